From an optimization exercise on the open Yosys and OpenROAD flow, aimed at small area; shortcuts taken in it are not production practice. At most, simulation tests tie the RTL to the original design; equivalence was not proved. Order is by start time. A run may have started before the one above it ended, and the first run may already hold edits. Not every run is shown, and edits may drop behaviour that the tests do not exercise. For runs 5 and 6, only the layout was checked, not whether the RTL still works. The clock cells of runs 4 to 18 come from the design's own scripts or RTL, not from TritonCTS. The flow treats the clock pin as an ideal source. Dropping or thinning the clock tree relies on that and would not hold on a real chip. Power and IR drop assume default switching activity.

===== design.v =====
module random_byte(
	input  logic       clk,
	input  logic       rst,
	input  logic       fwd,
	input  logic       bwd,
	output logic [4:0] row,
	output logic [1:0] spr
);
	logic [27:0] w;
	wire fb_f = ^(w & 28'h6339973);
	wire fb_b = ^(w & 28'hb19ccb9);
	always_ff @(posedge clk, posedge rst)
		if (rst)	w <= 28'hb6cc389;
		else if (fwd)	w <= {fb_f, w[27:1]};
		else if (bwd)	w <= {w[26:0], fb_b};
	assign row[0] = ^(w & 28'h98c62b4);
	assign row[1] = ^(w & 28'h1);
	assign row[2] = ^(w & 28'h220ce32);
	assign row[3] = ^(w & 28'h7ea580);
	assign row[4] = ^(w & 28'h2f51055);
	assign spr[0] = ^(w & 28'hb4c4c56);
	assign spr[1] = ^(w & 28'h5d08b47);
endmodule
module digits(
	input [3:0]		  digit,
	input [3:0]		  line,
	output logic [15:0]		data_line
);	
	wire [7:0] address = {digit, line};
	always_comb 
		case (address)
			8'b0000_0010: data_line = 16'b00111111_11111100;
			8'b0000_0011: data_line = 16'b00111111_11111100;
			8'b0000_0100: data_line = 16'b00110000_00001100;
			8'b0000_0101: data_line = 16'b00110000_00001100;
			8'b0000_0110: data_line = 16'b00110000_00001100;
			8'b0000_0111: data_line = 16'b00110000_00001100;
			8'b0000_1000: data_line = 16'b00110000_00001100;
			8'b0000_1001: data_line = 16'b00110000_00001100;
			8'b0000_1010: data_line = 16'b00110000_00001100;
			8'b0000_1011: data_line = 16'b00110000_00001100;
			8'b0000_1100: data_line = 16'b00111111_11111100;
			8'b0000_1101: data_line = 16'b00111111_11111100;
			8'b0001_0010: data_line = 16'b00111111_11000000;
			8'b0001_0011: data_line = 16'b00111111_11000000;
			8'b0001_0100: data_line = 16'b00000000_11000000;
			8'b0001_0101: data_line = 16'b00000000_11000000;
			8'b0001_0110: data_line = 16'b00000000_11000000;
			8'b0001_0111: data_line = 16'b00000000_11000000;
			8'b0001_1000: data_line = 16'b00000000_11000000;
			8'b0001_1001: data_line = 16'b00000000_11000000;
			8'b0001_1010: data_line = 16'b00000000_11000000;
			8'b0001_1011: data_line = 16'b00000000_11000000;
			8'b0001_1100: data_line = 16'b00111111_11111100;
			8'b0001_1101: data_line = 16'b00111111_11111100;
			8'b0010_0010: data_line = 16'b00111111_11111100;
			8'b0010_0011: data_line = 16'b00111111_11111100;
			8'b0010_0100: data_line = 16'b00000000_00001100;
			8'b0010_0101: data_line = 16'b00000000_00001100;
			8'b0010_0110: data_line = 16'b00111111_11111100;
			8'b0010_0111: data_line = 16'b00111111_11111100;
			8'b0010_1000: data_line = 16'b00110000_00000000;
			8'b0010_1001: data_line = 16'b00110000_00000000;
			8'b0010_1010: data_line = 16'b00110000_00000000;
			8'b0010_1011: data_line = 16'b00110000_00000000;
			8'b0010_1100: data_line = 16'b00111111_11111100;
			8'b0010_1101: data_line = 16'b00111111_11111100;
			8'b0011_0010: data_line = 16'b00111111_11111100;
			8'b0011_0011: data_line = 16'b00111111_11111100;
			8'b0011_0100: data_line = 16'b00000000_00001100;
			8'b0011_0101: data_line = 16'b00000000_00001100;
			8'b0011_0110: data_line = 16'b00111111_11111100;
			8'b0011_0111: data_line = 16'b00111111_11111100;
			8'b0011_1000: data_line = 16'b00000000_00001100;
			8'b0011_1001: data_line = 16'b00000000_00001100;
			8'b0011_1010: data_line = 16'b00000000_00001100;
			8'b0011_1011: data_line = 16'b00000000_00001100;
			8'b0011_1100: data_line = 16'b00111111_11111100;
			8'b0011_1101: data_line = 16'b00111111_11111100;
			8'b0100_0010: data_line = 16'b00110000_00001100;
			8'b0100_0011: data_line = 16'b00110000_00001100;
			8'b0100_0100: data_line = 16'b00110000_00001100;
			8'b0100_0101: data_line = 16'b00110000_00001100;
			8'b0100_0110: data_line = 16'b00111111_11111100;
			8'b0100_0111: data_line = 16'b00111111_11111100;
			8'b0100_1000: data_line = 16'b00000000_00001100;
			8'b0100_1001: data_line = 16'b00000000_00001100;
			8'b0100_1010: data_line = 16'b00000000_00001100;
			8'b0100_1011: data_line = 16'b00000000_00001100;
			8'b0100_1100: data_line = 16'b00000000_00001100;
			8'b0100_1101: data_line = 16'b00000000_00001100;
			8'b0101_0010: data_line = 16'b00111111_11111100;
			8'b0101_0011: data_line = 16'b00111111_11111100;
			8'b0101_0100: data_line = 16'b00110000_00000000;
			8'b0101_0101: data_line = 16'b00110000_00000000;
			8'b0101_0110: data_line = 16'b00111111_11111100;
			8'b0101_0111: data_line = 16'b00111111_11111100;
			8'b0101_1000: data_line = 16'b00000000_00001100;
			8'b0101_1001: data_line = 16'b00000000_00001100;
			8'b0101_1010: data_line = 16'b00000000_00001100;
			8'b0101_1011: data_line = 16'b00000000_00001100;
			8'b0101_1100: data_line = 16'b00111111_11111100;
			8'b0101_1101: data_line = 16'b00111111_11111100;
			8'b0110_0010: data_line = 16'b00111111_11111100;
			8'b0110_0011: data_line = 16'b00111111_11111100;
			8'b0110_0100: data_line = 16'b00110000_00000000;
			8'b0110_0101: data_line = 16'b00110000_00000000;
			8'b0110_0110: data_line = 16'b00111111_11111100;
			8'b0110_0111: data_line = 16'b00111111_11111100;
			8'b0110_1000: data_line = 16'b00110000_00001100;
			8'b0110_1001: data_line = 16'b00110000_00001100;
			8'b0110_1010: data_line = 16'b00110000_00001100;
			8'b0110_1011: data_line = 16'b00110000_00001100;
			8'b0110_1100: data_line = 16'b00111111_11111100;
			8'b0110_1101: data_line = 16'b00111111_11111100;
			8'b0111_0010: data_line = 16'b00111111_11111100;
			8'b0111_0011: data_line = 16'b00111111_11111100;
			8'b0111_0100: data_line = 16'b00000000_00001100;
			8'b0111_0101: data_line = 16'b00000000_00001100;
			8'b0111_0110: data_line = 16'b00000000_00001100;
			8'b0111_0111: data_line = 16'b00000000_00001100;
			8'b0111_1000: data_line = 16'b00000000_00110000;
			8'b0111_1001: data_line = 16'b00000000_00110000;
			8'b0111_1010: data_line = 16'b00000000_11000000;
			8'b0111_1011: data_line = 16'b00000000_11000000;
			8'b0111_1100: data_line = 16'b00000000_11000000;
			8'b0111_1101: data_line = 16'b00000000_11000000;
			8'b1000_0010: data_line = 16'b00111111_11111100;
			8'b1000_0011: data_line = 16'b00111111_11111100;
			8'b1000_0100: data_line = 16'b00110000_00001100;
			8'b1000_0101: data_line = 16'b00110000_00001100;
			8'b1000_0110: data_line = 16'b00111111_11111100;
			8'b1000_0111: data_line = 16'b00111111_11111100;
			8'b1000_1000: data_line = 16'b00110000_00001100;
			8'b1000_1001: data_line = 16'b00110000_00001100;
			8'b1000_1010: data_line = 16'b00110000_00001100;
			8'b1000_1011: data_line = 16'b00110000_00001100;
			8'b1000_1100: data_line = 16'b00111111_11111100;
			8'b1000_1101: data_line = 16'b00111111_11111100;
			8'b1001_0010: data_line = 16'b00111111_11111100;
			8'b1001_0011: data_line = 16'b00111111_11111100;
			8'b1001_0100: data_line = 16'b00110000_00001100;
			8'b1001_0101: data_line = 16'b00110000_00001100;
			8'b1001_0110: data_line = 16'b00111111_11111100;
			8'b1001_0111: data_line = 16'b00111111_11111100;
			8'b1001_1000: data_line = 16'b00000000_00001100;
			8'b1001_1001: data_line = 16'b00000000_00001100;
			8'b1001_1010: data_line = 16'b00000000_00001100;
			8'b1001_1011: data_line = 16'b00000000_00001100;
			8'b1001_1100: data_line = 16'b00111111_11111100;
			8'b1001_1101: data_line = 16'b00111111_11111100;
			default: 	 data_line = 8'b00000000_00000000;
		endcase
endmodule
module rom_ship(
	input	[3:0]     y,
	output logic [15:0] 	bits
);
always_comb case(y)
	4'b0000: bits = 16'b0000_0000_0000_0000;
	4'b0001: bits = 16'b0000_0000_0000_0000;
	4'b0010: bits = 16'b0011_1111_1111_1100;
	4'b0011: bits = 16'b0011_1111_0000_0000;
	4'b0100: bits = 16'b0011_1000_0000_0000;
	4'b0101: bits = 16'b0111_0000_0000_0000;
	4'b0110: bits = 16'b0111_1111_0000_0000;
	4'b0111: bits = 16'b0111_1111_1111_0000;
	4'b1000: bits = 16'b0111_1111_1111_0000;
	4'b1001: bits = 16'b0111_1111_0000_0000;
	4'b1010: bits = 16'b0111_0000_0000_0000;
	4'b1011: bits = 16'b0011_1000_0000_0000;
	4'b1100: bits = 16'b0011_1111_0000_0000;
	4'b1101: bits = 16'b0011_1111_1111_1100;
	4'b1110: bits = 16'b0000_0000_0000_0000;
	4'b1111: bits = 16'b0000_0000_0000_0000;
endcase
endmodule
module rom_tail(
	input	[3:0]     y,
	input [1:0]		  frame,
	output logic [15:0] 	bits
);
always_comb case({frame, y})
	6'b00_0000: bits = 16'b0000_0000_0000_0000;
	6'b00_0001: bits = 16'b0000_0000_0000_0000;
	6'b00_0010: bits = 16'b0000_0000_0000_0000;
	6'b00_0011: bits = 16'b0000_0000_0000_0000;
	6'b00_0100: bits = 16'b0000_0000_0000_0000;
	6'b00_0101: bits = 16'b0000_0000_0000_0111;
	6'b00_0110: bits = 16'b0000_0000_0001_1111;
	6'b00_0111: bits = 16'b0000_0000_1111_1111;
	6'b00_1000: bits = 16'b0000_0000_1111_1111;
	6'b00_1001: bits = 16'b0000_0000_0001_1111;
	6'b00_1010: bits = 16'b0000_0000_0000_0111;
	6'b00_1011: bits = 16'b0000_0000_0000_0000;
	6'b00_1100: bits = 16'b0000_0000_0000_0000;
	6'b00_1101: bits = 16'b0000_0000_0000_0000;
	6'b00_1110: bits = 16'b0000_0000_0000_0000;
	6'b00_1111: bits = 16'b0000_0000_0000_0000;
	6'b01_0000: bits = 16'b0000_0000_0000_0000;
	6'b01_0001: bits = 16'b0000_0000_0000_0000;
	6'b01_0010: bits = 16'b0000_0000_0000_0000;
	6'b01_0011: bits = 16'b0000_0000_0000_0000;
	6'b01_0100: bits = 16'b0000_0000_0000_0000;
	6'b01_0101: bits = 16'b0000_0000_0000_1110;
	6'b01_0110: bits = 16'b0000_0000_0011_0000;
	6'b01_0111: bits = 16'b0000_0001_1111_1100;
	6'b01_1000: bits = 16'b0000_0001_1111_1100;
	6'b01_1001: bits = 16'b0000_0000_0011_0000;
	6'b01_1010: bits = 16'b0000_0000_0000_1110;
	6'b01_1011: bits = 16'b0000_0000_0000_0000;
	6'b01_1100: bits = 16'b0000_0000_0000_0000;
	6'b01_1101: bits = 16'b0000_0000_0000_0000;
	6'b01_1110: bits = 16'b0000_0000_0000_0000;
	6'b01_1111: bits = 16'b0000_0000_0000_0000;
	6'b10_0000: bits = 16'b0000_0000_0000_0000;
	6'b10_0001: bits = 16'b0000_0000_0000_0000;
	6'b10_0010: bits = 16'b0000_0000_0000_0000;
	6'b10_0011: bits = 16'b0000_0000_0000_0000;
	6'b10_0100: bits = 16'b0000_0000_0000_0000;
	6'b10_0101: bits = 16'b0000_0000_0001_1000;
	6'b10_0110: bits = 16'b0000_0000_1111_0000;
	6'b10_0111: bits = 16'b0000_0111_1100_0001;
	6'b10_1000: bits = 16'b0000_0111_1100_0001;
	6'b10_1001: bits = 16'b0000_0000_1111_0000;
	6'b10_1010: bits = 16'b0000_0000_0001_1000;
	6'b10_1011: bits = 16'b0000_0000_0000_0000;
	6'b10_1100: bits = 16'b0000_0000_0000_0000;
	6'b10_1101: bits = 16'b0000_0000_0000_0000;
	6'b10_1110: bits = 16'b0000_0000_0000_0000;
	6'b10_1111: bits = 16'b0000_0000_0000_0000;
	6'b11_0000: bits = 16'b0000_0000_0000_0000;
	6'b11_0001: bits = 16'b0000_0000_0000_0000;
	6'b11_0010: bits = 16'b0000_0000_0000_0000;
	6'b11_0011: bits = 16'b0000_0000_0000_0000;
	6'b11_0100: bits = 16'b0000_0000_0000_0000;
	6'b11_0101: bits = 16'b0000_0000_0011_0001;
	6'b11_0110: bits = 16'b0000_0001_1000_0011;
	6'b11_0111: bits = 16'b0000_0111_0001_1111;
	6'b11_1000: bits = 16'b0000_0111_0001_1111;
	6'b11_1001: bits = 16'b0000_0001_1000_0011;
	6'b11_1010: bits = 16'b0000_0000_0011_0001;
	6'b11_1011: bits = 16'b0000_0000_0000_0000;
	6'b11_1100: bits = 16'b0000_0000_0000_0000;
	6'b11_1101: bits = 16'b0000_0000_0000_0000;
	6'b11_1110: bits = 16'b0000_0000_0000_0000;
	6'b11_1111: bits = 16'b0000_0000_0000_0000;
endcase
endmodule
module rom_meteor(
	input	[3:0]     y,
	input	[1:0]	    sprite,
	output logic [15:0] 	bits
);
always_comb case({y, sprite})
	6'b0000_00: bits = 16'b0000_0000_0000_0000;
	6'b0001_00: bits = 16'b0000_1111_1000_0000;
	6'b0010_00: bits = 16'b0001_1111_1110_0000;
	6'b0011_00: bits = 16'b0000_0000_1111_0000;
	6'b0100_00: bits = 16'b0010_1111_0111_1000;
	6'b0101_00: bits = 16'b0111_0111_0111_1000;
	6'b0110_00: bits = 16'b0111_1111_1001_1100;
	6'b0111_00: bits = 16'b0111_1111_1001_1100;
	6'b1000_00: bits = 16'b0111_0011_1111_1110;
	6'b1001_00: bits = 16'b0111_0111_1111_1110;
	6'b1010_00: bits = 16'b0111_1101_1111_1110;
	6'b1011_00: bits = 16'b0111_1111_1001_1100;
	6'b1100_00: bits = 16'b0011_1111_0001_1100;
	6'b1101_00: bits = 16'b0000_1111_1111_1000;
	6'b1110_00: bits = 16'b0000_0011_1111_0000;
	6'b1111_00: bits = 16'b0000_0000_0000_0000;
	6'b0000_01: bits = 16'b0000_0000_0000_0000;
	6'b0001_01: bits = 16'b0000_0111_1100_0000;
	6'b0010_01: bits = 16'b0000_1111_1110_0000;
	6'b0011_01: bits = 16'b0001_1110_1111_0000;
	6'b0100_01: bits = 16'b0011_1000_1111_1000;
	6'b0101_01: bits = 16'b0011_1001_1111_1100;
	6'b0110_01: bits = 16'b0101_1111_1110_0110;
	6'b0111_01: bits = 16'b0100_1110_1111_0110;
	6'b1000_01: bits = 16'b0111_1100_1101_1110;
	6'b1001_01: bits = 16'b0111_1111_1111_1110;
	6'b1010_01: bits = 16'b0011_1111_1111_1100;
	6'b1011_01: bits = 16'b0011_1001_1100_1000;
	6'b1100_01: bits = 16'b0000_1111_1011_0000;
	6'b1101_01: bits = 16'b0000_0111_1110_0000;
	6'b1110_01: bits = 16'b0000_0000_0000_0000;
	6'b1111_01: bits = 16'b0000_0000_0000_0000;
	6'b0000_10: bits = 16'b0000_0000_0000_0000;
	6'b0001_10: bits = 16'b0000_1111_1000_0000;
	6'b0010_10: bits = 16'b0001_1111_1110_0000;
	6'b0011_10: bits = 16'b0000_0000_1111_0000;
	6'b0100_10: bits = 16'b0010_1111_0111_1000;
	6'b0101_10: bits = 16'b0111_0111_0111_1000;
	6'b0110_10: bits = 16'b0111_1111_1001_1100;
	6'b0111_10: bits = 16'b0111_1111_1001_1100;
	6'b1000_10: bits = 16'b0011_0011_1111_1110;
	6'b1001_10: bits = 16'b0011_0111_1111_1110;
	6'b1010_10: bits = 16'b0001_1101_1111_1110;
	6'b1011_10: bits = 16'b0001_1111_1001_1100;
	6'b1100_10: bits = 16'b0000_0111_0001_1100;
	6'b1101_10: bits = 16'b0000_0011_1111_1000;
	6'b1110_10: bits = 16'b0000_0000_0111_0000;
	6'b1111_10: bits = 16'b0000_0000_0000_0000;
	6'b0000_11: bits = 16'b0000_0000_0000_0000;
	6'b0001_11: bits = 16'b0000_0000_0000_0000;
	6'b0010_11: bits = 16'b0000_0011_1000_0000;
	6'b0011_11: bits = 16'b0000_0110_1100_0000;
	6'b0100_11: bits = 16'b0000_0110_1100_0000;
	6'b0101_11: bits = 16'b0000_1100_1110_0000;
	6'b0110_11: bits = 16'b0000_1100_0110_0000;
	6'b0111_11: bits = 16'b0000_1100_0110_0000;
	6'b1000_11: bits = 16'b0000_1100_0110_0000;
	6'b1001_11: bits = 16'b0000_1100_0110_0000;
	6'b1010_11: bits = 16'b0000_1100_1110_0000;
	6'b1011_11: bits = 16'b0000_0110_1100_0000;
	6'b1100_11: bits = 16'b0000_0110_1100_0000;
	6'b1101_11: bits = 16'b0000_0011_1000_0000;
	6'b1110_11: bits = 16'b0000_0000_0000_0000;
	6'b1111_11: bits = 16'b0000_0000_0000_0000;
endcase
endmodule
module main(
	input logic		_clk, _rst,
	input logic		up, down,
	output logic		hsync, vsync,
	output logic		active,
	output logic		r, g, b
);
	logic clk;
	logic rst;
	assign clk = _clk;
	assign rst = ~_rst;
	localparam MAX_H = 799;
	localparam MAX_V = 524;
	logic [9:0] hp, vp;
	always_ff @(posedge clk, posedge rst)
		if (rst)		hp <= '0;
		else if (hp == MAX_H)	hp <= '0;
		else			hp <= hp + 1'b1;
	always_ff @(posedge clk, posedge rst)
		if (rst)		vp <= '0;
		else if (hp == MAX_H) begin
			if (vp == MAX_V)	vp <= '0;
			else 			vp <= vp + 1'b1;
		end
	wire tick = (hp == MAX_H) && (vp == 10'd489);
	assign hsync = (10'd656 <= hp && hp <= 10'd751);
	assign vsync = (10'd490 <= vp && vp <= 10'd491);
	assign active = (hp < 10'd640) && (vp < 10'd480);
	wire [5:0] col = hp[9:4];
	wire [4:0] trow = vp[8:4];
	wire [3:0] py = vp[3:0];
	wire [3:0] px = hp[3:0];
	logic [4:0] ship_y;
	always_ff @(posedge clk, posedge rst)
		if (rst) 				ship_y <= '0;
		else if (!tick)				ship_y <= ship_y;
		else if (~up && (ship_y != '0))		ship_y <= ship_y - 5'd1;
		else if (~down && (ship_y != 5'd29))	ship_y <= ship_y + 5'd1;
	logic [5:0] d;
	always_ff @(posedge clk, posedge rst)
		if (rst)		d <= 6'd43;
		else if (tick)		d <= (d == 6'd0) ? 6'd3 : d - 6'd1;
	wire [1:0] tail_frame = ~d[1:0];
	wire fwd = (px == 4'd15 && col < 6'd39) || tick;
	wire bwd = (hp >= 10'd640) && (hp < 10'd679);
	logic [4:0] obj_row;
	logic [1:0] obj_spr;
	random_byte random_byte(.clk(clk), .rst(rst), .fwd(fwd), .bwd(bwd), .row(obj_row), .spr(obj_spr));
	logic ship_in_coin;
	logic [2:0] taken;
	always_ff @(posedge clk, posedge rst)
		if (rst)		taken <= '0;
		else if (tick)		taken <= {ship_in_coin, taken[2:1]};
	wire filled = ({1'b0, col} + 7'd3 >= {1'b0, d}) && !(col < 6'd3 && taken[col[1:0]]);
	wire coin_now = filled && (obj_row == ship_y) && (obj_spr == 2'b11);
	wire at_ship = (col == 6'd3);
	always_ff @(posedge clk, posedge rst)
		if (rst)		ship_in_coin <= 1'b0;
		else if (at_ship)	ship_in_coin <= coin_now;
	logic [3:0] score_0, score_1, score_2, score_3;
	always_ff @(posedge clk, posedge rst)
		if (rst)	begin
			score_0 <= '0;
			score_1 <= '0;
			score_2 <= '0;
			score_3 <= '0;
		end else if (at_ship && coin_now && !ship_in_coin) begin
			if (score_0 == 4'd9) begin
				score_0 <= '0;
				if (score_1 == 4'd9) begin
					score_1 <= '0;
					if (score_2 == 4'd9) begin
						score_2 <= '0;
						if (score_3 == 4'd9) begin
							score_3 <= '0;
						end else begin
							score_3 <= score_3 + 4'd1;
						end
					end else begin
						score_2 <= score_2 + 4'd1;
					end
				end else begin
					score_1 <= score_1 + 4'd1;
				end
			end else begin
				score_0 <= score_0 + 4'd1;
			end
		end
	logic [15:0] ship_line, tail_line, meteor_line, digit_line;
	logic [3:0] digit_to_show;
	always_comb
		case (hp[5:4])
			2'b00: digit_to_show = score_3;
			2'b01: digit_to_show = score_2;
			2'b10: digit_to_show = score_1;
			2'b11: digit_to_show = score_0;
		endcase
	rom_ship rom_ship(.y(py), .bits(ship_line));
	rom_tail rom_tail(.y(py), .frame(tail_frame), .bits(tail_line));
	rom_meteor rom_meteor(.y(py), .sprite(obj_spr), .bits(meteor_line));
	digits digits(.digit(digit_to_show), .line(py), .data_line(digit_line));
	wire ship_row = (trow == ship_y);
	wire ship_px = ship_row && (col == 6'd3) && ship_line[~px];
	wire tail_px = ship_row && (col == 6'd2) && tail_line[~px];
	wire score_px = (trow == 5'd1) && (col[5:2] == 4'd8) && digit_line[~px];
	wire enemy_px = filled && (obj_row == trow) && meteor_line[~px];
	wire coin_px = enemy_px && (obj_spr == 2'b11);
	wire blank = !enemy_px && !ship_px && !score_px && !tail_px;
	assign r = active && (blank || ship_px || score_px);
	assign g = active && (blank || coin_px);
	assign b = active && (blank || coin_px);
endmodule

===== config.mk =====
export PLATFORM = sky130hd
export DESIGN_NAME = main
export DESIGN_NICKNAME = main
export VERILOG_FILES = /design/flow/design.v
export SDC_FILE = /design/flow/constraint.sdc
export NUM_CORES = 8
export LEC_CHECK = 0
export CAP_MARGIN = 20
export CORE_MARGIN = 2
export CORE_UTILIZATION = 30
export PLACE_DENSITY = 0.45
export SLEW_MARGIN = 20

===== constraint.sdc =====
create_clock -name core_clock -period 40.0 [get_ports {_clk}]
set_input_delay 8.0000 -clock core_clock [delete_from_list [all_inputs] [get_ports {_clk}]]
set_output_delay 8.0000 -clock core_clock [all_outputs]
set_load 0.01 [all_outputs]

===== run.sh =====
#!/bin/bash
# synth_recipe.tcl (not shown) runs the flow's synth.tcl, then flattens the netlist and writes it again
# the make line also repeats each setting of config.mk as NAME=value (left out here)
make -C /OpenROAD-flow-scripts/flow DESIGN_CONFIG=/design/flow/config.mk WORK_HOME=/design/flow/orfs CLKGATE_MAP_FILE= SYNTH_SCRIPT=/design/flow/synth_recipe.tcl finish

==> results.yml, run 1 <==
run_status:
  outcome: "timing/DRC/antenna clean"
timing:
  rsz0062_at_grt: "no"
  period_share_pct: 31.6
  setup_viol: 0
  slew_violations: 0
  hold_violations: 0
  slew_headroom_pct: 38.0
  tns_ps: 0
  tightest_slew_ps: 925
  fmax_mhz: 79.1
  finalCriticalPeriod_ps: 12650
  skew_ps: 10.5
die:
  io_pins: 10
  core_area_um2: 22800
  row_count: 55
  dieWidth_um: 157
  die-area_um2: 24600
  die_y_um: 157
  initial_core_util_pct: 30.8
logic_synthesis:
  synth_area_leaders: "dfrtp_1 22%, xnor2_1 8.7%, dfstp_2 6.7%"
  synth_most_common_cell: "nand2_1"
  synth_cells: 846
  synth_fp_nets: 881
  syn_avg_cell_area_um2: 8.29
  ys.flop_type: "dfrtp_1"
  synth_warnings: 6
  synth-edff-count: 0
  syn_area_um2: 7010
  postSynth.asyncResetShare_pct: 100
  netlist.area_leader.share_pct: 21.8
  synth.top_cells.by_count: "125 x nand2_1, 70 x xnor2_1, 61 x dfrtp_1"
  ys_seq_area_share_pct: 28.5
  yosysTopAreaCell: "dfrtp_1"
  ys_ff_latch: 79
  synth.distinct_cells: 77
setup_path:
  setup.worst_path.start: "random_byte.w[25]$_DFFE_PN1P_"
  reg2reg_depth: 10
  path_class: "reg -> out"
  start_kind: "register"
  cp.arrival_ps: 4650
  required_ps: 32000
  r2r-start: "vp[2]$_DFFE_PN0N_"
  cp-end-kind: "primary output"
  cp_max_fo: 19
worst_hold_path:
  hp-class: "reg -> reg"
  min_from: "random_byte.w[3]$_DFFE_PN1P_"
  holdPathStages: 2
detailed_routing:
  drtIter0Drc: 490
  wl_per_cell_um: 18.4
  drt_wl_total_um: 21000
  drt_drc_violations_left: 0
  vias: 6227
  drt-pass1-iter-count: 7
  routed_via_density: 5.47
  ant_nets: 0
cells_and_area:
  area_delta_synth_final_pct: 9.93
  nFillCells: 2400
  drive_gt1_share_pct: 9.08
  num_antenna_cells: 0
  fin_area_um2: 7700
  fin_nets: 856
placement:
  dp_hpwl_um: 14900
  placed_cell_area_um2: 7350
  port_buffers: 9
  gp_congestion: 0.878
global_route:
  gr-usage-met2_pct: 27.7
  grt_pass1_wl_um: 33800
  top_usage_layer: "met2"
  grt_max_degree: 57
  grt_util_all_layers_pct: 17.5
  grt_overflow: 0
  antenna_found_initial: 0
  grt_pass1_vias: 5939
  use_met3_pct: 3.07
  met1_usage_pct: 24.1
clocking:
  cts_hold_buf: 0
  cts_setup_buffers: 0
  clkTransAtPathRegs_ps: 60
  clock_latency_ps: 360
  postCtsResizedCells: 0
  cts_buffers: 9
  root_buffer: "clkbuf_16"
  clock-sinks: 79
  tritoncts: "built"
  clockBufferDepth: 2
  htreeDepth: 3
run:
  cap_violations: 0
[worst paths after layout]
kind	end	slack, ps
min reg2reg	random_byte.w[3]$_DFFE_PN1P_	490
max in group asynchronous	ship_y[0]$_DFFE_PN0P_	31390
min in group asynchronous	score_2[2]$_DFFE_PN0P_	7520
min	random_byte.w[3]$_DFFE_PN1P_	490
max	b	27350
max reg2reg	random_byte.w[17]$_DFFE_PN0P_	36060
[routing by layer]
metal / vias up / wire [µm]
met5: - / 0
met1: 3014 / 9880
met2: 179 / 9510
met4: 0 / 514
li1: 2999 / -
met3: 35 / 1050
[cell families (layout without fill, tap and decap cells)]
logic type	Yosys count	in the layout	synth area share, %
xor+xnor	105	105	15.2
simple gates	286	286	19.3
fa+ha+maj	32	32	5.78
mux	24	24	3.66
buf+inv	89	69	4.94
flops	79	79	28.5
compound gates	231	231	22.6
[worst max-delay path, stage by stage, from the launching register on]
cell             delay (ps)
dfstp_2                 580
xor2_1                  370
xor3_1                  560
xnor2_2                 740
nor3_1                   80
a2111oi_0               440
o41ai_1                 150
o211ai_1                130
nand4_1                 150
a21oi_2                 200
mux2i_1                 310
clkdlybuf4s50_1         590
[sequential cells by signal, indices dropped and copies added (netlist names)]
signal and cells:
ship_in_coin 1, ship_y 5, taken 3, hp 10, d 6, score_3 4, random_byte.w 28, vp 10
score_2 4, score_0 4, score_1 4
[metrics by stage]
step / setup WS (ps) / cells / hold slack, ps / util, %
2_1_floorplan: 28550 / 846 / 449 / -
3_3_place_gp: 27820 / 1123 / 473 / 32.3
3_5_place_dp: 27800 / 1123 / 481 / 32.3
4_1_cts: 27370 / 1139 / 491 / 33.8
5_1_grt: 27030 / 1139 / 499 / 33.8
6_report: 27350 / 1139 / 489 / 33.8
[cell type report]
type                    instances  area (µm²)  area share [%]
multi-input cells             678        4670            60.6
flip-flops and latches         79        2000            26.0
well taps                     313         392            5.08
clock buffers                  10         239            3.10
repair buffers                 19         163            2.11
inverters                      34         128            1.66
clock inverters                 6         115            1.49
[placed cells by master (no fill, tap or decap), drive strengths merged, types with 10 or more instances in the layout]
cell	instances
nand2	125
xnor2	74
dfrtp	61
nor2	59
a21oi	47
o21ai	46
inv	36
a22oi	32
ha	30
xor2	24
nand3	21
dfstp	18
nor3	17
mux2	13
nor2b	12
nand4	12
a211oi	12
o211ai	11
mux2i	11
buf	11
clkbuf	10
Power of run 1 is not shown: the default activity estimate is doubtful for this run.
==> inputs of run 2 (changes only) <==
--- a/config.mk
+++ b/config.mk
@@ -8,5 +8,8 @@
 export CAP_MARGIN = 20
 export CORE_MARGIN = 2
 export CORE_UTILIZATION = 30
+export CTS_BUF_LIST = sky130_fd_sc_hd__clkbuf_16
+export CTS_CLUSTER_DIAMETER = 500
+export CTS_CLUSTER_SIZE = 80
 export PLACE_DENSITY = 0.45
 export SLEW_MARGIN = 20
==> run 2 against run 1 <==
Net effect:
- non-clock buffer count unchanged
- worst hold slack unchanged
- critical path depth unchanged
- register-to-register slack about the same
- clock skew unchanged
- wire length unchanged
- flip-flop and latch count unchanged
- clock-buffer cell count decreased by 1
- global-route usage unchanged
- final area decreased by 0.13%
- sequential share of layout area about the same
- maximum frequency about the same
==> results.yml, run 2 <==
run_status:
  outcome: "timing/DRC/antenna clean"
timing:
  slew_headroom_pct: 38.0
  tightest_slew_ps: 925
  rsz0062_at_grt: "no"
  finalCriticalPeriod_ps: 12650
  tns_ps: 0
  period_share_pct: 31.6
  fmax_mhz: 79.1
  slew_violations: 0
  hold_violations: 0
  hold_ws_ps: 489
  setup_viol: 0
  skew_ps: 10.5
setup_path:
  reg2reg_depth: 10
  cp-end-kind: "primary output"
  r2r-start: "vp[2]$_DFFE_PN0N_"
  path_class: "reg -> out"
  cp-endpoint: "b"
  setup.worst_path.start: "random_byte.w[18]$_DFFE_PN1P_"
  required_ps: 32000
  start_kind: "register"
  r2r_setup_slack_ps: 36060
  cp_max_fo: 19
  cp.arrival_ps: 4650
  r2r_end: "random_byte.w[17]$_DFFE_PN0P_"
detailed_routing:
  drtIter0Drc: 490
  ant_nets: 0
  drt_drc_violations_left: 0
  wl_per_cell_um: 18.4
  routed_via_density: 5.47
  vias: 6227
  drt-pass1-iter-count: 7
  drt_wl_total_um: 21000
global_route:
  grt_util_all_layers_pct: 17.5
  grt_overflow: 0
  grt_pass1_vias: 5939
  grt_max_degree: 57
  antenna_found_initial: 0
  grt_pass1_wl_um: 33800
cells_and_area:
  num_antenna_cells: 0
  drive_gt1_share_pct: 8.96
  largestRegisters: "random_byte.w: 28 flops, hp: 10 flops, vp: 10 flops"
  nFillCells: 2401
  fin_nets: 856
  area_delta_synth_final_pct: 9.78
  largest_reg_flops: 28
  final_cell_mix: "125 x nand2_1, 70 x xnor2_1, 61 x dfrtp_1"
  final_common_cell: "nand2_1"
  max_flop_register: "random_byte.w"
die:
  initial_core_util_pct: 30.8
  row_count: 55
  die-area_um2: 24600
  die_y_um: 157
  core_area_um2: 22800
  dieWidth_um: 157
  io_pins: 10
logic_synthesis:
  synth_warnings: 6
  synth_area_leaders: "dfrtp_1 22%, xnor2_1 8.7%, dfstp_2 6.7%"
  netlist.area_leader.share_pct: 21.8
  syn_avg_cell_area_um2: 8.29
  ys_seq_area_share_pct: 28.5
  synth-edff-count: 0
  ys.flop_type: "dfrtp_1"
  synth_most_common_cell: "nand2_1"
  synth_fp_nets: 881
  synth.distinct_cells: 77
  synth.top_cells.by_count: "125 x nand2_1, 70 x xnor2_1, 61 x dfrtp_1"
  postSynth.asyncResetShare_pct: 100
  ys_ff_latch: 79
  syn_area_um2: 7010
  synth_cells: 846
  yosysTopAreaCell: "dfrtp_1"
run:
  cap_violations: 0
clocking:
  root_buffer: "clkbuf_16"
  cts_hold_buf: 0
  htreeDepth: 3
  clkTransAtPathRegs_ps: 60
  clock_latency_ps: 360
  tritoncts: "built"
  cts_buffers: 9
  postCtsResizedCells: 0
  cts_setup_buffers: 0
  clockBufferDepth: 2
  clock-sinks: 79
placement:
  gp_congestion: 0.878
  dp_hpwl_um: 14900
  port_buffers: 9
worst_hold_path:
  holdPathStages: 2
  hp-class: "reg -> reg"
==> run 2: cell counts after synthesis <==
No cell type changed its count.
==> run 2: cell families (layout without fill, tap and decap cells) <==
kind of cell               after synthesis  after routing  share of synthesized area (%)
AOI/OAI and AO/OA                      231            231                           22.6
muxes                                   24             24                           3.66
buffers and inverters                   89             69                           4.94
xor gates and xnor gates               105            105                           15.2
DFF                                     79             79                           28.5
adders and majority gates               32             32                           5.78
and+or+nand+nor                        286            286                           19.3
==> run 2: stage by stage <==
step                      instances  util (%)  area [µm²]  worst slack [ps]
after floorplan                 846         -        7010             28550
after global placement         1123      32.3        7350             27820
after detailed placement       1123      32.3        7350             27800
after CTS                      1139      33.8        7690             27370
after global routing           1139      33.8        7690             27030
final                          1139      33.8        7690             27350
==> run 2: layout make-up <==
| type | instances | area, µm² | area share, % |
|---|---|---|---|
| sequential | 79 | 2000 | 26.0 |
| clock inverter | 7 | 119 | 1.54 |
| inverter | 34 | 128 | 1.66 |
| tap | 313 | 392 | 5.09 |
| timing repair buffer | 19 | 163 | 2.11 |
| clock buffer | 9 | 225 | 2.93 |
| multi-input combinational | 678 | 4670 | 60.7 |
==> run 2: worst min-delay path by stage <==
| stage | from | slack [ps] | end |
|---|---|---|---|
| 2_1_floorplan | random_byte.w[27]$_DFFE_PN1P_ | 450 | random_byte.w[27]$_DFFE_PN1P_ |
| 3_3_place_gp | random_byte.w[27]$_DFFE_PN1P_ | 470 | random_byte.w[27]$_DFFE_PN1P_ |
| 3_5_place_dp | random_byte.w[3]$_DFFE_PN1P_ | 480 | random_byte.w[3]$_DFFE_PN1P_ |
| 4_1_cts | random_byte.w[3]$_DFFE_PN1P_ | 490 | random_byte.w[3]$_DFFE_PN1P_ |
| 5_1_grt | random_byte.w[27]$_DFFE_PN1P_ | 500 | random_byte.w[27]$_DFFE_PN1P_ |
| 6_report | random_byte.w[3]$_DFFE_PN1P_ | 490 | random_byte.w[3]$_DFFE_PN1P_ |
==> run 2: worst max-delay path: stages (launching register included) <==
cell	delay, ps
dfstp_2	580
xor2_1	310
xnor3_1	570
xnor2_2	780
nor3_1	80
a2111oi_0	440
o41ai_1	150
o211ai_1	130
nand4_1	150
a21oi_2	200
mux2i_1	310
clkdlybuf4s50_1	590
==> run 2: metal layers <==
layer	wire, µm	up-vias	global-route usage, %	part of all wire (%)
met2	9510	179	27.7	45
li1	-	2999	-	-
met3	1050	35	3.07	5.0
met1	9880	3014	24.1	47
met4	514	0	5.77	2.5
met5	0	-	0	0
Power of run 2 is not shown: the default activity estimate is doubtful for this run.
==> inputs of run 3 (changes only) <==
--- a/config.mk
+++ b/config.mk
@@ -8,8 +8,8 @@
 export CAP_MARGIN = 20
 export CORE_MARGIN = 2
 export CORE_UTILIZATION = 30
-export CTS_BUF_LIST = sky130_fd_sc_hd__clkbuf_16
-export CTS_CLUSTER_DIAMETER = 500
-export CTS_CLUSTER_SIZE = 80
+export CTS_BUF_LIST = sky130_fd_sc_hd__clkbuf_8
+export CTS_CLUSTER_DIAMETER = 200
+export CTS_CLUSTER_SIZE = 40
 export PLACE_DENSITY = 0.45
 export SLEW_MARGIN = 20
==> run 3 against run 2 <==
Net effect:
- global-route usage down 0.10 points
- still clean
- highest routed layer unchanged
- utilization down 0.40 points
- clock skew up 5.6 ps
- largest cell class unchanged
- critical path type unchanged
==> results.yml, run 3 <==
run_status:
  outcome: "timing/DRC/antenna clean"
detailed_routing:
  ant_nets: 0
  drt_wl_total_um: 20900
  drt-pass1-iter-count: 8
  routed_via_density: 5.45
  wl_per_cell_um: 18.3
  drt_drc_violations_left: 0
  drtIter0Drc: 558
  vias: 6203
clocking:
  cts_buffers: 9
  clockBufferDepth: 2
  postCtsResizedCells: 0
  root_buffer: "clkbuf_8"
  cts_setup_buffers: 0
  htreeDepth: 3
  clock-sinks: 79
  cts_hold_buf: 0
  clock_latency_ps: 380
  tritoncts: "built"
  clkTransAtPathRegs_ps: 90
logic_synthesis:
  postSynth.asyncResetShare_pct: 100
  ys_seq_area_share_pct: 28.5
  synth_fp_nets: 881
  syn_area_um2: 7010
  synth_warnings: 6
  syn_avg_cell_area_um2: 8.29
  ys.flop_type: "dfrtp_1"
  synth-compound-area-share_pct: 22.6
  synth.distinct_cells: 77
  synthSimpleGateAreaFrac_pct: 19.3
  synth.top_cells.by_count: "125 x nand2_1, 70 x xnor2_1, 61 x dfrtp_1"
  synth_top_family_by_area: "compound AO/OA/AOI/OAI gates"
  ys_ff_latch: 79
  synth.area.mux_share_pct: 3.66
  netlist.area_leader.share_pct: 21.8
  synth_area_leaders: "dfrtp_1 22%, xnor2_1 8.7%, dfstp_2 6.7%"
  synth-edff-count: 0
  synth-adder-area-share_pct: 5.78
  synth_cells: 846
  synth-xor-area-share_pct: 15.2
  yosysTopAreaCell: "dfrtp_1"
  synth_most_common_cell: "nand2_1"
die:
  row_count: 55
  dieWidth_um: 157
  core_area_um2: 22800
  io_pins: 10
  die-area_um2: 24600
  die_y_um: 157
  initial_core_util_pct: 30.8
setup_path:
  reg2reg_depth: 10
  path_class: "reg -> out"
  cp-end-kind: "primary output"
  crit_cells: 11
  required_ps: 32000
  cp-endpoint: "b"
  setup.worst_path.start: "random_byte.w[18]$_DFFE_PN1P_"
  cp_max_fo: 7
  r2r-start: "vp[2]$_DFFE_PN0N_"
  cp_cell_sequence: "xor2_1 > xnor3_1 > xnor2_1 > and3_1 > or2_1 > or3_1 > a221oi_1 > o32ai_1 > a21oi_2 > mux2i_1 > clkdlybuf4s50_1"
  cp.arrival_ps: 4670
  start_kind: "register"
  slowest_delay_ps: 590
  crit_buf_inv: 1
  path_delay_family: "XOR/XNOR gates"
  r2r_setup_slack_ps: 36000
  r2r_end: "random_byte.w[17]$_DFFE_PN0P_"
  timing.critical_path.slowest_stage_cell: "dfstp_2"
placement:
  dp_hpwl_um: 14900
  port_buffers: 9
  gp_congestion: 0.878
cells_and_area:
  area_delta_synth_final_pct: 8.48
  ff_latch_area_um2: 2000
  largest_reg_flops: 28
  largestRegisters: "random_byte.w: 28 flops, hp: 10 flops, vp: 10 flops"
  final_cell_mix: "125 x nand2_1, 70 x xnor2_1, 61 x dfrtp_1"
  max_flop_register: "random_byte.w"
  final_common_cell: "nand2_1"
  num_antenna_cells: 0
  drive_gt1_share_pct: 9.08
  nFillCells: 2417
  multi_input_area_um2: 4670
  fin_nets: 856
global_route:
  grt_pass1_vias: 5944
  grt_pass1_wl_um: 33800
  grt_overflow: 0
  grt_max_degree: 57
  antenna_found_initial: 0
  grt_util_all_layers_pct: 17.4
worst_hold_path:
  hp-class: "reg -> reg"
timing:
  slew_violations: 0
  tns_ps: 0
  fmax_mhz: 78.9
  skew_ps: 16.1
  period_share_pct: 31.7
  setup_viol: 0
  hold_ws_ps: 491
  rsz0062_at_grt: "no"
  hold_violations: 0
  tightest_slew_ps: 913
  finalCriticalPeriod_ps: 12670
  slew_headroom_pct: 39.0
run:
  cap_violations: 0
run 3: cells by family (layout without fill, tap and decap cells):
group / Yosys count / after routing
XOR/XNOR: 105 / 105
AND/OR/NAND/NOR: 286 / 286
adder cells (fa/ha/maj): 32 / 32
multiplexers: 24 / 24
buffers and inverters: 89 / 69
flip-flops: 79 / 79
AO/OA/AOI/OAI: 231 / 231
run 3: how the worst min path moves through the flow:
| stage | from | to | slack [ps] | cells past startpoint |
|---|---|---|---|---|
| floorplan | random_byte.w[27]$_DFFE_PN1P_ | random_byte.w[27]$_DFFE_PN1P_ | 450 | 2 |
| global placement | random_byte.w[27]$_DFFE_PN1P_ | random_byte.w[27]$_DFFE_PN1P_ | 470 | 2 |
| detailed placement | random_byte.w[3]$_DFFE_PN1P_ | random_byte.w[3]$_DFFE_PN1P_ | 480 | 2 |
| global route | random_byte.w[27]$_DFFE_PN1P_ | random_byte.w[27]$_DFFE_PN1P_ | 500 | 2 |
| finish | random_byte.w[27]$_DFFE_PN1P_ | random_byte.w[27]$_DFFE_PN1P_ | 490 | 2 |
| CTS | random_byte.w[3]$_DFFE_PN1P_ | random_byte.w[3]$_DFFE_PN1P_ | 490 | 2 |
run 3: through the flow:
| step | instance area [µm²] | util [%] | cells | worst slack, ps |
|---|---|---|---|---|
| after detailed placement | 7350 | 32.3 | 1123 | 27800 |
| after CTS | 7600 | 33.4 | 1139 | 27330 |
| after global routing | 7600 | 33.4 | 1139 | 26990 |
| after floorplan | 7010 | - | 846 | 28550 |
| after global placement | 7350 | 32.3 | 1123 | 27820 |
| final | 7600 | 33.4 | 1139 | 27330 |
run 3: tightest hold or removal path, cell delays in order (launching register included):
cell	delay, ps
dfstp_2	390
nand2_1	50
nand2_1	50
run 3: area by class of cell:
| cell class | count | share of cell area [%] |
|---|---|---|
| well taps | 313 | 5.15 |
| repair buffers | 19 | 2.14 |
| flip-flops and latches | 79 | 26.3 |
| inverters | 34 | 1.68 |
| clock inverters | 6 | 1.51 |
| clock buffers | 10 | 1.81 |
| multi-input cells | 678 | 61.4 |
run 3: metal layers:
metal / track usage (%) / share of wire [%]
met2: 27.7 / 46
met1: 24.1 / 47
met5: 0 / 0
met3: 2.99 / 5.0
met4: 5.11 / 2.2
Power of run 3 is not shown: the default activity estimate is doubtful for this run.
==> inputs of run 4 (changes only) <==
==> flow/run.sh (new file) <==
#!/bin/bash
# Own layout flow: the standard flow (standard.sh) with two changes:
#  - synthesis maps the combinational logic with a stronger ABC script
#    (area.abc); registers are mapped before ABC, as in the standard synthesis;
#  - the clock is distributed by cts_own.tcl (a few clock buffers driven by
#    the clock port) instead of ORFS's CTS.
# Each step's output goes to a log file of its own in the work folder.
set -euo pipefail
W=$(pwd)
export OWN_ABC_SCRIPT=$W/flow/area.abc
export OWN_CLOCK_PORT=_clk
export OWN_CLOCK_BUF=${OWN_CLOCK_BUF:-sky130_fd_sc_hd__clkbuf_16}
export OWN_CLOCK_GROUPS=${OWN_CLOCK_GROUPS:-4}
S=(SYNTH_SCRIPT=$W/flow/own_synth.tcl ADDER_MAP_FILE= "BUFFER_PORTS_ARGS=-buffer_cell sky130_fd_sc_hd__buf_1")
bash standard.sh "${S[@]}" place > $W/flow_place.log 2>&1
bash standard.sh "${S[@]}" RUN_SCRIPT=$W/flow/cts_own.tcl RUN_LOG_NAME_STEM=4_1_cts run > $W/flow_cts.log 2>&1
bash standard.sh "${S[@]}" finish > $W/flow_finish.log 2>&1
==> flow/area.abc (new file) <==
strash
&get -n
&deepsyn -T 30
&put
dch -f
amap
topo
==> flow/cts_own.tcl (new file) <==
# Clock distribution for a small design: the registers are split into
# OWN_CLOCK_GROUPS groups by place (k-means), and one clock buffer per group,
# driven by the clock port, drives the group's clock pins (ORFS's CTS builds a
# nine-buffer tree plus dummy loads for 79 registers). Writes the same
# results as ORFS's cts step.
source $::env(SCRIPTS_DIR)/load.tcl
erase_non_stage_variables cts
load_design 3_place.odb 3_place.sdc
set_dont_use $::env(DONT_USE_CELLS)

set block [ord::get_db_block]
set db [ord::get_db]
set port_net [[$block findBTerm $::env(OWN_CLOCK_PORT)] getNet]
set master [$db findMaster $::env(OWN_CLOCK_BUF)]
set k $::env(OWN_CLOCK_GROUPS)
$port_net setSigType CLOCK

# the clock pins and their locations
set pins {}
foreach it [$port_net getITerms] {
  set bb [[$it getInst] getBBox]
  lappend pins [list $it [expr { ([$bb xMin] + [$bb xMax]) / 2.0 }] \
    [expr { ([$bb yMin] + [$bb yMax]) / 2.0 }]]
}
set n [llength $pins]
# k-means on the pin locations, seeded along the sorted x order
set sorted [lsort -real -index 1 $pins]
set cx {}
set cy {}
for { set g 0 } { $g < $k } { incr g } {
  set p [lindex $sorted [expr { int(($g + 0.5) * $n / $k) }]]
  lappend cx [lindex $p 1]
  lappend cy [lindex $p 2]
}
for { set iter 0 } { $iter < 50 } { incr iter } {
  set assign {}
  foreach p $pins {
    set best 0
    set bd 1e30
    for { set g 0 } { $g < $k } { incr g } {
      set dx [expr { [lindex $p 1] - [lindex $cx $g] }]
      set dy [expr { [lindex $p 2] - [lindex $cy $g] }]
      set d [expr { abs($dx) + abs($dy) }]
      if { $d < $bd } { set bd $d; set best $g }
    }
    lappend assign $best
  }
  for { set g 0 } { $g < $k } { incr g } {
    set sx 0.0; set sy 0.0; set m 0
    foreach p $pins a $assign {
      if { $a == $g } {
        set sx [expr { $sx + [lindex $p 1] }]
        set sy [expr { $sy + [lindex $p 2] }]
        incr m
      }
    }
    if { $m > 0 } {
      lset cx $g [expr { $sx / $m }]
      lset cy $g [expr { $sy / $m }]
    }
  }
}
for { set g 0 } { $g < $k } { incr g } {
  set buf [odb::dbInst_create $block $master clkbuf_own_$g]
  set net [odb::dbNet_create $block clknet_own_$g]
  $net setSigType CLOCK
  set m 0
  foreach p $pins a $assign {
    if { $a == $g } {
      set it [lindex $p 0]
      $it disconnect
      $it connect $net
      incr m
    }
  }
  puts "clock buffer $g drives $m clock pins"
  [$buf findITerm A] connect $port_net
  [$buf findITerm X] connect $net
  $buf setLocation [expr { int([lindex $cx $g]) }] [expr { int([lindex $cy $g]) }]
  $buf setPlacementStatus PLACED
}

set_placement_padding -global \
  -left $::env(CELL_PAD_IN_SITES_DETAIL_PLACEMENT) \
  -right $::env(CELL_PAD_IN_SITES_DETAIL_PLACEMENT)
detailed_placement
check_placement -verbose

set_propagated_clock [all_clocks]
estimate_parasitics -placement
report_clock_skew
report_check_types -max_slew -max_capacitance -violators
repair_timing_helper
detailed_placement
check_placement -verbose
report_metrics 4 "cts final"
orfs_write_db $::env(RESULTS_DIR)/4_1_cts.odb
orfs_write_sdc $::env(RESULTS_DIR)/4_cts.sdc
==> flow/own_synth.tcl (new file) <==
# The standard synthesis (synth_recipe.tcl), with one change: ABC maps the
# combinational logic with the script named by OWN_ABC_SCRIPT instead of
# ORFS's speed script. Registers are mapped before ABC runs, so they come out
# as in the standard synthesis.
proc synth {args} { yosys synth -nofsm -noshare {*}$args }
proc abc {args} {
  set i [lsearch -exact $args -script]
  if { $i >= 0 } { lset args [expr { $i + 1 }] $::env(OWN_ABC_SCRIPT) }
  yosys abc {*}$args
}
source $::env(SCRIPTS_DIR)/synth.tcl
# left out here: clear keep_hierarchy, flatten, clean up, hide names made inside functions, write 1_2_yosys.v
==> standard.sh (new file) <==
#!/bin/bash
# synth_recipe.tcl (not shown) runs the flow's synth.tcl, then flattens the netlist and writes it again
# the make line also repeats each setting of config.mk as NAME=value (left out here)
make -C /OpenROAD-flow-scripts/flow DESIGN_CONFIG=/design/flow/config.mk WORK_HOME=/design/flow/orfs CLKGATE_MAP_FILE= SYNTH_SCRIPT=/design/flow/synth_recipe.tcl "${@:-finish}"
==> config.mk (replaced) <==
export PLATFORM = sky130hd
export DESIGN_NAME = main
export DESIGN_NICKNAME = main
export VERILOG_FILES = /design/flow/design.v
export SDC_FILE = /design/flow/constraint.sdc
export NUM_CORES = 8
export LEC_CHECK = 0
export CAP_MARGIN = 20
export CORE_MARGIN = 2
export CORE_UTILIZATION = 70
export GPL_TIMING_DRIVEN = 0
export PLACE_DENSITY = 0.8
export SLEW_MARGIN = 20
removed: run.sh
==> run 4 against run 3 <==
Net effect:
- die area fell by 66%
- synthesized area fell by 23%
- largest cell class unchanged
- critical path type unchanged
- cell count fell by 24%
- still clean
- critical path depth rose by 13
- first-iteration DRC count rose by 46%
- flip-flop and latch count did not move
- wire length fell by 24%
- worst setup slack got worse by 1400 ps
- via count fell by 2.0%
==> results.yml, run 4 <==
logic_synthesis:
  postSynth.asyncResetShare_pct: 100
  ys_seq_area_share_pct: 37.2
  ys.flop_type: "dfrtp_1"
  netlist.area_leader.share_pct: 28.4
  synth.top_cells.by_count: "169 x nor2_1, 121 x clkinv_1, 75 x nand2_1"
  syn_area_um2: 5370
  synth.distinct_cells: 40
  syn_avg_cell_area_um2: 7.16
  synth_fp_nets: 754
  synth_most_common_cell: "nor2_1"
  yosysTopAreaCell: "dfrtp_1"
  synth_cells: 750
  synth-edff-count: 0
  ys_ff_latch: 79
  synth_warnings: 6
  synth_area_leaders: "dfrtp_1 28%, nor2_1 12%, dfstp_2 8.8%"
setup_path:
  start_kind: "register"
  r2r_setup_slack_ps: 33380
  path_class: "reg -> out"
  r2r-start: "random_byte.w[0]$_DFFE_PN1P_"
  cp_cell_sequence: "clkinv_1 > o22ai_1 > nor2_1 > a21oi_1 > nor2_1 > a21oi_1 > clkinv_1 > o22ai_1 > nor2_1 > a21oi_1 > nor2_1 > a21oi_1 > clkinv_1 > nor2_1 > clkinv_1 > o31ai_1 > a31oi_1 > a211oi_1 > nor4_1 > nor3_1 > o21ai_0 > o31ai_1 > buf_4 > buf_1"
  path_delay_family: "compound AO/OA/AOI/OAI gates"
  cp-end-kind: "primary output"
  setup.worst_path.start: "random_byte.w[0]$_DFFE_PN1P_"
  cp.arrival_ps: 6090
  required_ps: 32000
  crit_top_cell: "nor2_1"
  crit_buf_inv: 6
  cp_max_fo: 9
  slowest_delay_ps: 630
  timing.critical_path.slowest_stage_cell: "dfstp_2"
timing:
  period_share_pct: 35.2
  setup_slack_ps: 25910
  slew_violations: 0
  tightest_slew_ps: 1110
  slew_headroom_pct: 26.3
  setup_viol: 0
  skew_ps: 18.9
  tns_ps: 0
  fmax_mhz: 71.0
  rsz0062_at_grt: "no"
  finalCriticalPeriod_ps: 14090
  hold_violations: 0
die:
  die-area_um2: 8390
  initial_core_util_pct: 73.3
  dieWidth_um: 91.6
  die_y_um: 91.6
  row_count: 31
  core_area_um2: 7330
  io_pins: 10
cells_and_area:
  area_delta_synth_final_pct: 5.73
  final_common_cell: "nor2_1"
  final_cells: 864
  final_cell_mix: "168 x nor2_1, 121 x clkinv_1, 75 x nand2_1"
  num_antenna_cells: 0
  drive_gt1_share_pct: 3.66
  largest_reg_flops: 28
  largestRegisters: "random_byte.w: 28 flops, hp: 10 flops, vp: 10 flops"
  nFillCells: 525
  fin_util_pct: 77.5
  fin_nets: 771
  max_flop_register: "random_byte.w"
detailed_routing:
  drt_drc_violations_left: 0
  drt-pass1-iter-count: 9
  drt_wl_total_um: 15900
  vias: 6077
  drtIter0Drc: 814
  ant_nets: 0
  routed_via_density: 7.03
  wl_per_cell_um: 18.4
run_status:
  outcome: "timing/DRC/antenna clean"
global_route:
  antenna_found_initial: 0
  grt_max_degree: 36
  grt_pass1_wl_um: 26200
  grt_util_all_layers_pct: 37.6
  grt_overflow: 0
  grt_pass1_vias: 5416
placement:
  place_inst: 860
  port_buffers: 9
  place_ws_ps: 26530
  gp_congestion: 1.07
  dp_hpwl_um: 11800
clocking:
  cts_hold_buf: 0
  clkTransAtPathRegs_ps: 90
  cts_setup_buffers: 0
  postCtsResizedCells: 0
  clock_latency_ps: 160
worst_hold_path:
  min_from: "d[5]$_DFFE_PN1P_"
  hp-class: "reg -> reg"
run:
  cap_violations: 0
## run 4: changes by cell type after synthesis, sizes merged, moves of 23 or more
cell and change:
a22oi -27, clkbuf -46, clkinv +121, ha -30, inv -34, nand2 -50
nor2 +110, o22ai +49, xnor2 -74, xor2 -23
## run 4: final timing paths
path / endpoint / depth (start not counted)
setup / recovery: g / 24
hold / removal: d[5]$_DFFE_PN1P_ / 2
setup reg to reg: score_3[1]$_DFFE_PN0P_ / 29
hold reg to reg: d[5]$_DFFE_PN1P_ / 2
max in group asynchronous: d[5]$_DFFE_PN1P_ / 2
min in group asynchronous: ship_y[1]$_DFFE_PN0P_ / 1
## run 4: kinds of logic (layout without fill, tap and decap cells)
family	Yosys count	after routing	synth area share, %
simple gates	303	303	23.2
compound gates	245	245	30.8
buf+inv	122	137	8.60
flops	79	79	37.2
xor+xnor	1	1	0.163
## run 4: worst reg2reg max path: cells and delay by family (launching register included)
family,cells,cell delay [ps]
buffers and inverters,4,1100
AO/OA/AOI/OAI,7,1620
flip-flops,1,630
AND/OR/NAND/NOR,18,3190
## run 4: area by class of cell
| class | count | area [µm²] | share of cell area, % |
|---|---|---|---|
| Buffer | 5 | 108 | 1.89 |
| Sequential cell | 79 | 2000 | 35.2 |
| Multi-Input combinational cell | 549 | 2920 | 51.4 |
| Tap cell | 99 | 124 | 2.18 |
| Timing Repair Buffer | 11 | 75.1 | 1.32 |
| Inverter | 121 | 454 | 8.00 |
## run 4: per-layer routing
metal | GRT usage (%) | share of wire, % | vias to the layer above
met3 | 6.14 | 12 | 81
met5 | 0 | 0 | -
met4 | 10.1 | 3.9 | 0
met1 | 54.4 | 40 | 2768
met2 | 58.9 | 44 | 465
li1 | - | - | 2763
## run 4: metrics by stage
stage                     area [µm²]  hold slack, ps
after floorplan                 5370             457
after global placement          5530             476
after detailed placement        5570             489
after global routing            5680             523
final                           5680             503
Power of run 4 is not shown: the default activity estimate is doubtful for this run.
==> inputs of run 5 (changes only) <==
==> design.v (replaced) <==
module random_byte(
	input  logic       clk,
	input  logic       rst,
	input  logic       fwd,
	input  logic       bwd,
	output logic [4:0] row,
	output logic [1:0] spr
);
	logic [27:0] w;
	wire x0 = w[4] ^ w[25];
	wire x1 = w[0] ^ w[20];
	wire x2 = w[1] ^ w[11];
	wire x3 = w[16] ^ x1;
	wire x4 = w[5] ^ w[15];
	wire x5 = w[10] ^ x0;
	wire x6 = w[14] ^ x5;
	wire x7 = w[18] ^ w[22];
	wire x8 = w[19] ^ w[27];
	wire x9 = w[6] ^ x2;
	wire x10 = w[2] ^ w[23];
	wire x11 = w[24] ^ x8;
	wire x12 = w[21] ^ x4;
	wire x13 = w[8] ^ w[17];
	wire x14 = x0 ^ x3;
	wire x15 = w[9] ^ x10;
	wire x16 = w[21] ^ x7;
	wire x17 = w[7] ^ w[13];
	wire x18 = x6 ^ x11;
	wire x19 = w[26] ^ x9;
	wire x20 = w[12] ^ x14;
	assign row[0] = w[4] ^ w[5] ^ w[14] ^ w[18] ^ x11 ^ x15 ^ x17;
	assign row[1] = w[0];
	assign row[2] = w[9] ^ x2 ^ x6 ^ x12;
	assign row[3] = w[10] ^ w[15] ^ w[19] ^ w[20] ^ x13 ^ x16 ^ x17;
	assign row[4] = w[6] ^ x10 ^ x16 ^ x20;
	assign spr[0] = w[2] ^ x7 ^ x9 ^ x18;
	assign spr[1] = w[8] ^ w[15] ^ w[22] ^ w[24] ^ x1 ^ x15 ^ x19;
	wire fb_f = x12 ^ x13 ^ x19 ^ x20;
	wire fb_b = w[3] ^ w[7] ^ w[11] ^ x3 ^ x4 ^ x18;
	always_ff @(posedge clk, posedge rst)
		if (rst)	w <= 28'hb6cc389;
		else if (fwd)	w <= {fb_f, w[27:1]};
		else if (bwd)	w <= {w[26:0], fb_b};
endmodule
module digits(input [3:0] digit, input [3:0] line, input [3:0] x, output logic pixel);
	wire d3 = digit[3];
	wire d2 = digit[2];
	wire d1 = digit[1];
	wire d0 = digit[0];
	wire y3 = line[3];
	wire y2 = line[2];
	wire y1 = line[1];
	wire y0 = line[0];
	wire x3 = x[3];
	wire x2 = x[2];
	wire x1 = x[1];
	wire x0 = x[0];
  wire new_n14, new_n15, new_n16, new_n17, new_n18, new_n19, new_n20,
    new_n21, new_n22, new_n23, new_n24, new_n25, new_n26, new_n27, new_n28,
    new_n29, new_n30, new_n31, new_n32, new_n33, new_n34, new_n35, new_n36,
    new_n37, new_n38, new_n39, new_n40, new_n41, new_n42, new_n43, new_n44,
    new_n45, new_n46, new_n47, new_n48, new_n49, new_n50, new_n51, new_n52,
    new_n53, new_n54, new_n55, new_n56, new_n57, new_n58, new_n59, new_n60,
    new_n61, new_n62, new_n63, new_n64, new_n65, new_n66, new_n67, new_n68,
    new_n69, new_n70, new_n71;
  assign new_n14 = y3 & d2;
  assign new_n15 = d1 & ~new_n14;
  assign new_n16 = y1 & ~y3;
  assign new_n17 = ~y3 & ~d1;
  assign new_n18 = ~y3 & ~d2;
  assign new_n19 = ~d0 & ~new_n18;
  assign new_n20 = y2 & y3;
  assign new_n21 = ~y1 & ~y3;
  assign new_n22 = ~y2 & new_n21;
  assign new_n23 = ~new_n20 & ~new_n22;
  assign new_n24 = ~new_n17 & ~new_n19;
  assign new_n25 = new_n23 & ~new_n24;
  assign new_n26 = new_n15 & ~new_n16;
  assign new_n27 = new_n25 & new_n26;
  assign new_n28 = ~x1 & ~new_n27;
  assign new_n29 = x2 & ~new_n28;
  assign new_n30 = ~y2 & ~y1;
  assign new_n31 = d1 & new_n30;
  assign new_n32 = ~x1 & ~x2;
  assign new_n33 = new_n31 & new_n32;
  assign new_n34 = d2 & ~d1;
  assign new_n35 = ~d0 & new_n34;
  assign new_n36 = d0 & d2;
  assign new_n37 = ~y1 & new_n20;
  assign new_n38 = d1 & new_n36;
  assign new_n39 = new_n37 & ~new_n38;
  assign new_n40 = ~d2 & ~d1;
  assign new_n41 = ~d3 & new_n40;
  assign new_n42 = ~new_n38 & ~new_n41;
  assign new_n43 = d0 & ~new_n15;
  assign new_n44 = ~new_n42 & new_n43;
  assign new_n45 = x1 & ~new_n31;
  assign new_n46 = ~x2 & ~new_n45;
  assign new_n47 = y2 & ~new_n42;
  assign new_n48 = ~y2 & new_n35;
  assign new_n49 = ~new_n47 & ~new_n48;
  assign new_n50 = new_n16 & new_n49;
  assign new_n51 = ~new_n23 & ~new_n37;
  assign new_n52 = ~d1 & new_n36;
  assign new_n53 = ~y3 & new_n52;
  assign new_n54 = ~new_n51 & ~new_n53;
  assign new_n55 = ~x2 & ~new_n44;
  assign new_n56 = new_n54 & ~new_n55;
  assign new_n57 = new_n44 & ~new_n46;
  assign new_n58 = ~new_n50 & ~new_n56;
  assign new_n59 = ~new_n57 & ~new_n58;
  assign new_n60 = ~new_n35 & new_n39;
  assign new_n61 = ~new_n59 & ~new_n60;
  assign new_n62 = new_n25 & new_n55;
  assign new_n63 = y3 & new_n35;
  assign new_n64 = ~new_n32 & ~new_n63;
  assign new_n65 = ~x3 & new_n64;
  assign new_n66 = ~new_n39 & ~new_n62;
  assign new_n67 = ~new_n50 & new_n66;
  assign new_n68 = new_n65 & ~new_n67;
  assign new_n69 = ~new_n29 & ~new_n33;
  assign new_n70 = x3 & ~new_n61;
  assign new_n71 = new_n69 & new_n70;
  assign pixel = new_n68 | new_n71;
endmodule
module rom_ship(input [3:0] y, input [3:0] x, output logic pixel);
	wire y3 = y[3];
	wire y2 = y[2];
	wire y1 = y[1];
	wire y0 = y[0];
	wire x3 = x[3];
	wire x2 = x[2];
	wire x1 = x[1];
	wire x0 = x[0];
  wire new_n10, new_n11, new_n12, new_n13, new_n14, new_n15, new_n16,
    new_n17, new_n18, new_n19, new_n20, new_n21, new_n22, new_n23, new_n24,
    new_n25, new_n26, new_n27, new_n28, new_n29, new_n30, new_n31, new_n32,
    new_n33, new_n34, new_n35, new_n36;
  assign new_n10 = ~x3 & ~x2;
  assign new_n11 = y3 & ~y2;
  assign new_n12 = ~y3 & y2;
  assign new_n13 = ~new_n11 & ~new_n12;
  assign new_n14 = ~x3 & ~x0;
  assign new_n15 = ~new_n13 & ~new_n14;
  assign new_n16 = ~y1 & ~y3;
  assign new_n17 = y1 & y3;
  assign new_n18 = ~new_n16 & ~new_n17;
  assign new_n19 = new_n13 & ~new_n18;
  assign new_n20 = ~y3 & y0;
  assign new_n21 = y3 & ~y0;
  assign new_n22 = ~new_n20 & ~new_n21;
  assign new_n23 = ~x1 & new_n22;
  assign new_n24 = ~y2 & ~y0;
  assign new_n25 = y2 & y0;
  assign new_n26 = ~new_n24 & ~new_n25;
  assign new_n27 = ~x2 & ~new_n26;
  assign new_n28 = x3 & ~new_n27;
  assign new_n29 = new_n10 & ~new_n23;
  assign new_n30 = ~new_n15 & new_n23;
  assign new_n31 = ~new_n29 & ~new_n30;
  assign new_n32 = new_n18 & ~new_n28;
  assign new_n33 = new_n31 & ~new_n32;
  assign new_n34 = new_n10 & ~new_n15;
  assign new_n35 = ~x1 & new_n34;
  assign new_n36 = ~new_n33 & ~new_n35;
  assign pixel = ~new_n19 & new_n36;
endmodule
module rom_tail(input [3:0] y, input [1:0] frame, input [3:0] x, output logic pixel);
	wire f1 = frame[1];
	wire f0 = frame[0];
	wire y3 = y[3];
	wire y2 = y[2];
	wire y1 = y[1];
	wire y0 = y[0];
	wire x3 = x[3];
	wire x2 = x[2];
	wire x1 = x[1];
	wire x0 = x[0];
  wire new_n12, new_n13, new_n14, new_n15, new_n16, new_n17, new_n18,
    new_n19, new_n20, new_n21, new_n22, new_n23, new_n24, new_n25, new_n26,
    new_n27, new_n28, new_n29, new_n30, new_n31, new_n32, new_n33, new_n34,
    new_n35, new_n36, new_n37, new_n38, new_n39, new_n40, new_n41, new_n42,
    new_n43, new_n44, new_n45, new_n46, new_n47, new_n48, new_n49, new_n50,
    new_n51, new_n52, new_n53, new_n54, new_n55, new_n56, new_n57, new_n58,
    new_n59, new_n60, new_n61, new_n62, new_n63, new_n64, new_n65;
  assign new_n12 = f0 & x1;
  assign new_n13 = ~f1 & ~f0;
  assign new_n14 = x3 & ~new_n13;
  assign new_n15 = y2 & ~y1;
  assign new_n16 = ~y2 & y1;
  assign new_n17 = ~new_n15 & ~new_n16;
  assign new_n18 = x2 & new_n17;
  assign new_n19 = x1 & x0;
  assign new_n20 = ~f0 & ~new_n19;
  assign new_n21 = ~new_n12 & ~new_n20;
  assign new_n22 = y2 & ~y0;
  assign new_n23 = ~y2 & y0;
  assign new_n24 = ~new_n22 & ~new_n23;
  assign new_n25 = new_n21 & new_n24;
  assign new_n26 = f1 & new_n12;
  assign new_n27 = ~new_n25 & ~new_n26;
  assign new_n28 = new_n18 & new_n27;
  assign new_n29 = new_n14 & new_n28;
  assign new_n30 = ~y3 & y2;
  assign new_n31 = y3 & ~y2;
  assign new_n32 = ~new_n30 & ~new_n31;
  assign new_n33 = ~x1 & ~x0;
  assign new_n34 = ~new_n19 & ~new_n33;
  assign new_n35 = ~new_n21 & ~new_n34;
  assign new_n36 = f1 & new_n24;
  assign new_n37 = ~new_n35 & ~new_n36;
  assign new_n38 = ~f1 & ~new_n24;
  assign new_n39 = ~new_n37 & ~new_n38;
  assign new_n40 = new_n18 & new_n39;
  assign new_n41 = ~new_n33 & new_n40;
  assign new_n42 = ~x3 & ~new_n41;
  assign new_n43 = ~x2 & ~new_n19;
  assign new_n44 = ~new_n12 & new_n43;
  assign new_n45 = x1 & new_n24;
  assign new_n46 = ~f0 & ~new_n45;
  assign new_n47 = ~f1 & new_n12;
  assign new_n48 = ~new_n24 & new_n33;
  assign new_n49 = ~new_n47 & ~new_n48;
  assign new_n50 = ~x2 & new_n49;
  assign new_n51 = ~new_n46 & new_n50;
  assign new_n52 = ~new_n24 & new_n44;
  assign new_n53 = ~f1 & new_n52;
  assign new_n54 = ~new_n51 & ~new_n53;
  assign new_n55 = ~x2 & ~new_n17;
  assign new_n56 = ~new_n35 & ~new_n55;
  assign new_n57 = ~new_n44 & ~new_n56;
  assign new_n58 = ~f1 & ~new_n56;
  assign new_n59 = f1 & ~new_n57;
  assign new_n60 = ~new_n58 & ~new_n59;
  assign new_n61 = new_n24 & new_n60;
  assign new_n62 = new_n17 & new_n54;
  assign new_n63 = ~new_n61 & ~new_n62;
  assign new_n64 = ~new_n29 & ~new_n32;
  assign new_n65 = ~new_n42 & new_n64;
  assign pixel = ~new_n63 & new_n65;
endmodule
module rom_meteor(input [3:0] y, input [1:0] sprite, input [3:0] x, output logic pixel);
	wire s1 = sprite[1];
	wire s0 = sprite[0];
	wire y3 = y[3];
	wire y2 = y[2];
	wire y1 = y[1];
	wire y0 = y[0];
	wire x3 = x[3];
	wire x2 = x[2];
	wire x1 = x[1];
	wire x0 = x[0];
  wire new_n12, new_n13, new_n14, new_n15, new_n16, new_n17, new_n18,
    new_n19, new_n20, new_n21, new_n22, new_n23, new_n24, new_n25, new_n26,
    new_n27, new_n28, new_n29, new_n30, new_n31, new_n32, new_n33, new_n34,
    new_n35, new_n36, new_n37, new_n38, new_n39, new_n40, new_n41, new_n42,
    new_n43, new_n44, new_n45, new_n46, new_n47, new_n48, new_n49, new_n50,
    new_n51, new_n52, new_n53, new_n54, new_n55, new_n56, new_n57, new_n58,
    new_n59, new_n60, new_n61, new_n62, new_n63, new_n64, new_n65, new_n66,
    new_n67, new_n68, new_n69, new_n70, new_n71, new_n72, new_n73, new_n74,
    new_n75, new_n76, new_n77, new_n78, new_n79, new_n80, new_n81, new_n82,
    new_n83, new_n84, new_n85, new_n86, new_n87, new_n88, new_n89, new_n90,
    new_n91, new_n92, new_n93, new_n94, new_n95, new_n96, new_n97, new_n98,
    new_n99, new_n100, new_n101, new_n102, new_n103, new_n104, new_n105,
    new_n106, new_n107, new_n108, new_n109, new_n110, new_n111, new_n112,
    new_n113, new_n114, new_n115, new_n116, new_n117, new_n118, new_n119,
    new_n120, new_n121, new_n122, new_n123, new_n124, new_n125, new_n126,
    new_n127, new_n128, new_n129, new_n130, new_n131, new_n132, new_n133,
    new_n134, new_n135, new_n136, new_n137, new_n138, new_n139, new_n140,
    new_n141, new_n142, new_n143, new_n144, new_n145, new_n146, new_n147,
    new_n148, new_n149, new_n150, new_n151, new_n152, new_n153, new_n154,
    new_n155, new_n156, new_n157, new_n158, new_n159, new_n160, new_n161,
    new_n162, new_n163, new_n164, new_n165, new_n166, new_n167, new_n168,
    new_n169, new_n170, new_n171, new_n172, new_n173, new_n174, new_n175,
    new_n176, new_n177, new_n178, new_n179, new_n180, new_n181;
  assign new_n12 = ~x1 & ~x0;
  assign new_n13 = ~x2 & ~new_n12;
  assign new_n14 = ~s1 & y3;
  assign new_n15 = new_n13 & new_n14;
  assign new_n16 = y1 & y0;
  assign new_n17 = ~y0 & x0;
  assign new_n18 = ~y1 & new_n17;
  assign new_n19 = x1 & new_n16;
  assign new_n20 = ~new_n18 & ~new_n19;
  assign new_n21 = x1 & x0;
  assign new_n22 = y2 & ~new_n12;
  assign new_n23 = ~new_n21 & ~new_n22;
  assign new_n24 = ~y3 & ~new_n20;
  assign new_n25 = ~s0 & new_n24;
  assign new_n26 = ~new_n23 & ~new_n25;
  assign new_n27 = y2 & y1;
  assign new_n28 = ~y2 & ~y1;
  assign new_n29 = ~new_n27 & ~new_n28;
  assign new_n30 = x1 & ~new_n29;
  assign new_n31 = ~x3 & ~new_n30;
  assign new_n32 = y1 & ~x1;
  assign new_n33 = s1 & y1;
  assign new_n34 = s0 & ~new_n33;
  assign new_n35 = y3 & ~y2;
  assign new_n36 = y0 & ~new_n12;
  assign new_n37 = ~new_n34 & new_n35;
  assign new_n38 = ~new_n36 & new_n37;
  assign new_n39 = ~new_n32 & new_n38;
  assign new_n40 = x2 & ~new_n39;
  assign new_n41 = ~x1 & ~new_n13;
  assign new_n42 = ~s0 & ~new_n41;
  assign new_n43 = ~x1 & ~new_n42;
  assign new_n44 = ~x2 & ~new_n43;
  assign new_n45 = y0 & ~new_n44;
  assign new_n46 = s0 & ~new_n21;
  assign new_n47 = new_n16 & ~new_n46;
  assign new_n48 = x2 & new_n47;
  assign new_n49 = ~y1 & ~new_n45;
  assign new_n50 = ~new_n48 & ~new_n49;
  assign new_n51 = y0 & ~x3;
  assign new_n52 = x2 & ~new_n51;
  assign new_n53 = y2 & ~y1;
  assign new_n54 = ~s0 & new_n53;
  assign new_n55 = y3 & new_n50;
  assign new_n56 = new_n54 & ~new_n55;
  assign new_n57 = ~new_n52 & new_n56;
  assign new_n58 = ~new_n17 & new_n57;
  assign new_n59 = new_n31 & ~new_n40;
  assign new_n60 = ~new_n58 & ~new_n59;
  assign new_n61 = new_n36 & new_n54;
  assign new_n62 = ~y3 & ~y2;
  assign new_n63 = ~new_n21 & ~new_n61;
  assign new_n64 = ~new_n62 & new_n63;
  assign new_n65 = ~y0 & new_n53;
  assign new_n66 = y3 & ~y0;
  assign new_n67 = y1 & ~new_n66;
  assign new_n68 = y3 & new_n65;
  assign new_n69 = ~new_n67 & ~new_n68;
  assign new_n70 = new_n22 & new_n69;
  assign new_n71 = ~y0 & new_n70;
  assign new_n72 = new_n64 & ~new_n71;
  assign new_n73 = x2 & ~new_n72;
  assign new_n74 = new_n64 & ~new_n69;
  assign new_n75 = new_n42 & new_n74;
  assign new_n76 = ~new_n73 & ~new_n75;
  assign new_n77 = ~x2 & ~x0;
  assign new_n78 = ~new_n21 & ~new_n77;
  assign new_n79 = ~new_n17 & ~new_n78;
  assign new_n80 = ~x3 & new_n79;
  assign new_n81 = x3 & x1;
  assign new_n82 = new_n17 & new_n81;
  assign new_n83 = ~y3 & ~new_n82;
  assign new_n84 = ~x3 & ~x2;
  assign new_n85 = new_n32 & new_n84;
  assign new_n86 = new_n16 & new_n81;
  assign new_n87 = ~new_n85 & ~new_n86;
  assign new_n88 = ~new_n27 & new_n87;
  assign new_n89 = ~new_n80 & new_n83;
  assign new_n90 = ~new_n88 & ~new_n89;
  assign new_n91 = ~s1 & ~y1;
  assign new_n92 = ~y3 & ~x3;
  assign new_n93 = x0 & new_n92;
  assign new_n94 = y3 & y2;
  assign new_n95 = y0 & new_n94;
  assign new_n96 = ~y0 & new_n62;
  assign new_n97 = ~new_n95 & ~new_n96;
  assign new_n98 = ~y1 & new_n62;
  assign new_n99 = ~new_n21 & ~new_n98;
  assign new_n100 = new_n97 & ~new_n99;
  assign new_n101 = ~y0 & x1;
  assign new_n102 = new_n91 & new_n101;
  assign new_n103 = ~y2 & new_n77;
  assign new_n104 = new_n102 & new_n103;
  assign new_n105 = x3 & new_n104;
  assign new_n106 = new_n93 & ~new_n100;
  assign new_n107 = new_n91 & new_n106;
  assign new_n108 = ~new_n105 & ~new_n107;
  assign new_n109 = ~new_n84 & ~new_n100;
  assign new_n110 = s1 & ~new_n109;
  assign new_n111 = new_n21 & ~new_n97;
  assign new_n112 = s1 & new_n12;
  assign new_n113 = ~new_n29 & new_n112;
  assign new_n114 = y2 & ~new_n65;
  assign new_n115 = x1 & ~new_n114;
  assign new_n116 = y3 & ~x3;
  assign new_n117 = ~s1 & ~new_n116;
  assign new_n118 = ~new_n12 & ~new_n35;
  assign new_n119 = ~new_n117 & new_n118;
  assign new_n120 = new_n97 & ~new_n115;
  assign new_n121 = new_n119 & ~new_n120;
  assign new_n122 = y2 & ~x1;
  assign new_n123 = ~s1 & y1;
  assign new_n124 = ~y3 & ~new_n123;
  assign new_n125 = x1 & ~new_n14;
  assign new_n126 = ~x1 & new_n14;
  assign new_n127 = ~new_n125 & ~new_n126;
  assign new_n128 = ~y0 & ~x3;
  assign new_n129 = new_n127 & ~new_n128;
  assign new_n130 = ~new_n92 & new_n129;
  assign new_n131 = y1 & new_n130;
  assign new_n132 = ~new_n115 & new_n124;
  assign new_n133 = ~new_n122 & new_n132;
  assign new_n134 = ~new_n131 & ~new_n133;
  assign new_n135 = new_n94 & ~new_n121;
  assign new_n136 = ~s1 & ~new_n135;
  assign new_n137 = ~x1 & ~new_n97;
  assign new_n138 = new_n31 & ~new_n137;
  assign new_n139 = ~x3 & ~new_n94;
  assign new_n140 = s1 & new_n65;
  assign new_n141 = new_n12 & new_n140;
  assign new_n142 = new_n32 & new_n36;
  assign new_n143 = new_n14 & new_n142;
  assign new_n144 = new_n102 & new_n139;
  assign new_n145 = ~new_n143 & ~new_n144;
  assign new_n146 = x2 & new_n145;
  assign new_n147 = ~new_n141 & new_n146;
  assign new_n148 = ~x0 & ~new_n134;
  assign new_n149 = ~new_n136 & ~new_n138;
  assign new_n150 = ~new_n148 & ~new_n149;
  assign new_n151 = new_n147 & new_n150;
  assign new_n152 = ~new_n111 & ~new_n113;
  assign new_n153 = ~x2 & ~new_n121;
  assign new_n154 = new_n152 & new_n153;
  assign new_n155 = ~new_n151 & ~new_n154;
  assign new_n156 = ~new_n90 & new_n108;
  assign new_n157 = ~new_n110 & new_n156;
  assign new_n158 = ~new_n155 & new_n157;
  assign new_n159 = ~y1 & x1;
  assign new_n160 = ~new_n18 & ~new_n159;
  assign new_n161 = ~x3 & new_n160;
  assign new_n162 = s1 & new_n161;
  assign new_n163 = ~s1 & ~x2;
  assign new_n164 = new_n18 & new_n163;
  assign new_n165 = ~new_n16 & ~new_n164;
  assign new_n166 = ~new_n13 & ~new_n163;
  assign new_n167 = new_n32 & new_n166;
  assign new_n168 = new_n165 & ~new_n167;
  assign new_n169 = ~new_n84 & ~new_n162;
  assign new_n170 = new_n168 & new_n169;
  assign new_n171 = new_n50 & ~new_n82;
  assign new_n172 = new_n62 & ~new_n171;
  assign new_n173 = ~new_n102 & ~new_n170;
  assign new_n174 = new_n94 & new_n173;
  assign new_n175 = ~new_n172 & ~new_n174;
  assign new_n176 = x3 & ~new_n76;
  assign new_n177 = s0 & ~new_n158;
  assign new_n178 = ~new_n176 & ~new_n177;
  assign new_n179 = new_n175 & new_n178;
  assign new_n180 = ~new_n26 & ~new_n60;
  assign new_n181 = ~new_n15 & new_n180;
  assign pixel = new_n179 & ~new_n181;
endmodule
module main(
	input logic		_clk, _rst,
	input logic		up, down,
	output logic		hsync, vsync,
	output logic		active,
	output logic		r, g, b
);
	logic clk;
	logic rst;
	assign clk = _clk;
	assign rst = ~_rst;
	localparam MAX_H = 799;
	localparam MAX_V = 524;
	logic [9:0] hp, vp;
	always_ff @(posedge clk, posedge rst)
		if (rst)		hp <= '0;
		else if (hp == MAX_H)	hp <= '0;
		else			hp <= hp + 1'b1;
	always_ff @(posedge clk, posedge rst)
		if (rst)		vp <= '0;
		else if (hp == MAX_H) begin
			if (vp == MAX_V)	vp <= '0;
			else 			vp <= vp + 1'b1;
		end
	wire hblank = hp[9] && (hp[8] || hp[7]);	 
	wire tick = (hp == MAX_H) && (vp == 10'd489);
	assign hsync = (10'd656 <= hp && hp <= 10'd751);
	assign vsync = (10'd490 <= vp && vp <= 10'd491);
	assign active = !hblank && (vp < 10'd480);
	wire [5:0] col = hp[9:4];
	wire [4:0] trow = vp[8:4];
	wire [3:0] py = vp[3:0];
	wire [3:0] px = hp[3:0];
	logic [4:0] ship_y;
	always_ff @(posedge clk, posedge rst)
		if (rst) 				ship_y <= '0;
		else if (!tick)				ship_y <= ship_y;
		else if (~up && (ship_y != '0))		ship_y <= ship_y - 5'd1;
		else if (~down && (ship_y != 5'd29))	ship_y <= ship_y + 5'd1;
	logic [5:0] d;
	always_ff @(posedge clk, posedge rst)
		if (rst)		d <= 6'd43;
		else if (tick)		d <= (d == 6'd0) ? 6'd3 : d - 6'd1;
	wire [1:0] tail_frame = ~d[1:0];
	wire fwd = (px == 4'd15 && !hblank) || tick;
	wire bwd = hblank && (hp[1:0] == 2'b00);
	logic [4:0] obj_row;
	logic [1:0] obj_spr;
	random_byte random_byte(.clk(clk), .rst(rst), .fwd(fwd), .bwd(bwd), .row(obj_row), .spr(obj_spr));
	logic ship_in_coin;
	logic [2:0] taken;
	always_ff @(posedge clk, posedge rst)
		if (rst)		taken <= '0;
		else if (tick)		taken <= {ship_in_coin, taken[2:1]};
	wire filled = ({1'b0, col} + 7'd3 >= {1'b0, d}) && !(col < 6'd3 && taken[col[1:0]]);
	wire coin_now = filled && (obj_row == ship_y) && (obj_spr == 2'b11);
	wire at_ship = (col == 6'd3);
	always_ff @(posedge clk, posedge rst)
		if (rst)		ship_in_coin <= 1'b0;
		else if (at_ship)	ship_in_coin <= coin_now;
	logic [3:0] score_0, score_1, score_2, score_3;
	always_ff @(posedge clk, posedge rst)
		if (rst)	begin
			score_0 <= '0;
			score_1 <= '0;
			score_2 <= '0;
			score_3 <= '0;
		end else if (at_ship && coin_now && !ship_in_coin) begin
			if (score_0 == 4'd9) begin
				score_0 <= '0;
				if (score_1 == 4'd9) begin
					score_1 <= '0;
					if (score_2 == 4'd9) begin
						score_2 <= '0;
						if (score_3 == 4'd9) begin
							score_3 <= '0;
						end else begin
							score_3 <= score_3 + 4'd1;
						end
					end else begin
						score_2 <= score_2 + 4'd1;
					end
				end else begin
					score_1 <= score_1 + 4'd1;
				end
			end else begin
				score_0 <= score_0 + 4'd1;
			end
		end
	logic ship_bit, tail_bit, meteor_bit, digit_bit;
	logic [3:0] digit_to_show;
	always_comb
		case (hp[5:4])
			2'b00: digit_to_show = score_3;
			2'b01: digit_to_show = score_2;
			2'b10: digit_to_show = score_1;
			2'b11: digit_to_show = score_0;
		endcase
	rom_ship rom_ship(.y(py), .x(px), .pixel(ship_bit));
	rom_tail rom_tail(.y(py), .frame(tail_frame), .x(px), .pixel(tail_bit));
	rom_meteor rom_meteor(.y(py), .sprite(obj_spr), .x(px), .pixel(meteor_bit));
	digits digits(.digit(digit_to_show), .line(py), .x(px), .pixel(digit_bit));
	wire ship_row = (trow == ship_y);
	wire ship_px = ship_row && (col == 6'd3) && ship_bit;
	wire tail_px = ship_row && (col == 6'd2) && tail_bit;
	wire score_px = (trow == 5'd1) && (col[5:2] == 4'd8) && digit_bit;
	wire enemy_px = filled && (obj_row == trow) && meteor_bit;
	wire coin_px = enemy_px && (obj_spr == 2'b11);
	wire blank = !enemy_px && !ship_px && !score_px && !tail_px;
	assign r = active && (blank || ship_px || score_px);
	assign g = active && (blank || coin_px);
	assign b = active && (blank || coin_px);
endmodule
==> run 5 against run 4 <==
Net effect:
- still clean
- synthesized cell count shrank 8.5%
- first-iteration DRC count fell by 18%
- final area fell by 3.5%
- cell count fell by 6.9%
- utilization down 1.1 points
- maximum frequency is 7.3% higher
- critical path type unchanged
- worst setup slack improved by 960 ps
- global-route usage decreased by 0.35 points
- worst hold slack better by 2.5 ps
==> results.yml, run 5 <==
setup_path:
  cp-end-kind: "primary output"
  crit_top_cell: "nor2_1"
  path_class: "reg -> out"
  slowest_delay_ps: 390
  r2r_setup_slack_ps: 33280
  crit_buf_inv: 6
  setup.worst_path.start: "random_byte.w[11]$_DFFE_PN0P_"
  path_delay_family: "compound AO/OA/AOI/OAI gates"
  cp.arrival_ps: 5130
  cp_max_fo: 7
  start_kind: "register"
  r2r-start: "hp[1]$_DFF_PN0_"
  required_ps: 32000
  timing.critical_path.slowest_stage_cell: "nor4_1"
timing:
  tns_ps: 0
  slew_violations: 0
  tightest_slew_ps: 905
  hold_violations: 0
  period_share_pct: 32.8
  skew_ps: 26.9
  finalCriticalPeriod_ps: 13130
  rsz0062_at_grt: "no"
  fmax_mhz: 76.2
  setup_viol: 0
  slew_headroom_pct: 39.1
cells_and_area:
  nFillCells: 514
  area_delta_synth_final_pct: 6.98
  largest_reg_flops: 28
  final_cell_mix: "124 x nor2_1, 122 x clkinv_1, 61 x dfrtp_1"
  final_common_cell: "nor2_1"
  fin_nets: 711
  num_antenna_cells: 0
  drive_gt1_share_pct: 4.68
  largestRegisters: "random_byte.w: 28 flops, hp: 10 flops, vp: 10 flops"
  max_flop_register: "random_byte.w"
die:
  die_y_um: 89.6
  core_area_um2: 7180
  io_pins: 10
  die-area_um2: 8020
  initial_core_util_pct: 71.4
  dieWidth_um: 89.6
  row_count: 31
global_route:
  grt_overflow: 0
  antenna_found_initial: 0
  grt_pass1_vias: 4947
  grt_util_all_layers_pct: 37.3
  grt_pass1_wl_um: 23800
  grt_max_degree: 36
detailed_routing:
  wl_per_cell_um: 18.4
  ant_nets: 0
  drt_drc_violations_left: 0
  drtIter0Drc: 667
  drt-pass1-iter-count: 9
  drt_wl_total_um: 14800
  vias: 5596
  routed_via_density: 6.96
logic_synthesis:
  ys_seq_area_share_pct: 39.0
  synth_most_common_cell: "nor2_1"
  ys_ff_latch: 79
  netlist.area_leader.share_pct: 29.8
  yosysTopAreaCell: "dfrtp_1"
  synth_cells: 686
  synth_warnings: 2
  synth_fp_nets: 690
  syn_avg_cell_area_um2: 7.47
  synth-edff-count: 0
  synth_area_leaders: "dfrtp_1 30%, dfstp_2 9.2%, nor2_1 9.2%"
  synth.top_cells.by_count: "126 x nor2_1, 122 x clkinv_1, 61 x dfrtp_1"
  synth.distinct_cells: 44
  syn_area_um2: 5120
  ys.flop_type: "dfrtp_1"
  postSynth.asyncResetShare_pct: 100
worst_hold_path:
  min_from: "d[3]$_DFFE_PN1P_"
  hp-class: "reg -> reg"
placement:
  dp_hpwl_um: 11000
  gp_congestion: 1.01
  port_buffers: 9
clocking:
  cts_setup_buffers: 0
  postCtsResizedCells: 0
  clock_latency_ps: 160
  cts_hold_buf: 0
  clkTransAtPathRegs_ps: 80
run:
  cap_violations: 0
run_status:
  outcome: "timing/DRC/antenna clean"
==> run 5: cell count changes after synthesis, sizes merged, moves of 8 or more <==
cell    before  now
a21oi       57   49
a222oi      21   29
nand2       75   49
nor2       169  126
o21ai       34   45
o221ai      15    4
==> run 5: tightest hold or removal path, delay by kind of cell, from the launching register on <==
family / cells / cell delay (ps)
flip-flops: 1 / 390
AO/OA/AOI/OAI: 1 / 60
AND/OR/NAND/NOR: 1 / 60
==> run 5: cell families (layout without fill, tap and decap cells) <==
logic type / Yosys count / count (layout) / share of synthesized area (%)
simple gates: 238 / 238 / 19.7
flops: 79 / 79 / 39.0
xor+xnor: 5 / 5 / 0.855
compound gates: 241 / 241 / 31.3
buf+inv: 123 / 142 / 9.08
==> run 5: final timing paths <==
kind / end / depth (start not counted)
worst max-delay path: g / 27
worst min-delay path: d[3]$_DFFE_PN1P_ / 2
worst max register to register: random_byte.w[4]$_DFFE_PN0P_ / 18
worst min register to register: d[3]$_DFFE_PN1P_ / 2
max in group asynchronous: d[1]$_DFFE_PN1P_ / 3
min in group asynchronous: score_1[2]$_DFFE_PN0P_ / 1
==> run 5: area by class of cell <==
type                    instances  area [µm²]  share of cell area (%)
multi-input cells             484        2670                    48.7
flip-flops and latches         79        2000                    36.5
inverters                     122         458                    8.35
repair buffers                 15         125                    2.28
well taps                      99         124                    2.26
plain buffers                   5         108                    1.96
==> run 5: metrics by stage <==
step                      cell area (µm²)  cells  util, %  worst slack, ps  hold slack [ps]
final                                5480    804     76.4            26870              505
after global routing                 5480    804     76.4            26530              518
after detailed placement             5380    799     74.9            26610              492
after global placement               5280    794     73.6            26690              466
after floorplan                      5120    686        -            28040              450
==> run 5: routing by layer <==
| layer | GRT usage, % | wire [µm] | share of wire, % | up-vias |
|---|---|---|---|---|
| li1 | - | - | - | 2578 |
| met2 | 63.6 | 7010 | 47 | 402 |
| met4 | 11.4 | 600 | 4.1 | 0 |
| met5 | 0 | 0 | 0 | - |
| met1 | 50.4 | 5640 | 38 | 2547 |
| met3 | 3.51 | 1560 | 11 | 69 |
Power of run 5 is not shown: the default activity estimate is doubtful for this run.
==> inputs of run 6 (changes only) <==
--- a/flow/run.sh
+++ b/flow/run.sh
@@ -10,7 +10,7 @@
 export OWN_ABC_SCRIPT=$W/flow/area.abc
 export OWN_CLOCK_PORT=_clk
 export OWN_CLOCK_BUF=${OWN_CLOCK_BUF:-sky130_fd_sc_hd__clkbuf_16}
-export OWN_CLOCK_GROUPS=${OWN_CLOCK_GROUPS:-4}
+export OWN_CLOCK_GROUPS=${OWN_CLOCK_GROUPS:-3}
 S=(SYNTH_SCRIPT=$W/flow/own_synth.tcl ADDER_MAP_FILE= "BUFFER_PORTS_ARGS=-buffer_cell sky130_fd_sc_hd__buf_1")
 bash standard.sh "${S[@]}" place > $W/flow_place.log 2>&1
 bash standard.sh "${S[@]}" RUN_SCRIPT=$W/flow/cts_own.tcl RUN_LOG_NAME_STEM=4_1_cts run > $W/flow_cts.log 2>&1
--- a/config.mk
+++ b/config.mk
@@ -5,9 +5,9 @@
 export SDC_FILE = /design/flow/constraint.sdc
 export NUM_CORES = 8
 export LEC_CHECK = 0
-export CAP_MARGIN = 20
+export CAP_MARGIN = 5
 export CORE_MARGIN = 2
 export CORE_UTILIZATION = 70
 export GPL_TIMING_DRIVEN = 0
 export PLACE_DENSITY = 0.8
-export SLEW_MARGIN = 20
+export SLEW_MARGIN = 5
==> run 6 against run 5 <==
Net effect:
- final area down 0.55%
- flip-flop and latch count unchanged
- wire length fell by 0.90%
- utilization decreased by 0.42 points
- sequential share of layout area increased by 0.20 points
- critical path depth shrank 3
- cell count fell by 0.25%
- die area unchanged
- worst setup slack got worse by 600 ps
- maximum frequency shrank 4.4%
- largest cell class unchanged
- highest routed layer unchanged
==> results.yml, run 6 <==
timing:
  skew_ps: 20.3
  finalCriticalPeriod_ps: 13730
  period_share_pct: 34.3
  rsz0062_at_grt: "no"
  tightest_slew_ps: 1100
  setup_viol: 0
  slew_violations: 0
  fmax_mhz: 72.9
  tns_ps: 0
  hold_violations: 0
  slew_headroom_pct: 25.9
die:
  row_count: 31
  io_pins: 10
  die-area_um2: 8020
  initial_core_util_pct: 71.4
  dieWidth_um: 89.6
  core_area_um2: 7180
  die_y_um: 89.6
run_status:
  outcome: "timing/DRC/antenna clean"
cells_and_area:
  num_antenna_cells: 0
  fin_util_pct: 76.0
  area_delta_synth_final_pct: 6.40
  final_common_cell: "nor2_1"
  final_cell_mix: "124 x nor2_1, 122 x clkinv_1, 61 x dfrtp_1"
  drive_gt1_share_pct: 4.41
  fin_area_um2: 5450
  fin_nets: 709
  largestRegisters: "random_byte.w: 28 flops, hp: 10 flops, vp: 10 flops"
  nFillCells: 515
  max_flop_register: "random_byte.w"
  largest_reg_flops: 28
setup_path:
  start_kind: "register"
  required_ps: 32000
  slowest_delay_ps: 870
  reg2reg_depth: 18
  timing.critical_path.slowest_stage_cell: "o21ai_0"
  path_class: "reg -> out"
  cp_max_fo: 8
  r2r_setup_slack_ps: 33220
  cp-end-kind: "primary output"
  r2r_end: "random_byte.w[18]$_DFFE_PN1P_"
  r2r-start: "hp[1]$_DFF_PN0_"
  cp_cell_sequence: "clkinv_1 > o22ai_1 > nand2_1 > o21ai_0 > clkinv_1 > o22ai_1 > a21oi_1 > o21ai_0 > clkinv_1 > nor2_1 > o21ai_0 > nand3_1 > o21ai_0 > a21oi_1 > nor2_1 > o32a_1 > nor4_1 > nor2_1 > nor4_1 > a31oi_1 > a22oi_1 > nor2_1 > buf_4 > buf_1"
  cp.arrival_ps: 5730
run:
  cap_violations: 0
detailed_routing:
  drt-pass1-iter-count: 6
  wl_per_cell_um: 18.3
  drt_drc_violations_left: 0
  vias: 5462
  drtIter0Drc: 704
  drt_wl_total_um: 14700
  ant_nets: 0
  routed_via_density: 6.81
worst_hold_path:
  holdPathStages: 2
  hp-class: "reg -> reg"
  min_from: "d[3]$_DFFE_PN1P_"
  min_to: "d[3]$_DFFE_PN1P_"
logic_synthesis:
  synth-xor-area-share_pct: 0.855
  ys.flop_type: "dfrtp_1"
  syn_avg_cell_area_um2: 7.47
  synth_fp_nets: 690
  synth-compound-area-share_pct: 31.3
  yosysTopAreaCell: "dfrtp_1"
  synth.area.mux_share_pct: 0
  synth.distinct_cells: 44
  synth-edff-count: 0
  synth_area_leaders: "dfrtp_1 30%, dfstp_2 9.2%, nor2_1 9.2%"
  synth_top_family_by_area: "compound AO/OA/AOI/OAI gates"
  synth.top_cells.by_count: "126 x nor2_1, 122 x clkinv_1, 61 x dfrtp_1"
  synthSimpleGateAreaFrac_pct: 19.7
  ys_seq_area_share_pct: 39.0
  synth_warnings: 2
  synth-adder-area-share_pct: 0
  ys_ff_latch: 79
  synth_most_common_cell: "nor2_1"
  netlist.area_leader.share_pct: 29.8
  synth_cells: 686
  postSynth.asyncResetShare_pct: 100
  syn_area_um2: 5120
global_route:
  grt_max_degree: 38
  grt_pass1_vias: 5039
  grt_pass1_wl_um: 24100
  grt_overflow: 0
  grt_util_all_layers_pct: 37.8
  antenna_found_initial: 0
clocking:
  clock_latency_ps: 170
  cts_hold_buf: 0
  cts_setup_buffers: 0
  postCtsResizedCells: 0
  clkTransAtPathRegs_ps: 100
placement:
  placed_cell_area_um2: 5380
  port_buffers: 9
  dp_hpwl_um: 11000
  gp_congestion: 1.01
run 6: worst max-delay path by stage:
stage	startpoint	to	slack (ps)
floorplan	random_byte.w[11]$_DFFE_PN0P_	g	28040
global placement	random_byte.w[11]$_DFFE_PN0P_	g	26690
detailed placement	random_byte.w[11]$_DFFE_PN0P_	g	26770
CTS	random_byte.w[24]$_DFFE_PN1P_	g	26480
global route	random_byte.w[11]$_DFFE_PN0P_	g	25880
finish	random_byte.w[24]$_DFFE_PN1P_	g	26270
run 6: area by class of cell:
| cell class | count | area [µm²] | area share [%] |
|---|---|---|---|
| multi-input cells | 484 | 2670 | 48.9 |
| well taps | 99 | 124 | 2.27 |
| flip-flops and latches | 79 | 2000 | 36.7 |
| repair buffers | 14 | 120 | 2.20 |
| plain buffers | 4 | 82.6 | 1.51 |
| inverters | 122 | 458 | 8.40 |
run 6: metal layers:
layer  up-vias  part of all wire (%)  track usage, %
met5         -                     0               0
met1      2494                    39            50.0
met3        70                   9.0            4.06
met2       347                    48            64.6
met4         0                   4.2            13.0
li1       2551                     -               -
run 6: logic make-up (layout without fill, tap and decap cells):
group | Yosys count | count (layout)
DFF | 79 | 79
AOI/OAI and AO/OA | 241 | 241
xor gates and xnor gates | 5 | 5
buffers and inverters | 123 | 140
and+or+nand+nor | 238 | 238
run 6: critical path, delay by kind of cell, from the launching register on:
family | cells | cell delay [ps]
buf+inv | 5 | 1050
compound gates | 11 | 2620
simple gates | 8 | 1310
flops | 1 | 560
run 6: through the flow:
| stage | std cells | setup WS (ps) | hold slack [ps] |
|---|---|---|---|
| final | 802 | 26270 | 507 |
| after global routing | 802 | 25880 | 521 |
| after detailed placement | 799 | 26770 | 492 |
| after global placement | 794 | 26690 | 466 |
| after floorplan | 686 | 28040 | 450 |
Power of run 6 is not shown: the default activity estimate is doubtful for this run.
==> inputs of run 7 (changes only) <==
--- a/design.v
+++ b/design.v
@@ -240,16 +240,16 @@
   assign pixel = ~new_n63 & new_n65;
 endmodule
 module rom_meteor(input [3:0] y, input [1:0] sprite, input [3:0] x, output logic pixel);
-	wire s1 = sprite[1];
-	wire s0 = sprite[0];
 	wire y3 = y[3];
-	wire y2 = y[2];
-	wire y1 = y[1];
-	wire y0 = y[0];
-	wire x3 = x[3];
+	wire s0 = sprite[0];
 	wire x2 = x[2];
-	wire x1 = x[1];
+	wire x3 = x[3];
+	wire y1 = y[1];
+	wire y2 = y[2];
+	wire s1 = sprite[1];
 	wire x0 = x[0];
+	wire x1 = x[1];
+	wire y0 = y[0];
   wire new_n12, new_n13, new_n14, new_n15, new_n16, new_n17, new_n18,
     new_n19, new_n20, new_n21, new_n22, new_n23, new_n24, new_n25, new_n26,
     new_n27, new_n28, new_n29, new_n30, new_n31, new_n32, new_n33, new_n34,
@@ -270,180 +270,165 @@
     new_n141, new_n142, new_n143, new_n144, new_n145, new_n146, new_n147,
     new_n148, new_n149, new_n150, new_n151, new_n152, new_n153, new_n154,
     new_n155, new_n156, new_n157, new_n158, new_n159, new_n160, new_n161,
-    new_n162, new_n163, new_n164, new_n165, new_n166, new_n167, new_n168,
-    new_n169, new_n170, new_n171, new_n172, new_n173, new_n174, new_n175,
-    new_n176, new_n177, new_n178, new_n179, new_n180, new_n181;
-  assign new_n12 = ~x1 & ~x0;
-  assign new_n13 = ~x2 & ~new_n12;
-  assign new_n14 = ~s1 & y3;
-  assign new_n15 = new_n13 & new_n14;
-  assign new_n16 = y1 & y0;
-  assign new_n17 = ~y0 & x0;
-  assign new_n18 = ~y1 & new_n17;
-  assign new_n19 = x1 & new_n16;
-  assign new_n20 = ~new_n18 & ~new_n19;
-  assign new_n21 = x1 & x0;
-  assign new_n22 = y2 & ~new_n12;
-  assign new_n23 = ~new_n21 & ~new_n22;
-  assign new_n24 = ~y3 & ~new_n20;
-  assign new_n25 = ~s0 & new_n24;
-  assign new_n26 = ~new_n23 & ~new_n25;
-  assign new_n27 = y2 & y1;
-  assign new_n28 = ~y2 & ~y1;
-  assign new_n29 = ~new_n27 & ~new_n28;
-  assign new_n30 = x1 & ~new_n29;
-  assign new_n31 = ~x3 & ~new_n30;
-  assign new_n32 = y1 & ~x1;
-  assign new_n33 = s1 & y1;
-  assign new_n34 = s0 & ~new_n33;
-  assign new_n35 = y3 & ~y2;
-  assign new_n36 = y0 & ~new_n12;
-  assign new_n37 = ~new_n34 & new_n35;
-  assign new_n38 = ~new_n36 & new_n37;
-  assign new_n39 = ~new_n32 & new_n38;
-  assign new_n40 = x2 & ~new_n39;
-  assign new_n41 = ~x1 & ~new_n13;
-  assign new_n42 = ~s0 & ~new_n41;
-  assign new_n43 = ~x1 & ~new_n42;
-  assign new_n44 = ~x2 & ~new_n43;
-  assign new_n45 = y0 & ~new_n44;
-  assign new_n46 = s0 & ~new_n21;
-  assign new_n47 = new_n16 & ~new_n46;
-  assign new_n48 = x2 & new_n47;
-  assign new_n49 = ~y1 & ~new_n45;
-  assign new_n50 = ~new_n48 & ~new_n49;
-  assign new_n51 = y0 & ~x3;
-  assign new_n52 = x2 & ~new_n51;
-  assign new_n53 = y2 & ~y1;
-  assign new_n54 = ~s0 & new_n53;
-  assign new_n55 = y3 & new_n50;
-  assign new_n56 = new_n54 & ~new_n55;
-  assign new_n57 = ~new_n52 & new_n56;
-  assign new_n58 = ~new_n17 & new_n57;
-  assign new_n59 = new_n31 & ~new_n40;
-  assign new_n60 = ~new_n58 & ~new_n59;
-  assign new_n61 = new_n36 & new_n54;
-  assign new_n62 = ~y3 & ~y2;
-  assign new_n63 = ~new_n21 & ~new_n61;
-  assign new_n64 = ~new_n62 & new_n63;
-  assign new_n65 = ~y0 & new_n53;
-  assign new_n66 = y3 & ~y0;
-  assign new_n67 = y1 & ~new_n66;
-  assign new_n68 = y3 & new_n65;
-  assign new_n69 = ~new_n67 & ~new_n68;
-  assign new_n70 = new_n22 & new_n69;
-  assign new_n71 = ~y0 & new_n70;
-  assign new_n72 = new_n64 & ~new_n71;
-  assign new_n73 = x2 & ~new_n72;
-  assign new_n74 = new_n64 & ~new_n69;
-  assign new_n75 = new_n42 & new_n74;
-  assign new_n76 = ~new_n73 & ~new_n75;
-  assign new_n77 = ~x2 & ~x0;
-  assign new_n78 = ~new_n21 & ~new_n77;
-  assign new_n79 = ~new_n17 & ~new_n78;
-  assign new_n80 = ~x3 & new_n79;
-  assign new_n81 = x3 & x1;
-  assign new_n82 = new_n17 & new_n81;
-  assign new_n83 = ~y3 & ~new_n82;
-  assign new_n84 = ~x3 & ~x2;
-  assign new_n85 = new_n32 & new_n84;
-  assign new_n86 = new_n16 & new_n81;
-  assign new_n87 = ~new_n85 & ~new_n86;
-  assign new_n88 = ~new_n27 & new_n87;
-  assign new_n89 = ~new_n80 & new_n83;
+    new_n162, new_n163, new_n164, new_n165, new_n166, new_n167, new_n168;
+  assign new_n12 = ~x2 & x3;
+  assign new_n13 = y3 & x0;
+  assign new_n14 = y1 & ~x0;
+  assign new_n15 = ~y3 & new_n14;
+  assign new_n16 = y2 & ~new_n13;
+  assign new_n17 = ~y1 & new_n16;
+  assign new_n18 = ~new_n15 & ~new_n17;
+  assign new_n19 = ~y1 & x0;
+  assign new_n20 = ~x2 & ~x3;
+  assign new_n21 = ~new_n19 & new_n20;
+  assign new_n22 = y1 & y0;
+  assign new_n23 = x0 & new_n22;
+  assign new_n24 = ~y2 & ~new_n23;
+  assign new_n25 = y3 & new_n24;
+  assign new_n26 = ~y1 & ~y0;
+  assign new_n27 = y1 & y2;
+  assign new_n28 = ~new_n26 & ~new_n27;
+  assign new_n29 = x2 & ~y1;
+  assign new_n30 = ~x0 & ~new_n29;
+  assign new_n31 = ~y3 & ~new_n30;
+  assign new_n32 = x0 & new_n26;
+  assign new_n33 = y2 & ~new_n32;
+  assign new_n34 = ~x3 & new_n19;
+  assign new_n35 = new_n33 & ~new_n34;
+  assign new_n36 = new_n31 & new_n35;
+  assign new_n37 = ~new_n21 & new_n25;
+  assign new_n38 = new_n12 & new_n28;
+  assign new_n39 = ~new_n37 & ~new_n38;
+  assign new_n40 = ~new_n36 & new_n39;
+  assign new_n41 = ~x1 & ~new_n40;
+  assign new_n42 = ~y3 & ~new_n22;
+  assign new_n43 = y3 & ~y2;
+  assign new_n44 = ~new_n42 & ~new_n43;
+  assign new_n45 = ~y1 & y0;
+  assign new_n46 = ~x3 & ~new_n45;
+  assign new_n47 = ~x0 & ~x1;
+  assign new_n48 = ~x3 & ~new_n47;
+  assign new_n49 = ~y1 & ~y2;
+  assign new_n50 = x0 & x1;
+  assign new_n51 = ~y3 & ~y1;
+  assign new_n52 = ~new_n50 & ~new_n51;
+  assign new_n53 = ~new_n27 & ~new_n49;
+  assign new_n54 = x1 & ~new_n53;
+  assign new_n55 = new_n52 & new_n54;
+  assign new_n56 = y0 & new_n50;
+  assign new_n57 = y3 & new_n22;
+  assign new_n58 = ~new_n49 & ~new_n57;
+  assign new_n59 = new_n46 & ~new_n58;
+  assign new_n60 = ~y1 & y2;
+  assign new_n61 = ~y3 & new_n60;
+  assign new_n62 = ~new_n59 & ~new_n61;
+  assign new_n63 = ~new_n48 & ~new_n55;
+  assign new_n64 = ~new_n46 & new_n63;
+  assign new_n65 = ~new_n56 & ~new_n62;
+  assign new_n66 = ~new_n64 & ~new_n65;
+  assign new_n67 = ~new_n15 & new_n44;
+  assign new_n68 = y1 & new_n67;
+  assign new_n69 = x2 & ~new_n68;
+  assign new_n70 = new_n66 & new_n69;
+  assign new_n71 = new_n12 & ~new_n18;
+  assign new_n72 = ~new_n70 & ~new_n71;
+  assign new_n73 = ~new_n41 & new_n72;
+  assign new_n74 = ~x3 & y2;
+  assign new_n75 = ~y3 & ~new_n26;
+  assign new_n76 = ~y2 & y0;
+  assign new_n77 = new_n14 & new_n76;
+  assign new_n78 = ~y2 & new_n42;
+  assign new_n79 = new_n33 & ~new_n75;
+  assign new_n80 = ~new_n78 & ~new_n79;
+  assign new_n81 = ~new_n77 & new_n80;
+  assign new_n82 = ~new_n74 & new_n81;
+  assign new_n83 = ~x2 & ~s1;
+  assign new_n84 = x1 & new_n83;
+  assign new_n85 = x3 & new_n22;
+  assign new_n86 = y3 & new_n85;
+  assign new_n87 = new_n84 & ~new_n86;
+  assign new_n88 = new_n42 & ~new_n74;
+  assign new_n89 = new_n44 & ~new_n82;
   assign new_n90 = ~new_n88 & ~new_n89;
-  assign new_n91 = ~s1 & ~y1;
-  assign new_n92 = ~y3 & ~x3;
-  assign new_n93 = x0 & new_n92;
-  assign new_n94 = y3 & y2;
-  assign new_n95 = y0 & new_n94;
-  assign new_n96 = ~y0 & new_n62;
-  assign new_n97 = ~new_n95 & ~new_n96;
-  assign new_n98 = ~y1 & new_n62;
-  assign new_n99 = ~new_n21 & ~new_n98;
-  assign new_n100 = new_n97 & ~new_n99;
-  assign new_n101 = ~y0 & x1;
-  assign new_n102 = new_n91 & new_n101;
-  assign new_n103 = ~y2 & new_n77;
-  assign new_n104 = new_n102 & new_n103;
-  assign new_n105 = x3 & new_n104;
-  assign new_n106 = new_n93 & ~new_n100;
-  assign new_n107 = new_n91 & new_n106;
-  assign new_n108 = ~new_n105 & ~new_n107;
-  assign new_n109 = ~new_n84 & ~new_n100;
-  assign new_n110 = s1 & ~new_n109;
-  assign new_n111 = new_n21 & ~new_n97;
-  assign new_n112 = s1 & new_n12;
-  assign new_n113 = ~new_n29 & new_n112;
-  assign new_n114 = y2 & ~new_n65;
-  assign new_n115 = x1 & ~new_n114;
-  assign new_n116 = y3 & ~x3;
-  assign new_n117 = ~s1 & ~new_n116;
-  assign new_n118 = ~new_n12 & ~new_n35;
-  assign new_n119 = ~new_n117 & new_n118;
-  assign new_n120 = new_n97 & ~new_n115;
-  assign new_n121 = new_n119 & ~new_n120;
-  assign new_n122 = y2 & ~x1;
-  assign new_n123 = ~s1 & y1;
-  assign new_n124 = ~y3 & ~new_n123;
-  assign new_n125 = x1 & ~new_n14;
-  assign new_n126 = ~x1 & new_n14;
+  assign new_n91 = new_n87 & new_n90;
+  assign new_n92 = ~new_n28 & new_n66;
+  assign new_n93 = ~x0 & new_n92;
+  assign new_n94 = new_n91 & ~new_n93;
+  assign new_n95 = y1 & new_n50;
+  assign new_n96 = ~x2 & ~new_n95;
+  assign new_n97 = new_n33 & ~new_n47;
+  assign new_n98 = ~new_n49 & ~new_n96;
+  assign new_n99 = ~y0 & new_n98;
+  assign new_n100 = ~new_n97 & ~new_n99;
+  assign new_n101 = new_n12 & new_n47;
+  assign new_n102 = ~x3 & new_n29;
+  assign new_n103 = ~new_n101 & ~new_n102;
+  assign new_n104 = new_n76 & ~new_n103;
+  assign new_n105 = y1 & new_n12;
+  assign new_n106 = new_n100 & new_n105;
+  assign new_n107 = ~x3 & ~new_n100;
+  assign new_n108 = ~new_n106 & ~new_n107;
+  assign new_n109 = ~new_n104 & new_n108;
+  assign new_n110 = ~y3 & new_n109;
+  assign new_n111 = ~x3 & x1;
+  assign new_n112 = x2 & ~new_n81;
+  assign new_n113 = new_n111 & new_n112;
+  assign new_n114 = ~new_n101 & ~new_n113;
+  assign new_n115 = new_n12 & ~new_n47;
+  assign new_n116 = x2 & ~x1;
+  assign new_n117 = ~new_n50 & new_n115;
+  assign new_n118 = ~x3 & new_n116;
+  assign new_n119 = ~new_n117 & ~new_n118;
+  assign new_n120 = new_n81 & ~new_n119;
+  assign new_n121 = ~new_n27 & ~new_n114;
+  assign new_n122 = ~new_n49 & new_n121;
+  assign new_n123 = ~new_n120 & ~new_n122;
+  assign new_n124 = ~s1 & ~new_n110;
+  assign new_n125 = ~new_n123 & ~new_n124;
+  assign new_n126 = ~s1 & ~new_n73;
   assign new_n127 = ~new_n125 & ~new_n126;
-  assign new_n128 = ~y0 & ~x3;
-  assign new_n129 = new_n127 & ~new_n128;
-  assign new_n130 = ~new_n92 & new_n129;
-  assign new_n131 = y1 & new_n130;
-  assign new_n132 = ~new_n115 & new_n124;
-  assign new_n133 = ~new_n122 & new_n132;
-  assign new_n134 = ~new_n131 & ~new_n133;
-  assign new_n135 = new_n94 & ~new_n121;
-  assign new_n136 = ~s1 & ~new_n135;
-  assign new_n137 = ~x1 & ~new_n97;
-  assign new_n138 = new_n31 & ~new_n137;
-  assign new_n139 = ~x3 & ~new_n94;
-  assign new_n140 = s1 & new_n65;
-  assign new_n141 = new_n12 & new_n140;
-  assign new_n142 = new_n32 & new_n36;
-  assign new_n143 = new_n14 & new_n142;
-  assign new_n144 = new_n102 & new_n139;
-  assign new_n145 = ~new_n143 & ~new_n144;
-  assign new_n146 = x2 & new_n145;
-  assign new_n147 = ~new_n141 & new_n146;
-  assign new_n148 = ~x0 & ~new_n134;
-  assign new_n149 = ~new_n136 & ~new_n138;
-  assign new_n150 = ~new_n148 & ~new_n149;
-  assign new_n151 = new_n147 & new_n150;
-  assign new_n152 = ~new_n111 & ~new_n113;
-  assign new_n153 = ~x2 & ~new_n121;
-  assign new_n154 = new_n152 & new_n153;
-  assign new_n155 = ~new_n151 & ~new_n154;
-  assign new_n156 = ~new_n90 & new_n108;
-  assign new_n157 = ~new_n110 & new_n156;
-  assign new_n158 = ~new_n155 & new_n157;
-  assign new_n159 = ~y1 & x1;
-  assign new_n160 = ~new_n18 & ~new_n159;
-  assign new_n161 = ~x3 & new_n160;
-  assign new_n162 = s1 & new_n161;
-  assign new_n163 = ~s1 & ~x2;
-  assign new_n164 = new_n18 & new_n163;
-  assign new_n165 = ~new_n16 & ~new_n164;
-  assign new_n166 = ~new_n13 & ~new_n163;
-  assign new_n167 = new_n32 & new_n166;
-  assign new_n168 = new_n165 & ~new_n167;
-  assign new_n169 = ~new_n84 & ~new_n162;
-  assign new_n170 = new_n168 & new_n169;
-  assign new_n171 = new_n50 & ~new_n82;
-  assign new_n172 = new_n62 & ~new_n171;
-  assign new_n173 = ~new_n102 & ~new_n170;
-  assign new_n174 = new_n94 & new_n173;
-  assign new_n175 = ~new_n172 & ~new_n174;
-  assign new_n176 = x3 & ~new_n76;
-  assign new_n177 = s0 & ~new_n158;
-  assign new_n178 = ~new_n176 & ~new_n177;
-  assign new_n179 = new_n175 & new_n178;
-  assign new_n180 = ~new_n26 & ~new_n60;
-  assign new_n181 = ~new_n15 & new_n180;
-  assign pixel = new_n179 & ~new_n181;
+  assign new_n128 = ~new_n94 & new_n127;
+  assign new_n129 = ~new_n52 & new_n115;
+  assign new_n130 = ~new_n102 & new_n116;
+  assign new_n131 = ~new_n19 & new_n130;
+  assign new_n132 = ~new_n129 & ~new_n131;
+  assign new_n133 = y2 & ~new_n132;
+  assign new_n134 = new_n110 & ~new_n133;
+  assign new_n135 = ~new_n27 & ~new_n132;
+  assign new_n136 = new_n12 & ~new_n26;
+  assign new_n137 = x2 & ~s1;
+  assign new_n138 = new_n74 & new_n137;
+  assign new_n139 = x1 & new_n138;
+  assign new_n140 = ~new_n111 & ~new_n138;
+  assign new_n141 = ~s1 & new_n26;
+  assign new_n142 = ~new_n29 & ~new_n141;
+  assign new_n143 = ~new_n140 & ~new_n142;
+  assign new_n144 = ~new_n136 & ~new_n139;
+  assign new_n145 = ~new_n143 & new_n144;
+  assign new_n146 = s1 & new_n47;
+  assign new_n147 = y1 & new_n146;
+  assign new_n148 = ~new_n145 & ~new_n147;
+  assign new_n149 = ~new_n22 & new_n148;
+  assign new_n150 = new_n22 & ~new_n47;
+  assign new_n151 = ~new_n50 & ~new_n150;
+  assign new_n152 = x3 & new_n151;
+  assign new_n153 = ~y2 & ~x1;
+  assign new_n154 = ~new_n14 & ~new_n153;
+  assign new_n155 = x2 & y0;
+  assign new_n156 = ~new_n83 & ~new_n155;
+  assign new_n157 = ~new_n154 & new_n156;
+  assign new_n158 = new_n48 & ~new_n157;
+  assign new_n159 = x2 & new_n32;
+  assign new_n160 = ~new_n152 & ~new_n158;
+  assign new_n161 = y2 & ~new_n159;
+  assign new_n162 = ~new_n160 & ~new_n161;
+  assign new_n163 = y3 & ~new_n135;
+  assign new_n164 = ~new_n149 & new_n163;
+  assign new_n165 = ~new_n162 & new_n164;
+  assign new_n166 = ~new_n134 & ~new_n165;
+  assign new_n167 = ~s0 & new_n166;
+  assign new_n168 = s0 & ~new_n128;
+  assign pixel = new_n167 | new_n168;
 endmodule
 module main(
 	input logic		_clk, _rst,
--- a/flow/run.sh
+++ b/flow/run.sh
@@ -11,7 +11,11 @@
 export OWN_CLOCK_PORT=_clk
 export OWN_CLOCK_BUF=${OWN_CLOCK_BUF:-sky130_fd_sc_hd__clkbuf_16}
 export OWN_CLOCK_GROUPS=${OWN_CLOCK_GROUPS:-3}
-S=(SYNTH_SCRIPT=$W/flow/own_synth.tcl ADDER_MAP_FILE= "BUFFER_PORTS_ARGS=-buffer_cell sky130_fd_sc_hd__buf_1")
+# the platform's don't-use cells, plus the largest buffers, which repair_design
+# otherwise picks for the high-fanout reset and select nets
+DU=$(bash standard.sh print-DONT_USE_CELLS 2>/dev/null | sed -n 's/^DONT_USE_CELLS: //p')
+DU="$DU ${OWN_EXTRA_DONT_USE-sky130_fd_sc_hd__buf_4 sky130_fd_sc_hd__buf_6 sky130_fd_sc_hd__buf_8 sky130_fd_sc_hd__buf_12 sky130_fd_sc_hd__buf_16 sky130_fd_sc_hd__bufbuf_8 sky130_fd_sc_hd__bufbuf_16}"
+S=(SYNTH_SCRIPT=$W/flow/own_synth.tcl ADDER_MAP_FILE= "BUFFER_PORTS_ARGS=-buffer_cell sky130_fd_sc_hd__buf_1" "DONT_USE_CELLS=$DU" "MIN_BUF_CELL_AND_PORTS=sky130_fd_sc_hd__buf_1 A X")
 bash standard.sh "${S[@]}" place > $W/flow_place.log 2>&1
 bash standard.sh "${S[@]}" RUN_SCRIPT=$W/flow/cts_own.tcl RUN_LOG_NAME_STEM=4_1_cts run > $W/flow_cts.log 2>&1
 bash standard.sh "${S[@]}" finish > $W/flow_finish.log 2>&1
==> run 7 against run 6 <==
Net effect:
- still clean
- utilization fell by 0.44 points
- critical path depth down 4
- via count is 0.62% lower
- sequential share of layout area is 0.21 points higher
- clock skew is 2.1 ps lower
- register-to-register slack improved by 190 ps
- synthesized cell count up 1.3%
- first-iteration DRC count shrank 11%
- final area is 0.57% lower
- maximum frequency up 8.5%
- global-route usage is 5.0 points lower
- critical path type unchanged
- critical endpoint unchanged
- largest cell class unchanged
- highest routed layer unchanged
==> results.yml, run 7 <==
detailed_routing:
  drt_wl_total_um: 13900
  drt-pass1-iter-count: 7
  drt_drc_violations_left: 0
  ant_nets: 0
  vias: 5428
  wl_per_cell_um: 17.1
  drtIter0Drc: 630
  routed_via_density: 6.69
timing:
  skew_ps: 18.2
  hold_violations: 0
  finalCriticalPeriod_ps: 12650
  slew_violations: 0
  rsz0062_at_grt: "no"
  setup_viol: 0
  tightest_slew_ps: 904
  tns_ps: 0
  setup_slack_ps: 27350
  period_share_pct: 31.6
  slew_headroom_pct: 39.3
  hold_ws_ps: 521
  fmax_mhz: 79.0
logic_synthesis:
  netlist.area_leader.share_pct: 29.6
  synth-edff-count: 0
  ys_ff_latch: 79
  postSynth.asyncResetShare_pct: 100
  ys.flop_type: "dfrtp_1"
  synth_warnings: 2
  synth.top_cells.by_count: "123 x nor2_1, 120 x clkinv_1, 67 x nand2_1"
  synth.distinct_cells: 48
  ys_seq_area_share_pct: 38.8
  synth_most_common_cell: "nor2_1"
  yosysTopAreaCell: "dfrtp_1"
  synth_area_leaders: "dfrtp_1 30%, dfstp_2 9.2%, nor2_1 9.0%"
  syn_area_um2: 5150
  synth_cells: 695
  syn_avg_cell_area_um2: 7.41
  synth_fp_nets: 699
global_route:
  grt_overflow: 0
  grt_max_degree: 37
  top_usage_layer: "met2"
  grt_pass1_wl_um: 22500
  gr-usage-met2_pct: 54.6
  use_met3_pct: 3.35
  grt_pass1_vias: 4786
  met1_usage_pct: 45.7
  grt_util_all_layers_pct: 32.8
  antenna_found_initial: 0
placement:
  dp_hpwl_um: 10300
  placed_cell_area_um2: 5350
  gp_congestion: 1.00
  port_buffers: 9
  place_ws_ps: 27840
setup_path:
  timing.critical_path.slowest_stage_cell: "dfrtp_1"
  r2r_setup_slack_ps: 33410
  r2r_end: "random_byte.w[1]$_DFFE_PN0P_"
  slowest_delay_ps: 630
  path_class: "reg -> out"
  required_ps: 32000
  cp_cell_sequence: "clkinv_1 > o22ai_1 > clkinv_1 > nor2_1 > nand2_1 > clkinv_1 > nor2_1 > or4_1 > a31oi_1 > nor3_1 > o211ai_1 > a21oi_1 > a2111oi_0 > o21ai_0 > o41ai_1 > nor2_1 > a31oi_1 > nor2_1 > buf_1 > buf_1"
  cp-end-kind: "primary output"
  crit_top_cell: "nor2_1"
  cp.arrival_ps: 4650
  r2r-start: "hp[1]$_DFF_PN0_"
  cp_max_fo: 12
  reg2reg_depth: 21
  start_kind: "register"
cells_and_area:
  largestRegisters: "random_byte.w: 28 flops, hp: 10 flops, vp: 10 flops"
  drive_gt1_share_pct: 4.21
  final_common_cell: "nor2_1"
  fin_area_um2: 5420
  fin_nets: 718
  area_delta_synth_final_pct: 5.20
  final_cell_mix: "121 x nor2_1, 120 x clkinv_1, 67 x nand2_1"
  max_flop_register: "random_byte.w"
  num_antenna_cells: 0
  largest_reg_flops: 28
worst_hold_path:
  holdPathStages: 2
  min_from: "d[3]$_DFFE_PN1P_"
  hp-class: "reg -> reg"
  min_to: "d[3]$_DFFE_PN1P_"
run_status:
  outcome: "timing/DRC/antenna clean"
die:
  die_y_um: 89.8
  dieWidth_um: 89.8
  die-area_um2: 8060
  io_pins: 10
  initial_core_util_pct: 71.8
  core_area_um2: 7180
  row_count: 31
clocking:
  clock_latency_ps: 170
  clkTransAtPathRegs_ps: 110
  postCtsResizedCells: 0
  cts_setup_buffers: 0
  cts_hold_buf: 0
run:
  cap_violations: 0
pwr:
  totalPowerFinal_uw: 118
  power_density_nw_per_um2: 21.8
  p_leak_nw: 2.01
  ir_worst_vdd_uv: 40.2
run 7: changes by cell type in the layout (fill, tap and decap cells not counted), sizes merged, moves of 3 or more:
cell / change
a211oi: +4
a21oi: +5
a222oi: -5
a22oi: +4
nand2: +18
nor2: -3
nor3: -3
nor4: -3
o21ai: +7
o22ai: -16
o31ai: -3
run 7: area by class of cell:
class | instances | area, µm²
repair buffers | 14 | 60.1
inverters | 120 | 450
well taps | 99 | 124
fillers | 552 | 1760
flip-flops and latches | 79 | 2000
plain buffers | 4 | 78.8
multi-input cells | 495 | 2710
run 7: worst max-delay path by stage:
| stage | from | cells past startpoint | end | slack, ps |
|---|---|---|---|---|
| 6_report | vp[2]$_DFFE_PN0N_ | 20 | g | 27350 |
| 5_1_grt | vp[2]$_DFFE_PN0N_ | 20 | g | 27060 |
| 3_5_place_dp | vp[2]$_DFFE_PN0N_ | 20 | g | 27840 |
| 3_3_place_gp | vp[2]$_DFFE_PN0N_ | 20 | g | 27790 |
| 4_1_cts | vp[2]$_DFFE_PN0N_ | 20 | g | 27580 |
| 2_1_floorplan | random_byte.w[22]$_DFFE_PN1P_ | 18 | g | 28760 |
run 7: critical path, delay by kind of cell, from the launching register on:
| kind | cells | cell delay (ps) |
|---|---|---|
| AO/OA/AOI/OAI | 8 | 1840 |
| AND/OR/NAND/NOR | 7 | 1070 |
| buffers and inverters | 5 | 940 |
| flip-flops | 1 | 630 |
run 7: layer usage:
layer	vias up	share of wire (%)
li1	2571	-
met4	0	3.6
met1	2476	41
met3	63	8.9
met2	318	46
met5	-	0
run 7: cell families after synthesis:
kind of cell    after synthesis  synth area share [%]
compound gates              246                  31.9
flops                        79                  38.8
simple gates                246                  19.9
buf+inv                     121                  8.81
xor+xnor                      3                 0.510
run 7: where the power goes:
group	internal, mW	total, mW	switching (mW)
Sequential	0.0802	0.0806	0.000453
Combinational	0.000612	0.00297	0.00236
Clock	0.0139	0.0343	0.0204
run 7: metrics by stage:
step	cells	util, %
after floorplan	695	-
after global routing	811	75.5
after detailed placement	808	74.5
final	811	75.5
after global placement	803	74.0
==> inputs of run 8 (changes only) <==
--- a/design.v
+++ b/design.v
@@ -43,85 +43,80 @@
 		else if (bwd)	w <= {w[26:0], fb_b};
 endmodule
 module digits(input [3:0] digit, input [3:0] line, input [3:0] x, output logic pixel);
-	wire d3 = digit[3];
+	wire x3 = x[3];
+	wire x0 = x[0];
+	wire y3 = line[3];
 	wire d2 = digit[2];
 	wire d1 = digit[1];
 	wire d0 = digit[0];
-	wire y3 = line[3];
 	wire y2 = line[2];
+	wire x1 = x[1];
+	wire x2 = x[2];
 	wire y1 = line[1];
+	wire d3 = digit[3];
 	wire y0 = line[0];
-	wire x3 = x[3];
-	wire x2 = x[2];
-	wire x1 = x[1];
-	wire x0 = x[0];
   wire new_n14, new_n15, new_n16, new_n17, new_n18, new_n19, new_n20,
     new_n21, new_n22, new_n23, new_n24, new_n25, new_n26, new_n27, new_n28,
     new_n29, new_n30, new_n31, new_n32, new_n33, new_n34, new_n35, new_n36,
     new_n37, new_n38, new_n39, new_n40, new_n41, new_n42, new_n43, new_n44,
     new_n45, new_n46, new_n47, new_n48, new_n49, new_n50, new_n51, new_n52,
     new_n53, new_n54, new_n55, new_n56, new_n57, new_n58, new_n59, new_n60,
-    new_n61, new_n62, new_n63, new_n64, new_n65, new_n66, new_n67, new_n68,
-    new_n69, new_n70, new_n71;
-  assign new_n14 = y3 & d2;
-  assign new_n15 = d1 & ~new_n14;
-  assign new_n16 = y1 & ~y3;
-  assign new_n17 = ~y3 & ~d1;
-  assign new_n18 = ~y3 & ~d2;
-  assign new_n19 = ~d0 & ~new_n18;
-  assign new_n20 = y2 & y3;
-  assign new_n21 = ~y1 & ~y3;
-  assign new_n22 = ~y2 & new_n21;
-  assign new_n23 = ~new_n20 & ~new_n22;
-  assign new_n24 = ~new_n17 & ~new_n19;
-  assign new_n25 = new_n23 & ~new_n24;
-  assign new_n26 = new_n15 & ~new_n16;
-  assign new_n27 = new_n25 & new_n26;
-  assign new_n28 = ~x1 & ~new_n27;
-  assign new_n29 = x2 & ~new_n28;
-  assign new_n30 = ~y2 & ~y1;
-  assign new_n31 = d1 & new_n30;
-  assign new_n32 = ~x1 & ~x2;
-  assign new_n33 = new_n31 & new_n32;
-  assign new_n34 = d2 & ~d1;
-  assign new_n35 = ~d0 & new_n34;
-  assign new_n36 = d0 & d2;
-  assign new_n37 = ~y1 & new_n20;
-  assign new_n38 = d1 & new_n36;
-  assign new_n39 = new_n37 & ~new_n38;
-  assign new_n40 = ~d2 & ~d1;
-  assign new_n41 = ~d3 & new_n40;
-  assign new_n42 = ~new_n38 & ~new_n41;
-  assign new_n43 = d0 & ~new_n15;
-  assign new_n44 = ~new_n42 & new_n43;
-  assign new_n45 = x1 & ~new_n31;
-  assign new_n46 = ~x2 & ~new_n45;
-  assign new_n47 = y2 & ~new_n42;
-  assign new_n48 = ~y2 & new_n35;
+    new_n61, new_n62, new_n63, new_n64, new_n65, new_n66, new_n67;
+  assign new_n14 = y3 & y2;
+  assign new_n15 = ~d2 & d1;
+  assign new_n16 = ~x2 & ~new_n15;
+  assign new_n17 = ~x3 & ~new_n16;
+  assign new_n18 = y2 & ~new_n17;
+  assign new_n19 = ~y3 & ~y1;
+  assign new_n20 = ~new_n18 & new_n19;
+  assign new_n21 = d1 & d0;
+  assign new_n22 = ~d1 & ~d0;
+  assign new_n23 = ~new_n21 & ~new_n22;
+  assign new_n24 = d2 & ~new_n23;
+  assign new_n25 = d1 & ~y1;
+  assign new_n26 = ~y2 & new_n25;
+  assign new_n27 = x1 & ~new_n26;
+  assign new_n28 = y3 & new_n24;
+  assign new_n29 = ~d2 & ~d3;
+  assign new_n30 = ~new_n21 & ~new_n29;
+  assign new_n31 = ~new_n15 & ~new_n30;
+  assign new_n32 = ~new_n23 & ~new_n28;
+  assign new_n33 = new_n31 & ~new_n32;
+  assign new_n34 = ~x1 & new_n26;
+  assign new_n35 = new_n33 & ~new_n34;
+  assign new_n36 = ~new_n27 & new_n35;
+  assign new_n37 = ~d0 & new_n15;
+  assign new_n38 = ~y2 & new_n37;
+  assign new_n39 = d2 & y2;
+  assign new_n40 = new_n23 & new_n39;
+  assign new_n41 = y2 & new_n31;
+  assign new_n42 = ~y2 & new_n24;
+  assign new_n43 = ~d0 & new_n42;
+  assign new_n44 = ~y3 & ~new_n43;
+  assign new_n45 = ~new_n41 & new_n44;
+  assign new_n46 = ~new_n38 & ~new_n40;
+  assign new_n47 = x2 & new_n46;
+  assign new_n48 = y1 & new_n45;
   assign new_n49 = ~new_n47 & ~new_n48;
-  assign new_n50 = new_n16 & new_n49;
-  assign new_n51 = ~new_n23 & ~new_n37;
-  assign new_n52 = ~d1 & new_n36;
-  assign new_n53 = ~y3 & new_n52;
-  assign new_n54 = ~new_n51 & ~new_n53;
-  assign new_n55 = ~x2 & ~new_n44;
-  assign new_n56 = new_n54 & ~new_n55;
-  assign new_n57 = new_n44 & ~new_n46;
-  assign new_n58 = ~new_n50 & ~new_n56;
-  assign new_n59 = ~new_n57 & ~new_n58;
-  assign new_n60 = ~new_n35 & new_n39;
-  assign new_n61 = ~new_n59 & ~new_n60;
-  assign new_n62 = new_n25 & new_n55;
-  assign new_n63 = y3 & new_n35;
-  assign new_n64 = ~new_n32 & ~new_n63;
-  assign new_n65 = ~x3 & new_n64;
-  assign new_n66 = ~new_n39 & ~new_n62;
-  assign new_n67 = ~new_n50 & new_n66;
-  assign new_n68 = new_n65 & ~new_n67;
-  assign new_n69 = ~new_n29 & ~new_n33;
-  assign new_n70 = x3 & ~new_n61;
-  assign new_n71 = new_n69 & new_n70;
-  assign pixel = new_n68 | new_n71;
+  assign new_n50 = ~new_n33 & ~new_n49;
+  assign new_n51 = new_n14 & ~new_n24;
+  assign new_n52 = ~x2 & new_n36;
+  assign new_n53 = ~new_n51 & ~new_n52;
+  assign new_n54 = ~new_n50 & new_n53;
+  assign new_n55 = x1 & x2;
+  assign new_n56 = x3 & ~new_n55;
+  assign new_n57 = ~new_n54 & new_n56;
+  assign new_n58 = ~d0 & ~x2;
+  assign new_n59 = ~new_n14 & ~new_n58;
+  assign new_n60 = ~new_n45 & new_n59;
+  assign new_n61 = ~x1 & ~x2;
+  assign new_n62 = ~new_n60 & ~new_n61;
+  assign new_n63 = ~new_n28 & new_n62;
+  assign new_n64 = ~x3 & new_n63;
+  assign new_n65 = ~new_n57 & ~new_n64;
+  assign new_n66 = y1 & new_n14;
+  assign new_n67 = ~new_n65 & ~new_n66;
+  assign pixel = ~new_n20 & new_n67;
 endmodule
 module rom_ship(input [3:0] y, input [3:0] x, output logic pixel);
 	wire y3 = y[3];
@@ -166,78 +161,76 @@
   assign pixel = ~new_n19 & new_n36;
 endmodule
 module rom_tail(input [3:0] y, input [1:0] frame, input [3:0] x, output logic pixel);
-	wire f1 = frame[1];
-	wire f0 = frame[0];
 	wire y3 = y[3];
-	wire y2 = y[2];
+	wire f1 = frame[1];
 	wire y1 = y[1];
-	wire y0 = y[0];
+	wire x0 = x[0];
 	wire x3 = x[3];
 	wire x2 = x[2];
+	wire f0 = frame[0];
+	wire y0 = y[0];
+	wire y2 = y[2];
 	wire x1 = x[1];
-	wire x0 = x[0];
   wire new_n12, new_n13, new_n14, new_n15, new_n16, new_n17, new_n18,
     new_n19, new_n20, new_n21, new_n22, new_n23, new_n24, new_n25, new_n26,
     new_n27, new_n28, new_n29, new_n30, new_n31, new_n32, new_n33, new_n34,
     new_n35, new_n36, new_n37, new_n38, new_n39, new_n40, new_n41, new_n42,
     new_n43, new_n44, new_n45, new_n46, new_n47, new_n48, new_n49, new_n50,
     new_n51, new_n52, new_n53, new_n54, new_n55, new_n56, new_n57, new_n58,
-    new_n59, new_n60, new_n61, new_n62, new_n63, new_n64, new_n65;
-  assign new_n12 = f0 & x1;
-  assign new_n13 = ~f1 & ~f0;
-  assign new_n14 = x3 & ~new_n13;
-  assign new_n15 = y2 & ~y1;
-  assign new_n16 = ~y2 & y1;
+    new_n59, new_n60, new_n61, new_n62, new_n63;
+  assign new_n12 = ~y3 & y2;
+  assign new_n13 = y3 & ~y2;
+  assign new_n14 = ~new_n12 & ~new_n13;
+  assign new_n15 = f0 & x1;
+  assign new_n16 = ~x0 & ~f0;
   assign new_n17 = ~new_n15 & ~new_n16;
-  assign new_n18 = x2 & new_n17;
-  assign new_n19 = x1 & x0;
-  assign new_n20 = ~f0 & ~new_n19;
-  assign new_n21 = ~new_n12 & ~new_n20;
-  assign new_n22 = y2 & ~y0;
-  assign new_n23 = ~y2 & y0;
-  assign new_n24 = ~new_n22 & ~new_n23;
-  assign new_n25 = new_n21 & new_n24;
-  assign new_n26 = f1 & new_n12;
-  assign new_n27 = ~new_n25 & ~new_n26;
-  assign new_n28 = new_n18 & new_n27;
-  assign new_n29 = new_n14 & new_n28;
-  assign new_n30 = ~y3 & y2;
-  assign new_n31 = y3 & ~y2;
-  assign new_n32 = ~new_n30 & ~new_n31;
-  assign new_n33 = ~x1 & ~x0;
-  assign new_n34 = ~new_n19 & ~new_n33;
-  assign new_n35 = ~new_n21 & ~new_n34;
-  assign new_n36 = f1 & new_n24;
-  assign new_n37 = ~new_n35 & ~new_n36;
-  assign new_n38 = ~f1 & ~new_n24;
-  assign new_n39 = ~new_n37 & ~new_n38;
-  assign new_n40 = new_n18 & new_n39;
-  assign new_n41 = ~new_n33 & new_n40;
-  assign new_n42 = ~x3 & ~new_n41;
-  assign new_n43 = ~x2 & ~new_n19;
-  assign new_n44 = ~new_n12 & new_n43;
-  assign new_n45 = x1 & new_n24;
-  assign new_n46 = ~f0 & ~new_n45;
-  assign new_n47 = ~f1 & new_n12;
-  assign new_n48 = ~new_n24 & new_n33;
-  assign new_n49 = ~new_n47 & ~new_n48;
-  assign new_n50 = ~x2 & new_n49;
-  assign new_n51 = ~new_n46 & new_n50;
-  assign new_n52 = ~new_n24 & new_n44;
-  assign new_n53 = ~f1 & new_n52;
-  assign new_n54 = ~new_n51 & ~new_n53;
-  assign new_n55 = ~x2 & ~new_n17;
-  assign new_n56 = ~new_n35 & ~new_n55;
-  assign new_n57 = ~new_n44 & ~new_n56;
-  assign new_n58 = ~f1 & ~new_n56;
-  assign new_n59 = f1 & ~new_n57;
-  assign new_n60 = ~new_n58 & ~new_n59;
-  assign new_n61 = new_n24 & new_n60;
-  assign new_n62 = new_n17 & new_n54;
-  assign new_n63 = ~new_n61 & ~new_n62;
-  assign new_n64 = ~new_n29 & ~new_n32;
-  assign new_n65 = ~new_n42 & new_n64;
-  assign pixel = ~new_n63 & new_n65;
+  assign new_n18 = ~x0 & x1;
+  assign new_n19 = ~new_n17 & ~new_n18;
+  assign new_n20 = ~f1 & ~new_n19;
+  assign new_n21 = ~y1 & ~y2;
+  assign new_n22 = y1 & y2;
+  assign new_n23 = ~new_n21 & ~new_n22;
+  assign new_n24 = y0 & ~y2;
+  assign new_n25 = ~y0 & y2;
+  assign new_n26 = ~new_n24 & ~new_n25;
+  assign new_n27 = x1 & new_n26;
+  assign new_n28 = ~x0 & ~new_n27;
+  assign new_n29 = ~new_n23 & ~new_n28;
+  assign new_n30 = ~new_n20 & new_n29;
+  assign new_n31 = ~x3 & ~new_n30;
+  assign new_n32 = ~f0 & ~x1;
+  assign new_n33 = new_n26 & ~new_n32;
+  assign new_n34 = f1 & ~new_n15;
+  assign new_n35 = ~f1 & f0;
+  assign new_n36 = ~new_n34 & ~new_n35;
+  assign new_n37 = new_n17 & new_n33;
+  assign new_n38 = ~new_n36 & ~new_n37;
+  assign new_n39 = f1 & new_n19;
+  assign new_n40 = ~new_n20 & ~new_n39;
+  assign new_n41 = new_n23 & ~new_n40;
+  assign new_n42 = x3 & ~new_n41;
+  assign new_n43 = ~new_n23 & ~new_n38;
+  assign new_n44 = new_n26 & ~new_n42;
+  assign new_n45 = ~new_n43 & ~new_n44;
+  assign new_n46 = x2 & new_n45;
+  assign new_n47 = new_n23 & new_n26;
+  assign new_n48 = f1 & ~new_n47;
+  assign new_n49 = ~f1 & new_n23;
+  assign new_n50 = ~new_n16 & ~new_n49;
+  assign new_n51 = x1 & new_n50;
+  assign new_n52 = x0 & f0;
+  assign new_n53 = new_n34 & ~new_n52;
+  assign new_n54 = ~new_n26 & ~new_n53;
+  assign new_n55 = new_n33 & new_n40;
+  assign new_n56 = ~new_n54 & ~new_n55;
+  assign new_n57 = ~new_n23 & new_n56;
+  assign new_n58 = ~new_n48 & new_n51;
+  assign new_n59 = ~new_n57 & ~new_n58;
+  assign new_n60 = x3 & ~new_n59;
+  assign new_n61 = ~x2 & ~new_n60;
+  assign new_n62 = ~new_n14 & ~new_n31;
+  assign new_n63 = ~new_n46 & new_n62;
+  assign pixel = ~new_n61 & new_n63;
 endmodule
 module rom_meteor(input [3:0] y, input [1:0] sprite, input [3:0] x, output logic pixel);
 	wire y3 = y[3];
==> flow/area.abc (replaced) <==
strash
&get -n
&deepsyn -S 5 -T 240
&deepsyn -S 7 -T 240
&deepsyn -S 9 -T 240
&put
dch -f
amap
topo
==> run 8 against run 7 <==
Net effect:
- wire length rose by 0.83%
- flip-flop and latch count did not move
- global-route usage rose by 3.9 points
- largest cell class unchanged
==> results.yml, run 8 <==
cells_and_area:
  drive_gt1_share_pct: 4.01
  largestRegisters: "random_byte.w: 28 flops, hp: 10 flops, vp: 10 flops"
  area_delta_synth_final_pct: 5.01
  fin_nets: 680
  fin_util_pct: 76.7
  nFillCells: 518
  largest_reg_flops: 28
  max_flop_register: "random_byte.w"
  final_cell_mix: "118 x clkinv_1, 118 x nor2_1, 61 x dfrtp_1"
  num_antenna_cells: 0
logic_synthesis:
  synth_area_leaders: "dfrtp_1 30%, dfstp_2 9.4%, nor2_1 8.9%"
  synth_most_common_cell: "nor2_1"
  ys_seq_area_share_pct: 39.9
  netlist.area_leader.share_pct: 30.4
  yosysTopAreaCell: "dfrtp_1"
  ys_ff_latch: 79
  synth_top_family_by_area: "compound AO/OA/AOI/OAI gates"
  postSynth.asyncResetShare_pct: 100
  synth_fp_nets: 663
  syn_avg_cell_area_um2: 7.61
  synth-compound-area-share_pct: 32.9
  synth_warnings: 2
  synthSimpleGateAreaFrac_pct: 18.2
  synth-edff-count: 0
  synth.distinct_cells: 41
  syn_area_um2: 5010
  synth_cells: 659
  synth.area.mux_share_pct: 0
  synth.top_cells.by_count: "119 x nor2_1, 118 x clkinv_1, 61 x dfrtp_1"
  synth-adder-area-share_pct: 0
  ys.flop_type: "dfrtp_1"
  synth-xor-area-share_pct: 0.175
run:
  cap_violations: 0
timing:
  setup_slack_ps: 27760
  tns_ps: 0
  slew_violations: 0
  tightest_slew_ps: 945
  fmax_mhz: 81.7
  hold_violations: 0
  hold_ws_ps: 486
  setup_viol: 0
  rsz0062_at_grt: "no"
  period_share_pct: 30.6
  skew_ps: 26.3
  finalCriticalPeriod_ps: 12240
  slew_headroom_pct: 36.5
detailed_routing:
  drtIter0Drc: 911
  routed_via_density: 6.98
  ant_nets: 0
  drt-pass1-iter-count: 9
  vias: 5374
  drt_wl_total_um: 14000
  drt_drc_violations_left: 0
  wl_per_cell_um: 18.2
placement:
  gp_congestion: 0.987
  port_buffers: 9
  place_ws_ps: 28160
  dp_hpwl_um: 10400
die:
  core_area_um2: 6870
  dieWidth_um: 88.6
  row_count: 30
  die_y_um: 88.6
  initial_core_util_pct: 73.0
  die-area_um2: 7860
  io_pins: 10
clocking:
  clkTransAtPathRegs_ps: 100
  postCtsResizedCells: 0
  cts_setup_buffers: 0
  clock_latency_ps: 170
  cts_hold_buf: 0
setup_path:
  start_kind: "register"
  r2r-start: "hp[1]$_DFF_PN0_"
  cp-end-kind: "primary output"
  required_ps: 32000
  path_class: "reg -> out"
  cp.arrival_ps: 4240
  setup.worst_path.start: "random_byte.w[15]$_DFFE_PN1P_"
  cp_max_fo: 5
global_route:
  grt_max_degree: 42
  grt_util_all_layers_pct: 36.7
  grt_pass1_wl_um: 23300
  antenna_found_initial: 0
  grt_pass1_vias: 4796
  grt_overflow: 0
run_status:
  outcome: "timing/DRC/antenna clean"
worst_hold_path:
  min_from: "d[5]$_DFFE_PN1P_"
  hp-class: "reg -> reg"
-- run 8: cells by family (layout without fill, tap and decap cells) --
kind of cell / count (synthesis) / in the layout
DFF: 79 / 79
AOI/OAI and AO/OA: 241 / 241
and+or+nand+nor: 219 / 219
xor gates and xnor gates: 1 / 1
buffers and inverters: 119 / 134
-- run 8: final cells by class --
type / instances / area, µm² / area share, %
buffer: 4 / 78.8 / 1.50
inverter: 118 / 443 / 8.41
multi-input combinational: 461 / 2570 / 48.9
sequential: 79 / 2000 / 38.0
tap: 96 / 120 / 2.28
timing repair buffer: 12 / 50.0 / 0.950
-- run 8: final timing paths --
path | endpoint | slack [ps] | cells past startpoint
worst max register to register | random_byte.w[16]$_DFFE_PN0P_ | 33520 | 18
max in group asynchronous | random_byte.w[1]$_DFFE_PN0P_ | 30700 | 2
min in group asynchronous | d[2]$_DFFE_PN0P_ | 7950 | 1
worst min register to register | d[5]$_DFFE_PN1P_ | 490 | 2
worst min-delay path | d[5]$_DFFE_PN1P_ | 490 | 2
worst max-delay path | g | 27760 | 18
-- run 8: metal layers --
| metal | vias up | part of all wire (%) | global-route usage [%] |
|---|---|---|---|
| met5 | - | 0 | 0 |
| met4 | 0 | 1.9 | 5.79 |
| met3 | 40 | 12 | 3.82 |
| met2 | 398 | 45 | 59.0 |
| met1 | 2454 | 41 | 55.2 |
| li1 | 2482 | - | - |
-- run 8: critical path, cell delays in order (launching register included) --
cell and delay, ps:
dfstp_2 560, clkinv_1 140, o22ai_1 400, clkinv_1 240, o22ai_1 270, a21oi_1 140
o21ai_0 580, a211oi_1 180, a2111oi_0 300, or3_1 210, a31oi_1 90, o21a_1 190
o21bai_1 130, o41ai_1 120, clkinv_1 60, a21oi_1 50, nor2_1 170, buf_1 110
buf_1 140
-- run 8: stage by stage --
step,cell area (µm²),instances
floorplan,5010,659
global placement,5170,764
detailed placement,5190,767
global route,5270,770
finish,5270,770
Power of run 8 is not shown: the default activity estimate is doubtful for this run.
==> inputs of run 9 (changes only) <==
==> design.v: back to that of run 7 <==
==> flow/area.abc (replaced) <==
strash
&get -n
&deepsyn -T 30
&put
dch -f
amap
topo
--- a/config.mk
+++ b/config.mk
@@ -7,7 +7,7 @@
 export LEC_CHECK = 0
 export CAP_MARGIN = 5
 export CORE_MARGIN = 2
-export CORE_UTILIZATION = 70
+export CORE_UTILIZATION = 78
 export GPL_TIMING_DRIVEN = 0
-export PLACE_DENSITY = 0.8
+export PLACE_DENSITY = 0.85
 export SLEW_MARGIN = 5
==> run 9 against run 8 <==
Net effect:
- still clean on timing, DRC and antenna
- synthesized area rose by 2.7%
- critical path depth rose by 2
- worst hold slack improved by 15 ps
- global-route usage rose by 1.2 points
- first-iteration DRC count fell by 8.9%
- maximum frequency fell by 3.3%
- clock skew fell by 3.5 ps
- cell count rose by 2.5%
- worst setup slack got worse by 410 ps
- wire length fell by 0.94%
- highest routed layer unchanged
==> results.yml, run 9 <==
run_status:
  outcome: "timing/DRC/antenna clean"
logic_synthesis:
  syn_area_um2: 5150
  postSynth.asyncResetShare_pct: 100
  synth_most_common_cell: "nor2_1"
  synth.top_cells.by_count: "123 x nor2_1, 120 x clkinv_1, 67 x nand2_1"
  synth_area_leaders: "dfrtp_1 30%, dfstp_2 9.2%, nor2_1 9.0%"
  synth_fp_nets: 699
  ys_ff_latch: 79
  netlist.area_leader.share_pct: 29.6
  synth.distinct_cells: 48
  yosysTopAreaCell: "dfrtp_1"
  syn_avg_cell_area_um2: 7.41
  synth_cells: 695
  ys_seq_area_share_pct: 38.8
  synth-edff-count: 0
  ys.flop_type: "dfrtp_1"
  synth_warnings: 2
cells_and_area:
  area_delta_synth_final_pct: 4.66
  final_common_cell: "nor2_1"
  fin_nets: 718
  largestRegisters: "random_byte.w: 28 flops, hp: 10 flops, vp: 10 flops"
  final_cell_mix: "121 x nor2_1, 120 x clkinv_1, 67 x nand2_1"
  num_antenna_cells: 0
  drive_gt1_share_pct: 4.21
  max_flop_register: "random_byte.w"
  largest_reg_flops: 28
detailed_routing:
  routed_via_density: 7.12
  drt_wl_total_um: 13900
  ant_nets: 0
  drt_drc_violations_left: 0
  wl_per_cell_um: 17.6
  drtIter0Drc: 830
  drt-pass1-iter-count: 8
  vias: 5620
global_route:
  grt_pass1_wl_um: 23100
  grt_max_degree: 38
  antenna_found_initial: 0
  grt_pass1_vias: 4952
  grt_util_all_layers_pct: 38.0
  grt_overflow: 0
timing:
  period_share_pct: 31.6
  hold_violations: 0
  finalCriticalPeriod_ps: 12650
  tns_ps: 0
  setup_viol: 0
  skew_ps: 22.7
  fmax_mhz: 79.0
  slew_headroom_pct: 41.8
  rsz0062_at_grt: "no"
  tightest_slew_ps: 851
  slew_violations: 0
  hold_ws_ps: 501
die:
  core_area_um2: 6390
  initial_core_util_pct: 80.7
  die-area_um2: 7270
  row_count: 29
  dieWidth_um: 85.3
  io_pins: 10
  die_y_um: 85.3
clocking:
  clock_latency_ps: 170
  cts_setup_buffers: 0
  cts_hold_buf: 0
  postCtsResizedCells: 0
  clkTransAtPathRegs_ps: 110
setup_path:
  reg2reg_depth: 20
  required_ps: 32000
  cp-end-kind: "primary output"
  path_class: "reg -> out"
  start_kind: "register"
  cp.arrival_ps: 4650
  cp_max_fo: 12
placement:
  dp_hpwl_um: 10100
  gp_congestion: 1.05
  port_buffers: 9
run:
  cap_violations: 0
pwr:
  p_leak_nw: 2.01
  ir_worst_vdd_uv: 31.9
  power_density_nw_per_um2: 21.8
worst_hold_path:
  hp-class: "reg -> reg"
  holdPathStages: 2
-- run 9: metrics by stage --
step | utilization [%] | instances | cell area (µm²) | setup WS [ps] | total power [mW]
floorplan | - | 695 | 5150 | 28760 | 0.0830
global placement | 82.7 | 781 | 5280 | 27770 | 0.0849
detailed placement | 83.3 | 786 | 5320 | 27790 | 0.0852
global route | 84.4 | 789 | 5390 | 27060 | 0.121
finish | 84.4 | 789 | 5390 | 27350 | 0.118
-- run 9: final timing paths --
path / startpoint / to / slack [ps]
setup / recovery: vp[2]$_DFFE_PN0N_ / g / 27350
hold reg to reg: d[3]$_DFFE_PN1P_ / d[3]$_DFFE_PN1P_ / 500
min in group asynchronous: _rst / hp[1]$_DFF_PN0_ / 7670
setup reg to reg: hp[1]$_DFF_PN0_ / random_byte.w[12]$_DFFE_PN0P_ / 34440
max in group asynchronous: _rst / random_byte.w[23]$_DFFE_PN0P_ / 30530
hold / removal: d[3]$_DFFE_PN1P_ / d[3]$_DFFE_PN1P_ / 500
-- run 9: logic make-up (layout without fill, tap and decap cells) --
kind of cell    after synthesis  count (layout)  synth area share [%]
simple gates                246             246                  19.9
buf+inv                     121             138                  8.81
xor+xnor                      3               3                 0.510
compound gates              246             246                  31.9
flops                        79              79                  38.8
-- run 9: where the power goes --
part	internal [mW]	switching, mW	total (mW)
Clock	0.0139	0.0202	0.0341
Combinational	0.000611	0.00240	0.00301
Sequential	0.0802	0.000524	0.0807
Total	0.0946	0.0231	0.118
-- run 9: final cells by class --
class	instances	area, µm²
buffer	4	78.8
multi-input combinational	495	2710
tap	77	96.3
sequential	79	2000
fill	419	993
timing repair buffer	14	60.1
inverter	120	450
-- run 9: critical path, cell delays in order, from the launching register on --
cell,delay (ps)
dfrtp_1,580
clkinv_1,420
o22ai_1,420
clkinv_1,180
nor2_1,150
nand2_1,100
clkinv_1,70
nor2_1,50
or4_1,470
a31oi_1,160
nor3_1,80
o211ai_1,90
a21oi_1,110
a2111oi_0,690
o21ai_0,220
o41ai_1,140
nor2_1,100
a31oi_1,180
nor2_1,70
buf_1,90
buf_1,120
-- run 9: per-layer routing --
layer | vias up | routed length [µm] | GRT usage (%)
met5 | - | 0 | 0
met4 | 0 | 500 | 11.3
li1 | 2570 | - | -
met2 | 425 | 6270 | 62.4
met3 | 71 | 1580 | 4.18
met1 | 2554 | 5520 | 53.5
==> inputs of run 10 (changes only) <==
--- a/design.v
+++ b/design.v
@@ -6,122 +6,119 @@
 	output logic [4:0] row,
 	output logic [1:0] spr
 );
-	logic [27:0] w;
-	wire x0 = w[4] ^ w[25];
-	wire x1 = w[0] ^ w[20];
-	wire x2 = w[1] ^ w[11];
-	wire x3 = w[16] ^ x1;
-	wire x4 = w[5] ^ w[15];
-	wire x5 = w[10] ^ x0;
-	wire x6 = w[14] ^ x5;
-	wire x7 = w[18] ^ w[22];
-	wire x8 = w[19] ^ w[27];
-	wire x9 = w[6] ^ x2;
-	wire x10 = w[2] ^ w[23];
-	wire x11 = w[24] ^ x8;
-	wire x12 = w[21] ^ x4;
-	wire x13 = w[8] ^ w[17];
-	wire x14 = x0 ^ x3;
-	wire x15 = w[9] ^ x10;
-	wire x16 = w[21] ^ x7;
-	wire x17 = w[7] ^ w[13];
-	wire x18 = x6 ^ x11;
-	wire x19 = w[26] ^ x9;
-	wire x20 = w[12] ^ x14;
-	assign row[0] = w[4] ^ w[5] ^ w[14] ^ w[18] ^ x11 ^ x15 ^ x17;
+	localparam logic [27:0] W0 = 28'hb6cc389;
+	logic [27:0] x;
+	wire [27:0] w = x ^ W0;
+	wire t0 = w[4] ^ w[25];
+	wire t1 = w[0] ^ w[20];
+	wire t2 = w[1] ^ w[11];
+	wire t3 = w[16] ^ t1;
+	wire t4 = w[5] ^ w[15];
+	wire t5 = w[10] ^ t0;
+	wire t6 = w[14] ^ t5;
+	wire t7 = w[18] ^ w[22];
+	wire t8 = w[19] ^ w[27];
+	wire t9 = w[6] ^ t2;
+	wire t10 = w[2] ^ w[23];
+	wire t11 = w[24] ^ t8;
+	wire t12 = w[21] ^ t4;
+	wire t13 = w[8] ^ w[17];
+	wire t14 = t0 ^ t3;
+	wire t15 = w[9] ^ t10;
+	wire t16 = w[21] ^ t7;
+	wire t17 = w[7] ^ w[13];
+	wire t18 = t6 ^ t11;
+	wire t19 = w[26] ^ t9;
+	wire t20 = w[12] ^ t14;
+	assign row[0] = w[4] ^ w[5] ^ w[14] ^ w[18] ^ t11 ^ t15 ^ t17;
 	assign row[1] = w[0];
-	assign row[2] = w[9] ^ x2 ^ x6 ^ x12;
-	assign row[3] = w[10] ^ w[15] ^ w[19] ^ w[20] ^ x13 ^ x16 ^ x17;
-	assign row[4] = w[6] ^ x10 ^ x16 ^ x20;
-	assign spr[0] = w[2] ^ x7 ^ x9 ^ x18;
-	assign spr[1] = w[8] ^ w[15] ^ w[22] ^ w[24] ^ x1 ^ x15 ^ x19;
-	wire fb_f = x12 ^ x13 ^ x19 ^ x20;
-	wire fb_b = w[3] ^ w[7] ^ w[11] ^ x3 ^ x4 ^ x18;
+	assign row[2] = w[9] ^ t2 ^ t6 ^ t12;
+	assign row[3] = w[10] ^ w[15] ^ w[19] ^ w[20] ^ t13 ^ t16 ^ t17;
+	assign row[4] = w[6] ^ t10 ^ t16 ^ t20;
+	assign spr[0] = w[2] ^ t7 ^ t9 ^ t18;
+	assign spr[1] = w[8] ^ w[15] ^ w[22] ^ w[24] ^ t1 ^ t15 ^ t19;
+	wire fb_f = t12 ^ t13 ^ t19 ^ t20;
+	wire fb_b = w[3] ^ w[7] ^ w[11] ^ t3 ^ t4 ^ t18;
 	always_ff @(posedge clk, posedge rst)
-		if (rst)	w <= 28'hb6cc389;
-		else if (fwd)	w <= {fb_f, w[27:1]};
-		else if (bwd)	w <= {w[26:0], fb_b};
+		if (rst)	x <= '0;
+		else if (fwd)	x <= {fb_f, w[27:1]} ^ W0;
+		else if (bwd)	x <= {w[26:0], fb_b} ^ W0;
 endmodule
 module digits(input [3:0] digit, input [3:0] line, input [3:0] x, output logic pixel);
-	wire d3 = digit[3];
+	wire x3 = x[3];
+	wire x0 = x[0];
+	wire y3 = line[3];
 	wire d2 = digit[2];
 	wire d1 = digit[1];
 	wire d0 = digit[0];
-	wire y3 = line[3];
 	wire y2 = line[2];
+	wire x1 = x[1];
+	wire x2 = x[2];
 	wire y1 = line[1];
+	wire d3 = digit[3];
 	wire y0 = line[0];
-	wire x3 = x[3];
-	wire x2 = x[2];
-	wire x1 = x[1];
-	wire x0 = x[0];
   wire new_n14, new_n15, new_n16, new_n17, new_n18, new_n19, new_n20,
     new_n21, new_n22, new_n23, new_n24, new_n25, new_n26, new_n27, new_n28,
     new_n29, new_n30, new_n31, new_n32, new_n33, new_n34, new_n35, new_n36,
     new_n37, new_n38, new_n39, new_n40, new_n41, new_n42, new_n43, new_n44,
     new_n45, new_n46, new_n47, new_n48, new_n49, new_n50, new_n51, new_n52,
     new_n53, new_n54, new_n55, new_n56, new_n57, new_n58, new_n59, new_n60,
-    new_n61, new_n62, new_n63, new_n64, new_n65, new_n66, new_n67, new_n68,
-    new_n69, new_n70, new_n71;
-  assign new_n14 = y3 & d2;
-  assign new_n15 = d1 & ~new_n14;
-  assign new_n16 = y1 & ~y3;
-  assign new_n17 = ~y3 & ~d1;
-  assign new_n18 = ~y3 & ~d2;
-  assign new_n19 = ~d0 & ~new_n18;
-  assign new_n20 = y2 & y3;
-  assign new_n21 = ~y1 & ~y3;
-  assign new_n22 = ~y2 & new_n21;
-  assign new_n23 = ~new_n20 & ~new_n22;
-  assign new_n24 = ~new_n17 & ~new_n19;
-  assign new_n25 = new_n23 & ~new_n24;
-  assign new_n26 = new_n15 & ~new_n16;
-  assign new_n27 = new_n25 & new_n26;
-  assign new_n28 = ~x1 & ~new_n27;
-  assign new_n29 = x2 & ~new_n28;
-  assign new_n30 = ~y2 & ~y1;
-  assign new_n31 = d1 & new_n30;
-  assign new_n32 = ~x1 & ~x2;
-  assign new_n33 = new_n31 & new_n32;
-  assign new_n34 = d2 & ~d1;
-  assign new_n35 = ~d0 & new_n34;
-  assign new_n36 = d0 & d2;
-  assign new_n37 = ~y1 & new_n20;
-  assign new_n38 = d1 & new_n36;
-  assign new_n39 = new_n37 & ~new_n38;
-  assign new_n40 = ~d2 & ~d1;
-  assign new_n41 = ~d3 & new_n40;
-  assign new_n42 = ~new_n38 & ~new_n41;
-  assign new_n43 = d0 & ~new_n15;
-  assign new_n44 = ~new_n42 & new_n43;
-  assign new_n45 = x1 & ~new_n31;
-  assign new_n46 = ~x2 & ~new_n45;
-  assign new_n47 = y2 & ~new_n42;
-  assign new_n48 = ~y2 & new_n35;
+    new_n61, new_n62, new_n63, new_n64, new_n65, new_n66, new_n67;
+  assign new_n14 = y3 & y2;
+  assign new_n15 = ~d2 & d1;
+  assign new_n16 = ~x2 & ~new_n15;
+  assign new_n17 = ~x3 & ~new_n16;
+  assign new_n18 = y2 & ~new_n17;
+  assign new_n19 = ~y3 & ~y1;
+  assign new_n20 = ~new_n18 & new_n19;
+  assign new_n21 = d1 & d0;
+  assign new_n22 = ~d1 & ~d0;
+  assign new_n23 = ~new_n21 & ~new_n22;
+  assign new_n24 = d2 & ~new_n23;
+  assign new_n25 = d1 & ~y1;
+  assign new_n26 = ~y2 & new_n25;
+  assign new_n27 = x1 & ~new_n26;
+  assign new_n28 = y3 & new_n24;
+  assign new_n29 = ~d2 & ~d3;
+  assign new_n30 = ~new_n21 & ~new_n29;
+  assign new_n31 = ~new_n15 & ~new_n30;
+  assign new_n32 = ~new_n23 & ~new_n28;
+  assign new_n33 = new_n31 & ~new_n32;
+  assign new_n34 = ~x1 & new_n26;
+  assign new_n35 = new_n33 & ~new_n34;
+  assign new_n36 = ~new_n27 & new_n35;
+  assign new_n37 = ~d0 & new_n15;
+  assign new_n38 = ~y2 & new_n37;
+  assign new_n39 = d2 & y2;
+  assign new_n40 = new_n23 & new_n39;
+  assign new_n41 = y2 & new_n31;
+  assign new_n42 = ~y2 & new_n24;
+  assign new_n43 = ~d0 & new_n42;
+  assign new_n44 = ~y3 & ~new_n43;
+  assign new_n45 = ~new_n41 & new_n44;
+  assign new_n46 = ~new_n38 & ~new_n40;
+  assign new_n47 = x2 & new_n46;
+  assign new_n48 = y1 & new_n45;
   assign new_n49 = ~new_n47 & ~new_n48;
-  assign new_n50 = new_n16 & new_n49;
-  assign new_n51 = ~new_n23 & ~new_n37;
-  assign new_n52 = ~d1 & new_n36;
-  assign new_n53 = ~y3 & new_n52;
-  assign new_n54 = ~new_n51 & ~new_n53;
-  assign new_n55 = ~x2 & ~new_n44;
-  assign new_n56 = new_n54 & ~new_n55;
-  assign new_n57 = new_n44 & ~new_n46;
-  assign new_n58 = ~new_n50 & ~new_n56;
-  assign new_n59 = ~new_n57 & ~new_n58;
-  assign new_n60 = ~new_n35 & new_n39;
-  assign new_n61 = ~new_n59 & ~new_n60;
-  assign new_n62 = new_n25 & new_n55;
-  assign new_n63 = y3 & new_n35;
-  assign new_n64 = ~new_n32 & ~new_n63;
-  assign new_n65 = ~x3 & new_n64;
-  assign new_n66 = ~new_n39 & ~new_n62;
-  assign new_n67 = ~new_n50 & new_n66;
-  assign new_n68 = new_n65 & ~new_n67;
-  assign new_n69 = ~new_n29 & ~new_n33;
-  assign new_n70 = x3 & ~new_n61;
-  assign new_n71 = new_n69 & new_n70;
-  assign pixel = new_n68 | new_n71;
+  assign new_n50 = ~new_n33 & ~new_n49;
+  assign new_n51 = new_n14 & ~new_n24;
+  assign new_n52 = ~x2 & new_n36;
+  assign new_n53 = ~new_n51 & ~new_n52;
+  assign new_n54 = ~new_n50 & new_n53;
+  assign new_n55 = x1 & x2;
+  assign new_n56 = x3 & ~new_n55;
+  assign new_n57 = ~new_n54 & new_n56;
+  assign new_n58 = ~d0 & ~x2;
+  assign new_n59 = ~new_n14 & ~new_n58;
+  assign new_n60 = ~new_n45 & new_n59;
+  assign new_n61 = ~x1 & ~x2;
+  assign new_n62 = ~new_n60 & ~new_n61;
+  assign new_n63 = ~new_n28 & new_n62;
+  assign new_n64 = ~x3 & new_n63;
+  assign new_n65 = ~new_n57 & ~new_n64;
+  assign new_n66 = y1 & new_n14;
+  assign new_n67 = ~new_n65 & ~new_n66;
+  assign pixel = ~new_n20 & new_n67;
 endmodule
 module rom_ship(input [3:0] y, input [3:0] x, output logic pixel);
 	wire y3 = y[3];
@@ -166,78 +163,76 @@
   assign pixel = ~new_n19 & new_n36;
 endmodule
 module rom_tail(input [3:0] y, input [1:0] frame, input [3:0] x, output logic pixel);
-	wire f1 = frame[1];
-	wire f0 = frame[0];
 	wire y3 = y[3];
-	wire y2 = y[2];
+	wire f1 = frame[1];
 	wire y1 = y[1];
-	wire y0 = y[0];
+	wire x0 = x[0];
 	wire x3 = x[3];
 	wire x2 = x[2];
+	wire f0 = frame[0];
+	wire y0 = y[0];
+	wire y2 = y[2];
 	wire x1 = x[1];
-	wire x0 = x[0];
   wire new_n12, new_n13, new_n14, new_n15, new_n16, new_n17, new_n18,
     new_n19, new_n20, new_n21, new_n22, new_n23, new_n24, new_n25, new_n26,
     new_n27, new_n28, new_n29, new_n30, new_n31, new_n32, new_n33, new_n34,
     new_n35, new_n36, new_n37, new_n38, new_n39, new_n40, new_n41, new_n42,
     new_n43, new_n44, new_n45, new_n46, new_n47, new_n48, new_n49, new_n50,
     new_n51, new_n52, new_n53, new_n54, new_n55, new_n56, new_n57, new_n58,
-    new_n59, new_n60, new_n61, new_n62, new_n63, new_n64, new_n65;
-  assign new_n12 = f0 & x1;
-  assign new_n13 = ~f1 & ~f0;
-  assign new_n14 = x3 & ~new_n13;
-  assign new_n15 = y2 & ~y1;
-  assign new_n16 = ~y2 & y1;
+    new_n59, new_n60, new_n61, new_n62, new_n63;
+  assign new_n12 = ~y3 & y2;
+  assign new_n13 = y3 & ~y2;
+  assign new_n14 = ~new_n12 & ~new_n13;
+  assign new_n15 = f0 & x1;
+  assign new_n16 = ~x0 & ~f0;
   assign new_n17 = ~new_n15 & ~new_n16;
-  assign new_n18 = x2 & new_n17;
-  assign new_n19 = x1 & x0;
-  assign new_n20 = ~f0 & ~new_n19;
-  assign new_n21 = ~new_n12 & ~new_n20;
-  assign new_n22 = y2 & ~y0;
-  assign new_n23 = ~y2 & y0;
-  assign new_n24 = ~new_n22 & ~new_n23;
-  assign new_n25 = new_n21 & new_n24;
-  assign new_n26 = f1 & new_n12;
-  assign new_n27 = ~new_n25 & ~new_n26;
-  assign new_n28 = new_n18 & new_n27;
-  assign new_n29 = new_n14 & new_n28;
-  assign new_n30 = ~y3 & y2;
-  assign new_n31 = y3 & ~y2;
-  assign new_n32 = ~new_n30 & ~new_n31;
-  assign new_n33 = ~x1 & ~x0;
-  assign new_n34 = ~new_n19 & ~new_n33;
-  assign new_n35 = ~new_n21 & ~new_n34;
-  assign new_n36 = f1 & new_n24;
-  assign new_n37 = ~new_n35 & ~new_n36;
-  assign new_n38 = ~f1 & ~new_n24;
-  assign new_n39 = ~new_n37 & ~new_n38;
-  assign new_n40 = new_n18 & new_n39;
-  assign new_n41 = ~new_n33 & new_n40;
-  assign new_n42 = ~x3 & ~new_n41;
-  assign new_n43 = ~x2 & ~new_n19;
-  assign new_n44 = ~new_n12 & new_n43;
-  assign new_n45 = x1 & new_n24;
-  assign new_n46 = ~f0 & ~new_n45;
-  assign new_n47 = ~f1 & new_n12;
-  assign new_n48 = ~new_n24 & new_n33;
-  assign new_n49 = ~new_n47 & ~new_n48;
-  assign new_n50 = ~x2 & new_n49;
-  assign new_n51 = ~new_n46 & new_n50;
-  assign new_n52 = ~new_n24 & new_n44;
-  assign new_n53 = ~f1 & new_n52;
-  assign new_n54 = ~new_n51 & ~new_n53;
-  assign new_n55 = ~x2 & ~new_n17;
-  assign new_n56 = ~new_n35 & ~new_n55;
-  assign new_n57 = ~new_n44 & ~new_n56;
-  assign new_n58 = ~f1 & ~new_n56;
-  assign new_n59 = f1 & ~new_n57;
-  assign new_n60 = ~new_n58 & ~new_n59;
-  assign new_n61 = new_n24 & new_n60;
-  assign new_n62 = new_n17 & new_n54;
-  assign new_n63 = ~new_n61 & ~new_n62;
-  assign new_n64 = ~new_n29 & ~new_n32;
-  assign new_n65 = ~new_n42 & new_n64;
-  assign pixel = ~new_n63 & new_n65;
+  assign new_n18 = ~x0 & x1;
+  assign new_n19 = ~new_n17 & ~new_n18;
+  assign new_n20 = ~f1 & ~new_n19;
+  assign new_n21 = ~y1 & ~y2;
+  assign new_n22 = y1 & y2;
+  assign new_n23 = ~new_n21 & ~new_n22;
+  assign new_n24 = y0 & ~y2;
+  assign new_n25 = ~y0 & y2;
+  assign new_n26 = ~new_n24 & ~new_n25;
+  assign new_n27 = x1 & new_n26;
+  assign new_n28 = ~x0 & ~new_n27;
+  assign new_n29 = ~new_n23 & ~new_n28;
+  assign new_n30 = ~new_n20 & new_n29;
+  assign new_n31 = ~x3 & ~new_n30;
+  assign new_n32 = ~f0 & ~x1;
+  assign new_n33 = new_n26 & ~new_n32;
+  assign new_n34 = f1 & ~new_n15;
+  assign new_n35 = ~f1 & f0;
+  assign new_n36 = ~new_n34 & ~new_n35;
+  assign new_n37 = new_n17 & new_n33;
+  assign new_n38 = ~new_n36 & ~new_n37;
+  assign new_n39 = f1 & new_n19;
+  assign new_n40 = ~new_n20 & ~new_n39;
+  assign new_n41 = new_n23 & ~new_n40;
+  assign new_n42 = x3 & ~new_n41;
+  assign new_n43 = ~new_n23 & ~new_n38;
+  assign new_n44 = new_n26 & ~new_n42;
+  assign new_n45 = ~new_n43 & ~new_n44;
+  assign new_n46 = x2 & new_n45;
+  assign new_n47 = new_n23 & new_n26;
+  assign new_n48 = f1 & ~new_n47;
+  assign new_n49 = ~f1 & new_n23;
+  assign new_n50 = ~new_n16 & ~new_n49;
+  assign new_n51 = x1 & new_n50;
+  assign new_n52 = x0 & f0;
+  assign new_n53 = new_n34 & ~new_n52;
+  assign new_n54 = ~new_n26 & ~new_n53;
+  assign new_n55 = new_n33 & new_n40;
+  assign new_n56 = ~new_n54 & ~new_n55;
+  assign new_n57 = ~new_n23 & new_n56;
+  assign new_n58 = ~new_n48 & new_n51;
+  assign new_n59 = ~new_n57 & ~new_n58;
+  assign new_n60 = x3 & ~new_n59;
+  assign new_n61 = ~x2 & ~new_n60;
+  assign new_n62 = ~new_n14 & ~new_n31;
+  assign new_n63 = ~new_n46 & new_n62;
+  assign pixel = ~new_n61 & new_n63;
 endmodule
 module rom_meteor(input [3:0] y, input [1:0] sprite, input [3:0] x, output logic pixel);
 	wire y3 = y[3];
@@ -469,11 +464,12 @@
 		else if (!tick)				ship_y <= ship_y;
 		else if (~up && (ship_y != '0))		ship_y <= ship_y - 5'd1;
 		else if (~down && (ship_y != 5'd29))	ship_y <= ship_y + 5'd1;
-	logic [5:0] d;
+	logic [5:0] eq;
+	wire [5:0] e = eq ^ 6'd40;
 	always_ff @(posedge clk, posedge rst)
-		if (rst)		d <= 6'd43;
-		else if (tick)		d <= (d == 6'd0) ? 6'd3 : d - 6'd1;
-	wire [1:0] tail_frame = ~d[1:0];
+		if (rst)		eq <= '0;
+		else if (tick)		eq <= ((e == 6'd61) ? 6'd0 : e - 6'd1) ^ 6'd40;
+	wire [1:0] tail_frame = {e[1] ^ e[0], e[0]};
 	wire fwd = (px == 4'd15 && !hblank) || tick;
 	wire bwd = hblank && (hp[1:0] == 2'b00);
 	logic [4:0] obj_row;
@@ -484,7 +480,7 @@
 	always_ff @(posedge clk, posedge rst)
 		if (rst)		taken <= '0;
 		else if (tick)		taken <= {ship_in_coin, taken[2:1]};
-	wire filled = ({1'b0, col} + 7'd3 >= {1'b0, d}) && !(col < 6'd3 && taken[col[1:0]]);
+	wire filled = (col >= e || e[5:2] == 4'b1111) && !(col < 6'd3 && taken[col[1:0]]);
 	wire coin_now = filled && (obj_row == ship_y) && (obj_spr == 2'b11);
 	wire at_ship = (col == 6'd3);
 	always_ff @(posedge clk, posedge rst)
==> flow/area.abc (replaced) <==
strash
&get -n
&deepsyn -S 5 -T 240
&deepsyn -S 7 -T 240
&deepsyn -S 9 -T 240
&put
dch -f
amap
topo
--- a/config.mk
+++ b/config.mk
@@ -7,7 +7,7 @@
 export LEC_CHECK = 0
 export CAP_MARGIN = 5
 export CORE_MARGIN = 2
-export CORE_UTILIZATION = 78
+export CORE_UTILIZATION = 70
 export GPL_TIMING_DRIVEN = 0
-export PLACE_DENSITY = 0.85
+export PLACE_DENSITY = 0.8
 export SLEW_MARGIN = 5
==> run 10 against run 9 <==
Net effect:
- cell count down 0.76%
- synthesized area decreased by 1.9%
- clock skew fell by 4.7 ps
- final area decreased by 1.5%
- maximum frequency shrank 2.0%
- sequential share of layout area up 0.13 points
- first-iteration DRC count is 30% lower
- synthesized cell count decreased by 3.5%
- still clean on timing, DRC and antenna
- register-to-register slack worse by 320 ps
==> results.yml, run 10 <==
detailed_routing:
  vias: 5522
  drt_drc_violations_left: 0
  routed_via_density: 7.05
  drt-pass1-iter-count: 6
  wl_per_cell_um: 18.7
  ant_nets: 0
  drtIter0Drc: 582
  drt_wl_total_um: 14600
setup_path:
  required_ps: 32000
  r2r-start: "hp[1]$_DFF_PN0_"
  r2r_setup_slack_ps: 34120
  cp.arrival_ps: 4900
  reg2reg_depth: 14
  start_kind: "register"
  r2r_end: "random_byte.x[19]$_DFFE_PN0P_"
  path_class: "reg -> out"
  cp_max_fo: 14
  cp-end-kind: "primary output"
cells_and_area:
  fin_area_um2: 5310
  fin_nets: 693
  drive_gt1_share_pct: 1.46
  area_delta_synth_final_pct: 5.13
  largest_reg_flops: 28
  final_common_cell: "nor2_1"
  final_cell_mix: "125 x nor2_1, 104 x clkinv_1, 79 x dfrtp_1"
  largestRegisters: "random_byte.x: 28 flops, hp: 10 flops, vp: 10 flops"
  num_antenna_cells: 0
  max_flop_register: "random_byte.x"
  fin_util_pct: 76.9
timing:
  slew_violations: 0
  setup_viol: 0
  rsz0062_at_grt: "no"
  period_share_pct: 32.3
  tightest_slew_ps: 962
  skew_ps: 18.0
  finalCriticalPeriod_ps: 12900
  hold_violations: 0
  slew_headroom_pct: 35.3
  fmax_mhz: 77.5
  tns_ps: 0
logic_synthesis:
  synth_area_leaders: "dfrtp_1 39%, nor2_1 9.4%, clkinv_1 7.7%"
  netlist.area_leader.share_pct: 39.1
  ys.flop_type: "dfrtp_1"
  synth_cells: 671
  syn_area_um2: 5050
  synth_warnings: 2
  ys_ff_latch: 79
  postSynth.asyncResetShare_pct: 100
  synth_fp_nets: 675
  synth.top_cells.by_count: "126 x nor2_1, 104 x clkinv_1, 79 x dfrtp_1"
  yosysTopAreaCell: "dfrtp_1"
  synth_most_common_cell: "nor2_1"
  ys_seq_area_share_pct: 39.1
  synth.distinct_cells: 45
  synth-edff-count: 0
  syn_avg_cell_area_um2: 7.53
global_route:
  grt_pass1_wl_um: 24400
  grt_max_degree: 34
  grt_util_all_layers_pct: 38.8
  antenna_found_initial: 0
  grt_overflow: 0
  grt_pass1_vias: 5032
worst_hold_path:
  hp-class: "reg -> reg"
  min_from: "random_byte.x[27]$_DFFE_PN0P_"
  holdPathStages: 1
  min_to: "random_byte.x[26]$_DFFE_PN0P_"
run:
  cap_violations: 0
die:
  die_y_um: 89.0
  core_area_um2: 6910
  row_count: 30
  io_pins: 10
  die-area_um2: 7910
  initial_core_util_pct: 73.2
  dieWidth_um: 89.0
clocking:
  clkTransAtPathRegs_ps: 110
  cts_hold_buf: 0
  cts_setup_buffers: 0
  postCtsResizedCells: 0
  clock_latency_ps: 170
placement:
  dp_hpwl_um: 10800
  port_buffers: 9
  gp_congestion: 1.01
  placed_cell_area_um2: 5240
run_status:
  outcome: "timing/DRC/antenna clean"
[run 10: metrics by stage]
| stage | hold WS, ps | instances | worst slack (ps) |
|---|---|---|---|
| 5_1_grt | 550 | 783 | 26890 |
| 3_5_place_dp | 496 | 780 | 27580 |
| 6_report | 523 | 783 | 27100 |
| 2_1_floorplan | 460 | 671 | 28700 |
| 3_3_place_gp | 487 | 776 | 27580 |
[run 10: how the worst max path moves through the flow]
stage	from	to	slack, ps	cells after the start
6_report	vp[2]$_DFFE_PN0N_	g	27100	19
5_1_grt	vp[2]$_DFFE_PN0N_	g	26890	19
4_1_cts	vp[2]$_DFFE_PN0N_	g	27400	19
3_5_place_dp	vp[2]$_DFFE_PN0N_	g	27580	19
3_3_place_gp	vp[2]$_DFFE_PN0N_	g	27580	19
2_1_floorplan	vp[2]$_DFFE_PN0N_	g	28700	17
[run 10: worst max-delay path: stages, from the launching register on]
cell and delay [ps]:
dfrtp_1 660, clkinv_1 360, o22ai_1 640, clkinv_1 340, nand2_1 160, nand2_1 80, o21ai_0 210, clkinv_1 300
o221ai_1 270, o22ai_1 150, o22a_1 240, a21oi_1 110, a21oi_1 60, o21ai_0 220, o21ai_0 190, nor2_1 120
a31oi_1 50, nor2_1 290, buf_1 130, buf_1 150
[run 10: layout make-up]
type / count / area (µm²)
fillers: 497 / 1590
inverters: 104 / 390
repair buffers: 13 / 55.1
plain buffers: 4 / 78.8
multi-input cells: 487 / 2690
flip-flops and latches: 79 / 1980
well taps: 96 / 120
[run 10: routing by layer]
metal	up-vias	routed length [µm]	global-route usage, %	part of all wire [%]
li1	2509	-	-	-
met1	2533	5580	54.4	38
met2	406	6930	64.0	47
met3	74	1530	4.25	10
met4	0	596	12.2	4.1
met5	-	0	0	0
[run 10: cell families (layout without fill, tap and decap cells)]
group	Yosys count	after routing	share of synthesized area (%)
AO/OA/AOI/OAI	230	230	30.8
XOR/XNOR	3	3	0.520
buffers and inverters	105	121	7.80
flip-flops	79	79	39.1
AND/OR/NAND/NOR	254	254	21.8
Power of run 10 is not shown: the default activity estimate is doubtful for this run.
==> inputs of run 11 (changes only) <==
==> design.v: back to that of run 7 <==
--- a/flow/run.sh
+++ b/flow/run.sh
@@ -9,7 +9,7 @@
 W=$(pwd)
 export OWN_ABC_SCRIPT=$W/flow/area.abc
 export OWN_CLOCK_PORT=_clk
-export OWN_CLOCK_BUF=${OWN_CLOCK_BUF:-sky130_fd_sc_hd__clkbuf_16}
+export OWN_CLOCK_BUF=${OWN_CLOCK_BUF:-sky130_fd_sc_hd__buf_12}
 export OWN_CLOCK_GROUPS=${OWN_CLOCK_GROUPS:-3}
 # the platform's don't-use cells, plus the largest buffers, which repair_design
 # otherwise picks for the high-fanout reset and select nets
==> flow/area.abc (replaced) <==
strash
&get -n
&deepsyn -T 30
&put
dch -f
amap
topo
==> run 11 against run 10 <==
Net effect:
- still clean
- cell count is 3.6% higher
- synthesized area up 2.0%
- die area increased by 1.9%
- sequential share of layout area down 0.22 points
- worst setup slack gained 310 ps
- largest cell class unchanged
==> results.yml, run 11 <==
run_status:
  outcome: "timing/DRC/antenna clean"
timing:
  hold_violations: 0
  finalCriticalPeriod_ps: 12590
  slew_violations: 0
  fmax_mhz: 79.4
  slew_headroom_pct: 39.4
  rsz0062_at_grt: "no"
  tightest_slew_ps: 902
  skew_ps: 14.4
  setup_viol: 0
  tns_ps: 0
  hold_ws_ps: 515
  period_share_pct: 31.5
global_route:
  grt_overflow: 0
  grt_pass1_vias: 4722
  antenna_found_initial: 0
  grt_util_all_layers_pct: 32.6
  grt_max_degree: 37
  grt_pass1_wl_um: 22400
logic_synthesis:
  yosysTopAreaCell: "dfrtp_1"
  ys.flop_type: "dfrtp_1"
  netlist.area_leader.share_pct: 29.6
  synth-edff-count: 0
  postSynth.asyncResetShare_pct: 100
  ys_seq_area_share_pct: 38.8
  synth.top_cells.by_count: "123 x nor2_1, 120 x clkinv_1, 67 x nand2_1"
  synth_cells: 695
  ys_ff_latch: 79
  synth_most_common_cell: "nor2_1"
  syn_avg_cell_area_um2: 7.41
  synth.distinct_cells: 48
  synth_warnings: 2
  synth_fp_nets: 699
  synth_area_leaders: "dfrtp_1 30%, dfstp_2 9.2%, nor2_1 9.0%"
  syn_area_um2: 5150
detailed_routing:
  drt_wl_total_um: 13700
  routed_via_density: 6.68
  wl_per_cell_um: 16.8
  drt-pass1-iter-count: 9
  drt_drc_violations_left: 0
  drtIter0Drc: 673
  vias: 5414
  ant_nets: 0
cells_and_area:
  num_antenna_cells: 0
  drive_gt1_share_pct: 4.21
  nFillCells: 555
  fin_util_pct: 75.3
  largestRegisters: "random_byte.w: 28 flops, hp: 10 flops, vp: 10 flops"
  area_delta_synth_final_pct: 4.91
  largest_reg_flops: 28
  max_flop_register: "random_byte.w"
  final_cell_mix: "121 x nor2_1, 120 x clkinv_1, 67 x nand2_1"
  final_common_cell: "nor2_1"
  final_cells: 811
  fin_nets: 718
setup_path:
  slowest_delay_ps: 620
  timing.critical_path.slowest_stage_cell: "dfrtp_1"
  crit_top_cell: "nor2_1"
  cp_cell_sequence: "clkinv_1 > o22ai_1 > clkinv_1 > nor2_1 > nand2_1 > clkinv_1 > nor2_1 > or4_1 > a31oi_1 > nor3_1 > o211ai_1 > a21oi_1 > a2111oi_0 > o21ai_0 > o41ai_1 > nor2_1 > a31oi_1 > nor2_1 > buf_1 > buf_1"
  cp-end-kind: "primary output"
  cp.arrival_ps: 4590
  cp_max_fo: 12
  r2r-start: "hp[1]$_DFF_PN0_"
  r2r_end: "random_byte.w[4]$_DFFE_PN0P_"
  start_kind: "register"
  required_ps: 32000
  r2r_setup_slack_ps: 33400
  reg2reg_depth: 21
  path_class: "reg -> out"
clocking:
  postCtsResizedCells: 0
  cts_setup_buffers: 0
  cts_hold_buf: 0
  clock_latency_ps: 140
  clkTransAtPathRegs_ps: 110
die:
  die_y_um: 89.8
  core_area_um2: 7180
  initial_core_util_pct: 71.8
  die-area_um2: 8060
  dieWidth_um: 89.8
  io_pins: 10
  row_count: 31
pwr:
  totalPowerFinal_uw: 116
  p_leak_nw: 2.00
  power_density_nw_per_um2: 21.5
  ir_worst_vdd_uv: 39.0
run:
  cap_violations: 0
placement:
  dp_hpwl_um: 10300
  place_inst: 808
  gp_congestion: 1.00
  port_buffers: 9
worst_hold_path:
  hp-class: "reg -> reg"
  min_from: "d[3]$_DFFE_PN1P_"
  holdPathStages: 2
  min_to: "d[3]$_DFFE_PN1P_"
==> run 11: cell types whose count changed after synthesis, sizes merged, moves of 4 or more <==
cell    previous run  this run
o221ai            17         6
nand2             57        67
nor2b              7         3
a21oi             49        54
dfrtp             79        61
o21ai             35        52
o22ai             49        38
a22oi              4         9
clkinv           104       120
a222oi            17        24
dfstp              0        18
==> run 11: cells by family (layout without fill, tap and decap cells) <==
kind of cell           count (synthesis)  in the layout  synth area share [%]
buffers and inverters                121            138                  8.81
XOR/XNOR                               3              3                 0.510
AND/OR/NAND/NOR                      246            246                  19.9
AO/OA/AOI/OAI                        246            246                  31.9
flip-flops                            79             79                  38.8
==> run 11: how the worst max path moves through the flow <==
stage	end	from	slack (ps)	depth (start not counted)
CTS	g	vp[2]$_DFFE_PN0N_	27610	20
global placement	g	vp[2]$_DFFE_PN0N_	27790	20
detailed placement	g	vp[2]$_DFFE_PN0N_	27840	20
floorplan	g	random_byte.w[22]$_DFFE_PN1P_	28760	18
finish	g	vp[2]$_DFFE_PN0N_	27410	20
global route	g	vp[2]$_DFFE_PN0N_	27080	20
==> run 11: layer usage <==
metal / up-vias / global-route usage (%) / wire [µm]
met2: 311 / 54.1 / 6310
met3: 50 / 3.19 / 1180
met5: - / 0 / 0
met4: 0 / 9.10 / 432
li1: 2579 / - / -
met1: 2474 / 46.1 / 5740
==> run 11: metrics by stage <==
stage | setup WS (ps) | instance area (µm²)
after floorplan | 28760 | 5150
final | 27410 | 5410
after global routing | 27080 | 5410
after global placement | 27790 | 5310
after detailed placement | 27840 | 5350
==> run 11: power breakdown <==
group | internal [mW] | switching, mW
combinational | 0.000612 | 0.00235
clock | 0.0123 | 0.0205
sequential | 0.0801 | 0.000449
==> run 11: critical path, delay by kind of cell, from the launching register on <==
kind                   cells  cell delay (ps)
buffers and inverters      5              920
AOI/OAI and AO/OA          8             1830
DFF                        1              620
and+or+nand+nor            7             1060
==> run 11: cell type report <==
class,instances,area [µm²],area share (%)
sequential,79,2000,37.0
timing repair buffer,14,60.1,1.11
inverter,120,450,8.33
multi-input combinational,495,2710,50.1
tap,99,124,2.29
buffer,4,63.8,1.18
==> inputs of run 12 (changes only) <==
==> design.v (replaced) <==
module random_byte(
	input  logic       clk,
	input  logic       rst,
	input  logic       fwd,
	input  logic       bwd,
	output logic [4:0] row,
	output logic [1:0] spr
);
	localparam logic [27:0] W0 = 28'hb6cc389;
	logic [27:0] x;
	wire [27:0] w = x ^ W0;
	wire t0 = w[4] ^ w[25];
	wire t1 = w[0] ^ w[20];
	wire t2 = w[1] ^ w[11];
	wire t3 = w[16] ^ t1;
	wire t4 = w[5] ^ w[15];
	wire t5 = w[10] ^ t0;
	wire t6 = w[14] ^ t5;
	wire t7 = w[18] ^ w[22];
	wire t8 = w[19] ^ w[27];
	wire t9 = w[6] ^ t2;
	wire t10 = w[2] ^ w[23];
	wire t11 = w[24] ^ t8;
	wire t12 = w[21] ^ t4;
	wire t13 = w[8] ^ w[17];
	wire t14 = t0 ^ t3;
	wire t15 = w[9] ^ t10;
	wire t16 = w[21] ^ t7;
	wire t17 = w[7] ^ w[13];
	wire t18 = t6 ^ t11;
	wire t19 = w[26] ^ t9;
	wire t20 = w[12] ^ t14;
	assign row[0] = w[4] ^ w[5] ^ w[14] ^ w[18] ^ t11 ^ t15 ^ t17;
	assign row[1] = w[0];
	assign row[2] = w[9] ^ t2 ^ t6 ^ t12;
	assign row[3] = w[10] ^ w[15] ^ w[19] ^ w[20] ^ t13 ^ t16 ^ t17;
	assign row[4] = w[6] ^ t10 ^ t16 ^ t20;
	assign spr[0] = w[2] ^ t7 ^ t9 ^ t18;
	assign spr[1] = w[8] ^ w[15] ^ w[22] ^ w[24] ^ t1 ^ t15 ^ t19;
	wire fb_f = t12 ^ t13 ^ t19 ^ t20;
	wire fb_b = w[3] ^ w[7] ^ w[11] ^ t3 ^ t4 ^ t18;
	always_ff @(posedge clk, posedge rst)
		if (rst)	x <= '0;
		else if (fwd)	x <= {fb_f, w[27:1]} ^ W0;
		else if (bwd)	x <= {w[26:0], fb_b} ^ W0;
endmodule
module digits(input [3:0] digit, input [3:0] line, input [3:0] x, output logic pixel);
	wire x3 = x[3];
	wire x0 = x[0];
	wire y3 = line[3];
	wire d2 = digit[2];
	wire d1 = digit[1];
	wire d0 = digit[0];
	wire y2 = line[2];
	wire x1 = x[1];
	wire x2 = x[2];
	wire y1 = line[1];
	wire d3 = digit[3];
	wire y0 = line[0];
  wire new_n14, new_n15, new_n16, new_n17, new_n18, new_n19, new_n20,
    new_n21, new_n22, new_n23, new_n24, new_n25, new_n26, new_n27, new_n28,
    new_n29, new_n30, new_n31, new_n32, new_n33, new_n34, new_n35, new_n36,
    new_n37, new_n38, new_n39, new_n40, new_n41, new_n42, new_n43, new_n44,
    new_n45, new_n46, new_n47, new_n48, new_n49, new_n50, new_n51, new_n52,
    new_n53, new_n54, new_n55, new_n56, new_n57, new_n58, new_n59, new_n60,
    new_n61, new_n62, new_n63, new_n64, new_n65, new_n66, new_n67;
  assign new_n14 = y3 & y2;
  assign new_n15 = ~d2 & d1;
  assign new_n16 = ~x2 & ~new_n15;
  assign new_n17 = ~x3 & ~new_n16;
  assign new_n18 = y2 & ~new_n17;
  assign new_n19 = ~y3 & ~y1;
  assign new_n20 = ~new_n18 & new_n19;
  assign new_n21 = d1 & d0;
  assign new_n22 = ~d1 & ~d0;
  assign new_n23 = ~new_n21 & ~new_n22;
  assign new_n24 = d2 & ~new_n23;
  assign new_n25 = d1 & ~y1;
  assign new_n26 = ~y2 & new_n25;
  assign new_n27 = x1 & ~new_n26;
  assign new_n28 = y3 & new_n24;
  assign new_n29 = ~d2 & ~d3;
  assign new_n30 = ~new_n21 & ~new_n29;
  assign new_n31 = ~new_n15 & ~new_n30;
  assign new_n32 = ~new_n23 & ~new_n28;
  assign new_n33 = new_n31 & ~new_n32;
  assign new_n34 = ~x1 & new_n26;
  assign new_n35 = new_n33 & ~new_n34;
  assign new_n36 = ~new_n27 & new_n35;
  assign new_n37 = ~d0 & new_n15;
  assign new_n38 = ~y2 & new_n37;
  assign new_n39 = d2 & y2;
  assign new_n40 = new_n23 & new_n39;
  assign new_n41 = y2 & new_n31;
  assign new_n42 = ~y2 & new_n24;
  assign new_n43 = ~d0 & new_n42;
  assign new_n44 = ~y3 & ~new_n43;
  assign new_n45 = ~new_n41 & new_n44;
  assign new_n46 = ~new_n38 & ~new_n40;
  assign new_n47 = x2 & new_n46;
  assign new_n48 = y1 & new_n45;
  assign new_n49 = ~new_n47 & ~new_n48;
  assign new_n50 = ~new_n33 & ~new_n49;
  assign new_n51 = new_n14 & ~new_n24;
  assign new_n52 = ~x2 & new_n36;
  assign new_n53 = ~new_n51 & ~new_n52;
  assign new_n54 = ~new_n50 & new_n53;
  assign new_n55 = x1 & x2;
  assign new_n56 = x3 & ~new_n55;
  assign new_n57 = ~new_n54 & new_n56;
  assign new_n58 = ~d0 & ~x2;
  assign new_n59 = ~new_n14 & ~new_n58;
  assign new_n60 = ~new_n45 & new_n59;
  assign new_n61 = ~x1 & ~x2;
  assign new_n62 = ~new_n60 & ~new_n61;
  assign new_n63 = ~new_n28 & new_n62;
  assign new_n64 = ~x3 & new_n63;
  assign new_n65 = ~new_n57 & ~new_n64;
  assign new_n66 = y1 & new_n14;
  assign new_n67 = ~new_n65 & ~new_n66;
  assign pixel = ~new_n20 & new_n67;
endmodule
module rom_ship(input [3:0] y, input [3:0] x, output logic pixel);
	wire y3 = y[3];
	wire y2 = y[2];
	wire y1 = y[1];
	wire y0 = y[0];
	wire x3 = x[3];
	wire x2 = x[2];
	wire x1 = x[1];
	wire x0 = x[0];
  wire new_n10, new_n11, new_n12, new_n13, new_n14, new_n15, new_n16,
    new_n17, new_n18, new_n19, new_n20, new_n21, new_n22, new_n23, new_n24,
    new_n25, new_n26, new_n27, new_n28, new_n29, new_n30, new_n31, new_n32,
    new_n33, new_n34, new_n35, new_n36;
  assign new_n10 = ~x3 & ~x2;
  assign new_n11 = y3 & ~y2;
  assign new_n12 = ~y3 & y2;
  assign new_n13 = ~new_n11 & ~new_n12;
  assign new_n14 = ~x3 & ~x0;
  assign new_n15 = ~new_n13 & ~new_n14;
  assign new_n16 = ~y1 & ~y3;
  assign new_n17 = y1 & y3;
  assign new_n18 = ~new_n16 & ~new_n17;
  assign new_n19 = new_n13 & ~new_n18;
  assign new_n20 = ~y3 & y0;
  assign new_n21 = y3 & ~y0;
  assign new_n22 = ~new_n20 & ~new_n21;
  assign new_n23 = ~x1 & new_n22;
  assign new_n24 = ~y2 & ~y0;
  assign new_n25 = y2 & y0;
  assign new_n26 = ~new_n24 & ~new_n25;
  assign new_n27 = ~x2 & ~new_n26;
  assign new_n28 = x3 & ~new_n27;
  assign new_n29 = new_n10 & ~new_n23;
  assign new_n30 = ~new_n15 & new_n23;
  assign new_n31 = ~new_n29 & ~new_n30;
  assign new_n32 = new_n18 & ~new_n28;
  assign new_n33 = new_n31 & ~new_n32;
  assign new_n34 = new_n10 & ~new_n15;
  assign new_n35 = ~x1 & new_n34;
  assign new_n36 = ~new_n33 & ~new_n35;
  assign pixel = ~new_n19 & new_n36;
endmodule
module rom_tail(input [3:0] y, input [1:0] frame, input [3:0] x, output logic pixel);
	wire y3 = y[3];
	wire f1 = frame[1];
	wire y1 = y[1];
	wire x0 = x[0];
	wire x3 = x[3];
	wire x2 = x[2];
	wire f0 = frame[0];
	wire y0 = y[0];
	wire y2 = y[2];
	wire x1 = x[1];
  wire new_n12, new_n13, new_n14, new_n15, new_n16, new_n17, new_n18,
    new_n19, new_n20, new_n21, new_n22, new_n23, new_n24, new_n25, new_n26,
    new_n27, new_n28, new_n29, new_n30, new_n31, new_n32, new_n33, new_n34,
    new_n35, new_n36, new_n37, new_n38, new_n39, new_n40, new_n41, new_n42,
    new_n43, new_n44, new_n45, new_n46, new_n47, new_n48, new_n49, new_n50,
    new_n51, new_n52, new_n53, new_n54, new_n55, new_n56, new_n57, new_n58,
    new_n59, new_n60, new_n61, new_n62, new_n63;
  assign new_n12 = ~y3 & y2;
  assign new_n13 = y3 & ~y2;
  assign new_n14 = ~new_n12 & ~new_n13;
  assign new_n15 = f0 & x1;
  assign new_n16 = ~x0 & ~f0;
  assign new_n17 = ~new_n15 & ~new_n16;
  assign new_n18 = ~x0 & x1;
  assign new_n19 = ~new_n17 & ~new_n18;
  assign new_n20 = ~f1 & ~new_n19;
  assign new_n21 = ~y1 & ~y2;
  assign new_n22 = y1 & y2;
  assign new_n23 = ~new_n21 & ~new_n22;
  assign new_n24 = y0 & ~y2;
  assign new_n25 = ~y0 & y2;
  assign new_n26 = ~new_n24 & ~new_n25;
  assign new_n27 = x1 & new_n26;
  assign new_n28 = ~x0 & ~new_n27;
  assign new_n29 = ~new_n23 & ~new_n28;
  assign new_n30 = ~new_n20 & new_n29;
  assign new_n31 = ~x3 & ~new_n30;
  assign new_n32 = ~f0 & ~x1;
  assign new_n33 = new_n26 & ~new_n32;
  assign new_n34 = f1 & ~new_n15;
  assign new_n35 = ~f1 & f0;
  assign new_n36 = ~new_n34 & ~new_n35;
  assign new_n37 = new_n17 & new_n33;
  assign new_n38 = ~new_n36 & ~new_n37;
  assign new_n39 = f1 & new_n19;
  assign new_n40 = ~new_n20 & ~new_n39;
  assign new_n41 = new_n23 & ~new_n40;
  assign new_n42 = x3 & ~new_n41;
  assign new_n43 = ~new_n23 & ~new_n38;
  assign new_n44 = new_n26 & ~new_n42;
  assign new_n45 = ~new_n43 & ~new_n44;
  assign new_n46 = x2 & new_n45;
  assign new_n47 = new_n23 & new_n26;
  assign new_n48 = f1 & ~new_n47;
  assign new_n49 = ~f1 & new_n23;
  assign new_n50 = ~new_n16 & ~new_n49;
  assign new_n51 = x1 & new_n50;
  assign new_n52 = x0 & f0;
  assign new_n53 = new_n34 & ~new_n52;
  assign new_n54 = ~new_n26 & ~new_n53;
  assign new_n55 = new_n33 & new_n40;
  assign new_n56 = ~new_n54 & ~new_n55;
  assign new_n57 = ~new_n23 & new_n56;
  assign new_n58 = ~new_n48 & new_n51;
  assign new_n59 = ~new_n57 & ~new_n58;
  assign new_n60 = x3 & ~new_n59;
  assign new_n61 = ~x2 & ~new_n60;
  assign new_n62 = ~new_n14 & ~new_n31;
  assign new_n63 = ~new_n46 & new_n62;
  assign pixel = ~new_n61 & new_n63;
endmodule
module rom_meteor(input [3:0] y, input [1:0] sprite, input [3:0] x, output logic pixel);
	wire s1 = sprite[1];
	wire s0 = sprite[0];
	wire y3 = y[3];
	wire y2 = y[2];
	wire y1 = y[1];
	wire y0 = y[0];
	wire x3 = x[3];
	wire x2 = x[2];
	wire x1 = x[1];
	wire x0 = x[0];
  wire new_n12, new_n13, new_n14, new_n15, new_n16, new_n17, new_n18,
    new_n19, new_n20, new_n21, new_n22, new_n23, new_n24, new_n25, new_n26,
    new_n27, new_n28, new_n29, new_n30, new_n31, new_n32, new_n33, new_n34,
    new_n35, new_n36, new_n37, new_n38, new_n39, new_n40, new_n41, new_n42,
    new_n43, new_n44, new_n45, new_n46, new_n47, new_n48, new_n49, new_n50,
    new_n51, new_n52, new_n53, new_n54, new_n55, new_n56, new_n57, new_n58,
    new_n59, new_n60, new_n61, new_n62, new_n63, new_n64, new_n65, new_n66,
    new_n67, new_n68, new_n69, new_n70, new_n71, new_n72, new_n73, new_n74,
    new_n75, new_n76, new_n77, new_n78, new_n79, new_n80, new_n81, new_n82,
    new_n83, new_n84, new_n85, new_n86, new_n87, new_n88, new_n89, new_n90,
    new_n91, new_n92, new_n93, new_n94, new_n95, new_n96, new_n97, new_n98,
    new_n99, new_n100, new_n101, new_n102, new_n103, new_n104, new_n105,
    new_n106, new_n107, new_n108, new_n109, new_n110, new_n111, new_n112,
    new_n113, new_n114, new_n115, new_n116, new_n117, new_n118, new_n119,
    new_n120, new_n121, new_n122, new_n123, new_n124, new_n125, new_n126,
    new_n127, new_n128, new_n129, new_n130, new_n131, new_n132, new_n133,
    new_n134, new_n135, new_n136, new_n137, new_n138, new_n139, new_n140,
    new_n141, new_n142, new_n143, new_n144, new_n145, new_n146, new_n147,
    new_n148, new_n149, new_n150, new_n151, new_n152, new_n153, new_n154,
    new_n155, new_n156, new_n157, new_n158, new_n159, new_n160, new_n161,
    new_n162;
  assign new_n12 = y2 & ~y1;
  assign new_n13 = ~y2 & y1;
  assign new_n14 = ~new_n12 & ~new_n13;
  assign new_n15 = ~y3 & ~new_n14;
  assign new_n16 = ~x0 & new_n14;
  assign new_n17 = ~x1 & ~new_n14;
  assign new_n18 = y0 & ~new_n16;
  assign new_n19 = ~new_n17 & ~new_n18;
  assign new_n20 = y3 & new_n19;
  assign new_n21 = y0 & new_n15;
  assign new_n22 = ~new_n20 & ~new_n21;
  assign new_n23 = ~s0 & ~new_n22;
  assign new_n24 = ~x1 & ~x0;
  assign new_n25 = ~y1 & ~y0;
  assign new_n26 = x0 & new_n25;
  assign new_n27 = y2 & ~new_n26;
  assign new_n28 = ~x2 & ~new_n24;
  assign new_n29 = y3 & y2;
  assign new_n30 = y0 & new_n29;
  assign new_n31 = ~y3 & ~y2;
  assign new_n32 = ~y0 & new_n31;
  assign new_n33 = ~new_n30 & ~new_n32;
  assign new_n34 = ~y3 & ~x3;
  assign new_n35 = ~x0 & new_n12;
  assign new_n36 = ~x2 & new_n35;
  assign new_n37 = ~new_n34 & ~new_n36;
  assign new_n38 = ~y1 & new_n31;
  assign new_n39 = y1 & ~x3;
  assign new_n40 = ~x3 & ~x1;
  assign new_n41 = ~x0 & new_n39;
  assign new_n42 = ~new_n40 & ~new_n41;
  assign new_n43 = x1 & new_n38;
  assign new_n44 = new_n42 & ~new_n43;
  assign new_n45 = new_n33 & ~new_n37;
  assign new_n46 = ~s0 & new_n45;
  assign new_n47 = new_n44 & ~new_n46;
  assign new_n48 = y3 & new_n28;
  assign new_n49 = ~s1 & new_n48;
  assign new_n50 = ~new_n47 & ~new_n49;
  assign new_n51 = x2 & ~new_n23;
  assign new_n52 = ~new_n24 & new_n27;
  assign new_n53 = ~new_n51 & ~new_n52;
  assign new_n54 = new_n50 & new_n53;
  assign new_n55 = x1 & x0;
  assign new_n56 = ~x2 & ~new_n32;
  assign new_n57 = new_n55 & ~new_n56;
  assign new_n58 = y0 & new_n57;
  assign new_n59 = y1 & new_n58;
  assign new_n60 = ~new_n25 & ~new_n59;
  assign new_n61 = x2 & ~x1;
  assign new_n62 = s1 & ~new_n28;
  assign new_n63 = ~y0 & ~new_n61;
  assign new_n64 = ~new_n62 & new_n63;
  assign new_n65 = ~s1 & new_n25;
  assign new_n66 = s1 & ~x1;
  assign new_n67 = ~y0 & x0;
  assign new_n68 = ~x1 & x0;
  assign new_n69 = new_n65 & ~new_n68;
  assign new_n70 = ~x2 & ~new_n69;
  assign new_n71 = new_n66 & ~new_n67;
  assign new_n72 = ~new_n70 & ~new_n71;
  assign new_n73 = x3 & ~new_n65;
  assign new_n74 = ~new_n72 & ~new_n73;
  assign new_n75 = y1 & ~new_n64;
  assign new_n76 = ~new_n74 & ~new_n75;
  assign new_n77 = new_n31 & ~new_n60;
  assign new_n78 = new_n29 & ~new_n76;
  assign new_n79 = ~new_n77 & ~new_n78;
  assign new_n80 = ~y0 & ~new_n12;
  assign new_n81 = y0 & ~new_n13;
  assign new_n82 = ~new_n80 & ~new_n81;
  assign new_n83 = ~new_n24 & ~new_n55;
  assign new_n84 = y3 & ~new_n82;
  assign new_n85 = ~new_n15 & ~new_n84;
  assign new_n86 = ~new_n61 & new_n85;
  assign new_n87 = new_n83 & new_n86;
  assign new_n88 = y1 & x0;
  assign new_n89 = new_n27 & ~new_n88;
  assign new_n90 = ~new_n24 & new_n89;
  assign new_n91 = x2 & new_n90;
  assign new_n92 = ~new_n87 & ~new_n91;
  assign new_n93 = ~s0 & ~new_n92;
  assign new_n94 = ~y3 & x2;
  assign new_n95 = ~new_n27 & new_n94;
  assign new_n96 = ~new_n57 & ~new_n95;
  assign new_n97 = ~new_n93 & new_n96;
  assign new_n98 = x3 & ~new_n97;
  assign new_n99 = s1 & new_n82;
  assign new_n100 = ~y3 & ~new_n12;
  assign new_n101 = ~new_n39 & new_n100;
  assign new_n102 = ~new_n99 & ~new_n101;
  assign new_n103 = ~new_n30 & new_n102;
  assign new_n104 = new_n24 & ~new_n103;
  assign new_n105 = ~s1 & ~new_n29;
  assign new_n106 = ~new_n33 & new_n66;
  assign new_n107 = x3 & ~new_n105;
  assign new_n108 = ~new_n106 & ~new_n107;
  assign new_n109 = ~y0 & ~new_n39;
  assign new_n110 = ~s1 & ~new_n109;
  assign new_n111 = x3 & x1;
  assign new_n112 = new_n65 & new_n111;
  assign new_n113 = ~new_n66 & ~new_n112;
  assign new_n114 = ~s1 & ~new_n55;
  assign new_n115 = ~new_n24 & ~new_n114;
  assign new_n116 = new_n16 & ~new_n113;
  assign new_n117 = ~new_n33 & new_n115;
  assign new_n118 = ~new_n116 & ~new_n117;
  assign new_n119 = x1 & ~new_n29;
  assign new_n120 = ~new_n110 & new_n119;
  assign new_n121 = new_n118 & new_n120;
  assign new_n122 = y1 & y0;
  assign new_n123 = ~y3 & ~x0;
  assign new_n124 = ~new_n122 & ~new_n123;
  assign new_n125 = ~y3 & y1;
  assign new_n126 = ~new_n124 & ~new_n125;
  assign new_n127 = new_n83 & new_n126;
  assign new_n128 = ~new_n121 & ~new_n127;
  assign new_n129 = new_n103 & ~new_n128;
  assign new_n130 = new_n108 & ~new_n129;
  assign new_n131 = ~new_n104 & new_n130;
  assign new_n132 = x2 & ~new_n131;
  assign new_n133 = ~x3 & ~new_n105;
  assign new_n134 = x1 & new_n99;
  assign new_n135 = new_n118 & ~new_n134;
  assign new_n136 = ~new_n133 & new_n135;
  assign new_n137 = y0 & new_n111;
  assign new_n138 = ~x2 & new_n40;
  assign new_n139 = ~y2 & ~new_n138;
  assign new_n140 = ~new_n137 & new_n139;
  assign new_n141 = new_n34 & new_n68;
  assign new_n142 = ~s1 & new_n141;
  assign new_n143 = ~y1 & ~new_n142;
  assign new_n144 = ~x2 & ~x0;
  assign new_n145 = ~new_n55 & ~new_n144;
  assign new_n146 = ~x3 & ~new_n145;
  assign new_n147 = ~new_n67 & ~new_n146;
  assign new_n148 = new_n67 & ~new_n111;
  assign new_n149 = ~new_n147 & ~new_n148;
  assign new_n150 = new_n125 & ~new_n149;
  assign new_n151 = new_n33 & new_n55;
  assign new_n152 = ~new_n38 & ~new_n151;
  assign new_n153 = ~new_n143 & ~new_n150;
  assign new_n154 = ~new_n140 & new_n153;
  assign new_n155 = s1 & ~new_n152;
  assign new_n156 = ~new_n154 & ~new_n155;
  assign new_n157 = ~x2 & ~new_n136;
  assign new_n158 = new_n156 & ~new_n157;
  assign new_n159 = ~new_n132 & new_n158;
  assign new_n160 = s0 & ~new_n159;
  assign new_n161 = ~new_n54 & new_n79;
  assign new_n162 = ~new_n98 & new_n161;
  assign pixel = ~new_n160 & new_n162;
endmodule
module main(
	input logic		_clk, _rst,
	input logic		up, down,
	output logic		hsync, vsync,
	output logic		active,
	output logic		r, g, b
);
	logic clk;
	logic rst;
	assign clk = _clk;
	assign rst = ~_rst;
	localparam MAX_H = 799;
	localparam MAX_V = 524;
	logic [9:0] hp, vp;
	always_ff @(posedge clk, posedge rst)
		if (rst)		hp <= '0;
		else if (hp == MAX_H)	hp <= '0;
		else			hp <= hp + 1'b1;
	always_ff @(posedge clk, posedge rst)
		if (rst)		vp <= '0;
		else if (hp == MAX_H) begin
			if (vp == MAX_V)	vp <= '0;
			else 			vp <= vp + 1'b1;
		end
	wire hblank = hp[9] && (hp[8] || hp[7]);	 
	wire tick = (hp == MAX_H) && (vp == 10'd489);
	assign hsync = (10'd656 <= hp && hp <= 10'd751);
	assign vsync = (10'd490 <= vp && vp <= 10'd491);
	assign active = !hblank && (vp < 10'd480);
	wire [5:0] col = hp[9:4];
	wire [4:0] trow = vp[8:4];
	wire [3:0] py = vp[3:0];
	wire [3:0] px = hp[3:0];
	logic [4:0] ship_y;
	always_ff @(posedge clk, posedge rst)
		if (rst) 				ship_y <= '0;
		else if (!tick)				ship_y <= ship_y;
		else if (~up && (ship_y != '0))		ship_y <= ship_y - 5'd1;
		else if (~down && (ship_y != 5'd29))	ship_y <= ship_y + 5'd1;
	logic [5:0] eq;
	wire [5:0] e = eq ^ 6'd40;
	always_ff @(posedge clk, posedge rst)
		if (rst)		eq <= '0;
		else if (tick)		eq <= ((e == 6'd61) ? 6'd0 : e - 6'd1) ^ 6'd40;
	wire [1:0] tail_frame = {e[1] ^ e[0], e[0]};
	wire fwd = (px == 4'd15 && !hblank) || tick;
	wire bwd = hblank && (hp[1:0] == 2'b00);
	logic [4:0] obj_row;
	logic [1:0] obj_spr;
	random_byte random_byte(.clk(clk), .rst(rst), .fwd(fwd), .bwd(bwd), .row(obj_row), .spr(obj_spr));
	logic ship_in_coin;
	logic [2:0] taken;
	always_ff @(posedge clk, posedge rst)
		if (rst)		taken <= '0;
		else if (tick)		taken <= {ship_in_coin, taken[2:1]};
	wire filled = (col >= e || e[5:2] == 4'b1111) && !(col < 6'd3 && taken[col[1:0]]);
	wire coin_now = filled && (obj_row == ship_y) && (obj_spr == 2'b11);
	wire at_ship = (col == 6'd3);
	always_ff @(posedge clk, posedge rst)
		if (rst)		ship_in_coin <= 1'b0;
		else if (at_ship)	ship_in_coin <= coin_now;
	logic [3:0] score_0, score_1, score_2, score_3;
	always_ff @(posedge clk, posedge rst)
		if (rst)	begin
			score_0 <= '0;
			score_1 <= '0;
			score_2 <= '0;
			score_3 <= '0;
		end else if (at_ship && coin_now && !ship_in_coin) begin
			if (score_0 == 4'd9) begin
				score_0 <= '0;
				if (score_1 == 4'd9) begin
					score_1 <= '0;
					if (score_2 == 4'd9) begin
						score_2 <= '0;
						if (score_3 == 4'd9) begin
							score_3 <= '0;
						end else begin
							score_3 <= score_3 + 4'd1;
						end
					end else begin
						score_2 <= score_2 + 4'd1;
					end
				end else begin
					score_1 <= score_1 + 4'd1;
				end
			end else begin
				score_0 <= score_0 + 4'd1;
			end
		end
	logic ship_bit, tail_bit, meteor_bit, digit_bit;
	logic [3:0] digit_to_show;
	always_comb
		case (hp[5:4])
			2'b00: digit_to_show = score_3;
			2'b01: digit_to_show = score_2;
			2'b10: digit_to_show = score_1;
			2'b11: digit_to_show = score_0;
		endcase
	rom_ship rom_ship(.y(py), .x(px), .pixel(ship_bit));
	rom_tail rom_tail(.y(py), .frame(tail_frame), .x(px), .pixel(tail_bit));
	rom_meteor rom_meteor(.y(py), .sprite(obj_spr), .x(px), .pixel(meteor_bit));
	digits digits(.digit(digit_to_show), .line(py), .x(px), .pixel(digit_bit));
	wire ship_row = (trow == ship_y);
	wire ship_px = ship_row && (col == 6'd3) && ship_bit;
	wire tail_px = ship_row && (col == 6'd2) && tail_bit;
	wire score_px = (trow == 5'd1) && (col[5:2] == 4'd8) && digit_bit;
	wire enemy_px = filled && (obj_row == trow) && meteor_bit;
	wire coin_px = enemy_px && (obj_spr == 2'b11);
	wire blank = !enemy_px && !ship_px && !score_px && !tail_px;
	assign r = active && (blank || ship_px || score_px);
	assign g = active && (blank || coin_px);
	assign b = active && (blank || coin_px);
endmodule
--- a/flow/run.sh
+++ b/flow/run.sh
@@ -2,12 +2,14 @@
 # Own layout flow: the standard flow (standard.sh) with two changes:
 #  - synthesis maps the combinational logic with a stronger ABC script
 #    (area.abc); registers are mapped before ABC, as in the standard synthesis;
-#  - the clock is distributed by cts_own.tcl (a few clock buffers driven by
+#  - the clock is distributed by cts_own.tcl (a few buffers driven by
 #    the clock port) instead of ORFS's CTS.
 # Each step's output goes to a log file of its own in the work folder.
 set -euo pipefail
 W=$(pwd)
 export OWN_ABC_SCRIPT=$W/flow/area.abc
+export OWN_ABC_SEEDS=${OWN_ABC_SEEDS:-5 7 1 11}
+export OWN_ABC_SECONDS=${OWN_ABC_SECONDS:-150}
 export OWN_CLOCK_PORT=_clk
 export OWN_CLOCK_BUF=${OWN_CLOCK_BUF:-sky130_fd_sc_hd__buf_12}
 export OWN_CLOCK_GROUPS=${OWN_CLOCK_GROUPS:-3}
==> flow/area.abc (replaced) <==
strash
&get -n
&deepsyn -S @S1@ -T @T@
&deepsyn -S @S2@ -T @T@
&put
dch -f
amap
topo
==> flow/own_synth.tcl (replaced) <==
# The standard synthesis (synth_recipe.tcl), with one change: ABC maps the
# combinational logic with a stronger, area-oriented script (area.abc) instead
# of ORFS's speed script. It runs the script once per seed in OWN_ABC_SEEDS,
# each time from the same netlist, and keeps the smallest result. Registers
# are mapped before ABC runs, so they come out as in the standard synthesis.
proc synth {args} { yosys synth -nofsm -noshare {*}$args }
proc abc {args} {
  set si [lsearch -exact $args -script]
  set lib [lindex $args [expr { [lsearch -exact $args -liberty] + 1 }]]
  set template [read [open $::env(OWN_ABC_SCRIPT)]]
  yosys design -save own_abc_in
  set best_area -1
  set best_seed {}
  foreach seed $::env(OWN_ABC_SEEDS) {
    yosys design -load own_abc_in
    set script $::env(RESULTS_DIR)/own_abc_$seed.script
    set f [open $script w]
    puts $f [string map [list @S1@ $seed @S2@ [expr { $seed + 1 }] @T@ $::env(OWN_ABC_SECONDS)] $template]
    close $f
    lset args [expr { $si + 1 }] $script
    yosys abc {*}$args
    set report [yosys tee -q -s result.string stat -liberty $lib]
    regexp {Chip area for module[^:]*:\s*([0-9.]+)} $report -> area
    puts "own abc: seed $seed area $area"
    if { $best_area < 0 || $area < $best_area } {
      set best_area $area
      set best_seed $seed
      yosys design -save own_abc_best
    }
  }
  puts "own abc: kept seed $best_seed area $best_area"
  yosys design -load own_abc_best
}
source $::env(SCRIPTS_DIR)/synth.tcl
# left out here: clear keep_hierarchy, flatten, clean up, hide names made inside functions, write 1_2_yosys.v
==> run 12 against run 11 <==
Net effect:
- still clean on timing, DRC and antenna
- global-route usage up 3.6 points
- utilization up 1.1 points
- flip-flop and latch count unchanged
- worst setup slack worse by 490 ps
- via count down 0.22%
- sequential share of layout area up 0.66 points
- critical path depth up 2
- die area down 2.6%
- wire length up 1.2%
- first-iteration DRC count down 3.6%
- clock skew down 3.8 ps
- critical path type unchanged
==> results.yml, run 12 <==
timing:
  tns_ps: 0
  skew_ps: 10.6
  finalCriticalPeriod_ps: 13080
  tightest_slew_ps: 1100
  hold_violations: 0
  setup_viol: 0
  fmax_mhz: 76.4
  rsz0062_at_grt: "no"
  slew_headroom_pct: 25.8
  slew_violations: 0
  period_share_pct: 32.7
run_status:
  outcome: "timing/DRC/antenna clean"
placement:
  dp_hpwl_um: 10000
  port_buffers: 9
  gp_congestion: 1.01
setup_path:
  cp_cell_sequence: "clkinv_1 > o22ai_1 > clkinv_1 > o22ai_1 > clkinv_1 > o22ai_1 > xor2_1 > o21ai_0 > nand3_1 > o21ai_0 > nand3_1 > o31ai_1 > nor4_1 > o21ai_0 > a31oi_1 > o21a_1 > or4_1 > o22ai_1 > o22a_1 > nor2_1 > buf_1 > buf_1"
  required_ps: 32000
  cp_max_fo: 7
  timing.critical_path.slowest_stage_cell: "o21ai_0"
  slowest_delay_ps: 860
  r2r_setup_slack_ps: 33360
  crit_top_cell: "o22ai_1"
  crit_buf_inv: 5
  reg2reg_depth: 16
  r2r-start: "hp[1]$_DFF_PN0_"
  r2r_end: "random_byte.x[15]$_DFFE_PN0P_"
  path_delay_family: "compound AO/OA/AOI/OAI gates"
  cp-end-kind: "primary output"
  start_kind: "register"
  path_class: "reg -> out"
  cp.arrival_ps: 5080
logic_synthesis:
  synth_warnings: 2
  yosysTopAreaCell: "dfrtp_1"
  synth.top_cells.by_count: "114 x clkinv_1, 103 x nor2_1, 79 x dfrtp_1"
  ys_ff_latch: 79
  postSynth.asyncResetShare_pct: 100
  synth_fp_nets: 668
  synth_most_common_cell: "clkinv_1"
  ys.flop_type: "dfrtp_1"
  syn_avg_cell_area_um2: 7.55
  syn_area_um2: 5010
  synth.distinct_cells: 36
  synth_area_leaders: "dfrtp_1 39%, clkinv_1 8.5%, nor2_1 7.7%"
  synth_cells: 664
  ys_seq_area_share_pct: 39.4
  netlist.area_leader.share_pct: 39.4
  synth-edff-count: 0
die:
  dieWidth_um: 88.6
  row_count: 30
  io_pins: 10
  die_y_um: 88.6
  initial_core_util_pct: 73.0
  core_area_um2: 6870
  die-area_um2: 7860
clocking:
  postCtsResizedCells: 0
  clkTransAtPathRegs_ps: 110
  clock_latency_ps: 140
  cts_setup_buffers: 0
  cts_hold_buf: 0
cells_and_area:
  final_cell_mix: "114 x clkinv_1, 102 x nor2_1, 79 x dfrtp_1"
  drive_gt1_share_pct: 1.33
  final_common_cell: "clkinv_1"
  area_delta_synth_final_pct: 4.72
  largest_reg_flops: 28
  max_flop_register: "random_byte.x"
  fin_nets: 685
  largestRegisters: "random_byte.x: 28 flops, hp: 10 flops, vp: 10 flops"
  num_antenna_cells: 0
global_route:
  grt_max_degree: 42
  grt_util_all_layers_pct: 36.1
  grt_overflow: 0
  antenna_found_initial: 0
  grt_pass1_vias: 4893
  grt_pass1_wl_um: 23000
detailed_routing:
  drt-pass1-iter-count: 6
  drt_wl_total_um: 13800
  vias: 5402
  drtIter0Drc: 649
  routed_via_density: 6.97
  ant_nets: 0
  drt_drc_violations_left: 0
  wl_per_cell_um: 17.8
worst_hold_path:
  holdPathStages: 1
  min_from: "eq[4]$_DFFE_PN0P_"
  hp-class: "reg -> reg"
  min_to: "eq[4]$_DFFE_PN0P_"
run:
  cap_violations: 0
-- run 12: cell count changes after synthesis, sizes merged, moves of 6 or more --
cell    before  now
a21oi       54   43
clkinv     120  114
nor2       123  103
o22ai       38   57
dfstp       18    0
nand2       67   53
dfrtp       61   79
-- run 12: routing by layer --
layer	track usage (%)	up-vias	share of wire, %
met1	53.3	2438	42
met2	56.2	393	44
met4	11.0	0	3.2
met3	4.29	63	11
met5	0	-	0
li1	-	2508	-
-- run 12: worst max-delay path by stage --
stage	start	end	slack, ps	depth (start not counted)
5_1_grt	random_byte.x[24]$_DFFE_PN0P_	g	26520	20
3_5_place_dp	random_byte.x[24]$_DFFE_PN0P_	g	27300	22
4_1_cts	random_byte.x[24]$_DFFE_PN0P_	g	27100	22
2_1_floorplan	random_byte.x[24]$_DFFE_PN0P_	g	28220	21
3_3_place_gp	random_byte.x[24]$_DFFE_PN0P_	g	27240	20
6_report	random_byte.x[24]$_DFFE_PN0P_	g	26920	22
-- run 12: cells by family after synthesis --
logic type                synth area share (%)
buffers and inverters                     8.61
xor gates and xnor gates                 0.873
DFF                                       39.4
and+or+nand+nor                           18.6
AOI/OAI and AO/OA                         32.4
-- run 12: metrics by stage --
stage / utilization (%) / setup slack, ps / std cells / hold WS (ps) / instance area (µm²)
after global routing: 76.4 / 26520 / 775 / 488 / 5250
final: 76.4 / 26920 / 775 / 473 / 5250
after detailed placement: 75.6 / 27300 / 772 / 461 / 5190
after floorplan: - / 28220 / 664 / 442 / 5010
after global placement: 75.2 / 27240 / 769 / 457 / 5170
-- run 12: layout make-up --
| type | instances | area, µm² |
|---|---|---|
| Sequential cell | 79 | 1980 |
| Timing Repair Buffer | 12 | 50.0 |
| Multi-Input combinational cell | 470 | 2610 |
| Inverter | 114 | 428 |
| Tap cell | 96 | 120 |
| Fill cell | 525 | 1620 |
| Buffer | 4 | 63.8 |
Power of run 12 is not shown: the default activity estimate is doubtful for this run.
==> inputs of run 13 (changes only) <==
--- a/flow/run.sh
+++ b/flow/run.sh
@@ -1,6 +1,7 @@
 #!/bin/bash
 # Own layout flow: the standard flow (standard.sh) with two changes:
-#  - synthesis maps the combinational logic with a stronger ABC script
+#  - synthesis maps the combinational logic with a stronger ABC script,
+#    run for several seeds in parallel, keeping the smallest result
 #    (area.abc); registers are mapped before ABC, as in the standard synthesis;
 #  - the clock is distributed by cts_own.tcl (a few buffers driven by
 #    the clock port) instead of ORFS's CTS.
@@ -8,10 +9,11 @@
 set -euo pipefail
 W=$(pwd)
 export OWN_ABC_SCRIPT=$W/flow/area.abc
-export OWN_ABC_SEEDS=${OWN_ABC_SEEDS:-5 7 1 11}
-export OWN_ABC_SECONDS=${OWN_ABC_SECONDS:-150}
+export OWN_ABC_SEEDS=${OWN_ABC_SEEDS:-1 3 5 7 9 11 13 15}
+export OWN_ABC_SECONDS=${OWN_ABC_SECONDS:-300}
+export OWN_ABC_MAPS=${OWN_ABC_MAPS:-dch -f; amap | dch; amap | amap}
 export OWN_CLOCK_PORT=_clk
-export OWN_CLOCK_BUF=${OWN_CLOCK_BUF:-sky130_fd_sc_hd__buf_12}
+export OWN_CLOCK_BUF=${OWN_CLOCK_BUF:-sky130_fd_sc_hd__clkbuf_16}
 export OWN_CLOCK_GROUPS=${OWN_CLOCK_GROUPS:-3}
 # the platform's don't-use cells, plus the largest buffers, which repair_design
 # otherwise picks for the high-fanout reset and select nets
==> flow/area.abc (replaced) <==
strash
&get -n
&deepsyn -S @S1@ -T @T@
&deepsyn -S @S2@ -T @T@
&put
==> flow/own_synth.tcl (replaced) <==
# The standard synthesis (synth_recipe.tcl), with one change: ABC maps the
# combinational logic with a stronger, area-oriented script (area.abc) instead
# of ORFS's speed script. The logic ABC gets is written out once; area.abc is
# run on it by one yosys-abc process per seed in OWN_ABC_SEEDS, in parallel,
# and the smallest mapped result is read back in its place. Registers are
# mapped before ABC runs, so they come out as in the standard synthesis.
proc synth {args} { yosys synth -nofsm -noshare {*}$args }
proc own_abc_script { path text } {
  set f [open $path w]
  puts $f $text
  close $f
}
proc abc {args} {
  set si [lsearch -exact $args -script]
  set lib [lindex $args [expr { [lsearch -exact $args -liberty] + 1 }]]
  set dont_use {}
  for { set i 0 } { $i < [llength $args] } { incr i } {
    if { [lindex $args $i] eq "-dont_use" } {
      lappend dont_use -X [lindex $args [incr i]]
    }
  }
  set dir $::env(RESULTS_DIR)/own_abc
  file mkdir $dir
  set fh [open $::env(OWN_ABC_SCRIPT)]
  set template [read $fh]
  close $fh
  # 1. write out the logic ABC gets (the mapping made here is discarded)
  yosys design -save own_abc_in
  own_abc_script $dir/dump.script "write_blif $dir/in.blif\nstrash\nmap"
  lset args [expr { $si + 1 }] $dir/dump.script
  yosys abc {*}$args
  yosys design -load own_abc_in
  # 2. one yosys-abc per seed, in parallel
  set abc_exe [file join [file dirname $::env(YOSYS_EXE)] yosys-abc]
  if { ![file executable $abc_exe] } {
    set abc_exe yosys-abc
  }
  set maps {}
  foreach m [split $::env(OWN_ABC_MAPS) "|"] {
    lappend maps [string trim $m]
  }
  set jobs {}
  foreach seed $::env(OWN_ABC_SEEDS) {
    set body [string map [list @S1@ $seed @S2@ [expr { $seed + 1 }] \
      @T@ $::env(OWN_ABC_SECONDS)] $template]
    set text "read_lib -w $dont_use $lib\nread_blif $dir/in.blif\n$body\nwrite_blif $dir/opt_$seed.blif\n"
    set k 0
    foreach m $maps {
      append text "read_blif $dir/opt_$seed.blif\nstrash\n$m\ntopo\nstime -p\nwrite_blif $dir/out_${seed}_$k.blif\n"
      incr k
    }
    own_abc_script $dir/run_$seed.script $text
    append jobs "$abc_exe -f $dir/run_$seed.script > $dir/run_$seed.log 2>&1 &\n"
  }
  append jobs "wait\n"
  exec bash -c $jobs
  set best_area -1
  set best {}
  foreach seed $::env(OWN_ABC_SEEDS) {
    set fh [open $dir/run_$seed.log]
    set log [read $fh]
    close $fh
    set areas [regexp -all -inline {Area =\s*([0-9.]+)} $log]
    for { set k 0 } { $k < [llength $maps] } { incr k } {
      set area [lindex $areas [expr { 2 * $k + 1 }]]
      if { $area eq {} || ![file exists $dir/out_${seed}_$k.blif] } {
        puts "own abc: seed $seed mapping $k gave no result"
        continue
      }
      puts "own abc: seed $seed mapping $k area $area"
      if { $best_area < 0 || $area < $best_area } {
        set best_area $area
        set best out_${seed}_$k
      }
    }
  }
  if { $best eq {} } {
    error "own abc: no seed gave a result"
  }
  puts "own abc: kept $best area $best_area"
  # 3. read the best mapping back as ABC's result (under the model name
  # yosys expects)
  set fh [open $dir/$best.blif]
  set text [read $fh]
  close $fh
  regsub -line {^\.model .*$} $text {.model netlist} text
  set fh [open $dir/$best.blif w]
  puts -nonewline $fh $text
  close $fh
  own_abc_script $dir/load.script "read_blif $dir/$best.blif"
  lset args [expr { $si + 1 }] $dir/load.script
  yosys abc {*}$args
}
source $::env(SCRIPTS_DIR)/synth.tcl
# left out here: clear keep_hierarchy, flatten, clean up, hide names made inside functions, write 1_2_yosys.v
==> run 13 against run 12 <==
Net effect:
- highest routed layer unchanged
- worst hold slack improved by 33 ps
- synthesized area fell by 0.60%
- cell count fell by 1.4%
- maximum frequency rose by 4.4%
==> results.yml, run 13 <==
setup_path:
  required_ps: 32000
  setup.worst_path.start: "random_byte.x[0]$_DFFE_PN0P_"
  start_kind: "register"
  cp_max_fo: 8
  r2r-start: "hp[1]$_DFF_PN0_"
  path_class: "reg -> out"
  cp.arrival_ps: 4530
  cp-end-kind: "primary output"
logic_synthesis:
  synth_fp_nets: 657
  yosysTopAreaCell: "dfrtp_1"
  synth_area_leaders: "dfrtp_1 40%, nor2_1 9.0%, clkinv_1 8.6%"
  ys_seq_area_share_pct: 39.7
  syn_avg_cell_area_um2: 7.63
  netlist.area_leader.share_pct: 39.7
  synth.distinct_cells: 43
  postSynth.asyncResetShare_pct: 100
  synth_warnings: 2
  syn_area_um2: 4980
  synth_cells: 653
  synth-edff-count: 0
  synth.top_cells.by_count: "119 x nor2_1, 114 x clkinv_1, 79 x dfrtp_1"
  ys.flop_type: "dfrtp_1"
  ys_ff_latch: 79
  synth_most_common_cell: "nor2_1"
timing:
  hold_ws_ps: 506
  setup_viol: 0
  slew_headroom_pct: 12.5
  skew_ps: 13.2
  fmax_mhz: 79.8
  period_share_pct: 31.3
  setup_slack_ps: 27470
  rsz0062_at_grt: "no"
  hold_violations: 0
  tns_ps: 0
  tightest_slew_ps: 1310
  finalCriticalPeriod_ps: 12530
  slew_violations: 0
die:
  die-area_um2: 7810
  core_area_um2: 6830
  initial_core_util_pct: 72.9
  die_y_um: 88.4
  row_count: 30
  dieWidth_um: 88.4
  io_pins: 10
placement:
  gp_congestion: 0.999
  place_ws_ps: 27900
  dp_hpwl_um: 10400
  port_buffers: 9
  placed_cell_area_um2: 5160
global_route:
  antenna_found_initial: 0
  grt_pass1_wl_um: 23100
  grt_overflow: 0
  grt_max_degree: 36
  grt_pass1_vias: 4671
  grt_util_all_layers_pct: 36.7
detailed_routing:
  wl_per_cell_um: 18.4
  ant_nets: 0
  drt-pass1-iter-count: 7
  drt_drc_violations_left: 0
  drt_wl_total_um: 14100
  routed_via_density: 6.98
  vias: 5332
  drtIter0Drc: 702
cells_and_area:
  num_antenna_cells: 0
  largestRegisters: "random_byte.x: 28 flops, hp: 10 flops, vp: 10 flops"
  area_delta_synth_final_pct: 5.00
  largest_reg_flops: 28
  drive_gt1_share_pct: 1.20
  final_cell_mix: "119 x nor2_1, 114 x clkinv_1, 79 x dfrtp_1"
  nFillCells: 537
  max_flop_register: "random_byte.x"
  final_common_cell: "nor2_1"
  fin_area_um2: 5230
  fin_nets: 674
run:
  cap_violations: 0
clocking:
  postCtsResizedCells: 0
  cts_hold_buf: 0
  clock_latency_ps: 170
  cts_setup_buffers: 0
  clkTransAtPathRegs_ps: 110
run_status:
  outcome: "timing/DRC/antenna clean"
worst_hold_path:
  hp-class: "reg -> reg"
  min_from: "taken[0]$_DFFE_PN0P_"
## run 13: cells by family after synthesis
family	synth area share [%]
DFF	39.7
buffers and inverters	8.66
and+or+nand+nor	18.3
xor gates and xnor gates	0.879
AOI/OAI and AO/OA	32.5
## run 13: worst paths after layout
check	endpoint	slack, ps	depth (start not counted)
setup reg to reg	random_byte.x[27]$_DFFE_PN0P_	33430	15
min in group asynchronous	ship_y[2]$_DFFE_PN0P_	7690	1
setup / recovery	g	27470	20
hold / removal	taken[0]$_DFFE_PN0P_	510	2
max in group asynchronous	eq[4]$_DFFE_PN0P_	30500	3
hold reg to reg	taken[0]$_DFFE_PN0P_	510	2
## run 13: metrics by stage
step / instances / utilization (%)
after floorplan: 653 / -
after global placement: 758 / 75.2
after detailed placement: 761 / 75.5
after global routing: 764 / 76.6
final: 764 / 76.6
## run 13: critical path, stage by stage, from the launching register on
cell	delay, ps
dfrtp_1	520
clkinv_1	240
o22ai_1	240
nor2_1	60
a21oi_1	160
o21ai_0	150
o21ai_0	360
nor2_1	100
a21oi_1	580
clkinv_1	290
a21oi_1	210
a311oi_1	60
o21a_1	180
o31a_1	240
o221ai_1	280
o22ai_1	200
clkinv_1	80
a21oi_1	60
nor2_1	120
buf_1	100
buf_1	140
## run 13: area by class of cell
type	count	area [µm²]	share of cell area, %
buffer	4	78.8	1.51
inverter	114	428	8.18
multi-input combinational	459	2580	49.3
sequential	79	1980	37.8
tap	96	120	2.30
timing repair buffer	12	50.0	0.956
## run 13: per-layer routing
metal / up-vias / global-route usage (%) / wire, µm
li1: 2446 / - / -
met1: 2442 / 52.9 / 5620
met2: 376 / 59.3 / 6380
met3: 68 / 4.48 / 1580
met4: 0 / 9.50 / 515
met5: - / 0 / 0
Power of run 13 is not shown: the default activity estimate is doubtful for this run.
==> inputs of run 14 (changes only) <==
--- a/flow/run.sh
+++ b/flow/run.sh
@@ -13,7 +13,7 @@
 export OWN_ABC_SECONDS=${OWN_ABC_SECONDS:-300}
 export OWN_ABC_MAPS=${OWN_ABC_MAPS:-dch -f; amap | dch; amap | amap}
 export OWN_CLOCK_PORT=_clk
-export OWN_CLOCK_BUF=${OWN_CLOCK_BUF:-sky130_fd_sc_hd__clkbuf_16}
+export OWN_CLOCK_BUF=${OWN_CLOCK_BUF:-sky130_fd_sc_hd__buf_12}
 export OWN_CLOCK_GROUPS=${OWN_CLOCK_GROUPS:-3}
 # the platform's don't-use cells, plus the largest buffers, which repair_design
 # otherwise picks for the high-fanout reset and select nets
--- a/flow/cts_own.tcl
+++ b/flow/cts_own.tcl
@@ -60,6 +60,44 @@
     }
   }
 }
+# then size-balanced: no group takes more than ceil(n / k) pins (the largest
+# group sets the worst clock slew); greedy by distance, centres updated
+set cap [expr { ($n + $k - 1) / $k }]
+for { set iter 0 } { $iter < 20 } { incr iter } {
+  set pairs {}
+  set i 0
+  foreach p $pins {
+    for { set g 0 } { $g < $k } { incr g } {
+      set d [expr { abs([lindex $p 1] - [lindex $cx $g]) + abs([lindex $p 2] - [lindex $cy $g]) }]
+      lappend pairs [list $d $i $g]
+    }
+    incr i
+  }
+  set pairs [lsort -real -index 0 $pairs]
+  set assign [lrepeat $n -1]
+  set count [lrepeat $k 0]
+  foreach pr $pairs {
+    lassign $pr d i g
+    if { [lindex $assign $i] < 0 && [lindex $count $g] < $cap } {
+      lset assign $i $g
+      lset count $g [expr { [lindex $count $g] + 1 }]
+    }
+  }
+  for { set g 0 } { $g < $k } { incr g } {
+    set sx 0.0; set sy 0.0; set m 0
+    foreach p $pins a $assign {
+      if { $a == $g } {
+        set sx [expr { $sx + [lindex $p 1] }]
+        set sy [expr { $sy + [lindex $p 2] }]
+        incr m
+      }
+    }
+    if { $m > 0 } {
+      lset cx $g [expr { $sx / $m }]
+      lset cy $g [expr { $sy / $m }]
+    }
+  }
+}
 for { set g 0 } { $g < $k } { incr g } {
   set buf [odb::dbInst_create $block $master clkbuf_own_$g]
   set net [odb::dbNet_create $block clknet_own_$g]
==> run 14 against run 13 <==
Net effect:
- via count grew 0.47%
- worst hold slack gained 12 ps
- flip-flop and latch count is the same
- maximum frequency grew 0.29%
- clock skew shrank 4.6 ps
- worst setup slack gained 36 ps
- sequential share of layout area grew 0.11 points
- still clean on timing, DRC and antenna
- first-iteration DRC count shrank 12%
- wire length shrank 0.79%
- utilization shrank 0.22 points
- die area is the same
- register-to-register slack lost 40 ps
==> results.yml, run 14 <==
setup_path:
  setup.worst_path.start: "random_byte.x[0]$_DFFE_PN0P_"
  path_delay_family: "compound AO/OA/AOI/OAI gates"
  r2r-start: "hp[1]$_DFF_PN0_"
  cp-end-kind: "primary output"
  required_ps: 32000
  timing.critical_path.slowest_stage_cell: "a21oi_1"
  slowest_delay_ps: 550
  crit_top_cell: "a21oi_1"
  path_class: "reg -> out"
  cp_max_fo: 8
  start_kind: "register"
  cp.arrival_ps: 4490
  crit_buf_inv: 5
  cp_cell_sequence: "clkinv_1 > o22ai_1 > nor2_1 > a21oi_1 > o21ai_0 > o21ai_0 > nor2_1 > a21oi_1 > clkinv_1 > a21oi_1 > a311oi_1 > o21a_1 > o31a_1 > o221ai_1 > o22ai_1 > clkinv_1 > a21oi_1 > nor2_1 > buf_1 > buf_1"
cells_and_area:
  multi_input_area_um2: 2580
  final_cell_mix: "119 x nor2_1, 114 x clkinv_1, 79 x dfrtp_1"
  largestRegisters: "random_byte.x: 28 flops, hp: 10 flops, vp: 10 flops"
  drive_gt1_share_pct: 1.20
  area_delta_synth_final_pct: 4.69
  num_antenna_cells: 0
  final_common_cell: "nor2_1"
  largest_reg_flops: 28
  max_flop_register: "random_byte.x"
  nFillCells: 541
  ff_latch_area_um2: 1980
  fin_nets: 674
detailed_routing:
  wl_per_cell_um: 18.3
  drt-pass1-iter-count: 8
  ant_nets: 0
  drt_drc_violations_left: 0
  drt_wl_total_um: 14000
  routed_via_density: 7.01
  vias: 5357
  drtIter0Drc: 621
timing:
  setup_viol: 0
  tns_ps: 0
  period_share_pct: 31.2
  fmax_mhz: 80.1
  slew_violations: 0
  finalCriticalPeriod_ps: 12490
  slew_headroom_pct: 17.2
  skew_ps: 8.61
  hold_violations: 0
  setup_slack_ps: 27510
  rsz0062_at_grt: "no"
  tightest_slew_ps: 1240
logic_synthesis:
  synth_warnings: 2
  synth_area_leaders: "dfrtp_1 40%, nor2_1 9.0%, clkinv_1 8.6%"
  ys_ff_latch: 79
  ys.flop_type: "dfrtp_1"
  postSynth.asyncResetShare_pct: 100
  synth_most_common_cell: "nor2_1"
  netlist.area_leader.share_pct: 39.7
  synth_cells: 653
  synth_fp_nets: 657
  synth-edff-count: 0
  synth.distinct_cells: 43
  ys_seq_area_share_pct: 39.7
  syn_area_um2: 4980
  synth.top_cells.by_count: "119 x nor2_1, 114 x clkinv_1, 79 x dfrtp_1"
  yosysTopAreaCell: "dfrtp_1"
  syn_avg_cell_area_um2: 7.63
global_route:
  grt_max_degree: 36
  gr-usage-met2_pct: 59.5
  grt_pass1_wl_um: 23000
  grt_util_all_layers_pct: 36.5
  top_usage_layer: "met2"
  grt_overflow: 0
  grt_pass1_vias: 4746
  met1_usage_pct: 52.6
  use_met3_pct: 2.89
  antenna_found_initial: 0
clocking:
  cts_hold_buf: 0
  cts_setup_buffers: 0
  clock_latency_ps: 140
  clkTransAtPathRegs_ps: 110
  postCtsResizedCells: 0
placement:
  gp_congestion: 0.999
  dp_hpwl_um: 10400
  place_ws_ps: 27900
  port_buffers: 9
die:
  die-area_um2: 7810
  dieWidth_um: 88.4
  core_area_um2: 6830
  io_pins: 10
  initial_core_util_pct: 72.9
  die_y_um: 88.4
  row_count: 30
run:
  cap_violations: 0
worst_hold_path:
  hp-class: "reg -> reg"
  min_from: "taken[0]$_DFFE_PN0P_"
run_status:
  outcome: "timing/DRC/antenna clean"
[run 14: changes by cell type in the layout (fill, tap and decap cells not counted)]
cell	delta
clkbuf_16	-3
buf_12	+3
[run 14: layout make-up]
type / instances / area share (%)
Timing Repair Buffer: 12 / 0.959
Multi-Input combinational cell: 459 / 49.4
Tap cell: 96 / 2.30
Buffer: 4 / 1.22
Inverter: 114 / 8.20
Sequential cell: 79 / 37.9
[run 14: routing by layer]
metal | vias up | part of all wire [%]
li1 | 2438 | -
met1 | 2482 | 40
met2 | 384 | 46
met3 | 53 | 10
met4 | 0 | 3.2
met5 | - | 0
[run 14: final timing paths]
kind / endpoint / slack (ps) / depth (start not counted)
max: g / 27510 / 20
min: taken[0]$_DFFE_PN0P_ / 520 / 2
max reg2reg: random_byte.x[1]$_DFFE_PN0P_ / 33390 / 15
min reg2reg: taken[0]$_DFFE_PN0P_ / 520 / 2
max in group asynchronous: hp[6]$_DFF_PN0_ / 30500 / 3
min in group asynchronous: hp[3]$_DFF_PN0_ / 7710 / 1
[run 14: tightest hold or removal path: stages, from the launching register on]
cell and delay [ps]:
dfrtp_1 370, nand2_1 50, o21ai_0 70
[run 14: cell families (layout without fill, tap and decap cells)]
kind of cell    count (synthesis)  after routing  synth area share (%)
flops                          79             79                  39.7
simple gates                  220            220                  18.3
buf+inv                       115            130                  8.66
compound gates                234            234                  32.5
xor+xnor                        5              5                 0.879
[run 14: stage by stage]
stage          instance area, µm²  hold slack [ps]  std cells  utilization (%)
2_1_floorplan                4980              449        653                -
3_3_place_gp                 5140              467        758             75.2
3_5_place_dp                 5160              479        761             75.5
5_1_grt                      5220              535        764             76.4
6_report                     5220              518        764             76.4
Power of run 14 is not shown: the default activity estimate is doubtful for this run.
==> inputs of run 15 (changes only) <==
--- a/flow/run.sh
+++ b/flow/run.sh
@@ -9,9 +9,9 @@
 set -euo pipefail
 W=$(pwd)
 export OWN_ABC_SCRIPT=$W/flow/area.abc
-export OWN_ABC_SEEDS=${OWN_ABC_SEEDS:-1 3 5 7 9 11 13 15}
+export OWN_ABC_SEEDS=${OWN_ABC_SEEDS:-1 3 5 7 9 11 13 15 17 19 21 23 25 27 29 31}
 export OWN_ABC_SECONDS=${OWN_ABC_SECONDS:-300}
-export OWN_ABC_MAPS=${OWN_ABC_MAPS:-dch -f; amap | dch; amap | amap}
+export OWN_ABC_MAPS=${OWN_ABC_MAPS:-dch -f; amap | dch; amap | dch; amap -m | amap}
 export OWN_CLOCK_PORT=_clk
 export OWN_CLOCK_BUF=${OWN_CLOCK_BUF:-sky130_fd_sc_hd__buf_12}
 export OWN_CLOCK_GROUPS=${OWN_CLOCK_GROUPS:-3}
--- a/flow/own_synth.tcl
+++ b/flow/own_synth.tcl
@@ -1,7 +1,8 @@
 # The standard synthesis (synth_recipe.tcl), with one change: ABC maps the
 # combinational logic with a stronger, area-oriented script (area.abc) instead
 # of ORFS's speed script. The logic ABC gets is written out once; area.abc is
-# run on it by one yosys-abc process per seed in OWN_ABC_SEEDS, in parallel,
+# run on it by one yosys-abc process per seed in OWN_ABC_SEEDS, NUM_CORES at a
+# time,
 # and the smallest mapped result is read back in its place. Registers are
 # mapped before ABC runs, so they come out as in the standard synthesis.
 proc synth {args} { yosys synth -nofsm -noshare {*}$args }
@@ -50,10 +51,12 @@
       incr k
     }
     own_abc_script $dir/run_$seed.script $text
-    append jobs "$abc_exe -f $dir/run_$seed.script > $dir/run_$seed.log 2>&1 &\n"
+    append jobs "$abc_exe -f $dir/run_$seed.script > $dir/run_$seed.log 2>&1\n"
   }
-  append jobs "wait\n"
-  exec bash -c $jobs
+  set fh [open $dir/jobs.txt w]
+  puts -nonewline $fh $jobs
+  close $fh
+  exec bash -c "xargs -d '\\n' -P $::env(NUM_CORES) -I CMD bash -c CMD < $dir/jobs.txt"
   set best_area -1
   set best {}
   foreach seed $::env(OWN_ABC_SEEDS) {
==> run 15 against run 14 <==
Net effect:
- die area decreased by 0.94%
- final area decreased by 0.96%
- synthesized cell count decreased by 1.5%
- critical endpoint unchanged
- highest routed layer unchanged
==> results.yml, run 15 <==
timing:
  setup_viol: 0
  hold_violations: 0
  tightest_slew_ps: 1020
  fmax_mhz: 78.9
  tns_ps: 0
  slew_violations: 0
  finalCriticalPeriod_ps: 12680
  period_share_pct: 31.7
  slew_headroom_pct: 31.5
  rsz0062_at_grt: "no"
  skew_ps: 18.8
die:
  die-area_um2: 7740
  row_count: 30
  io_pins: 10
  die_y_um: 88.0
  core_area_um2: 6790
  initial_core_util_pct: 72.6
  dieWidth_um: 88.0
logic_synthesis:
  synth_cells: 643
  synth_area_leaders: "dfrtp_1 40%, nor2_1 8.1%, clkinv_1 8.1%"
  synth_warnings: 2
  synth.distinct_cells: 39
  synth-edff-count: 0
  netlist.area_leader.share_pct: 40.1
  postSynth.asyncResetShare_pct: 100
  ys.flop_type: "dfrtp_1"
  ys_seq_area_share_pct: 40.1
  synth_fp_nets: 647
  ys_ff_latch: 79
  yosysTopAreaCell: "dfrtp_1"
  synth_most_common_cell: "nor2_1"
  synth.top_cells.by_count: "107 x nor2_1, 106 x clkinv_1, 79 x dfrtp_1"
  syn_area_um2: 4930
  syn_avg_cell_area_um2: 7.67
detailed_routing:
  wl_per_cell_um: 18.6
  drt_wl_total_um: 14100
  drtIter0Drc: 795
  vias: 5239
  drt-pass1-iter-count: 8
  ant_nets: 0
  drt_drc_violations_left: 0
  routed_via_density: 6.95
setup_path:
  start_kind: "register"
  cp_max_fo: 6
  required_ps: 32000
  cp.arrival_ps: 4680
  path_class: "reg -> out"
  cp-end-kind: "primary output"
  reg2reg_depth: 16
cells_and_area:
  drive_gt1_share_pct: 1.22
  fin_nets: 664
  max_flop_register: "random_byte.x"
  largest_reg_flops: 28
  multi_input_area_um2: 2560
  ff_latch_area_um2: 1980
  final_cell_mix: "106 x clkinv_1, 106 x nor2_1, 79 x dfrtp_1"
  nFillCells: 495
  area_delta_synth_final_pct: 4.72
  num_antenna_cells: 0
  largestRegisters: "random_byte.x: 28 flops, hp: 10 flops, vp: 10 flops"
worst_hold_path:
  holdPathStages: 1
  hp-class: "reg -> reg"
placement:
  gp_congestion: 0.989
  port_buffers: 9
  dp_hpwl_um: 10400
clocking:
  clock_latency_ps: 140
  postCtsResizedCells: 0
  cts_setup_buffers: 0
  cts_hold_buf: 0
  clkTransAtPathRegs_ps: 100
global_route:
  antenna_found_initial: 0
  grt_util_all_layers_pct: 37.0
  grt_max_degree: 42
  grt_overflow: 0
  grt_pass1_wl_um: 23000
  grt_pass1_vias: 4642
run_status:
  outcome: "timing/DRC/antenna clean"
run:
  cap_violations: 0
-- run 15: cell types whose count changed in the layout (fill, tap and decap cells not counted), sizes merged, moves of 4 or more --
cell / delta
a211oi: +9
clkinv: -8
nand3: -4
nor2: -12
nor3: +4
o211ai: -8
o21ai: +16
o22a: +5
xor2: -4
-- run 15: through the flow --
step	hold WS, ps	setup slack [ps]	util (%)	area (µm²)	std cells
floorplan	449	28590	-	4930	643
global placement	466	27760	74.9	5090	748
detailed placement	517	27750	75.2	5110	751
global route	552	26870	76.1	5170	754
finish	527	27320	76.1	5170	754
-- run 15: routing by layer --
layer / vias to the layer above / share of wire [%] / track usage, %
li1: 2421 / - / -
met2: 353 / 45 / 56.7
met3: 55 / 12 / 6.41
met1: 2410 / 40 / 53.9
met5: - / 0 / 0
met4: 0 / 3.3 / 11.5
-- run 15: cell families (layout without fill, tap and decap cells) --
family,Yosys count,count (layout),synth area share (%)
buffers and inverters,107,122,8.14
and+or+nand+nor,208,208,17.6
AOI/OAI and AO/OA,247,247,33.8
DFF,79,79,40.1
xor gates and xnor gates,2,2,0.355
-- run 15: worst paths after layout --
check / startpoint / end / slack, ps
min in group asynchronous: _rst / ship_y[0]$_DFFE_PN0P_ / 7960
worst min-delay path: eq[5]$_DFFE_PN0P_ / eq[5]$_DFFE_PN0P_ / 530
worst min register to register: eq[5]$_DFFE_PN0P_ / eq[5]$_DFFE_PN0P_ / 530
worst max-delay path: random_byte.x[15]$_DFFE_PN0P_ / g / 27320
worst max register to register: hp[1]$_DFF_PN0_ / random_byte.x[27]$_DFFE_PN0P_ / 33400
max in group asynchronous: _rst / hp[2]$_DFF_PN0_ / 30660
-- run 15: area by class of cell --
cell class | instances | area share, %
inverter | 106 | 7.70
multi-input combinational | 457 | 49.5
sequential | 79 | 38.3
buffer | 4 | 1.23
timing repair buffer | 12 | 0.969
tap | 96 | 2.32
-- run 15: critical path: stages, from the launching register on --
cell and delay, ps:
dfrtp_1 410, clkinv_1 140, o22ai_1 280, clkinv_1 150, nand2_1 90, o21ai_0 90
o21ai_0 330, nor2_1 80, a21oi_1 240, a21oi_1 130, o21ai_0 560, clkinv_1 360
a222oi_1 370, o22ai_1 130, o311ai_0 160, nand2_1 100, o311ai_0 120, o21ai_0 270
clkinv_1 90, a21oi_1 60, nor2_1 130, buf_1 100, buf_1 140
Power of run 15 is not shown: the default activity estimate is doubtful for this run.
==> inputs of run 16 (changes only) <==
--- a/flow/run.sh
+++ b/flow/run.sh
@@ -9,7 +9,7 @@
 set -euo pipefail
 W=$(pwd)
 export OWN_ABC_SCRIPT=$W/flow/area.abc
-export OWN_ABC_SEEDS=${OWN_ABC_SEEDS:-1 3 5 7 9 11 13 15 17 19 21 23 25 27 29 31}
+export OWN_ABC_SEEDS=${OWN_ABC_SEEDS:-1 3 5 7 9 11 13 15 17 19 21 23 25 27 29 31 33 35 37 39 41 43 45 47 49 51 53 55 57 59 61 63}
 export OWN_ABC_SECONDS=${OWN_ABC_SECONDS:-300}
 export OWN_ABC_MAPS=${OWN_ABC_MAPS:-dch -f; amap | dch; amap | dch; amap -m | amap}
 export OWN_CLOCK_PORT=_clk
==> run 16 against run 15 <==
Net effect:
- sequential share of layout area up 0.32 points
- final area is 0.82% lower
- highest routed layer unchanged
- critical path depth decreased by 5
- utilization is 0.63 points lower
==> results.yml, run 16 <==
detailed_routing:
  drtIter0Drc: 653
  routed_via_density: 7.09
  drt-pass1-iter-count: 6
  vias: 5265
  drt_drc_violations_left: 0
  wl_per_cell_um: 19.1
  ant_nets: 0
  drt_wl_total_um: 14200
global_route:
  grt_pass1_wl_um: 22900
  grt_overflow: 0
  antenna_found_initial: 0
  grt_pass1_vias: 4828
  grt_util_all_layers_pct: 37.2
  grt_max_degree: 41
setup_path:
  cp-end-kind: "primary output"
  path_class: "reg -> out"
  timing.critical_path.slowest_stage_cell: "a2111oi_0"
  required_ps: 32000
  cp_cell_sequence: "clkinv_1 > o22ai_1 > clkinv_1 > o22ai_1 > clkinv_1 > o22ai_1 > o21ai_0 > o2111ai_1 > o21ai_0 > a2111oi_0 > o21ai_0 > nor4_1 > clkinv_1 > o211ai_1 > o21ai_0 > buf_1 > buf_1"
  reg2reg_depth: 28
  slowest_delay_ps: 510
  cp_max_fo: 5
  start_kind: "register"
  cp.arrival_ps: 4380
  r2r_end: "score_3[1]$_DFFE_PN0P_"
  r2r_setup_slack_ps: 33680
  r2r-start: "random_byte.x[11]$_DFFE_PN0P_"
logic_synthesis:
  synth_top_family_by_area: "compound AO/OA/AOI/OAI gates"
  syn_avg_cell_area_um2: 7.73
  synth_most_common_cell: "nor2_1"
  synth.area.mux_share_pct: 0
  synth-adder-area-share_pct: 0
  synth.distinct_cells: 40
  netlist.area_leader.share_pct: 40.4
  synth_area_leaders: "dfrtp_1 40%, nor2_1 8.4%, clkinv_1 8.4%"
  synth-compound-area-share_pct: 34.0
  synthSimpleGateAreaFrac_pct: 16.8
  syn_area_um2: 4890
  synth_warnings: 2
  synth.top_cells.by_count: "110 x nor2_1, 109 x clkinv_1, 79 x dfrtp_1"
  postSynth.asyncResetShare_pct: 100
  ys.flop_type: "dfrtp_1"
  ys_ff_latch: 79
  yosysTopAreaCell: "dfrtp_1"
  ys_seq_area_share_pct: 40.4
  synth_cells: 632
  synth-xor-area-share_pct: 0.358
  synth_fp_nets: 636
  synth-edff-count: 0
die:
  initial_core_util_pct: 72.0
  die-area_um2: 7670
  row_count: 30
  die_y_um: 87.6
  core_area_um2: 6790
  io_pins: 10
  dieWidth_um: 87.6
clocking:
  clkTransAtPathRegs_ps: 110
  cts_hold_buf: 0
  cts_setup_buffers: 0
  postCtsResizedCells: 0
  clock_latency_ps: 150
timing:
  rsz0062_at_grt: "no"
  tns_ps: 0
  hold_ws_ps: 496
  tightest_slew_ps: 1150
  period_share_pct: 30.9
  skew_ps: 15.1
  slew_violations: 0
  fmax_mhz: 80.8
  slew_headroom_pct: 23.2
  hold_violations: 0
  finalCriticalPeriod_ps: 12380
  setup_viol: 0
cells_and_area:
  nFillCells: 487
  drive_gt1_share_pct: 1.39
  final_cells: 743
  final_cell_mix: "109 x clkinv_1, 109 x nor2_1, 79 x dfrtp_1"
  num_antenna_cells: 0
  largestRegisters: "random_byte.x: 28 flops, hp: 10 flops, vp: 10 flops"
  area_delta_synth_final_pct: 4.84
  fin_nets: 653
  largest_reg_flops: 28
  max_flop_register: "random_byte.x"
worst_hold_path:
  hp-class: "reg -> reg"
  min_to: "random_byte.x[15]$_DFFE_PN0P_"
  holdPathStages: 1
  min_from: "random_byte.x[16]$_DFFE_PN0P_"
placement:
  place_inst: 740
  gp_congestion: 1.05
  dp_hpwl_um: 10500
  port_buffers: 9
run_status:
  outcome: "timing/DRC/antenna clean"
run:
  cap_violations: 0
[run 16: metrics by stage]
stage | util (%) | setup slack (ps) | instance area, µm²
6_report | 75.4 | 27620 | 5120
5_1_grt | 75.4 | 27330 | 5120
3_5_place_dp | 74.5 | 27990 | 5060
3_3_place_gp | 74.2 | 28090 | 5040
2_1_floorplan | - | 28880 | 4890
[run 16: layout make-up]
class	count	area, µm²	area share, %
Multi-Input combinational cell	443	2500	48.9
Sequential cell	79	1980	38.6
Inverter	109	409	7.98
Tap cell	96	120	2.34
Buffer	4	63.8	1.25
Timing Repair Buffer	12	50.0	0.977
[run 16: worst max-delay path by stage]
stage / start / endpoint / slack, ps / depth (start not counted)
6_report: random_byte.x[11]$_DFFE_PN0P_ / g / 27620 / 17
5_1_grt: random_byte.x[11]$_DFFE_PN0P_ / g / 27330 / 17
4_1_cts: random_byte.x[11]$_DFFE_PN0P_ / g / 27800 / 17
3_5_place_dp: random_byte.x[11]$_DFFE_PN0P_ / g / 27990 / 17
3_3_place_gp: _rst / hp[0]$_DFF_PN0_ / 28090 / 1
2_1_floorplan: random_byte.x[20]$_DFFE_PN0P_ / g / 28880 / 15
[run 16: kinds of logic after synthesis]
| kind of cell | count (synthesis) |
|---|---|
| compound gates | 245 |
| buf+inv | 110 |
| simple gates | 196 |
| xor+xnor | 2 |
| flops | 79 |
[run 16: metal layers]
layer  vias up  share of wire (%)  track usage (%)  wire [µm]
met2       337                 48             63.7       6800
li1       2424                  -                -          -
met1      2450                 39             48.9       5460
met3        54                 10             5.00       1440
met4         0                3.4             12.4        478
met5         -                  0                0          0
[run 16: critical path, delay by kind of cell, from the launching register on]
| family | cells | cell delay (ps) |
|---|---|---|
| simple gates | 1 | 380 |
| compound gates | 10 | 2580 |
| flops | 1 | 420 |
| buf+inv | 6 | 830 |
Power of run 16 is not shown: the default activity estimate is doubtful for this run.
==> inputs of run 17 (changes only) <==
--- a/flow/run.sh
+++ b/flow/run.sh
@@ -9,7 +9,7 @@
 set -euo pipefail
 W=$(pwd)
 export OWN_ABC_SCRIPT=$W/flow/area.abc
-export OWN_ABC_SEEDS=${OWN_ABC_SEEDS:-1 3 5 7 9 11 13 15 17 19 21 23 25 27 29 31 33 35 37 39 41 43 45 47 49 51 53 55 57 59 61 63}
+export OWN_ABC_SEEDS=${OWN_ABC_SEEDS:-1 3 5 7 9 11 13 15 17 19 21 23 25 27 29 31 33 35 37 39 41 43 45 47 49 51 53 55 57 59 61 63 65 67 69 71 73 75 77 79 81 83 85 87 89 91 93 95 97 99 101 103 105 107 109 111 113 115 117 119 121 123 125 127}
 export OWN_ABC_SECONDS=${OWN_ABC_SECONDS:-300}
 export OWN_ABC_MAPS=${OWN_ABC_MAPS:-dch -f; amap | dch; amap | dch; amap -m | amap}
 export OWN_CLOCK_PORT=_clk
==> run 17 against run 16 <==
Net effect:
- still clean on timing, DRC and antenna
- synthesized cell count did not move
- register-to-register slack is essentially flat
- worst setup slack unchanged
- critical endpoint unchanged
==> results.yml, run 17 <==
run_status:
  outcome: "timing/DRC/antenna clean"
placement:
  gp_congestion: 1.05
  dp_hpwl_um: 10500
  port_buffers: 9
global_route:
  grt_util_all_layers_pct: 37.2
  grt_pass1_vias: 4828
  grt_overflow: 0
  grt_max_degree: 41
  antenna_found_initial: 0
  grt_pass1_wl_um: 22900
logic_synthesis:
  netlist.area_leader.share_pct: 40.4
  synth.distinct_cells: 40
  synth-edff-count: 0
  synth.top_cells.by_count: "110 x nor2_1, 109 x clkinv_1, 79 x dfrtp_1"
  ys.flop_type: "dfrtp_1"
  syn_area_um2: 4890
  postSynth.asyncResetShare_pct: 100
  synth_fp_nets: 636
  synth_warnings: 2
  ys_seq_area_share_pct: 40.4
  syn_avg_cell_area_um2: 7.73
  ys_ff_latch: 79
  yosysTopAreaCell: "dfrtp_1"
  synth_most_common_cell: "nor2_1"
  synth_area_leaders: "dfrtp_1 40%, nor2_1 8.4%, clkinv_1 8.4%"
  synth_cells: 632
cells_and_area:
  final_cell_mix: "109 x clkinv_1, 109 x nor2_1, 79 x dfrtp_1"
  fin_nets: 653
  max_flop_register: "random_byte.x"
  largestRegisters: "random_byte.x: 28 flops, hp: 10 flops, vp: 10 flops"
  largest_reg_flops: 28
  num_antenna_cells: 0
  area_delta_synth_final_pct: 4.84
  drive_gt1_share_pct: 1.39
detailed_routing:
  drt-pass1-iter-count: 6
  drt_wl_total_um: 14200
  drt_drc_violations_left: 0
  routed_via_density: 7.09
  wl_per_cell_um: 19.1
  ant_nets: 0
  drtIter0Drc: 653
  vias: 5265
setup_path:
  cp_cell_sequence: "clkinv_1 > o22ai_1 > clkinv_1 > o22ai_1 > clkinv_1 > o22ai_1 > o21ai_0 > o2111ai_1 > o21ai_0 > a2111oi_0 > o21ai_0 > nor4_1 > clkinv_1 > o211ai_1 > o21ai_0 > buf_1 > buf_1"
  crit_buf_inv: 6
  path_delay_family: "compound AO/OA/AOI/OAI gates"
  r2r_setup_slack_ps: 33680
  r2r_end: "score_3[1]$_DFFE_PN0P_"
  r2r-start: "random_byte.x[11]$_DFFE_PN0P_"
  required_ps: 32000
  cp-end-kind: "primary output"
  cp.arrival_ps: 4380
  start_kind: "register"
  timing.critical_path.slowest_stage_cell: "a2111oi_0"
  path_class: "reg -> out"
  cp_max_fo: 5
  reg2reg_depth: 28
  slowest_delay_ps: 510
timing:
  hold_violations: 0
  period_share_pct: 30.9
  fmax_mhz: 80.8
  skew_ps: 15.1
  slew_headroom_pct: 23.2
  tns_ps: 0
  finalCriticalPeriod_ps: 12380
  rsz0062_at_grt: "no"
  tightest_slew_ps: 1150
  slew_violations: 0
  setup_viol: 0
clocking:
  clock_latency_ps: 150
  cts_hold_buf: 0
  clkTransAtPathRegs_ps: 110
  cts_setup_buffers: 0
  postCtsResizedCells: 0
run:
  cap_violations: 0
die:
  initial_core_util_pct: 72.0
  io_pins: 10
  row_count: 30
  die_y_um: 87.6
  dieWidth_um: 87.6
  core_area_um2: 6790
  die-area_um2: 7670
worst_hold_path:
  holdPathStages: 1
  min_from: "random_byte.x[16]$_DFFE_PN0P_"
  min_to: "random_byte.x[15]$_DFFE_PN0P_"
  hp-class: "reg -> reg"
-- run 17: layout make-up --
class | count | area, µm²
buffer | 4 | 63.8
fill | 487 | 1670
inverter | 109 | 409
multi-input combinational | 443 | 2500
sequential | 79 | 1980
tap | 96 | 120
timing repair buffer | 12 | 50.0
-- run 17: worst max-delay path by stage --
stage / slack [ps] / endpoint / cells after the start / from
2_1_floorplan: 28880 / g / 15 / random_byte.x[20]$_DFFE_PN0P_
3_3_place_gp: 28090 / hp[0]$_DFF_PN0_ / 1 / _rst
3_5_place_dp: 27990 / g / 17 / random_byte.x[11]$_DFFE_PN0P_
4_1_cts: 27800 / g / 17 / random_byte.x[11]$_DFFE_PN0P_
5_1_grt: 27330 / g / 17 / random_byte.x[11]$_DFFE_PN0P_
6_report: 27620 / g / 17 / random_byte.x[11]$_DFFE_PN0P_
-- run 17: worst register-to-register path, delay by kind of cell, from the launching register on --
family / cells / cell delay, ps
and+or+nand+nor: 15 / 3040
AOI/OAI and AO/OA: 6 / 1460
buffers and inverters: 6 / 940
DFF: 1 / 420
xor gates and xnor gates: 1 / 320
-- run 17: cells by family after synthesis --
family	count (synthesis)	synth area share, %
and+or+nand+nor	196	16.8
buffers and inverters	110	8.45
DFF	79	40.4
xor gates and xnor gates	2	0.358
AOI/OAI and AO/OA	245	34.0
-- run 17: per-stage QoR --
step / cell area (µm²) / util, % / instances / hold WS [ps] / setup WS, ps
2_1_floorplan: 4890 / - / 632 / 461 / 28880
3_3_place_gp: 5040 / 74.2 / 737 / 486 / 28090
3_5_place_dp: 5060 / 74.5 / 740 / 486 / 27990
5_1_grt: 5120 / 75.4 / 743 / 520 / 27330
6_report: 5120 / 75.4 / 743 / 496 / 27620
-- run 17: routing by layer --
metal	routed length, µm	global-route usage (%)	vias to the layer above	part of all wire (%)
met5	0	0	-	0
met4	478	12.4	0	3.4
met3	1440	5.00	54	10
met2	6800	63.7	337	48
met1	5460	48.9	2450	39
li1	-	-	2424	-
Power of run 17 is not shown: the default activity estimate is doubtful for this run.
==> inputs of run 18 (changes only) <==
--- a/design.v
+++ b/design.v
@@ -6,39 +6,40 @@
 	output logic [4:0] row,
 	output logic [1:0] spr
 );
-	localparam logic [27:0] W0 = 28'hb6cc389;
+	localparam logic [27:0] W0 = 28'h5fb4dcb;
 	logic [27:0] x;
 	wire [27:0] w = x ^ W0;
-	wire t0 = w[4] ^ w[25];
-	wire t1 = w[0] ^ w[20];
-	wire t2 = w[1] ^ w[11];
-	wire t3 = w[16] ^ t1;
-	wire t4 = w[5] ^ w[15];
-	wire t5 = w[10] ^ t0;
-	wire t6 = w[14] ^ t5;
-	wire t7 = w[18] ^ w[22];
-	wire t8 = w[19] ^ w[27];
-	wire t9 = w[6] ^ t2;
-	wire t10 = w[2] ^ w[23];
-	wire t11 = w[24] ^ t8;
-	wire t12 = w[21] ^ t4;
-	wire t13 = w[8] ^ w[17];
-	wire t14 = t0 ^ t3;
-	wire t15 = w[9] ^ t10;
-	wire t16 = w[21] ^ t7;
-	wire t17 = w[7] ^ w[13];
-	wire t18 = t6 ^ t11;
-	wire t19 = w[26] ^ t9;
-	wire t20 = w[12] ^ t14;
-	assign row[0] = w[4] ^ w[5] ^ w[14] ^ w[18] ^ t11 ^ t15 ^ t17;
-	assign row[1] = w[0];
-	assign row[2] = w[9] ^ t2 ^ t6 ^ t12;
-	assign row[3] = w[10] ^ w[15] ^ w[19] ^ w[20] ^ t13 ^ t16 ^ t17;
-	assign row[4] = w[6] ^ t10 ^ t16 ^ t20;
-	assign spr[0] = w[2] ^ t7 ^ t9 ^ t18;
-	assign spr[1] = w[8] ^ w[15] ^ w[22] ^ w[24] ^ t1 ^ t15 ^ t19;
-	wire fb_f = t12 ^ t13 ^ t19 ^ t20;
-	wire fb_b = w[3] ^ w[7] ^ w[11] ^ t3 ^ t4 ^ t18;
+	wire t0 = w[4] ^ w[20];
+	wire t1 = w[24] ^ w[27];
+	wire t2 = w[21] ^ t0;
+	wire t3 = w[13] ^ w[19];
+	wire t4 = w[11] ^ w[15];
+	wire t5 = w[25] ^ t4;
+	wire t6 = w[16] ^ t2;
+	wire t7 = w[5] ^ w[14];
+	wire t8 = w[8] ^ w[12];
+	wire t9 = w[0] ^ t5;
+	wire t10 = w[23] ^ t3;
+	wire t11 = w[1] ^ t8;
+	wire t12 = t1 ^ t7;
+	wire t13 = w[9] ^ t10;
+	wire t14 = w[10] ^ t0;
+	wire t15 = w[17] ^ t11;
+	wire t16 = w[3] ^ w[7];
+	wire t17 = w[6] ^ w[26];
+	wire t18 = w[18] ^ t13;
+	wire t19 = t6 ^ t9;
+	wire t20 = w[22] ^ t1;
+	wire t21 = w[5] ^ t17;
+	assign row[0] = w[10] ^ t2 ^ t20 ^ t21;
+	assign row[1] = w[2] ^ w[17] ^ t3 ^ t19 ^ t20;
+	assign row[2] = w[2] ^ w[4] ^ w[7] ^ t12 ^ t18;
+	assign row[3] = w[0];
+	assign row[4] = w[1] ^ w[4] ^ w[9] ^ w[10] ^ w[21] ^ t5 ^ t7;
+	assign spr[0] = w[6] ^ w[14] ^ w[27] ^ t14 ^ t15 ^ t18;
+	assign spr[1] = t6 ^ t8 ^ t10 ^ t16;
+	wire fb_f = t15 ^ t19 ^ t21;
+	wire fb_b = w[16] ^ w[19] ^ t9 ^ t12 ^ t14 ^ t16;
 	always_ff @(posedge clk, posedge rst)
 		if (rst)	x <= '0;
 		else if (fwd)	x <= {fb_f, w[27:1]} ^ W0;
@@ -464,8 +465,8 @@
 		if (rst)		eq <= '0;
 		else if (tick)		eq <= ((e == 6'd61) ? 6'd0 : e - 6'd1) ^ 6'd40;
 	wire [1:0] tail_frame = {e[1] ^ e[0], e[0]};
-	wire fwd = (px == 4'd15 && !hblank) || tick;
-	wire bwd = hblank && (hp[1:0] == 2'b00);
+	wire fwd = (px == 4'd15) && !hblank;
+	wire bwd = hblank && (hp[1:0] == 2'b00) && !(hp == 10'd796 && vp == 10'd489);
 	logic [4:0] obj_row;
 	logic [1:0] obj_spr;
 	random_byte random_byte(.clk(clk), .rst(rst), .fwd(fwd), .bwd(bwd), .row(obj_row), .spr(obj_spr));
--- a/flow/run.sh
+++ b/flow/run.sh
@@ -9,7 +9,7 @@
 set -euo pipefail
 W=$(pwd)
 export OWN_ABC_SCRIPT=$W/flow/area.abc
-export OWN_ABC_SEEDS=${OWN_ABC_SEEDS:-1 3 5 7 9 11 13 15 17 19 21 23 25 27 29 31 33 35 37 39 41 43 45 47 49 51 53 55 57 59 61 63 65 67 69 71 73 75 77 79 81 83 85 87 89 91 93 95 97 99 101 103 105 107 109 111 113 115 117 119 121 123 125 127}
+export OWN_ABC_SEEDS=${OWN_ABC_SEEDS:-1 3 5 7 9 11 13 15 17 19 21 23 25 27 29 31 33 35 37 39 41 43 45 47 49 51 53 55 57 59 61 63}
 export OWN_ABC_SECONDS=${OWN_ABC_SECONDS:-300}
 export OWN_ABC_MAPS=${OWN_ABC_MAPS:-dch -f; amap | dch; amap | dch; amap -m | amap}
 export OWN_CLOCK_PORT=_clk
==> run 18 against run 17 <==
Net effect:
- critical path type unchanged
- global-route usage up 1.0 points
- flip-flop and latch count unchanged
- critical endpoint unchanged
- first-iteration DRC count up 4.4%
- synthesized area about the same
- wire length up 2.2%
- cell count down 1.5%
- clock skew down 4.7 ps
- largest cell class unchanged
- maximum frequency down 3.9%
==> results.yml, run 18 <==
timing:
  fmax_mhz: 77.7
  slew_headroom_pct: 37.0
  hold_violations: 0
  setup_viol: 0
  rsz0062_at_grt: "no"
  skew_ps: 10.3
  slew_violations: 0
  period_share_pct: 32.2
  tns_ps: 0
  finalCriticalPeriod_ps: 12880
  tightest_slew_ps: 940
die:
  die-area_um2: 7670
  dieWidth_um: 87.6
  io_pins: 10
  core_area_um2: 6790
  initial_core_util_pct: 72.0
  die_y_um: 87.6
  row_count: 30
logic_synthesis:
  synth_most_common_cell: "clkinv_1"
  syn_avg_cell_area_um2: 7.90
  synth-edff-count: 0
  synth_fp_nets: 623
  ys_ff_latch: 79
  yosysTopAreaCell: "dfrtp_1"
  synth_cells: 619
  synth_warnings: 2
  ys_seq_area_share_pct: 40.4
  postSynth.asyncResetShare_pct: 100
  netlist.area_leader.share_pct: 40.4
  syn_area_um2: 4890
  ys.flop_type: "dfrtp_1"
  synth.distinct_cells: 46
  synth.top_cells.by_count: "110 x clkinv_1, 96 x nor2_1, 79 x dfrtp_1"
  synth_area_leaders: "dfrtp_1 40%, clkinv_1 8.4%, nor2_1 7.4%"
clocking:
  cts_setup_buffers: 0
  cts_hold_buf: 0
  postCtsResizedCells: 0
  clkTransAtPathRegs_ps: 110
  clock_latency_ps: 140
setup_path:
  cp.arrival_ps: 4870
  start_kind: "register"
  setup.worst_path.start: "random_byte.x[13]$_DFFE_PN0P_"
  cp-end-kind: "primary output"
  path_class: "reg -> out"
  required_ps: 32000
  r2r-start: "random_byte.x[13]$_DFFE_PN0P_"
  cp_max_fo: 5
global_route:
  grt_util_all_layers_pct: 38.2
  antenna_found_initial: 0
  grt_max_degree: 31
  grt_overflow: 0
  grt_pass1_vias: 4739
  grt_pass1_wl_um: 23500
detailed_routing:
  drt_drc_violations_left: 0
  drt_wl_total_um: 14500
  drtIter0Drc: 682
  wl_per_cell_um: 19.8
  routed_via_density: 7.18
  ant_nets: 0
  drt-pass1-iter-count: 7
  vias: 5255
worst_hold_path:
  hp-class: "reg -> reg"
  min_from: "taken[0]$_DFFE_PN0P_"
cells_and_area:
  final_cell_mix: "110 x clkinv_1, 94 x nor2_1, 79 x dfrtp_1"
  final_common_cell: "clkinv_1"
  fin_nets: 642
  fin_util_pct: 75.7
  drive_gt1_share_pct: 1.89
  max_flop_register: "random_byte.x"
  multi_input_area_um2: 2510
  ff_latch_area_um2: 1980
  area_delta_synth_final_pct: 5.12
  nFillCells: 493
  largestRegisters: "random_byte.x: 28 flops, hp: 10 flops, vp: 10 flops"
  largest_reg_flops: 28
  num_antenna_cells: 0
placement:
  port_buffers: 9
  gp_congestion: 1.01
  dp_hpwl_um: 10900
run_status:
  outcome: "timing/DRC/antenna clean"
run:
  cap_violations: 0
-- run 18: area by class of cell --
cell class | count | share of cell area (%)
Multi-Input combinational cell | 429 | 48.8
Sequential cell | 79 | 38.5
Inverter | 110 | 8.03
Tap cell | 96 | 2.34
Buffer | 4 | 1.24
Timing Repair Buffer | 14 | 1.17
-- run 18: critical path, cell delays in order (launching register included) --
cell and delay [ps]:
dfrtp_1 420, clkinv_1 170, o22ai_1 300, nor2_1 80, a21oi_1 230, nand2_1 70
o21ai_0 120, nor2_1 70, a21oi_1 390, clkinv_1 350, nor2_1 230, clkinv_1 110
o21ai_0 110, nand2_1 70, o221ai_1 170, o2111ai_1 140, o21a_1 130, or4b_1 500
nor3_1 310, o2111ai_1 230, o21a_1 160, nor2_1 120, buf_1 100, buf_1 140
-- run 18: cells by family after synthesis --
group,count (synthesis),share of synthesized area [%]
XOR/XNOR,4,0.716
flip-flops,79,40.4
AND/OR/NAND/NOR,192,17.0
buffers and inverters,111,8.52
AO/OA/AOI/OAI,233,33.4
-- run 18: metrics by stage --
step | cells | hold slack (ps) | cell area [µm²] | setup slack, ps
final | 732 | 525 | 5140 | 27130
after detailed placement | 729 | 501 | 5080 | 27430
after global routing | 732 | 548 | 5140 | 26660
after floorplan | 619 | 449 | 4890 | 28330
after global placement | 724 | 466 | 5040 | 27290
-- run 18: path summary, 6_finish.rpt --
check	to	slack [ps]	cells after the start
worst max register to register	score_3[1]$_DFFE_PN0P_	34030	32
min in group asynchronous	hp[3]$_DFF_PN0_	7870	1
worst min register to register	taken[0]$_DFFE_PN0P_	520	2
worst max-delay path	g	27130	23
worst min-delay path	taken[0]$_DFFE_PN0P_	520	2
max in group asynchronous	score_2[2]$_DFFE_PN0P_	30530	3
-- run 18: metal layers --
| layer | vias to the layer above | routed length (µm) | track usage [%] |
|---|---|---|---|
| met2 | 441 | 6790 | 62.3 |
| met5 | - | 0 | 0 |
| li1 | 2381 | - | - |
| met3 | 62 | 1650 | 3.96 |
| met1 | 2371 | 5580 | 54.6 |
| met4 | 0 | 473 | 11.3 |
Power of run 18 is not shown: the default activity estimate is doubtful for this run.

==> port drivers added, routing unchanged <==
No port has a modelled driver above. Below, the same layouts with a new extraction and two added sets of constraints. Step 1 assumes that a clkbuf_16 drives the clock port and a buf_2 every other input. Step 2, shift: input delay + t, output delay - t, t = (earliest + latest rising clock arrival at the registers) / 2. This alone moves slack from input paths to output paths. Three values: ideal, step 1, step 2; two values: the first two.
| run | t (ns) | setup WS [ns] | clock arrival spread, ns | worst slew at a driven data input, ns | cell pins on the clock port's net |
|---|---|---|---|---|---|
| run 1 | 0.392 | 27.354 / 27.315 / 27.707 | 0.011 / 0.011 | 0.03 | 1 |
| run 2 | 0.392 | 27.354 / 27.315 / 27.707 | 0.011 / 0.011 | 0.03 | 1 |
| run 3 | 0.408 | 27.326 / 27.289 / 27.697 | 0.016 / 0.016 | 0.03 | 1 |
| run 4 | 0.228 | 25.914 / 25.831 / 26.060 | 0.018 / 0.019 | 0.03 | 4 |
| run 5 | 0.226 | 26.873 / 26.791 / 27.018 | 0.026 / 0.027 | 0.03 | 4 |
| run 6 | 0.222 | 26.274 / 26.209 / 26.431 | 0.021 / 0.020 | 0.03 | 3 |
| run 7 | 0.235 | 27.349 / 27.279 / 27.514 | 0.018 / 0.018 | 0.03 | 3 |
| run 8 | 0.226 | 27.761 / 27.693 / 27.919 | 0.027 / 0.026 | 0.03 | 3 |
| run 9 | 0.230 | 27.348 / 27.278 / 27.508 | 0.022 / 0.022 | 0.03 | 3 |
| run 10 | 0.231 | 27.096 / 27.027 / 27.258 | 0.018 / 0.018 | 0.03 | 3 |
| run 11 | 0.211 | 27.410 / 27.336 / 27.547 | 0.015 / 0.015 | 0.03 | 3 |
| run 12 | 0.208 | 26.918 / 26.845 / 27.052 | 0.011 / 0.011 | 0.03 | 3 |
| run 13 | 0.231 | 27.472 / 27.404 / 27.635 | 0.014 / 0.013 | 0.03 | 3 |
| run 14 | 0.211 | 27.508 / 27.433 / 27.644 | 0.009 / 0.008 | 0.03 | 3 |
| run 15 | 0.206 | 27.324 / 27.253 / 27.459 | 0.019 / 0.019 | 0.03 | 3 |
| run 16 | 0.220 | 27.622 / 27.543 / 27.762 | 0.015 / 0.015 | 0.03 | 3 |
| run 17 | 0.220 | 27.622 / 27.543 / 27.762 | 0.015 / 0.015 | 0.03 | 3 |
| run 18 | 0.211 | 27.125 / 27.053 / 27.264 | 0.010 / 0.010 | 0.03 | 3 |
After both steps setup and hold are still met in every run listed.
